What follows belongs to an exercise in optimizing a design on an open flow for a short achievable clock period and few clock cycles; a production flow would make more cautious choices. Only simulation tests tie the RTL to the original design; equivalence was not proved. Order is by start time. A run may have started before the one above it ended, and the first run may already hold edits. Some runs may be left out. An edit can pass the tests and still lose a function that they never use. In runs 7 and 9 to 18 the design's own scripts or RTL, not TritonCTS, make the clock network. The clock input has no modelled driver; a real chip could not lean on it and would need a root buffer or a full tree.

$ cat flow/constraint.sdc
create_clock -name core_clock -period 33.0 [get_ports {clk}]
set_input_delay 6.6000 -clock core_clock [delete_from_list [all_inputs] [get_ports {clk}]]
set_output_delay 6.6000 -clock core_clock [all_outputs]
set_load 0.01 [all_outputs]
$ cat flow/config.mk
export PLATFORM = sky130hd
export DESIGN_NAME = ARM
export DESIGN_NICKNAME = ARM
export VERILOG_FILES = /design/flow/design.v
export SDC_FILE = /design/flow/constraint.sdc
export NUM_CORES = 4
export LEC_CHECK = 0
export CAP_MARGIN = 20
export CORE_MARGIN = 2
export CORE_UTILIZATION = 40
export SLEW_MARGIN = 20
$ cat flow/design.v
module ALU(
	input [31:0] val1, val2,
	input [3:0] exec_cmd,
	input C_in,
	output reg [31:0] ALU_res,
	output reg C_out, V,
	output Z, N
);
	always@(*)begin
    	case (exec_cmd)
	      	4'b0001  : begin  
	      	ALU_res <= val2;
	      	{V, C_out} <= 0;
	      	end
	      	4'b1001  : begin  
	      	ALU_res <= ~val2;
	      	{V, C_out} <= 0; 
	      	end
	      	4'b0010  : begin  
	      	{C_out, ALU_res} <= val1 + val2;
	      	V <= (val1[31] & val2[31] & !ALU_res[31]) || (!val1[31] & !val2[31] & ALU_res[31]);
	      	end
	      	4'b0011  : begin  
	      	{C_out, ALU_res} <= val1 + val2 + C_in;
	      	V <= (val1[31] & val2[31] & !ALU_res[31]) || (!val1[31] & !val2[31] & ALU_res[31]);
	      	end
	      	4'b0100  : begin  
	      	{C_out, ALU_res} <= val1 - val2;
	      	V <= (!val1[31] & val2[31] & ALU_res[31]) || (val1[31] & !val2[31] & !ALU_res[31]);
	      	end
	      	4'b0101  : begin  
	      	{C_out, ALU_res} <= val1 - val2 - C_in;
			V <= (!val1[31] & val2[31] & ALU_res[31]) || (val1[31] & !val2[31] & !ALU_res[31]);
	      	end
	      	4'b0110  : begin  
	      	ALU_res <= val1 & val2;
	      	{V, C_out} <= 0;
	      	end
	      	4'b0111  : begin  
	      	ALU_res <= val1 | val2;
	      	{V, C_out} <= 0;
	      	end
	     	4'b1000  : begin  
	     	ALU_res <= val1 ^ val2;
	     	{V, C_out} <= 0;
	     	end
	      	4'b0100  : begin  
	      	ALU_res <= val1 - val2;
	      	{V, C_out} <= 0;
	      	end
	      	4'b0110  : begin  
	      	ALU_res <= val1 & val2;
	      	{V, C_out} <= 0;
	      	end
	      	4'b0010  : begin  
	      	ALU_res <= val1 + val2;
	      	{V, C_out} <= 0;
	      	end
	     	default  : begin  
			ALU_res <= 32'b0;
	     	{V, C_out} <= 0;
	     	end
    	endcase
	end
    assign N = ALU_res[31];
	assign Z = ~(|ALU_res);
endmodule  
module condition_check (
  input Z, N, C, V,
  input [3:0] cond,
  output reg matched
);
	always @* begin
		case(cond)
			4'b0000: matched <= Z;  
			4'b0001: matched <= !Z;  
			4'b0010: matched <= C;  
			4'b0011: matched <= !C;  
			4'b0100: matched <= N;  
			4'b0101: matched <= !N;  
			4'b0110: matched <= V;  
			4'b0111: matched <= !V;  
			4'b1000: matched <= C && (!Z);  
			4'b1001: matched <= (!C) && Z;  
			4'b1010: matched <= (N == V);  
			4'b1011: matched <= (N != V);  
			4'b1100: matched <= (!Z) && (N == V);  
			4'b1101: matched <= Z || (N != V);  
			4'b1110: matched <= 1;  
			default: matched <= 0;
		endcase
	end
endmodule
module control_unit(
  input [1:0] mode,
  input [3:0] opcode,
  input S_in, I,
  output reg [3:0] exec_cmd,
  output mem_read, mem_write, wb_enable, imm, B,
  output reg S_out
);
  assign B = (mode == 2'b10);  
  assign mem_read = (mode == 2'b01 && S_in==1);  
  assign mem_write = (mode == 2'b01 && S_in==0);  
  assign wb_enable = !(opcode==4'b1010) && !(opcode==4'b1000) && !(mode==2'b10) && !(mode==2'b01 && S_in==0);
  assign imm = I;
  always@(*)begin
    if(mode==2'b00)
      S_out <= S_in;
    else
      S_out <= 0;
  end
  always@(*)begin
    case (opcode)
      4'b1101  : exec_cmd <= 4'b0001;  
      4'b1111  : exec_cmd <= 4'b1001;  
      4'b0100  : exec_cmd <= 4'b0010;  
      4'b0101  : exec_cmd <= 4'b0011;  
      4'b0010  : exec_cmd <= 4'b0100;  
      4'b0110  : exec_cmd <= 4'b0101;  
      4'b0000  : exec_cmd <= 4'b0110;  
      4'b1100  : exec_cmd <= 4'b0111;  
      4'b0001  : exec_cmd <= 4'b1000;  
      4'b1010  : exec_cmd <= 4'b0100;  
      4'b1000  : exec_cmd <= 4'b0110;  
      4'b0100  : exec_cmd <= 4'b0010;  
      default : exec_cmd <= 4'b1111;  
    endcase
  end
endmodule
module forwarding_unit (
  input forwarding,
  input [3:0] src1, src2,
  input MEM_wb_en, WB_wb_en,
  input [3:0] MEM_wb_dest, WB_wb_dest,
  output reg [1:0] sel_src1, sel_src2
);
	always @(*) begin
		if(~forwarding)begin
			sel_src1 <= 2'b00;
		end
		else begin
			if(MEM_wb_en && (MEM_wb_dest==src1))begin
				sel_src1 <= 2'b01;
			end
			else if(WB_wb_en && (WB_wb_dest==src1))begin
				sel_src1 <= 2'b10;
			end
			else begin
				sel_src1 <= 2'b00;
			end
		end
	end
	always @(*) begin
		if(~forwarding)begin
			sel_src2 <= 2'b00;
		end
		else begin
			if(MEM_wb_en && (MEM_wb_dest==src2))begin
				sel_src2 <= 2'b01;
			end
			else if(WB_wb_en && (WB_wb_dest==src2))begin
				sel_src2 <= 2'b10;
			end
			else begin
				sel_src2 <= 2'b00;
			end
		end
	end
endmodule
module hazard_detection_unit (
  input forwarding,
  input [3:0] src1, src2, exec_dest, mem_dest,
  input exec_wb_enable, mem_wb_enable, two_src,
  output reg hazard
);
  always@(*)begin
    if(forwarding) begin
      hazard <= 0;
    end
    else if (
      (exec_wb_enable && exec_dest==src1) ||
      (exec_wb_enable && exec_dest==src2 && two_src) ||
      (mem_wb_enable && mem_dest==src1) ||
      (mem_wb_enable && mem_dest==src2 && two_src)
      ) 
    begin
        hazard <= 1;
    end
    else begin
      hazard <= 0;
    end
  end
endmodule
module register_file(
  input clk, rst,
  input [3:0] src1, src2, dest_wb,
  input[31:0] result_wb,
  input wb_en,
  output [31:0] reg1, reg2
);
  reg [31:0] reg_file [0:14];
  assign reg1 = reg_file[src1];
  assign reg2 = reg_file[src2];
  always@(negedge clk)begin
    if(wb_en)begin
        reg_file[dest_wb] <= result_wb;
    end
  end
endmodule
module status_register(
	input clk, rst, C_in, V_in, Z_in, N_in, S,
	output C_out, V_out, Z_out, N_out
);
	reg C, V, Z, N;
	always @(negedge clk, posedge rst) begin
		if(rst) begin
		 {C,V,Z,N} <= 4'b0;
		end
		else if(S) begin  
			C <= C_in;	
			V <= V_in;	
			Z <= Z_in;	
			N <= N_in;	
		end
	end
	assign C_out = C;	
	assign V_out = V;	
	assign Z_out = Z;	
	assign N_out = N;
endmodule
module val2_generator(
  input [31:0] val_Rm,
  input [11:0] shift_operand,
  input imm, load_store,
  output reg [31:0] val2
);
  reg [31:0] imm_32bit;
  reg [63:0] rot_tmp;
  always@(*)begin
    rot_tmp = 64'b0;
    imm_32bit = 32'b0;
    if(load_store) begin
      val2 = {{20{shift_operand[11]}},shift_operand};
    end
    else if (imm) begin
      rot_tmp = {24'b0, shift_operand[7:0], 24'b0, shift_operand[7:0]} >> {shift_operand[11:8], 1'b0};
      imm_32bit = rot_tmp[31:0];
	    val2 = imm_32bit;
	  end  
    else begin
      case (shift_operand[6:5])
        2'b00: val2 = val_Rm << shift_operand[11:7];  
        2'b01: val2 = val_Rm >> shift_operand[11:7];  
        2'b10: val2 = val_Rm >>> shift_operand[11:7];  
        2'b11: begin  
          rot_tmp = {val_Rm, val_Rm} >> shift_operand[11:7];
          val2 = rot_tmp[31:0];
        end
      endcase
    end
  end
endmodule
module IF_stage (
  input clk, rst, freeze, branch_taken, 
  input [31:0] branch_addr,
  input [31:0] imem_rdata,
  output [31:0] imem_addr,
  output [31:0] PC_out, instruction
);
  reg [31:0] PC;
  always@(posedge clk, posedge rst)begin
    if(rst)
      PC <= 32'b0;
    else if(!freeze)begin
      if(branch_taken)
        PC <= branch_addr;
      else
        PC <= PC+4;
    end
  end
  assign imem_addr = PC;
  assign instruction = imem_rdata;
  assign PC_out = PC+4;
endmodule
module IF_stage_reg(
  input clk, rst, freeze, flush, 
  input [31:0] PC_in, Instruction_in, 
  output reg [31:0] PC_out, Instruction_out
);
  always@(posedge clk, posedge rst) begin
    if(rst) begin 
      PC_out <= 32'b0;
      Instruction_out <= 32'b0;
    end
    else if(flush) begin 
      PC_out <= 32'b0;
      Instruction_out <= 32'b0;
    end
    else if(!freeze) begin 
      PC_out <= PC_in;
      Instruction_out <= Instruction_in;  
    end 
  end
endmodule  
module ID_stage (
  input clk, rst, 
  input [31:0] PC_in,
  input [31:0] instruction, 
  input [31:0] result_wb, 
  input write_back,
  input [3:0] dest_wb,
  input hazard, 
  input Z, N, C,V,	
  output [31:0] PC_out,
  output reg wb_enable,
  output reg mem_read, 
  output mem_write, 
  output reg B, S, imm,
  output reg [3:0] exec_cmd,
  output [31:0] val_Rn, val_Rm,
  output [3:0] Rd,
  output [11:0] shift_operand,
  output [23:0] signed_imm_24,
  output [3:0] src1, src2,
  output two_src 
);
	wire [3:0] cu_exec_cmd;
	reg [3:0] src2_mux_out;
	wire cu_mem_read, cu_mem_write, cu_wb_enable, cu_imm, cu_B, cu_S, cond_matched; 
	reg mem_write_mux_out;
	assign PC_out = PC_in;
	assign src1 = instruction[19:16];
	assign src2 = src2_mux_out;
	assign two_src = cu_mem_write || !cu_imm;
	control_unit cu(instruction[27:26], instruction[24:21], instruction[20], instruction[25],
	cu_exec_cmd, cu_mem_read, cu_mem_write, cu_wb_enable, cu_imm, cu_B, cu_S);
	condition_check cc(Z, N, C, V, instruction[31:28], cond_matched);
	always @(*) begin
		if(hazard || !cond_matched) begin
			{wb_enable, mem_read, mem_write_mux_out, exec_cmd, B, S, imm} <= 10'b0;
		end
		else begin
			{wb_enable, mem_read, mem_write_mux_out, exec_cmd, B, S, imm} <= {cu_wb_enable, cu_mem_read, cu_mem_write, cu_exec_cmd, cu_B, cu_S, cu_imm};
		end
	end
	always @(*) begin
		if(cu_mem_write) begin  
			src2_mux_out <= instruction[15:12];
		end
		else begin
			src2_mux_out <= instruction[3:0];
		end
	end
	register_file rf(clk, rst, instruction[19:16], src2_mux_out, dest_wb, result_wb, write_back, val_Rn, val_Rm);
	assign signed_imm_24 = instruction[23:0];
	assign Rd = instruction[15:12];
	assign shift_operand = instruction[11:0];
	assign mem_write = mem_write_mux_out;
endmodule
module ID_stage_reg(
  input clk, rst, flush, 
  input [31:0] PC_in,
  input wb_enable_in, mem_read_in, mem_write_in, B_in, S_in, imm_in,
  input [3:0] exec_cmd_in,
  input [31:0] val_Rn_in, val_Rm_in,
  input [3:0] Rd_in,
  input [11:0] shift_operand_in,
  input [23:0] signed_imm_24_in,
  input C_in,
  input [3:0] src1_in, src2_in,
  output reg [31:0] PC_out,
  output reg wb_enable_out, mem_read_out, mem_write_out, B_out, S_out, imm_out,
  output reg [3:0] exec_cmd_out,
  output reg [31:0] val_Rn_out, val_Rm_out,
  output reg [3:0] Rd_out,
  output reg [11:0] shift_operand_out,
  output reg [23:0] signed_imm_24_out,
  output reg C_out,
  output reg [3:0] src1_out, src2_out
);
  always@(posedge clk, posedge rst) begin
    if(rst)begin
      PC_out <= 32'b0;
      {wb_enable_out, mem_read_out, mem_write_out, B_out, S_out, imm_out} <= 6'b0;
      {val_Rn_out, val_Rm_out, Rd_out} <= 68'b0;
      {exec_cmd_out, shift_operand_out, signed_imm_24_out, C_out} <= 42'b0;
      {src1_out, src2_out} <= 8'b0;
    end
    else if(flush) begin
      PC_out <= 32'b0;
      {wb_enable_out, mem_read_out, mem_write_out, B_out, S_out, imm_out} <= 6'b0;
      {val_Rn_out, val_Rm_out, Rd_out} <= 68'b0;
      {exec_cmd_out, shift_operand_out, signed_imm_24_out, C_out} <= 42'b0;
      {src1_out, src2_out} <= 8'b0;
    end
    else begin
      PC_out <= PC_in;
      wb_enable_out <= wb_enable_in;
      mem_read_out <= mem_read_in;
      mem_write_out <= mem_write_in;
      B_out <= B_in;
      S_out <= S_in;
      imm_out <= imm_in;
      exec_cmd_out <= exec_cmd_in;
      val_Rn_out <= val_Rn_in;
      val_Rm_out <= val_Rm_in;
      Rd_out <= Rd_in;
      shift_operand_out <= shift_operand_in;
      signed_imm_24_out <= signed_imm_24_in;
      C_out <= C_in;
      src1_out <= src1_in;
      src2_out <= src2_in;
    end
  end
endmodule  
module exec_stage (
  input clk, 
  input [31:0] PC_in,
  input [3:0] exec_cmd, 
  input mem_write, mem_read, imm,
  input [31:0] val_Rn, val_Rm,
  input [11:0] shift_operand,
  input [23:0] signed_imm_24,
  input C_in,
  input [1:0] sel_src1, sel_src2,
  input [31:0] MEM_wb_val, WB_wb_val,
  output[31:0] PC_out,
  output [31:0] ALU_res, branch_addr,
  output C_out, V, Z, N,
  output [31:0] val_Rm_out
);
wire [31:0] val2;
wire load_store;
wire [31:0] extended_signed_im;
reg [31:0] src1_mux_out, src2_mux_out;
assign PC_out = PC_in;
assign load_store = mem_write || mem_read;
assign extended_signed_im = {{8{signed_imm_24[23]}}, signed_imm_24} << 2;
assign val_Rm_out = src2_mux_out;
always @(*) begin
  case(sel_src1)
    2'b00: src1_mux_out <= val_Rn;
    2'b01: src1_mux_out <= MEM_wb_val;
    2'b10: src1_mux_out <= WB_wb_val;
    default: src1_mux_out <= val_Rn;
  endcase
end
always @(*) begin
  case(sel_src2)
    2'b00: src2_mux_out <= val_Rm;
    2'b01: src2_mux_out <= MEM_wb_val;
    2'b10: src2_mux_out <= WB_wb_val;
    default: src2_mux_out <= val_Rm;
  endcase
end
val2_generator val2_gen(
  src2_mux_out,
  shift_operand,
  imm, load_store,
  val2
);
ALU alu( 
	src1_mux_out, val2,
	exec_cmd,
	C_in,
	ALU_res,
	C_out, V, Z, N
);
assign branch_addr = PC_in + extended_signed_im;
endmodule
module exec_stage_reg(
  	input clk, rst,
  	input [31:0] PC_in,
	input wb_enable_in, mem_read_in, mem_write_in,
	input [31:0] ALU_res_in, val_Rm_in,
	input [3:0 ] Rd_in,
  	output reg [31:0] PC_out,
  	output reg wb_enable_out, mem_read_out, mem_write_out,
	output reg [31:0] ALU_res_out, val_Rm_out,
	output reg [3:0] Rd_out
);
  always@(posedge clk, posedge rst) begin
    if(rst)begin
    	PC_out <= 32'b0;
    	{wb_enable_out, mem_read_out, mem_write_out} <= 3'b0;
    	{ALU_res_out, val_Rm_out} <= 64'b0;
    	Rd_out <= 4'b0;
    end
    else begin
      PC_out <= PC_in;
      wb_enable_out <= wb_enable_in;
      mem_read_out <= mem_read_in;
      mem_write_out <= mem_write_in;
      ALU_res_out <= ALU_res_in;
      val_Rm_out <= val_Rm_in;
      Rd_out <= Rd_in;
    end
  end
endmodule
module mem_stage (
  input clk, rst,
  input [31:0] PC_in, ALU_result, val_Rm,
  input mem_read, mem_write,
  input [31:0] dmem_rdata,
  output [31:0] dmem_addr, dmem_wdata,
  output dmem_we, dmem_re,
  output [31:0] PC_out, mem_result,
  output reg [31:0] wb_result
);
  always @(*) begin
    if(mem_read)begin
      wb_result <= mem_result;
    end
    else begin
      wb_result <= ALU_result;
    end
  end
  assign PC_out = PC_in;
  assign dmem_addr = ALU_result;
  assign dmem_wdata = val_Rm;
  assign dmem_we = mem_write;
  assign dmem_re = mem_read;
  assign mem_result = dmem_rdata;
endmodule
module mem_stage_reg(
  input clk, rst,
  input [31:0] PC_in,
  input mem_read_in, wb_enable_in,
  input [3:0] wb_dest_in,
  input [31:0] ALU_result_in, mem_result_in,
  output reg [31:0] PC_out,
  output reg mem_read_out, wb_enable_out,
  output reg [3:0] wb_dest_out,
  output reg [31:0] ALU_result_out, mem_result_out
);
  always@(posedge clk, posedge rst) begin
    if(rst) begin
      PC_out <= 32'b0;
      {mem_read_out, wb_enable_out, wb_dest_out, ALU_result_out, mem_result_out} <= 0;
    end
    else begin
      PC_out <= PC_in;
      {mem_read_out, wb_enable_out, wb_dest_out, ALU_result_out, mem_result_out} <= 
          {mem_read_in, wb_enable_in, wb_dest_in, ALU_result_in, mem_result_in};
    end
  end
endmodule
module WB_stage (
  input clk, rst, 
  input [31:0] PC_in, 
  input mem_read,
  input [31:0] mem_res, alu_res,
  output [31:0] PC_out,
  output reg [31:0] wb_val
);
  assign PC_out = PC_in;
  always @(*)begin
	  if(mem_read)
	  	wb_val <= mem_res;
	  else
	  	wb_val <= alu_res;
  end
endmodule
module ARM (
  input clk, rst,
  output [31:0] imem_addr,
  input [31:0] imem_rdata,
  output [31:0] dmem_addr, dmem_wdata,
  output dmem_we, dmem_re,
  input [31:0] dmem_rdata
);
wire forwarding = 1'b1;
wire hazard;
wire [31:0] PC_IF_out, PC_ID_in, PC_ID_out, PC_exec_in, PC_exec_out, PC_mem_in, PC_mem_out, PC_WB_in, PC_WB_out;
wire [31:0] inst_IF, inst_ID;
wire [31:0] wb_result_WB_out;
wire wb_enable_ID_out, mem_read_ID_out, mem_write_ID_out, B_ID_out, S_ID_out, imm_ID_out;
wire [3:0] exec_cmd_ID_out, Rd_ID_out;
wire [31:0] val_Rn_ID_out, val_Rm_ID_out;
wire [11:0] shift_operand_ID_out;
wire [23:0] signed_imm_24_ID_out;
wire [3:0] src1_ID_out, src2_ID_out;
wire two_src_ID_out;
wire Z, N, C, V;
wire wb_enable_exec_in, mem_read_exec_in, mem_write_exec_in, B_exec_in, S_exec_in, imm_exec_in, C_exec_in;
wire [3:0] exec_cmd_exec_in, Rd_exec_in;
wire [31:0] val_Rn_exec_in, val_Rm_exec_in;
wire [11:0] shift_operand_exec_in;
wire [23:0] signed_imm_24_exec_in;
wire [3:0] src1_exec_in, src2_exec_in;
wire C_exec_out, V_exec_out, Z_exec_out, N_exec_out;
wire [31:0] ALU_res_exec_out, branch_addr_exec_out, val_Rm_exec_out;
wire mem_read_wb_in, wb_enable_wb_in;
wire [3:0] wb_dest_wb_in;
wire [31:0] ALU_result_wb_in, mem_result_wb_in;
wire [3:0] Rd_mem_in;
wire wb_enable_mem_in;
wire [31:0] val_Rm_mem_in;
wire [31:0] ALU_res_mem_in;
wire [31:0] mem_result_mem_out, wb_result_mem_out;
wire [1:0] sel_src1, sel_src2;
IF_stage IF(clk, rst, hazard, B_exec_in, branch_addr_exec_out, imem_rdata, imem_addr, PC_IF_out, inst_IF);
IF_stage_reg IF_reg(clk, rst, hazard, B_exec_in, PC_IF_out, inst_IF, PC_ID_in, inst_ID);
status_register sr(
clk, rst, C_exec_out, V_exec_out, Z_exec_out, N_exec_out, 
S_exec_in,
C, V, Z, N);
ID_stage ID(clk, rst, PC_ID_in, inst_ID, wb_result_WB_out, wb_enable_wb_in, wb_dest_wb_in, hazard, Z, N, C, V,
PC_ID_out, wb_enable_ID_out, mem_read_ID_out, mem_write_ID_out, B_ID_out, S_ID_out, imm_ID_out,
exec_cmd_ID_out, val_Rn_ID_out, val_Rm_ID_out, Rd_ID_out, shift_operand_ID_out, signed_imm_24_ID_out,
src1_ID_out, src2_ID_out, two_src_ID_out);
ID_stage_reg ID_reg(clk, rst, B_exec_in, PC_ID_out, wb_enable_ID_out, mem_read_ID_out,
mem_write_ID_out, B_ID_out, S_ID_out, imm_ID_out, exec_cmd_ID_out, val_Rn_ID_out,val_Rm_ID_out,
Rd_ID_out, shift_operand_ID_out, signed_imm_24_ID_out, C, src1_ID_out, src2_ID_out,
PC_exec_in, wb_enable_exec_in, mem_read_exec_in, mem_write_exec_in, B_exec_in, S_exec_in,
imm_exec_in, exec_cmd_exec_in, val_Rn_exec_in, val_Rm_exec_in, Rd_exec_in,
shift_operand_exec_in, signed_imm_24_exec_in, C_exec_in, src1_exec_in, src2_exec_in);
exec_stage exec(
clk, PC_exec_in, exec_cmd_exec_in, 
mem_write_exec_in, mem_read_exec_in, imm_exec_in,
val_Rn_exec_in, val_Rm_exec_in,
shift_operand_exec_in,
signed_imm_24_exec_in,
C_exec_in,
sel_src1, sel_src2,
wb_result_mem_out, wb_result_WB_out,
PC_exec_out, 
ALU_res_exec_out, branch_addr_exec_out, 
C_exec_out, V_exec_out, Z_exec_out, N_exec_out, val_Rm_exec_out);
exec_stage_reg exec_reg(clk, rst, PC_exec_out, 
wb_enable_exec_in, mem_read_exec_in, mem_write_exec_in,
ALU_res_exec_out, val_Rm_exec_out, Rd_exec_in,
PC_mem_in,
wb_enable_mem_in, mem_read_mem_in, mem_write_mem_in,
ALU_res_mem_in, val_Rm_mem_in, Rd_mem_in);
mem_stage mem(clk, rst, PC_mem_in, ALU_res_mem_in, val_Rm_mem_in, mem_read_mem_in, mem_write_mem_in,
dmem_rdata, dmem_addr, dmem_wdata, dmem_we, dmem_re,
PC_mem_out, mem_result_mem_out, wb_result_mem_out);
mem_stage_reg mem_reg(clk, rst, PC_mem_out, mem_read_mem_in, wb_enable_mem_in, Rd_mem_in, 
ALU_res_mem_in, mem_result_mem_out,
PC_WB_in, mem_read_wb_in, wb_enable_wb_in, wb_dest_wb_in, ALU_result_wb_in, mem_result_wb_in);
WB_stage WB(clk, rst, PC_WB_in, mem_read_wb_in, mem_result_wb_in, ALU_result_wb_in, PC_WB_out, wb_result_WB_out);
hazard_detection_unit hazard_detect(forwarding, src1_ID_out, src2_ID_out, Rd_exec_in, Rd_mem_in, 
wb_enable_exec_in, wb_enable_mem_in, two_src_ID_out, hazard);
forwarding_unit forward_unit (forwarding, src1_exec_in, src2_exec_in,
  wb_enable_mem_in, wb_enable_wb_in, 
  Rd_mem_in, wb_dest_wb_in,
  sel_src1, sel_src2
);
endmodule
$ cat flow/run.sh
#!/bin/bash
# synth_recipe.tcl (not shown) runs the flow's synth.tcl, then flattens the netlist and writes it again
# the make line also repeats each setting of config.mk as NAME=value (left out here)
make -C /OpenROAD-flow-scripts/flow DESIGN_CONFIG=/design/flow/config.mk WORK_HOME=/design/flow/orfs CLKGATE_MAP_FILE= SYNTH_SCRIPT=/design/flow/synth_recipe.tcl finish
==> results.cfg, run 1 <==
[outcome]
status = finished clean

[critical_path]
end_kind = flip-flop
path_class = in -> reg
start_kind = input pin
reg2reg_to = sr.Z
crit_fanout = 9
r2r_start = mem_reg.mem_read_out
slowest_stage = nor4bb_1
rr_worst_depth = 28
cpPeakStageDelay_ns = 0.64
critPathArrivalTime_ns = 15.47
r2r_slack_ns = 5.99
cp.required_ns = 17.00

[timing]
finalSetupTns_ns = 0
setup_viol = 0
holdWs_ns = 0.363
slew_violations = 0
hold_violations = 0
worst_pin_slew_ns = 1.21
rsz0062_at_grt = false
fin_skew_ns = 0.0955
relSlewSlack_pct = 17.9

[clock_tree]
cts-root-buf = clkbuf_16
cts_buffer_depth = 3
cts.repair.resized = 0
cts_tree = done
htreeDepth = 3
clock-sinks = 856
clk_pin_slew_ns = 0.06
cts_hold_buf = 0
post-cts-setup-buffer-count = 0
clkLatencyLatePin_ns = 0.74
cts_buffers = 95

[final_layout]
layout_common_cells = 723 x nand2_1, 635 x inv_1, 480 x edfxtp_1
fill_cells = 11900
drive_gt1_share_pct = 11.4
antenna_cells = 0
area_growth_pct = 16.4
final_nets = 5698
final_common_cell = nand2_1

[global_routing]
use_met2_pct = 47.9
grt.busiest_layer = met2
grt_pass1_wl_mm = 299
grtUsageMet1_pct = 39.5
use_met3_pct = 7.54
grt_overflow = 0
track_usage_pct = 31.0
grt_pass1_vias = 43300
antenna_found_initial = 9
grt_max_degree = 94

[synthesis]
yosysTopAreaCellShare_pct = 28.0
yosys.area.top_type = edfxtp_1
syn_avg_cell_area_um2 = 10.3
syn_inst = 4998
synth_edf_count = 480
ys.flop_type = edfxtp_1
synth_seq_cells = 856
synthArstFlopShare_pct = 43.9
synth_area_leaders = edfxtp_1 28%, dfrtp_1 18%, mux4_2 7.1%
yosysSeqAreaShare_pct = 46.2
synth.distinct_cells = 118
synthesis.area_um2 = 51500
ys_warn_count = 19

[detailed_routing]
dr.pass1.iters = 8
drcViolationCount = 0
wl_per_cell_um = 28.9
via_per_inst = 6.25
ant_nets = 0
routed_wl_mm = 209
drt_iter0_markers = 5765
vias = 45200

[job]
cap_violations = 0

[place]
portBuffers = 163
place_hpwl_mm = 142
gp_congestion = 1.06

[die]
core_um2 = 128000
ios = 164
die_x_um = 363
start_util_pct = 40.4
row_count = 131
die_h_um = 363
die_area_um2 = 132000

[min_path]
hp-start = ID_reg.wb_enable_out
hold_end = exec_reg.wb_enable_out
holdPathStages = 0
hold_class = reg -> reg
## cell usage after synthesis (66+ instances only)
master      n
nor3_1     99
mux4_2    163
xnor2_1   109
a311oi_1  109
nor2_1    290
mux2i_1   126
nor2b_1   146
a21oi_1   183
inv_1     152
o21ai_0   223
clkbuf_1  268
a211oi_1   73
edfxtp_1  480
nand3_1   228
ha_1      135
dfrtp_1   372
nand2_1   723
and3_1     66
## cell type report
type,instances,area (µm²),area share [%]
repair buffers,289,2580,4.30
inverters,167,631,1.05
multi-input cells,3605,25800,43.0
clock inverters,538,2460,4.10
clock buffers,120,2620,4.36
well taps,1662,2080,3.47
flip-flops and latches,856,23800,39.8
## critical path, delay by kind of cell
family	cells	cell delay (ns)
compound gates	13	4.04
fa+ha+maj	1	0.46
buf+inv	3	0.86
xor+xnor	2	0.40
simple gates	6	1.72
mux	4	1.35
## layer usage
metal / vias to the layer above / share of wire, %
met4: 6 / 6.4
met1: 22300 / 38
met2: 2653 / 45
met5: - / 0.087
met3: 611 / 10
li1: 19700 / -
## worst max-delay path by stage
| stage | endpoint | start |
|---|---|---|
| floorplan | sr.Z | dmem_rdata[9] |
| global placement | sr.Z | dmem_rdata[15] |
| detailed placement | sr.V | dmem_rdata[5] |
| CTS | sr.V | dmem_rdata[5] |
| global route | sr.V | dmem_rdata[11] |
| finish | sr.V | dmem_rdata[5] |
## per-stage QoR
step           setup slack (ns)  cell area (µm²)  cells  util (%)
2_1_floorplan              3.32            51500   4998         -
3_3_place_gp               1.10            54900   6580      43.0
3_5_place_dp               1.20            54900   6580      43.0
4_1_cts                    1.82            60000   7237      47.0
5_1_grt                    1.12            60000   7237      47.0
6_report                   1.53            60000   7237      47.0
## kinds of logic (layout without fill, tap and decap cells)
family / after synthesis / count (layout) / share of synthesized area (%)
compound gates: 1172 / 1172 / 16.0
xor+xnor: 171 / 171 / 2.92
fa+ha+maj: 138 / 138 / 3.39
buf+inv: 537 / 1114 / 4.21
flops: 856 / 856 / 46.2
mux: 356 / 356 / 11.1
simple gates: 1768 / 1768 / 16.1
## sequential cells by signal, indices dropped and copies added, names as in the netlist, 3 cells and up
register                  count
ID_reg.val_Rn_out            32
mem_reg.wb_dest_out           4
ID_reg.PC_out                32
ID_reg.src1_out               3
ID.rf.reg_file              480
exec_reg.ALU_res_out         32
ID_reg.Rd_out                 3
IF_reg.PC_out                32
mem_reg.mem_result_out       32
exec_reg.Rd_out               4
ID_reg.shift_operand_out     11
ID_reg.exec_cmd_out           4
ID_reg.signed_imm_24_out      7
ID_reg.src2_out               4
exec_reg.val_Rm_out          32
ID_reg.val_Rm_out            32
IF.PC                        32
IF_reg.Instruction_out       32
mem_reg.ALU_result_out       32
Testbench counts, summed over its fixed seeds: cycles 42,383.
Power of run 1 is not shown: the default activity estimate is doubtful for this run.
==> run 2: changes to the inputs <==
==> flow/design.v (replaced) <==
module ARM (
  input clk, rst,
  output [31:0] imem_addr,
  input [31:0] imem_rdata,
  output [31:0] dmem_addr, dmem_wdata,
  output dmem_we, dmem_re,
  input [31:0] dmem_rdata
);
  function cond_ok(input [3:0] cond, input n, input z, input c, input v);
    case (cond)
      4'b0000: cond_ok = z;
      4'b0001: cond_ok = !z;
      4'b0010: cond_ok = c;
      4'b0011: cond_ok = !c;
      4'b0100: cond_ok = n;
      4'b0101: cond_ok = !n;
      4'b0110: cond_ok = v;
      4'b0111: cond_ok = !v;
      4'b1000: cond_ok = c & !z;
      4'b1001: cond_ok = !c & z;
      4'b1010: cond_ok = (n == v);
      4'b1011: cond_ok = (n != v);
      4'b1100: cond_ok = !z & (n == v);
      4'b1101: cond_ok = z | (n != v);
      4'b1110: cond_ok = 1'b1;
      default: cond_ok = 1'b0;
    endcase
  endfunction
  reg [29:0] pc;                  
  reg [31:0] ir, ir_hold;
  reg        use_hold;
  reg [29:0] id_pc4;              
  reg        id_valid;
  reg        fN, fZ, fC, fV;
  reg        ex_wb, ex_S, ex_ld, ex_st;
  reg [3:0]  ex_cond, ex_rd;
  reg [31:0] ex_a, ex_m, ex_imm, ex_mask;
  reg [4:0]  ex_rot;
  reg [3:0]  sa, sm;              
  reg        ex_arith, ex_sub, ex_c1, ex_cuse, ex_cinv;
  reg        ex_and, ex_orr, ex_eor, ex_mov, ex_mvn;
  reg [31:0] mem_res, mem_wdata;
  reg [3:0]  mem_rd;
  reg        mem_wb, mem_we, mem_re;
  reg [31:0] wb_ld, wb_alu;
  reg        wb_isld, wb_wb;
  reg [3:0]  wb_rd;
  reg [31:0] rf [0:14];
  wire cp = cond_ok(ex_cond, fN, fZ, fC, fV);
  wire [31:0] A = ({32{sa[0]}} & mem_res) | ({32{sa[1]}} & wb_ld) |
                  ({32{sa[2]}} & wb_alu)  | ({32{sa[3]}} & ex_a);
  wire [31:0] M = ({32{sm[0]}} & mem_res) | ({32{sm[1]}} & wb_ld) |
                  ({32{sm[2]}} & wb_alu)  | ({32{sm[3]}} & ex_m);
  wire [63:0] rot2 = {M, M} >> ex_rot;
  wire [31:0] B = (rot2[31:0] & ex_mask) | ex_imm;
  wire [31:0] Bx = B ^ {32{ex_sub}};
  wire cin = ex_c1 | (ex_cuse & (fC ^ ex_cinv));
  wire [32:0] sum = {1'b0, A} + {1'b0, Bx} + {32'd0, cin};
  wire [31:0] lres = ({32{ex_and}} & (A & B)) | ({32{ex_orr}} & (A | B)) |
                     ({32{ex_eor}} & (A ^ B)) | ({32{ex_mov}} & B) |
                     ({32{ex_mvn}} & ~B);
  wire [31:0] res = ex_arith ? sum[31:0] : lres;
  wire [31:0] pp = A ^ Bx;
  wire [31:0] kk = {A[30:0] | Bx[30:0], cin};
  wire z_arith = &(~(pp ^ kk));
  wire z_logic = ~|lres;
  wire nN = res[31];
  wire nZ = ex_arith ? z_arith : z_logic;
  wire nC = ex_arith & (sum[32] ^ ex_sub);
  wire nV = ex_arith & ((A[31] & Bx[31] & !sum[31]) | (!A[31] & !Bx[31] & sum[31]));
  wire setf = ex_S & cp;
  wire fN_n = setf ? nN : fN;
  wire fZ_n = setf ? nZ : fZ;
  wire fC_n = setf ? nC : fC;
  wire fV_n = setf ? nV : fV;
  wire [31:0] di = use_hold ? ir_hold : ir;
  wire [1:0] mode = di[27:26];
  wire [3:0] opc = di[24:21];
  wire       is_br = (mode == 2'b10);
  wire       is_mem = (mode == 2'b01);
  wire       d_ld = is_mem & di[20];
  wire       d_st = is_mem & !di[20];
  wire       d_S = (mode == 2'b00) & di[20];
  wire       d_wb = !(opc == 4'b1010) & !(opc == 4'b1000) & !is_br & !d_st;
  wire       d_useimm = is_mem | di[25];
  wire [3:0] rn = di[19:16];
  wire [3:0] rd = di[15:12];
  wire [3:0] s2 = d_st ? rd : di[3:0];
  wire       use_rn = !((mode != 2'b01) & ((opc == 4'b1101) | (opc == 4'b1111)));
  wire       use_s2 = d_st | !d_useimm;
  wire br_taken = id_valid & is_br & cond_ok(di[31:28], fN_n, fZ_n, fC_n, fV_n);
  wire [29:0] br_target = id_pc4 + {{6{di[23]}}, di[23:0]};
  wire ex_w = ex_wb & cp;
  wire stall = id_valid & !is_br & ex_ld & cp &
               ((use_rn & (ex_rd == rn)) | (use_s2 & (ex_rd == s2)));
  wire [63:0] irot = {24'd0, di[7:0], 24'd0, di[7:0]} >> {di[11:8], 1'b0};
  wire [31:0] d_imm = is_mem ? {{20{di[11]}}, di[11:0]} :
                      di[25] ? irot[31:0] : 32'd0;
  wire [4:0] shamt = di[11:7];
  wire [1:0] shtyp = di[6:5];
  wire [4:0] d_rot = (shtyp == 2'b00) ? (5'd0 - shamt) : shamt;
  wire [31:0] d_mask = d_useimm ? 32'd0 :
                       (shtyp == 2'b00) ? (32'hffffffff << shamt) :
                       (shtyp == 2'b11) ? 32'hffffffff :
                       (32'hffffffff >> shamt);
  wire o_mov = (opc == 4'b1101), o_mvn = (opc == 4'b1111);
  wire o_add = (opc == 4'b0100), o_adc = (opc == 4'b0101);
  wire o_sub = (opc == 4'b0010) | (opc == 4'b1010), o_sbc = (opc == 4'b0110);
  wire o_and = (opc == 4'b0000) | (opc == 4'b1000), o_orr = (opc == 4'b1100);
  wire o_eor = (opc == 4'b0001);
  wire [31:0] wb_val = wb_isld ? wb_ld : wb_alu;
  wire [31:0] rf_rn = (rn == 4'd15) ? 32'd0 : rf[rn];
  wire [31:0] rf_s2 = (s2 == 4'd15) ? 32'd0 : rf[s2];
  wire [31:0] rn_val = (wb_wb & (wb_rd == rn)) ? wb_val : rf_rn;
  wire [31:0] s2_val = (wb_wb & (wb_rd == s2)) ? wb_val : rf_s2;
  wire hE_a = ex_w & (ex_rd == rn);
  wire hM_a = mem_wb & (mem_rd == rn);
  wire hE_m = ex_w & (ex_rd == s2);
  wire hM_m = mem_wb & (mem_rd == s2);
  wire go = id_valid & !is_br & !stall;
  always @(posedge clk or posedge rst) begin
    if (rst) begin
      pc <= 30'd0;
      id_valid <= 1'b0;
      use_hold <= 1'b0;
      {fN, fZ, fC, fV} <= 4'b0;
      {ex_wb, ex_S, ex_ld, ex_st} <= 4'b0;
      {mem_wb, mem_we, mem_re} <= 3'b0;
      wb_wb <= 1'b0;
    end else begin
      use_hold <= stall;
      if (stall) begin
        pc <= pc;
      end else if (br_taken) begin
        pc <= br_target;
        id_valid <= 1'b0;
      end else begin
        pc <= pc + 30'd1;
        id_valid <= 1'b1;
      end
      {fN, fZ, fC, fV} <= {fN_n, fZ_n, fC_n, fV_n};
      ex_wb <= go & d_wb;
      ex_S  <= go & d_S;
      ex_ld <= go & d_ld;
      ex_st <= go & d_st;
      mem_wb <= ex_w;
      mem_we <= ex_st & cp;
      mem_re <= ex_ld & cp;
      wb_wb <= mem_wb;
    end
  end
  always @(posedge clk) begin
    ir <= imem_rdata;
    if (stall) ir_hold <= di;
    if (!stall) id_pc4 <= pc + 30'd1;
    ex_cond <= di[31:28];
    ex_rd <= rd;
    ex_a <= rn_val;
    ex_m <= s2_val;
    ex_imm <= d_imm;
    ex_mask <= d_mask;
    ex_rot <= d_rot;
    sa <= {!hE_a & !hM_a, !hE_a & hM_a & !mem_re, !hE_a & hM_a & mem_re, hE_a};
    sm <= {!hE_m & !hM_m, !hE_m & hM_m & !mem_re, !hE_m & hM_m & mem_re, hE_m};
    ex_arith <= o_add | o_adc | o_sub | o_sbc;
    ex_sub <= o_sub | o_sbc;
    ex_c1 <= o_sub;
    ex_cuse <= o_adc | o_sbc;
    ex_cinv <= o_sbc;
    ex_and <= o_and;
    ex_orr <= o_orr;
    ex_eor <= o_eor;
    ex_mov <= o_mov;
    ex_mvn <= o_mvn;
    mem_res <= res;
    mem_wdata <= M;
    mem_rd <= ex_rd;
    wb_ld <= dmem_rdata;
    wb_alu <= mem_res;
    wb_isld <= mem_re;
    wb_rd <= mem_rd;
    if (wb_wb && wb_rd != 4'd15) rf[wb_rd] <= wb_val;
  end
  assign imem_addr = {pc, 2'b00};
  assign dmem_addr = mem_res;
  assign dmem_wdata = mem_wdata;
  assign dmem_we = mem_we;
  assign dmem_re = mem_re;
endmodule
==> run 2 against run 1 <==
Area after synthesis shrank 7.5%. Still clean. Cell count shrank 19%. First-iteration DRC count shrank 25%. Synthesized cell count shrank 18%.
==> results.cfg, run 2 <==
[outcome]
status = finished clean

[critical_path]
path_class = reg -> reg
cp.required_ns = 33.56
path_cells = buf_4 > inv_2 > buf_4 > mux4_2 > mux4_2 > a221oi_2 > xnor2_1 > ha_1 > a211oi_1 > nor2_1 > o211ai_1 > nand3_1 > or4b_1 > a21o_1 > and3_1 > o41ai_1 > mux2i_4 > and2_1 > o2111ai_1 > o2111ai_4 > o31ai_4 > buf_4 > mux2_1 > o22a_1
crit_top_cell = buf_4
cp-startpoint = ex_rot[2]
end_kind = flip-flop
slowest_stage = o41ai_1
critPathArrivalTime_ns = 9.37
r2r_start = ex_rot[2]
crit_fanout = 55
cpPeakStageDelay_ns = 0.99
start_kind = flip-flop

[timing]
rsz0062_at_grt = false
fmax_ghz = 0.114
worst_pin_slew_ns = 1.12
hold_violations = 0
finalSetupTns_ns = 0
relSlewSlack_pct = 24.6
holdWs_ns = 0.367
period_share_pct = 26.7
setup_viol = 0
fin_skew_ns = 0.0534
slew_violations = 0
fin_crit_ns = 8.81

[clock_tree]
post-cts-setup-buffer-count = 0
clk_pin_slew_ns = 0.07
cts-root-buf = clkbuf_16
cts.repair.resized = 0
cts_buffer_depth = 3
cts_tree = done
cts_buffers = 100
clkLatencyLatePin_ns = 0.72
htreeDepth = 3
cts_hold_buf = 0
clock-sinks = 914

[synthesis]
yosysMostFrequentCell = edfxtp_1
ys.flop_type = edfxtp_1
yosysSeqAreaShare_pct = 50.2
synth.distinct_cells = 108
synthesis.area_um2 = 47700
synth_edf_count = 542
syn_inst = 4107
yosys.area.top_type = edfxtp_1
yosysTopAreaCellShare_pct = 34.1
synthArstFlopShare_pct = 4.81
synth_seq_cells = 914
synth_commonest_cells = 542 x edfxtp_1, 439 x nand2_1, 341 x a21oi_1
ys_warn_count = 1
synth_area_leaders = edfxtp_1 34%, dfxtp_1 14%, mux4_2 12%
syn_avg_cell_area_um2 = 11.6

[place]
gp_congestion = 0.960
place_hpwl_mm = 107
portBuffers = 161
placed_cells = 5639

[final_layout]
final_nets = 4436
final_common_cell = edfxtp_1
largest_register_ffs = 480
final_cells = 5829
antenna_cells = 0
drive_gt1_share_pct = 15.2
layout_common_cells = 542 x edfxtp_1, 439 x nand2_1, 338 x a21oi_1
area_growth_pct = 14.7
largest-register = rf

[global_routing]
grt_max_degree = 98
grt_pass1_vias = 33900
antenna_found_initial = 1
grt_pass1_wl_mm = 234
grt_overflow = 0
track_usage_pct = 25.9

[die]
core_um2 = 118000
die_area_um2 = 122000
row_count = 126
start_util_pct = 40.4
die_h_um = 349
ios = 164
die_x_um = 349

[job]
cap_violations = 0

[detailed_routing]
dr.pass1.iters = 6
routed_wl_mm = 161
drt_iter0_markers = 4351
ant_nets = 0
vias = 35700
drcViolationCount = 0
wl_per_cell_um = 27.6
via_per_inst = 6.12

[min_path]
hold_class = reg -> reg
hp-start = mem_rd[3]
==> run 2: layer usage <==
layer	track usage [%]	vias up	part of all wire, %
met3	4.56	287	9.2
met2	40.4	1830	46
met5	0	-	0
met4	9.89	0	4.0
li1	-	15600	-
met1	35.9	18000	41
==> run 2: logic make-up (layout without fill, tap and decap cells) <==
| logic type | after synthesis | after routing | synth area share [%] |
|---|---|---|---|
| DFF | 914 | 914 | 50.2 |
| buffers and inverters | 495 | 680 | 4.20 |
| and+or+nand+nor | 963 | 963 | 9.11 |
| other | 1 | 2 | 0.00787 |
| adders and majority gates | 166 | 166 | 4.40 |
| AOI/OAI and AO/OA | 1009 | 1009 | 14.1 |
| xor gates and xnor gates | 170 | 170 | 3.12 |
| muxes | 389 | 389 | 14.9 |
==> run 2: cell type report <==
| type | count | area, µm² |
|---|---|---|
| clock buffer | 142 | 2940 |
| clock inverter | 48 | 722 |
| tap | 1536 | 1920 |
| fill | 10500 | 63400 |
| multi-input combinational | 2699 | 21900 |
| inverter | 243 | 922 |
| sequential | 914 | 23900 |
| timing repair buffer | 247 | 2280 |
==> run 2: worst max-delay path: cells and delay by family (launching register included) <==
kind                       cells  cell delay [ns]
AOI/OAI and AO/OA              9             2.94
muxes                          4             1.69
buffers and inverters          4             1.66
and+or+nand+nor                5             1.32
adders and majority gates      1             0.39
DFF                            1             0.30
xor gates and xnor gates       1             0.25
==> run 2: final timing paths <==
path	endpoint	slack (ns)	depth (start not counted)
max	pc[24]	24.19	24
min	wb_rd[3]	0.37	0
max reg2reg	pc[24]	24.19	24
min reg2reg	wb_rd[3]	0.37	0
max in group asynchronous	use_hold	26.08	3
min in group asynchronous	pc[24]	6.41	3
==> run 2: metrics by stage <==
| stage | area, µm² | util, % | setup slack [ns] |
|---|---|---|---|
| 3_3_place_gp | 51000 | 43.2 | 24.34 |
| 4_1_cts | 54700 | 46.3 | 24.20 |
| 2_1_floorplan | 47700 | - | 25.37 |
| 3_5_place_dp | 51000 | 43.2 | 24.26 |
| 5_1_grt | 54700 | 46.3 | 23.78 |
| 6_report | 54700 | 46.3 | 24.19 |
Testbench counts for the RTL of run 2, summed over its fixed seeds: cycles 40,670.
Power of run 2 is not shown: the default activity estimate is doubtful for this run.
==> run 3: changes to the inputs <==
==> flow/flow/run.sh (new file) <==
#!/bin/bash
# Standard ORFS layout, with the timing repair steps told to aim for a large
# setup slack (the clock period and constraints stay the design's).
set -euo pipefail
MARGIN=$(cat flow/margin.txt)
bash standard.sh SETUP_SLACK_MARGIN=$MARGIN finish > flow_make.log 2>&1
==> flow/flow/margin.txt (new file) <==
26
==> flow/standard.sh (new file) <==
#!/bin/bash
# synth_recipe.tcl (not shown) runs the flow's synth.tcl, then flattens the netlist and writes it again
# the make line also repeats each setting of config.mk as NAME=value (left out here)
make -C /OpenROAD-flow-scripts/flow DESIGN_CONFIG=/design/flow/config.mk WORK_HOME=/design/flow/orfs CLKGATE_MAP_FILE= SYNTH_SCRIPT=/design/flow/synth_recipe.tcl "${@:-finish}"
--- a/flow/config.mk
+++ b/flow/config.mk
@@ -5,7 +5,8 @@
 export SDC_FILE = /design/flow/constraint.sdc
 export NUM_CORES = 4
 export LEC_CHECK = 0
+export ABC_CLOCK_PERIOD_IN_PS = 3000
 export CAP_MARGIN = 20
 export CORE_MARGIN = 2
-export CORE_UTILIZATION = 40
+export CORE_UTILIZATION = 50
 export SLEW_MARGIN = 20
removed: flow/run.sh
==> run 3 against run 2 <==
Critical path depth decreased by 23. Die area decreased by 20%. Clock skew about the same. Fmax increased by 12%. Critical path type is now reg -> out. Global-route usage increased by 7.2 points. Still clean. Register-to-register slack improved by 1.4 ns.
==> results.cfg, run 3 <==
[synthesis]
synth_seq_cells = 914
synth_commonest_cells = 542 x edfxtp_1, 439 x nand2_1, 341 x a21oi_1
yosysMostFrequentCell = edfxtp_1
synth_area_leaders = edfxtp_1 34%, dfxtp_1 14%, mux4_2 12%
yosys.area.top_type = edfxtp_1
syn_inst = 4107
yosysTopAreaCellShare_pct = 34.1
synthArstFlopShare_pct = 4.81
ys_warn_count = 1
synth_edf_count = 542
ys.flop_type = edfxtp_1
synth.distinct_cells = 108
yosysSeqAreaShare_pct = 50.2
syn_avg_cell_area_um2 = 11.6
synthesis.area_um2 = 47700

[global_routing]
grt_pass1_wl_mm = 239
grt_max_degree = 124
use_met3_pct = 4.92
grtUsageMet1_pct = 47.7
use_met2_pct = 51.2
grt_pass1_vias = 35200
track_usage_pct = 33.1
grt_overflow = 0
antenna_found_initial = 1
grt.busiest_layer = met2

[clock_tree]
htreeDepth = 3
clk_pin_slew_ns = 0.06
clock-sinks = 914
cts_tree = done
cts_buffers = 98
cts_hold_buf = 0
clkLatencyLatePin_ns = 0.71
cts-root-buf = clkbuf_16
cts_buffer_depth = 3

[detailed_routing]
wl_per_cell_um = 28.7
vias = 36300
dr.pass1.iters = 5
drt_iter0_markers = 4467
drcViolationCount = 0
ant_nets = 0
via_per_inst = 6.34
routed_wl_mm = 164

[timing]
rsz0062_at_grt = true
slew_violations = 0
worst_pin_slew_ns = 1.10
relSlewSlack_pct = 26.5
period_share_pct = 23.9
fin_skew_ns = 0.0530
finalSetupTns_ns = 0
setup_viol = 0
fin_crit_ns = 7.87
fmax_ghz = 0.127
hold_violations = 0

[die]
row_count = 113
die_area_um2 = 97800
ios = 164
die_h_um = 313
die_x_um = 313
core_um2 = 94700
start_util_pct = 50.3

[final_layout]
final_common_cell = edfxtp_1
antenna_cells = 0
final_nets = 4609
fill_cells = 7713
largest_register_ffs = 480
final_util_pct = 60.0
final_area_um2 = 56800
layout_common_cells = 542 x edfxtp_1, 439 x nand2_1, 331 x a21oi_1
area_growth_pct = 19.2
largest-register = rf
drive_gt1_share_pct = 24.8

[critical_path]
crit_fanout = 4
end_kind = output pin
path_buf_inv = 1
cpPeakStageDelay_ns = 0.44
path_cells = buf_6
cp.required_ns = 26.40
start_kind = flip-flop
path_class = reg -> out
critPathArrivalTime_ns = 1.27
slowest_stage = dfrtp_2
cp_top_family = flip-flops

[place]
post_dp_cell_area_um2 = 50700
place_hpwl_mm = 107
portBuffers = 161
gp_congestion = 1.01

[job]
cap_violations = 0

[outcome]
status = finished clean

[min_path]
hold_class = reg -> reg
[run 3: cell counts after synthesis]
No cell type changed its count.
[run 3: path summary, 6_finish.rpt]
kind / from / depth (start not counted) / slack (ns) / to
min in group asynchronous: rst / 3 / 6.38 / pc[21]
max in group asynchronous: rst / 3 / 26.16 / use_hold
worst min register to register: ex_rd[3] / 0 / 0.38 / mem_rd[3]
worst max-delay path: pc[26] / 1 / 25.13 / imem_addr[28]
worst max register to register: sm[2] / 29 / 25.57 / pc[28]
worst min-delay path: ex_rd[3] / 0 / 0.38 / mem_rd[3]
[run 3: what timing repair did]
| item | 4_1_cts | 5_1_grt |
|---|---|---|
| cloned | 11 | 0 |
| resized for setup | 739 | 82 |
| buffers inserted | 147 | 18 |
| setup endpoints to repair | 128 | 128 |
| pin swaps | 60 | 41 |
[run 3: cells by family (layout without fill, tap and decap cells)]
kind of cell	Yosys count	count (layout)	synth area share [%]
mux	389	389	14.9
fa+ha+maj	166	166	4.40
other cells	1	2	0.00787
xor+xnor	170	170	3.12
compound gates	1009	1009	14.1
flops	914	914	50.2
simple gates	963	964	9.11
buf+inv	495	850	4.20
[run 3: routing by layer]
| layer | share of wire (%) | vias to the layer above |
|---|---|---|
| li1 | - | 16000 |
| met1 | 42 | 18300 |
| met2 | 46 | 1812 |
| met3 | 8.7 | 293 |
| met4 | 3.8 | 0 |
| met5 | 0 | - |
[run 3: final cells by class]
type / instances / area, µm² / area share, %
clock buffer: 130 / 2720 / 4.79
clock inverter: 56 / 657 / 1.16
multi-input combinational: 2700 / 22700 / 39.9
sequential: 914 / 24100 / 42.5
inverter: 243 / 958 / 1.69
timing repair buffer: 421 / 4090 / 7.20
tap: 1265 / 1580 / 2.79
[run 3: per-stage QoR]
| stage | hold slack, ns | setup slack [ns] | instances |
|---|---|---|---|
| after CTS | 0.388 | 25.06 | 5711 |
| final | 0.384 | 25.13 | 5729 |
| after floorplan | 0.374 | 25.96 | 4108 |
| after global placement | 0.387 | 24.50 | 5367 |
| after detailed placement | 0.386 | 24.49 | 5367 |
| after global routing | 0.397 | 25.09 | 5729 |
Power of run 3 is not shown: the default activity estimate is doubtful for this run.
==> run 4: changes to the inputs <==
==> flow/run.sh (new file) <==
#!/bin/bash
# synth_recipe.tcl (not shown) runs the flow's synth.tcl, then flattens the netlist and writes it again
# the make line also repeats each setting of config.mk as NAME=value (left out here)
make -C /OpenROAD-flow-scripts/flow DESIGN_CONFIG=/design/flow/config.mk WORK_HOME=/design/flow/orfs CLKGATE_MAP_FILE= SYNTH_SCRIPT=/design/flow/synth_recipe.tcl finish
removed: flow/flow/run.sh
removed: flow/flow/margin.txt
removed: flow/standard.sh
==> run 4 against run 3 <==
Area after synthesis is the same. Critical path depth grew 23. Synthesized cell count is the same. Still clean on timing, DRC and antenna. Clock-buffer cell count increased by 3. Hold slack improved by 0.014 ns. Core utilization shrank 2.9 points. Via count fell by 2.6%. First-iteration DRC count is 2.9% higher. Global-route usage down 1.5 points. Clock skew down 0.016 ns. Die area unchanged. Fmax fell by 9.8%.
==> results.cfg, run 4 <==
[timing]
finalSetupTns_ns = 0
relSlewSlack_pct = 26.2
fmax_ghz = 0.115
fin_skew_ns = 0.0374
rsz0062_at_grt = false
slew_violations = 0
setup_viol = 0
hold_violations = 0
holdWs_ns = 0.399
worst_pin_slew_ns = 1.10
fin_crit_ns = 8.73
period_share_pct = 26.4

[critical_path]
cpPeakStageDelay_ns = 0.78
start_kind = flip-flop
slowest_stage = mux4_2
cp.required_ns = 33.57
end_kind = flip-flop
critPathArrivalTime_ns = 9.29
path_cells = buf_4 > clkinv_2 > mux4_2 > mux4_2 > a221oi_4 > xnor2_1 > fa_1 > fa_1 > a211oi_1 > o21a_1 > nor3_1 > o21ai_0 > a21oi_1 > nand3b_1 > nand3_1 > nand4_1 > and3_1 > o31ai_1 > nand2_1 > a41o_1 > o31ai_4 > buf_4 > mux2_1 > o22a_1
path_class = reg -> reg
crit_fanout = 55

[global_routing]
grt_overflow = 0
grt.busiest_layer = met2
use_met3_pct = 5.05
grt_pass1_vias = 33600
grt_max_degree = 127
grtUsageMet1_pct = 46.0
grt_pass1_wl_mm = 229
use_met2_pct = 48.1
antenna_found_initial = 1
track_usage_pct = 31.6

[detailed_routing]
dr.pass1.iters = 6
drcViolationCount = 0
wl_per_cell_um = 28.4
vias = 35400
routed_wl_mm = 158
via_per_inst = 6.37
drt_iter0_markers = 4596
ant_nets = 0

[die]
core_um2 = 94700
die_x_um = 313
start_util_pct = 50.3
die_h_um = 313
row_count = 113
die_area_um2 = 97800
ios = 164

[clock_tree]
cts_tree = done
cts-root-buf = clkbuf_16
clk_pin_slew_ns = 0.06
cts_hold_buf = 0
clock-sinks = 914
post-cts-setup-buffer-count = 0
cts_buffers = 98
cts.repair.resized = 0
htreeDepth = 3
cts_buffer_depth = 3
clkLatencyLatePin_ns = 0.70

[final_layout]
final-seq-area_um2 = 23900
largest-register = rf
multiInputGateArea_um2 = 21900
fill_cells = 7925
drive_gt1_share_pct = 15.0
area_growth_pct = 13.3
final_nets = 4437
final_common_cell = edfxtp_1
layout_common_cells = 542 x edfxtp_1, 439 x nand2_1, 338 x a21oi_1
largest_register_ffs = 480

[synthesis]
synth_area_leaders = edfxtp_1 34%, dfxtp_1 14%, mux4_2 12%
synth_edf_count = 542
yosysSeqAreaShare_pct = 50.2
syn_avg_cell_area_um2 = 11.6
ys_warn_count = 1
synthesis.area_um2 = 47700
yosysTopAreaCellShare_pct = 34.1
synth.distinct_cells = 108
synth_commonest_cells = 542 x edfxtp_1, 439 x nand2_1, 341 x a21oi_1
yosys.area.top_type = edfxtp_1
ys.flop_type = edfxtp_1
synth_seq_cells = 914
synthArstFlopShare_pct = 4.81
syn_inst = 4107
yosysMostFrequentCell = edfxtp_1

[place]
portBuffers = 161
place_hpwl_mm = 107
gp_congestion = 1.06

[outcome]
status = finished clean

[job]
cap_violations = 0

[min_path]
hold_class = reg -> reg
[run 4: kinds of logic (layout without fill, tap and decap cells)]
group	Yosys count	count (layout)	share of synthesized area, %
AND/OR/NAND/NOR	963	963	9.11
flip-flops	914	914	50.2
AO/OA/AOI/OAI	1009	1009	14.1
XOR/XNOR	170	170	3.12
other	1	3	0.00787
adder cells (fa/ha/maj)	166	166	4.40
multiplexers	389	389	14.9
buffers and inverters	495	678	4.20
[run 4: final timing paths]
path | end | slack (ns) | start | depth (start not counted)
max in group asynchronous | use_hold | 26.07 | rst | 3
hold reg to reg | mem_rd[3] | 0.40 | ex_rd[3] | 0
setup reg to reg | pc[11] | 24.27 | ex_rot[2] | 24
hold / removal | mem_rd[3] | 0.40 | ex_rd[3] | 0
min in group asynchronous | pc[15] | 6.41 | rst | 3
setup / recovery | pc[11] | 24.27 | ex_rot[2] | 24
[run 4: cell type report]
class	count	share of cell area [%]
tap	1265	2.93
multi-input combinational	2699	40.6
sequential	914	44.3
clock buffer	133	5.03
antenna	1	0.00463
timing repair buffer	250	4.27
inverter	243	1.71
clock inverter	52	1.13
[run 4: per-stage QoR]
stage | instance area, µm² | instances | utilization (%) | setup WS, ns
2_1_floorplan | 47700 | 4108 | - | 25.37
3_3_place_gp | 50700 | 5371 | 53.5 | 24.67
3_5_place_dp | 50700 | 5371 | 53.5 | 24.58
4_1_cts | 54000 | 5556 | 57.0 | 24.49
5_1_grt | 54000 | 5556 | 57.0 | 23.76
6_report | 54000 | 5557 | 57.0 | 24.27
[run 4: worst max-delay path: cells and delay by family, from the launching register on]
kind	cells	cell delay, ns
simple gates	6	1.17
flops	1	0.31
xor+xnor	1	0.17
fa+ha+maj	2	1.02
buf+inv	3	1.54
mux	3	1.73
compound gates	9	2.59
[run 4: layer usage]
metal / part of all wire (%) / wire [µm]
met1: 43 / 67100
met2: 45 / 70600
met3: 8.7 / 13800
met4: 3.9 / 6090
met5: 0 / 0
Power of run 4 is not shown: the default activity estimate is doubtful for this run.
==> run 5: changes to the inputs <==
--- a/flow/design.v
+++ b/flow/design.v
@@ -29,8 +29,10 @@
   reg [29:0] pc;                  
   reg [31:0] ir, ir_hold;
   reg        use_hold;
-  reg [29:0] id_pc4;              
+  reg [29:0] id_pc, id_pc4;       
   reg        id_valid;
+  reg        btb_v;
+  reg [29:0] btb_tag, btb_tgt;
   reg        fN, fZ, fC, fV;
   reg        ex_wb, ex_S, ex_ld, ex_st;
   reg [3:0]  ex_cond, ex_rd;
@@ -90,6 +92,13 @@
   wire       use_s2 = d_st | !d_useimm;
   wire br_taken = id_valid & is_br & cond_ok(di[31:28], fN_n, fZ_n, fC_n, fV_n);
   wire [29:0] br_target = id_pc4 + {{6{di[23]}}, di[23:0]};
+  wire        pred = btb_v & (pc == btb_tag);
+  wire [29:0] pc_seq = pred ? btb_tgt : pc + 30'd1;
+  wire        eq_t = (pc == br_target);
+  wire        eq_n = (pc == id_pc4);
+  wire [29:0] pc_nt = eq_n ? pc_seq : id_pc4;
+  wire [29:0] pc_t  = eq_t ? pc_seq : br_target;
+  wire        ok_nt = !id_valid | eq_n;
   wire ex_w = ex_wb & cp;
   wire stall = id_valid & !is_br & ex_ld & cp &
                ((use_rn & (ex_rd == rn)) | (use_s2 & (ex_rd == s2)));
@@ -123,6 +132,7 @@
       pc <= 30'd0;
       id_valid <= 1'b0;
       use_hold <= 1'b0;
+      btb_v <= 1'b0;
       {fN, fZ, fC, fV} <= 4'b0;
       {ex_wb, ex_S, ex_ld, ex_st} <= 4'b0;
       {mem_wb, mem_we, mem_re} <= 3'b0;
@@ -132,11 +142,12 @@
       if (stall) begin
         pc <= pc;
       end else if (br_taken) begin
-        pc <= br_target;
-        id_valid <= 1'b0;
+        pc <= pc_t;
+        id_valid <= eq_t;
+        if (!eq_t) btb_v <= 1'b1;
       end else begin
-        pc <= pc + 30'd1;
-        id_valid <= 1'b1;
+        pc <= id_valid ? pc_nt : pc_seq;
+        id_valid <= ok_nt;
       end
       {fN, fZ, fC, fV} <= {fN_n, fZ_n, fC_n, fV_n};
       ex_wb <= go & d_wb;
@@ -152,7 +163,14 @@
   always @(posedge clk) begin
     ir <= imem_rdata;
     if (stall) ir_hold <= di;
-    if (!stall) id_pc4 <= pc + 30'd1;
+    if (!stall) begin
+      id_pc <= pc;
+      id_pc4 <= pc + 30'd1;
+    end
+    if (!stall && br_taken && !eq_t) begin
+      btb_tag <= id_pc;
+      btb_tgt <= br_target;
+    end
     ex_cond <= di[31:28];
     ex_rd <= rd;
     ex_a <= rn_val;
==> flow/flow/run.sh (new file) <==
#!/bin/bash
# Standard ORFS layout, with the timing repair steps told to aim for a large
# setup slack (the clock period and constraints stay the design's).
set -euo pipefail
MARGIN=$(cat flow/margin.txt)
bash standard.sh SETUP_SLACK_MARGIN=$MARGIN finish > flow_make.log 2>&1
==> flow/flow/margin.txt (new file) <==
26
==> flow/standard.sh (new file) <==
#!/bin/bash
# synth_recipe.tcl (not shown) runs the flow's synth.tcl, then flattens the netlist and writes it again
# the make line also repeats each setting of config.mk as NAME=value (left out here)
make -C /OpenROAD-flow-scripts/flow DESIGN_CONFIG=/design/flow/config.mk WORK_HOME=/design/flow/orfs CLKGATE_MAP_FILE= SYNTH_SCRIPT=/design/flow/synth_recipe.tcl "${@:-finish}"
removed: flow/run.sh
==> run 5 against run 4 <==
Clock skew shrank 0.0048 ns. Fmax grew 9.6%. Critical path depth shrank 22. Die area grew 12%. Critical endpoint is now imem_addr[26].
==> results.cfg, run 5 <==
[outcome]
status = finished clean

[critical_path]
cp-startpoint = pc[24]
cp_top_family = flip-flops
rr_worst_depth = 30
reg2reg_to = btb_v
r2r_slack_ns = 25.79
crit_path_end = imem_addr[26]
path_buf_inv = 2
start_kind = flip-flop
cp.required_ns = 26.40
slowest_stage = dfrtp_1
cp.depth = 2
path_cells = buf_6 > buf_6
r2r_start = sm[2]
critPathArrivalTime_ns = 1.36
end_kind = output pin
path_class = reg -> out
crit_top_cell = buf_6
crit_fanout = 2
cpPeakStageDelay_ns = 0.38

[final_layout]
final_common_cell = nand2_1
layout_common_cells = 758 x nand2_1, 632 x edfxtp_1, 301 x a21oi_1
fill_cells = 8925
largest-register = rf
final_cells = 6714
area_growth_pct = 17.5
drive_gt1_share_pct = 20.2
final_nets = 5449
largest_register_ffs = 480

[synthesis]
ys_warn_count = 1
syn_avg_cell_area_um2 = 10.6
synth_compound_area_share_pct = 14.0
yosysSeqAreaShare_pct = 49.7
synthArstFlopShare_pct = 4.48
synth_edf_count = 632
synth.distinct_cells = 106
synth_seq_cells = 1005
synth_commonest_cells = 760 x nand2_1, 632 x edfxtp_1, 328 x dfxtp_1
synth_area_leaders = edfxtp_1 35%, dfxtp_1 12%, mux4_2 6.8%
synthesis.area_um2 = 53600
synth_top_family_by_area = compound AO/OA/AOI/OAI gates
yosys.area.top_type = edfxtp_1
yosysMostFrequentCell = nand2_1
ys.flop_type = edfxtp_1
synth-xor-area-share_pct = 4.37
syn_inst = 5045
synthAdderAreaFrac_pct = 3.89
synth_simple_gate_area_share_pct = 12.5
synth.area.mux_share_pct = 11.3
yosysTopAreaCellShare_pct = 35.4

[timing]
fin_ws_ns = 25.04
worst_pin_slew_ns = 1.06
rsz0062_at_grt = true
period_share_pct = 24.1
hold_violations = 0
finalSetupTns_ns = 0
holdWs_ns = 0.388
fin_skew_ns = 0.0325
fmax_ghz = 0.126
relSlewSlack_pct = 27.3
fin_crit_ns = 7.96
setup_viol = 0
slew_violations = 0

[min_path]
hold_class = reg -> reg
holdPathStages = 0

[detailed_routing]
drt_iter0_markers = 5224
ant_nets = 0
vias = 43000
dr.pass1.iters = 6
routed_wl_mm = 192
via_per_inst = 6.40
drcViolationCount = 0
wl_per_cell_um = 28.6

[clock_tree]
cts-root-buf = clkbuf_16
cts_tree = done
clock-sinks = 1005
cts_buffer_depth = 3
clkLatencyLatePin_ns = 0.73
clk_pin_slew_ns = 0.07
htreeDepth = 3
cts_buffers = 107

[place]
pre_cts_slack_ns = 24.81
gp_congestion = 0.994
place_hpwl_mm = 124
placed_cells = 6351
portBuffers = 161

[die]
start_util_pct = 50.2
ios = 164
core_um2 = 107000
die_area_um2 = 110000
die_h_um = 332
row_count = 120
die_x_um = 332

[global_routing]
antenna_found_initial = 8
grt_max_degree = 143
grt_overflow = 0
track_usage_pct = 34.1
grt_pass1_vias = 40700
grt_pass1_wl_mm = 280

[job]
cap_violations = 0
[run 5: what timing repair did]
item | 4_1_cts | 5_1_grt
setup buffers | 123 | 24
gates resized for setup | 723 | 103
gates cloned | 10 | 4
hold endpoints to repair | 0 | 0
endpoints found under the setup margin | 189 | 188
pin swaps | 30 | 22
hold buffers | 0 | 0
[run 5: layer usage]
| metal | wire length [µm] | track usage [%] | up-vias |
|---|---|---|---|
| met5 | 51 | 0 | - |
| met4 | 7130 | 11.7 | 8 |
| met3 | 19900 | 7.76 | 412 |
| met2 | 85200 | 51.6 | 2323 |
| met1 | 79900 | 48.5 | 21300 |
| li1 | - | - | 19000 |
[run 5: cells by family after synthesis]
| group | Yosys count |
|---|---|
| adder cells (fa/ha/maj) | 165 |
| buffers and inverters | 572 |
| other | 1 |
| AO/OA/AOI/OAI | 1136 |
| flip-flops | 1005 |
| XOR/XNOR | 266 |
| multiplexers | 392 |
| AND/OR/NAND/NOR | 1508 |
[run 5: final cells by class]
class / count / area (µm²) / area share, %
repair buffers: 413 / 4100 / 6.50
flip-flops and latches: 1005 / 26800 / 42.6
clock inverters: 66 / 852 / 1.35
well taps: 1403 / 1760 / 2.79
diodes: 2 / 5.00 / 0.00794
multi-input cells: 3469 / 25600 / 40.6
inverters: 222 / 868 / 1.38
clock buffers: 134 / 2990 / 4.75
[run 5: worst min path at each step]
stage / startpoint / end / slack [ns]
final: mem_res[9] / wb_alu[9] / 0.39
after global placement: mem_res[4] / wb_alu[4] / 0.38
after global routing: mem_res[9] / wb_alu[9] / 0.40
after CTS: mem_res[9] / wb_alu[9] / 0.40
after detailed placement: mem_res[25] / wb_alu[25] / 0.38
after floorplan: mem_wb / wb_wb / 0.37
[run 5: metrics by stage]
| step | instance area (µm²) | util (%) |
|---|---|---|
| final | 63000 | 59.0 |
| after global routing | 63000 | 59.0 |
| after CTS | 62300 | 58.4 |
| after detailed placement | 56600 | 53.0 |
| after global placement | 56600 | 53.0 |
| after floorplan | 53700 | - |
[run 5: worst register-to-register path: cells and delay by family, from the launching register on]
family	cells	cell delay [ns]
AOI/OAI and AO/OA	10	2.11
xor gates and xnor gates	1	0.17
adders and majority gates	1	0.43
buffers and inverters	7	0.94
DFF	1	0.40
muxes	4	1.43
and+or+nand+nor	7	1.60
Testbench counts for the RTL of run 5, summed over its fixed seeds: cycles 40,018.
Power of run 5 is not shown: the default activity estimate is doubtful for this run.
==> run 6: changes to the inputs <==
--- a/flow/design.v
+++ b/flow/design.v
@@ -127,6 +127,9 @@
   wire hE_m = ex_w & (ex_rd == s2);
   wire hM_m = mem_wb & (mem_rd == s2);
   wire go = id_valid & !is_br & !stall;
+  wire [29:0] pc_next = (stall | rst) ? pc :
+                        br_taken ? pc_t :
+                        id_valid ? pc_nt : pc_seq;
   always @(posedge clk or posedge rst) begin
     if (rst) begin
       pc <= 30'd0;
@@ -135,18 +138,16 @@
       btb_v <= 1'b0;
       {fN, fZ, fC, fV} <= 4'b0;
       {ex_wb, ex_S, ex_ld, ex_st} <= 4'b0;
-      {mem_wb, mem_we, mem_re} <= 3'b0;
+      {mem_wb, mem_re} <= 2'b0;
       wb_wb <= 1'b0;
     end else begin
       use_hold <= stall;
+      pc <= pc_next;
       if (stall) begin
-        pc <= pc;
       end else if (br_taken) begin
-        pc <= pc_t;
         id_valid <= eq_t;
         if (!eq_t) btb_v <= 1'b1;
       end else begin
-        pc <= id_valid ? pc_nt : pc_seq;
         id_valid <= ok_nt;
       end
       {fN, fZ, fC, fV} <= {fN_n, fZ_n, fC_n, fV_n};
@@ -155,10 +156,18 @@
       ex_ld <= go & d_ld;
       ex_st <= go & d_st;
       mem_wb <= ex_w;
-      mem_we <= ex_st & cp;
       mem_re <= ex_ld & cp;
       wb_wb <= mem_wb;
     end
+  end
+  reg [29:0] o_ia;
+  reg [31:0] o_da;
+  reg        o_re;
+  always @(posedge clk) begin
+    o_ia <= pc_next;
+    o_da <= (ex_ld | ex_st) ? res : 32'd0;
+    o_re <= !rst & ex_ld & cp;
+    mem_we <= !rst & ex_st & cp;
   end
   always @(posedge clk) begin
     ir <= imem_rdata;
@@ -199,9 +208,9 @@
     wb_rd <= mem_rd;
     if (wb_wb && wb_rd != 4'd15) rf[wb_rd] <= wb_val;
   end
-  assign imem_addr = {pc, 2'b00};
-  assign dmem_addr = mem_res;
+  assign imem_addr = {o_ia, 2'b00};
+  assign dmem_addr = o_da;
   assign dmem_wdata = mem_wdata;
   assign dmem_we = mem_we;
-  assign dmem_re = mem_re;
+  assign dmem_re = o_re;
 endmodule
==> run 6 against run 5 <==
Still clean. Fmax grew 1.8%. Via count increased by 3.3%. Critical path depth decreased by 1. Routed wire length increased by 7.1%. Global-route usage is 1.7 points higher. Register-to-register slack worse by 0.09 ns. Flip-flop and latch count grew 63. Clock skew fell by 0.0076 ns. Core utilization decreased by 0.081 points. Final area increased by 1.8%. Synthesized cell count is 4.5% higher. Sequential share of layout area up 1.1 points. Critical path type unchanged. Critical endpoint is now imem_addr[15]. Largest cell class unchanged.
==> results.cfg, run 6 <==
[global_routing]
grt_overflow = 0
grt_pass1_vias = 42000
grt_pass1_wl_mm = 295
track_usage_pct = 35.8
antenna_found_initial = 10
grt_max_degree = 133

[synthesis]
ys_warn_count = 1
synth_area_leaders = edfxtp_1 35%, dfxtp_1 14%, nand2_1 5.6%
synth_seq_cells = 1068
yosysSeqAreaShare_pct = 50.8
yosysMostFrequentCell = nand2_1
synthesis.area_um2 = 54900
syn_avg_cell_area_um2 = 10.4
yosysTopAreaCellShare_pct = 34.5
synth.distinct_cells = 95
synthArstFlopShare_pct = 4.12
syn_inst = 5272
synth_edf_count = 632
synth_commonest_cells = 814 x nand2_1, 632 x edfxtp_1, 392 x dfxtp_1
yosys.area.top_type = edfxtp_1
ys.flop_type = edfxtp_1

[critical_path]
path_cells = buf_6
critPathArrivalTime_ns = 1.22
cp.required_ns = 26.40
r2r_slack_ns = 25.70
path_buf_inv = 1
end_kind = output pin
r2r_start = sm[2]
cp-startpoint = o_ia[13]
slowest_stage = dfxtp_4
cpPeakStageDelay_ns = 0.37
rr_worst_depth = 32
start_kind = flip-flop
reg2reg_to = pc[15]
path_class = reg -> out
crit_fanout = 1
cp_top_family = flip-flops

[detailed_routing]
wl_met2_mm = 91.1
top_layer = met5
dr.pass1.iters = 6
drcViolationCount = 0
drt_iter0_markers = 5769
ant_nets = 0
wl_met1_mm = 86.0
wl_per_cell_um = 29.8
via_per_inst = 6.42
wl_met3_mm = 20.3
vias = 44400
routed_wl_mm = 206

[final_layout]
final_common_cell = nand2_1
antenna_cells = 0
final_nets = 5634
largest_register_ffs = 480
fill_cells = 9126
area_growth_pct = 16.8
multiInputGateArea_um2 = 25900
layout_common_cells = 811 x nand2_1, 632 x edfxtp_1, 328 x dfxtp_1
drive_gt1_share_pct = 17.3
final_cells = 6917
final-seq-area_um2 = 28000
largest-register = rf
final_area_um2 = 64200

[job]
cap_violations = 0

[clock_tree]
cts_tree = done
htreeDepth = 3
clock-sinks = 1068
cts-root-buf = clkbuf_16
clk_pin_slew_ns = 0.06
cts_buffers = 113
clkLatencyLatePin_ns = 0.73
cts_buffer_depth = 3

[timing]
relSlewSlack_pct = 28.9
fin_crit_ns = 7.82
period_share_pct = 23.7
setup_viol = 0
worst_pin_slew_ns = 1.06
fmax_ghz = 0.128
hold_violations = 0
holdWs_ns = 0.368
rsz0062_at_grt = true
slew_violations = 0
fin_skew_ns = 0.0249
finalSetupTns_ns = 0

[place]
post_dp_cell_area_um2 = 58000
placed_cells = 6593
gp_congestion = 1.03
place_hpwl_mm = 134
portBuffers = 161

[die]
die_h_um = 335
core_um2 = 109000
row_count = 121
start_util_pct = 50.5
die_area_um2 = 113000
ios = 164
die_x_um = 335

[min_path]
holdPathStages = 0
hp-start = mem_res[1]
hold_class = reg -> reg
hold_end = wb_alu[1]

[outcome]
status = finished clean
==> run 6: cell types whose count changed after synthesis, sizes merged, moves of 16 or more <==
cell,change
nor3,+22
mux4,-28
inv,+41
nor2b,+41
clkbuf,+16
a22oi,-35
nand2,+54
dfxtp,+64
mux2,-34
mux2i,+31
o21ai,+19
==> run 6: layout make-up <==
class	count	area share, %
Clock buffer	154	5.08
Clock inverter	61	0.866
Inverter	262	1.59
Multi-Input combinational cell	3595	40.4
Sequential cell	1068	43.7
Tap cell	1414	2.76
Timing Repair Buffer	363	5.66
==> run 6: worst max path at each step <==
| stage | endpoint | slack, ns | cells past startpoint |
|---|---|---|---|
| after floorplan | pc[23] | 24.78 | 5 |
| after global placement | pc[0] | 24.11 | 6 |
| after detailed placement | pc[0] | 24.04 | 6 |
| after CTS | imem_addr[15] | 25.14 | 1 |
| after global routing | dmem_wdata[22] | 25.16 | 1 |
| final | imem_addr[15] | 25.18 | 1 |
==> run 6: through the flow <==
| stage | setup WS, ns | utilization (%) |
|---|---|---|
| 6_report | 25.18 | 59.0 |
| 3_3_place_gp | 24.11 | 53.3 |
| 5_1_grt | 25.16 | 59.0 |
| 2_1_floorplan | 24.78 | - |
| 3_5_place_dp | 24.04 | 53.3 |
| 4_1_cts | 25.14 | 58.6 |
==> run 6: cells by family (layout without fill, tap and decap cells) <==
group,after synthesis,after routing,synth area share [%]
XOR/XNOR,264,264,4.23
adder cells (fa/ha/maj),165,165,3.80
multiplexers,361,361,9.71
other,1,2,0.00683
flip-flops,1068,1068,50.8
buffers and inverters,619,840,4.36
AO/OA/AOI/OAI,1154,1154,13.7
AND/OR/NAND/NOR,1640,1649,13.4
==> run 6: metal layers <==
layer | GRT usage [%] | vias up
met2 | 54.1 | 2449
met4 | 13.7 | 8
met1 | 51.3 | 22100
li1 | - | 19500
met5 | 0 | -
met3 | 6.52 | 383
==> run 6: what timing repair did <==
| item | 4_1_cts | 5_1_grt |
|---|---|---|
| hold buffers | 0 | 0 |
| pin swaps | 63 | 29 |
| gates resized for setup | 734 | 75 |
| endpoints found under the setup margin | 267 | 219 |
| setup buffers | 79 | 9 |
| gates cloned | 19 | 2 |
Testbench counts for the RTL of run 6, summed over its fixed seeds: cycles 40,018.
Power of run 6 is not shown: the default activity estimate is doubtful for this run.
==> run 7: changes to the inputs <==
--- a/flow/design.v
+++ b/flow/design.v
@@ -36,8 +36,8 @@
   reg        fN, fZ, fC, fV;
   reg        ex_wb, ex_S, ex_ld, ex_st;
   reg [3:0]  ex_cond, ex_rd;
-  reg [31:0] ex_a, ex_m, ex_imm, ex_mask;
-  reg [4:0]  ex_rot;
+  reg [31:0] ex_a, ex_m, ex_b;
+  reg        ex_bm;               
   reg [3:0]  sa, sm;              
   reg        ex_arith, ex_sub, ex_c1, ex_cuse, ex_cinv;
   reg        ex_and, ex_orr, ex_eor, ex_mov, ex_mvn;
@@ -53,8 +53,7 @@
                   ({32{sa[2]}} & wb_alu)  | ({32{sa[3]}} & ex_a);
   wire [31:0] M = ({32{sm[0]}} & mem_res) | ({32{sm[1]}} & wb_ld) |
                   ({32{sm[2]}} & wb_alu)  | ({32{sm[3]}} & ex_m);
-  wire [63:0] rot2 = {M, M} >> ex_rot;
-  wire [31:0] B = (rot2[31:0] & ex_mask) | ex_imm;
+  wire [31:0] B = ex_b | ({32{ex_bm}} & M);
   wire [31:0] Bx = B ^ {32{ex_sub}};
   wire cin = ex_c1 | (ex_cuse & (fC ^ ex_cinv));
   wire [32:0] sum = {1'b0, A} + {1'b0, Bx} + {32'd0, cin};
@@ -100,8 +99,14 @@
   wire [29:0] pc_t  = eq_t ? pc_seq : br_target;
   wire        ok_nt = !id_valid | eq_n;
   wire ex_w = ex_wb & cp;
-  wire stall = id_valid & !is_br & ex_ld & cp &
-               ((use_rn & (ex_rd == rn)) | (use_s2 & (ex_rd == s2)));
+  wire hE_a = ex_w & (ex_rd == rn);
+  wire hM_a = mem_wb & (mem_rd == rn);
+  wire hE_m = ex_w & (ex_rd == s2);
+  wire hM_m = mem_wb & (mem_rd == s2);
+  wire need_sh = !d_useimm & (di[11:7] != 5'd0);
+  wire stall = id_valid & !is_br &
+               ((ex_ld & cp & ((use_rn & (ex_rd == rn)) | (use_s2 & (ex_rd == s2)))) |
+                (need_sh & (hE_m | (hM_m & mem_re))));
   wire [63:0] irot = {24'd0, di[7:0], 24'd0, di[7:0]} >> {di[11:8], 1'b0};
   wire [31:0] d_imm = is_mem ? {{20{di[11]}}, di[11:0]} :
                       di[25] ? irot[31:0] : 32'd0;
@@ -122,10 +127,9 @@
   wire [31:0] rf_s2 = (s2 == 4'd15) ? 32'd0 : rf[s2];
   wire [31:0] rn_val = (wb_wb & (wb_rd == rn)) ? wb_val : rf_rn;
   wire [31:0] s2_val = (wb_wb & (wb_rd == s2)) ? wb_val : rf_s2;
-  wire hE_a = ex_w & (ex_rd == rn);
-  wire hM_a = mem_wb & (mem_rd == rn);
-  wire hE_m = ex_w & (ex_rd == s2);
-  wire hM_m = mem_wb & (mem_rd == s2);
+  wire [31:0] m_id = hM_m ? mem_res : s2_val;
+  wire [63:0] rot2 = {m_id, m_id} >> d_rot;
+  wire [31:0] d_b = d_useimm ? d_imm : need_sh ? (rot2[31:0] & d_mask) : 32'd0;
   wire go = id_valid & !is_br & !stall;
   wire [29:0] pc_next = (stall | rst) ? pc :
                         br_taken ? pc_t :
@@ -184,9 +188,8 @@
     ex_rd <= rd;
     ex_a <= rn_val;
     ex_m <= s2_val;
-    ex_imm <= d_imm;
-    ex_mask <= d_mask;
-    ex_rot <= d_rot;
+    ex_b <= d_b;
+    ex_bm <= !d_useimm & !need_sh;
     sa <= {!hE_a & !hM_a, !hE_a & hM_a & !mem_re, !hE_a & hM_a & mem_re, hE_a};
     sm <= {!hE_m & !hM_m, !hE_m & hM_m & !mem_re, !hE_m & hM_m & mem_re, hE_m};
     ex_arith <= o_add | o_adc | o_sub | o_sbc;
==> flow/flow/run.sh (replaced) <==
#!/bin/bash
# Standard ORFS layout, with two changes in how it is made (the clock period
# and constraints stay the design's):
#  - the timing repair steps aim for a large setup slack (flow/margin.txt);
#  - the clock tree is a balanced two-level tree built by flow/cts_hook.tcl.
set -euo pipefail
MARGIN=$(cat flow/margin.txt)
HOOK=$PWD/flow/cts_hook.tcl
export PRE_CTS_TCL=$HOOK
bash standard.sh SETUP_SLACK_MARGIN=$MARGIN PRE_CTS_TCL=$HOOK finish > flow_make.log 2>&1
==> flow/flow/cts_hook.tcl (new file) <==
# Build a two-level clock tree: NR root clkbuf_16 driven by the clk port, each
# driving a share of K leaf clkbuf_16 placed at k-means centres of the flops.
proc kmeans {pts k iters} {
  # pts: list of {x y}; returns list of centre {x y}
  set n [llength $pts]
  set cs {}
  for {set i 0} {$i < $k} {incr i} { lappend cs [lindex $pts [expr {int($i * $n / $k)}]] }
  for {set it 0} {$it < $iters} {incr it} {
    set sx [lrepeat $k 0.0]; set sy [lrepeat $k 0.0]; set sn [lrepeat $k 0]
    set asg {}
    foreach p $pts {
      lassign $p px py
      set best 0; set bd 1e30; set j 0
      foreach c $cs {
        lassign $c cx cy
        set d [expr {abs($px-$cx)+abs($py-$cy)}]
        if {$d < $bd} { set bd $d; set best $j }
        incr j
      }
      lappend asg $best
      lset sx $best [expr {[lindex $sx $best]+$px}]
      lset sy $best [expr {[lindex $sy $best]+$py}]
      lset sn $best [expr {[lindex $sn $best]+1}]
    }
    set ncs {}
    for {set j 0} {$j < $k} {incr j} {
      if {[lindex $sn $j] > 0} {
        lappend ncs [list [expr {[lindex $sx $j]/[lindex $sn $j]}] [expr {[lindex $sy $j]/[lindex $sn $j]}]]
      } else { lappend ncs [lindex $cs $j] }
    }
    set cs $ncs
  }
  return [list $cs $asg]
}

# Split a group of point indices into groups of at most cap points, by
# repeated two-way k-means.
proc split_group {pts idx cap} {
  if {[llength $idx] <= $cap} { return [list $idx] }
  set sub {}
  foreach i $idx { lappend sub [lindex $pts $i] }
  lassign [kmeans $sub 2 20] cs asg
  set a {}; set b {}
  set j 0
  foreach i $idx {
    if {[lindex $asg $j] == 0} { lappend a $i } else { lappend b $i }
    incr j
  }
  if {[llength $a] == 0 || [llength $b] == 0} {
    set h [expr {[llength $idx] / 2}]
    set a [lrange $idx 0 [expr {$h - 1}]]
    set b [lrange $idx $h end]
  }
  return [concat [split_group $pts $a $cap] [split_group $pts $b $cap]]
}

proc centre {pts idx} {
  set sx 0.0; set sy 0.0
  foreach i $idx { lassign [lindex $pts $i] x y; set sx [expr {$sx + $x}]; set sy [expr {$sy + $y}] }
  set n [llength $idx]
  return [list [expr {$sx / $n}] [expr {$sy / $n}]]
}

proc build_tree {K NR cap} {
  set db [ord::get_db]
  set block [ord::get_db_block]
  set master [$db findMaster sky130_fd_sc_hd__clkbuf_16]
  set clk [$block findNet clk]
  set sinks {}
  set pts {}
  foreach it [$clk getITerms] {
    set inst [$it getInst]
    set bb [$inst getBBox]
    lappend sinks $it
    lappend pts [list [expr {([$bb xMin]+[$bb xMax])/2.0}] [expr {([$bb yMin]+[$bb yMax])/2.0}]]
  }
  lassign [kmeans $pts $K 30] cs asg
  set groups {}
  for {set j 0} {$j < $K} {incr j} { lappend groups {} }
  set i 0
  foreach a $asg { lset groups $a [concat [lindex $groups $a] $i]; incr i }
  set leaves {}
  foreach g $groups {
    if {[llength $g] == 0} { continue }
    foreach h [split_group $pts $g $cap] { lappend leaves $h }
  }
  set lcs {}
  foreach g $leaves { lappend lcs [centre $pts $g] }
  puts "clock tree: [llength $sinks] sinks, [llength $leaves] leaf buffers, $NR roots"
  lassign [kmeans $lcs $NR 30] rcs rasg
  set rnets {}
  for {set r 0} {$r < $NR} {incr r} {
    set b [odb::dbInst_create $block $master "ctsroot_$r"]
    lassign [lindex $rcs $r] x y
    $b setLocation [expr {int($x)}] [expr {int($y)}]
    $b setPlacementStatus PLACED
    [$b findITerm A] connect $clk
    set n [odb::dbNet_create $block "clknet_root_$r"]
    $n setSigType CLOCK
    [$b findITerm X] connect $n
    lappend rnets $n
  }
  set j 0
  foreach g $leaves {
    set b [odb::dbInst_create $block $master "ctsleaf_$j"]
    lassign [lindex $lcs $j] x y
    $b setLocation [expr {int($x)}] [expr {int($y)}]
    $b setPlacementStatus PLACED
    [$b findITerm A] connect [lindex $rnets [lindex $rasg $j]]
    set n [odb::dbNet_create $block "clknet_leaf_$j"]
    $n setSigType CLOCK
    [$b findITerm X] connect $n
    foreach i $g {
      set it [lindex $sinks $i]
      $it disconnect
      $it connect $n
    }
    incr j
  }
}

# Place each output port's flip-flop next to the port's buffer, when the
# flip-flop drives nothing else (the detailed placement after this legalizes).
proc pull_output_flops {} {
  set block [ord::get_db_block]
  set moved 0
  foreach bt [$block getBTerms] {
    if {[$bt getIoType] != "OUTPUT"} { continue }
    set net [$bt getNet]
    set buf ""
    foreach it [$net getITerms] { if {[$it isOutputSignal]} { set buf [$it getInst] } }
    if {$buf == ""} { continue }
    set ait [$buf findITerm A]
    if {$ait == "NULL"} { continue }
    set ain [$ait getNet]
    if {$ain == "NULL"} { continue }
    set ff ""
    set nload 0
    foreach it [$ain getITerms] {
      if {[$it isOutputSignal]} { set ff [$it getInst] } else { incr nload }
    }
    if {$ff == "" || $nload != 1 || ![[$ff getMaster] isSequential]} { continue }
    lassign [$buf getLocation] x y
    $ff setLocation $x $y
    $ff setPlacementStatus PLACED
    incr moved
  }
  puts "pull_output_flops: moved $moved flip-flops"
}

# ---------------------------------------------------------------------------
# Hook run by ORFS's cts.tcl (PRE_CTS_TCL) after the placed design is loaded:
# build a balanced two-level tree (4 root clkbuf_16 on the clock port, leaf
# clkbuf_16 at k-means centres of the flip-flops, at most 20 flip-flops each)
# instead of TritonCTS's three-level H-tree, then make the flow's own
# clock_tree_synthesis call a no-op. Every flip-flop sees the same two buffer
# levels; nothing is skewed on purpose.
pull_output_flops
set nsinks [llength [[[ord::get_db_block] findNet clk] getITerms]]
set nleaf [expr {($nsinks + 17) / 18}]
build_tree $nleaf 4 20
set_propagated_clock [all_clocks]
rename clock_tree_synthesis __orig_clock_tree_synthesis
proc clock_tree_synthesis {args} {
  puts "clock tree built by cts_hook.tcl; TritonCTS skipped"
}
==> run 7 against run 6 <==
Largest cell class unchanged. Critical path depth unchanged. Fmax increased by 2.6%. Final area decreased by 3.6%. Still clean on timing, DRC and antenna. Highest routed layer is now met4. Sequential share of layout area increased by 0.45 points. Critical path type unchanged. Synthesized cell count increased by 9.5%.
==> results.cfg, run 7 <==
[critical_path]
path_class = reg -> out
end_kind = output pin
crit_fanout = 1
cp_top_family = flip-flops
slowest_stage = dfxtp_1
path_buf_inv = 1
path_cells = buf_2
cp.required_ns = 26.40
cpPeakStageDelay_ns = 0.32
critPathArrivalTime_ns = 1.02
start_kind = flip-flop

[die]
core_um2 = 111000
die_x_um = 339
die_h_um = 339
ios = 164
row_count = 122
start_util_pct = 50.6
die_area_um2 = 115000

[timing]
finalSetupTns_ns = 0
fmax_ghz = 0.131
relSlewSlack_pct = 15.9
setup_viol = 0
slew_violations = 0
rsz0062_at_grt = true
fin_ws_ns = 25.38
fin_crit_ns = 7.62
worst_pin_slew_ns = 1.26
period_share_pct = 23.1
hold_violations = 0
fin_skew_ns = 0.113

[detailed_routing]
wl_met3_mm = 23.2
wl_met2_mm = 96.7
wl_met1_mm = 89.6
ant_nets = 0
drcViolationCount = 0
top_layer = met4
via_per_inst = 6.68
drt_iter0_markers = 7370
dr.pass1.iters = 9
routed_wl_mm = 221
wl_per_cell_um = 30.6
vias = 48200

[clock_tree]
clk_pin_slew_ns = 0.06
clkLatencyLatePin_ns = 0.59
cts_hold_buf = 0

[synthesis]
yosysSeqAreaShare_pct = 48.4
ys_warn_count = 1
yosys.area.top_type = edfxtp_1
yosysMostFrequentCell = nand2_1
synth_commonest_cells = 854 x nand2_1, 632 x edfxtp_1, 356 x dfxtp_1
yosysTopAreaCellShare_pct = 33.8
synthesis.area_um2 = 56200
synth_area_leaders = edfxtp_1 34%, dfxtp_1 13%, nand2_1 5.7%
synth.distinct_cells = 108
ys.flop_type = edfxtp_1
synthArstFlopShare_pct = 4.26
synth_seq_cells = 1032
synth_edf_count = 632
syn_inst = 5771
syn_avg_cell_area_um2 = 9.74

[global_routing]
track_usage_pct = 36.6
grt_max_degree = 165
grt_pass1_wl_mm = 316
grt_pass1_vias = 44500
antenna_found_initial = 7
grt_overflow = 0

[place]
gp_congestion = 0.995
placed_cells = 7114
portBuffers = 161
place_hpwl_mm = 145
pre_cts_slack_ns = 24.62

[final_layout]
final_common_cell = nand2_1
final_cells = 7212
final_nets = 5951
drive_gt1_share_pct = 11.6
largest_register_ffs = 480
layout_common_cells = 838 x nand2_1, 632 x edfxtp_1, 275 x dfxtp_1
largest-register = rf
area_growth_pct = 10.1

[outcome]
status = finished clean

[job]
cap_violations = 0

[min_path]
hold_class = reg -> reg
==> run 7: cell types whose count changed in the layout (fill, tap and decap cells not counted), sizes merged, moves of 41 or more <==
| cell | previous run | this run |
|---|---|---|
| a211oi | 26 | 197 |
| a21oi | 317 | 255 |
| a22oi | 143 | 189 |
| a31oi | 28 | 83 |
| and3 | 52 | 209 |
| buf | 297 | 241 |
| clkbuf | 156 | 79 |
| clkinv | 48 | 5 |
| inv | 263 | 199 |
| mux2i | 194 | 126 |
| mux4 | 134 | 10 |
| nor2b | 52 | 9 |
| nor4 | 30 | 71 |
==> run 7: worst register-to-register path: cells and delay by family, from the launching register on <==
| kind | cells | cell delay [ns] |
|---|---|---|
| compound gates | 7 | 2.44 |
| simple gates | 4 | 1.83 |
| buf+inv | 3 | 1.79 |
| flops | 1 | 0.51 |
| mux | 1 | 0.14 |
==> run 7: worst paths after layout <==
| check | start | end | slack [ns] | depth (start not counted) |
|---|---|---|---|---|
| worst max-delay path | o_ia[18] | imem_addr[20] | 25.38 | 1 |
| worst min-delay path | ex_rd[2] | mem_rd[2] | 0.31 | 0 |
| worst max register to register | use_hold | ex_b[23] | 26.17 | 15 |
| worst min register to register | ex_rd[2] | mem_rd[2] | 0.31 | 0 |
| max in group asynchronous | rst | pc[19] | 26.30 | 3 |
| min in group asynchronous | rst | fN | 6.20 | 3 |
==> run 7: kinds of logic after synthesis <==
kind of cell               after synthesis  synth area share [%]
adders and majority gates              166                  3.74
DFF                                   1032                  48.4
other                                    1               0.00667
AOI/OAI and AO/OA                     1500                  18.5
buffers and inverters                  652                  4.73
muxes                                  205                  4.05
and+or+nand+nor                       1962                  16.5
xor gates and xnor gates               253                  4.12
==> run 7: layout make-up <==
type	count	area, µm²
fill	9785	49300
tap	1488	1860
timing repair buffer	305	2750
buffer	79	1980
inverter	206	791
multi-input combinational	4095	27200
sequential	1032	27300
antenna	7	17.5
==> run 7: per-stage QoR <==
| step | cell area (µm²) | utilization [%] | hold WS [ns] |
|---|---|---|---|
| 4_1_cts | 61300 | 55.2 | 0.311 |
| 3_5_place_dp | 59400 | 53.5 | 0.381 |
| 2_1_floorplan | 56400 | - | 0.360 |
| 6_report | 61900 | 55.7 | 0.315 |
| 3_3_place_gp | 59400 | 53.5 | 0.378 |
| 5_1_grt | 61800 | 55.6 | 0.339 |
==> run 7: metal layers <==
metal	vias up	track usage (%)
li1	21300	-
met1	23500	51.5
met2	2914	55.5
met3	465	6.93
met4	0	15.5
met5	-	0
==> run 7: repair_timing <==
action | 4_1_cts | 5_1_grt
resized for setup | 473 | 114
setup buffers | 3 | 2
setup endpoints to repair | 253 | 197
gates cloned | 6 | 1
pin swaps | 3 | 2
Testbench counts for the RTL of run 7, summed over its fixed seeds: cycles 40,413.
Power of run 7 is not shown: the default activity estimate is doubtful for this run.
==> run 8: changes to the inputs <==
==> flow/flow/run.sh (replaced) <==
#!/bin/bash
# Standard ORFS layout, with the timing repair steps told to aim for a large
# setup slack (the clock period and constraints stay the design's).
set -euo pipefail
MARGIN=$(cat flow/margin.txt)
bash standard.sh SETUP_SLACK_MARGIN=$MARGIN finish > flow_make.log 2>&1
removed: flow/flow/cts_hook.tcl
==> run 8 against run 7 <==
Still clean on timing, DRC and antenna. Flip-flop and latch count is the same. Cell count grew 1.6%. Die area is the same. Critical path depth is the same. Register-to-register slack lost 0.04 ns. Highest routed layer is now met5.
==> results.cfg, run 8 <==
[outcome]
status = finished clean

[final_layout]
final_nets = 5981
layout_common_cells = 838 x nand2_1, 632 x edfxtp_1, 303 x dfxtp_1
final_common_cell = nand2_1
fill_cells = 9789
largest_register_ffs = 480
largest-register = rf
drive_gt1_share_pct = 12.3
area_growth_pct = 12.2

[global_routing]
antenna_found_initial = 8
grt_pass1_wl_mm = 316
grt_overflow = 0
track_usage_pct = 36.9
grt_max_degree = 165
grt_pass1_vias = 44800

[critical_path]
path_class = reg -> out
start_kind = flip-flop
cp.required_ns = 26.40
cpPeakStageDelay_ns = 0.35
critPathArrivalTime_ns = 1.18
end_kind = output pin
cp_top_family = flip-flops
slowest_stage = dfxtp_2
crit_fanout = 1
path_buf_inv = 1
path_cells = buf_6

[die]
row_count = 122
die_area_um2 = 115000
core_um2 = 111000
die_x_um = 339
die_h_um = 339
start_util_pct = 50.6
ios = 164

[timing]
hold_violations = 0
fin_skew_ns = 0.0420
worst_pin_slew_ns = 1.24
fin_crit_ns = 7.78
setup_viol = 0
rsz0062_at_grt = true
slew_violations = 0
period_share_pct = 23.6
relSlewSlack_pct = 17.4
finalSetupTns_ns = 0
fmax_ghz = 0.128

[synthesis]
synth.area.mux_share_pct = 4.05
synth_compound_area_share_pct = 18.5
synth_edf_count = 632
synth_commonest_cells = 854 x nand2_1, 632 x edfxtp_1, 356 x dfxtp_1
yosysSeqAreaShare_pct = 48.4
syn_inst = 5771
ys_warn_count = 1
synthesis.area_um2 = 56200
synth_area_leaders = edfxtp_1 34%, dfxtp_1 13%, nand2_1 5.7%
syn_avg_cell_area_um2 = 9.74
ys.flop_type = edfxtp_1
yosysTopAreaCellShare_pct = 33.8
synth.distinct_cells = 108
synth_top_family_by_area = compound AO/OA/AOI/OAI gates
synth_simple_gate_area_share_pct = 16.5
synthAdderAreaFrac_pct = 3.74
yosys.area.top_type = edfxtp_1
synthArstFlopShare_pct = 4.26
yosysMostFrequentCell = nand2_1
synth-xor-area-share_pct = 4.12
synth_seq_cells = 1032

[clock_tree]
htreeDepth = 3
cts-root-buf = clkbuf_16
cts_buffer_depth = 3
clkLatencyLatePin_ns = 0.74
cts_tree = done
clock-sinks = 1032
cts_buffers = 109
clk_pin_slew_ns = 0.07

[detailed_routing]
dr.pass1.iters = 7
vias = 48600
routed_wl_mm = 221
wl_per_cell_um = 30.1
drcViolationCount = 0
via_per_inst = 6.64
drt_iter0_markers = 7126
ant_nets = 0

[place]
portBuffers = 161
gp_congestion = 0.995
place_hpwl_mm = 145

[min_path]
hold_class = reg -> reg

[job]
cap_violations = 0
-- run 8: cell counts after synthesis --
No cell type changed its count.
-- run 8: kinds of logic (layout without fill, tap and decap cells) --
family / count (synthesis) / count (layout)
multiplexers: 205 / 205
XOR/XNOR: 253 / 253
flip-flops: 1032 / 1032
adder cells (fa/ha/maj): 166 / 166
AO/OA/AOI/OAI: 1500 / 1500
AND/OR/NAND/NOR: 1962 / 1967
other: 1 / 4
buffers and inverters: 652 / 711
-- run 8: metal layers --
layer,share of wire [%],up-vias,GRT usage [%]
li1,-,21400,-
met1,40,23700,51.2
met2,43,3065,55.0
met3,11,469,8.02
met4,5.3,6,17.5
met5,0.022,-,0
-- run 8: stage by stage --
| step | utilization [%] | cell area [µm²] | hold slack [ns] | setup WS, ns | instances |
|---|---|---|---|---|---|
| final | 56.7 | 63100 | 0.381 | 25.22 | 7326 |
| after detailed placement | 53.5 | 59400 | 0.381 | 24.62 | 7114 |
| after floorplan | - | 56400 | 0.360 | 25.33 | 5772 |
| after global routing | 56.7 | 63100 | 0.406 | 25.20 | 7324 |
| after global placement | 53.5 | 59400 | 0.378 | 24.62 | 7113 |
| after CTS | 56.4 | 62700 | 0.387 | 25.18 | 7318 |
-- run 8: final timing paths --
| path | endpoint | slack (ns) | cells after the start | startpoint |
|---|---|---|---|---|
| min in group asynchronous | mem_re | 6.10 | 3 | rst |
| min | mem_rd[1] | 0.38 | 0 | ex_rd[1] |
| max reg2reg | ex_b[23] | 26.13 | 15 | use_hold |
| min reg2reg | mem_rd[1] | 0.38 | 0 | ex_rd[1] |
| max | imem_addr[19] | 25.22 | 1 | o_ia[17] |
| max in group asynchronous | pc[15] | 26.42 | 3 | rst |
-- run 8: final cells by class --
cell class	count	area, µm²	share of cell area [%]
multi-input cells	4093	27000	42.8
flip-flops and latches	1032	27300	43.2
repair buffers	307	2570	4.07
clock inverters	52	507	0.804
diodes	2	5.00	0.00794
well taps	1488	1860	2.95
clock buffers	146	3060	4.85
inverters	206	791	1.25
-- run 8: repair_timing --
item | 4_1_cts | 5_1_grt
gates cloned | 3 | 2
pin swaps | 3 | 2
hold endpoints to repair | 0 | 0
endpoints found under the setup margin | 254 | 257
gates resized for setup | 420 | 86
buffers inserted | 3 | 4
hold buffers | 0 | 0
Power of run 8 is not shown: the default activity estimate is doubtful for this run.
==> run 9: changes to the inputs <==
--- a/flow/design.v
+++ b/flow/design.v
@@ -33,6 +33,7 @@
   reg        id_valid;
   reg        btb_v;
   reg [29:0] btb_tag, btb_tgt;
+  reg [3:0]  btb_cond;
   reg        fN, fZ, fC, fV;
   reg        ex_wb, ex_S, ex_ld, ex_st;
   reg [3:0]  ex_cond, ex_rd;
@@ -91,13 +92,6 @@
   wire       use_s2 = d_st | !d_useimm;
   wire br_taken = id_valid & is_br & cond_ok(di[31:28], fN_n, fZ_n, fC_n, fV_n);
   wire [29:0] br_target = id_pc4 + {{6{di[23]}}, di[23:0]};
-  wire        pred = btb_v & (pc == btb_tag);
-  wire [29:0] pc_seq = pred ? btb_tgt : pc + 30'd1;
-  wire        eq_t = (pc == br_target);
-  wire        eq_n = (pc == id_pc4);
-  wire [29:0] pc_nt = eq_n ? pc_seq : id_pc4;
-  wire [29:0] pc_t  = eq_t ? pc_seq : br_target;
-  wire        ok_nt = !id_valid | eq_n;
   wire ex_w = ex_wb & cp;
   wire hE_a = ex_w & (ex_rd == rn);
   wire hM_a = mem_wb & (mem_rd == rn);
@@ -130,6 +124,17 @@
   wire [31:0] m_id = hM_m ? mem_res : s2_val;
   wire [63:0] rot2 = {m_id, m_id} >> d_rot;
   wire [31:0] d_b = d_useimm ? d_imm : need_sh ? (rot2[31:0] & d_mask) : 32'd0;
+  wire        zp_ok = id_valid & d_S & (di[31:28] == 4'b1110) & di[25] & o_sub &
+                      !hE_a & !hM_a;
+  wire        zp = (rn_val == d_imm);
+  wire        zp_nt = zp_ok & (((btb_cond == 4'b0001) & zp) | ((btb_cond == 4'b0000) & !zp));
+  wire        pred = btb_v & (pc == btb_tag) & !zp_nt;
+  wire [29:0] pc_seq = pred ? btb_tgt : pc + 30'd1;
+  wire        eq_t = (pc == br_target);
+  wire        eq_n = (pc == id_pc4);
+  wire [29:0] pc_nt = eq_n ? pc_seq : id_pc4;
+  wire [29:0] pc_t  = eq_t ? pc_seq : br_target;
+  wire        ok_nt = !id_valid | eq_n;
   wire go = id_valid & !is_br & !stall;
   wire [29:0] pc_next = (stall | rst) ? pc :
                         br_taken ? pc_t :
@@ -183,6 +188,7 @@
     if (!stall && br_taken && !eq_t) begin
       btb_tag <= id_pc;
       btb_tgt <= br_target;
+      btb_cond <= di[31:28];
     end
     ex_cond <= di[31:28];
     ex_rd <= rd;
==> flow/flow/run.sh (replaced) <==
#!/bin/bash
# Standard ORFS layout, with two changes in how it is made (the clock period
# and constraints stay the design's):
#  - the timing repair steps aim for a large setup slack (flow/margin.txt);
#  - the clock tree is a balanced two-level tree built by flow/cts_hook.tcl.
set -euo pipefail
MARGIN=$(cat flow/margin.txt)
HOOK=$PWD/flow/cts_hook.tcl
export PRE_CTS_TCL=$HOOK
bash standard.sh SETUP_SLACK_MARGIN=$MARGIN PRE_CTS_TCL=$HOOK finish > flow_make.log 2>&1
==> flow/flow/cts_hook.tcl (new file) <==
# Build a two-level clock tree: NR root clkbuf_16 driven by the clk port, each
# driving a share of K leaf clkbuf_16 placed at k-means centres of the flops.
proc kmeans {pts k iters} {
  # pts: list of {x y}; returns list of centre {x y}
  set n [llength $pts]
  set cs {}
  for {set i 0} {$i < $k} {incr i} { lappend cs [lindex $pts [expr {int($i * $n / $k)}]] }
  for {set it 0} {$it < $iters} {incr it} {
    set sx [lrepeat $k 0.0]; set sy [lrepeat $k 0.0]; set sn [lrepeat $k 0]
    set asg {}
    foreach p $pts {
      lassign $p px py
      set best 0; set bd 1e30; set j 0
      foreach c $cs {
        lassign $c cx cy
        set d [expr {abs($px-$cx)+abs($py-$cy)}]
        if {$d < $bd} { set bd $d; set best $j }
        incr j
      }
      lappend asg $best
      lset sx $best [expr {[lindex $sx $best]+$px}]
      lset sy $best [expr {[lindex $sy $best]+$py}]
      lset sn $best [expr {[lindex $sn $best]+1}]
    }
    set ncs {}
    for {set j 0} {$j < $k} {incr j} {
      if {[lindex $sn $j] > 0} {
        lappend ncs [list [expr {[lindex $sx $j]/[lindex $sn $j]}] [expr {[lindex $sy $j]/[lindex $sn $j]}]]
      } else { lappend ncs [lindex $cs $j] }
    }
    set cs $ncs
  }
  return [list $cs $asg]
}

# Split a group of point indices into groups of at most cap points, by
# repeated two-way k-means.
proc split_group {pts idx cap} {
  if {[llength $idx] <= $cap} { return [list $idx] }
  set sub {}
  foreach i $idx { lappend sub [lindex $pts $i] }
  lassign [kmeans $sub 2 20] cs asg
  set a {}; set b {}
  set j 0
  foreach i $idx {
    if {[lindex $asg $j] == 0} { lappend a $i } else { lappend b $i }
    incr j
  }
  if {[llength $a] == 0 || [llength $b] == 0} {
    set h [expr {[llength $idx] / 2}]
    set a [lrange $idx 0 [expr {$h - 1}]]
    set b [lrange $idx $h end]
  }
  return [concat [split_group $pts $a $cap] [split_group $pts $b $cap]]
}

proc centre {pts idx} {
  set sx 0.0; set sy 0.0
  foreach i $idx { lassign [lindex $pts $i] x y; set sx [expr {$sx + $x}]; set sy [expr {$sy + $y}] }
  set n [llength $idx]
  return [list [expr {$sx / $n}] [expr {$sy / $n}]]
}

proc build_tree {K NR cap} {
  set db [ord::get_db]
  set block [ord::get_db_block]
  set master [$db findMaster sky130_fd_sc_hd__clkbuf_16]
  set clk [$block findNet clk]
  set sinks {}
  set pts {}
  foreach it [$clk getITerms] {
    set inst [$it getInst]
    set bb [$inst getBBox]
    lappend sinks $it
    lappend pts [list [expr {([$bb xMin]+[$bb xMax])/2.0}] [expr {([$bb yMin]+[$bb yMax])/2.0}]]
  }
  lassign [kmeans $pts $K 30] cs asg
  set groups {}
  for {set j 0} {$j < $K} {incr j} { lappend groups {} }
  set i 0
  foreach a $asg { lset groups $a [concat [lindex $groups $a] $i]; incr i }
  set leaves {}
  foreach g $groups {
    if {[llength $g] == 0} { continue }
    foreach h [split_group $pts $g $cap] { lappend leaves $h }
  }
  set lcs {}
  foreach g $leaves { lappend lcs [centre $pts $g] }
  puts "clock tree: [llength $sinks] sinks, [llength $leaves] leaf buffers, $NR roots"
  # roots: split the leaves into NR (1, 2 or 4) equal groups, by x then by y
  set order [lsort -real -index 1 [lmap c $lcs i [lsearch -all $lcs *] {list $i [lindex $c 0]}]]
  set nl [llength $lcs]
  set halves [list [lrange $order 0 [expr {$nl / 2 - 1}]] [lrange $order [expr {$nl / 2}] end]]
  if {$NR == 1} { set halves [list $order] }
  set groups2 {}
  foreach h $halves {
    if {$NR == 4} {
      set hy [lsort -real -index 1 [lmap e $h {list [lindex $e 0] [lindex [lindex $lcs [lindex $e 0]] 1]}]]
      set m [expr {[llength $hy] / 2}]
      lappend groups2 [lrange $hy 0 [expr {$m - 1}]] [lrange $hy $m end]
    } else {
      lappend groups2 $h
    }
  }
  set rasg [lrepeat $nl 0]
  set rcs {}
  set r 0
  foreach g $groups2 {
    set sx 0.0; set sy 0.0
    foreach e $g {
      set j [lindex $e 0]
      lset rasg $j $r
      lassign [lindex $lcs $j] x y
      set sx [expr {$sx + $x}]; set sy [expr {$sy + $y}]
    }
    lappend rcs [list [expr {$sx / [llength $g]}] [expr {$sy / [llength $g]}]]
    incr r
  }
  set rnets {}
  for {set r 0} {$r < $NR} {incr r} {
    set b [odb::dbInst_create $block $master "ctsroot_$r"]
    lassign [lindex $rcs $r] x y
    $b setLocation [expr {int($x)}] [expr {int($y)}]
    $b setPlacementStatus PLACED
    [$b findITerm A] connect $clk
    set n [odb::dbNet_create $block "clknet_root_$r"]
    $n setSigType CLOCK
    [$b findITerm X] connect $n
    lappend rnets $n
  }
  set j 0
  foreach g $leaves {
    set b [odb::dbInst_create $block $master "ctsleaf_$j"]
    lassign [lindex $lcs $j] x y
    $b setLocation [expr {int($x)}] [expr {int($y)}]
    $b setPlacementStatus PLACED
    [$b findITerm A] connect [lindex $rnets [lindex $rasg $j]]
    set n [odb::dbNet_create $block "clknet_leaf_$j"]
    $n setSigType CLOCK
    [$b findITerm X] connect $n
    foreach i $g {
      set it [lindex $sinks $i]
      $it disconnect
      $it connect $n
    }
    incr j
  }
}

# Place each output port's flip-flop next to the port's buffer, when the
# flip-flop drives nothing else (the detailed placement after this legalizes).
proc pull_output_flops {} {
  set block [ord::get_db_block]
  set moved 0
  foreach bt [$block getBTerms] {
    if {[$bt getIoType] != "OUTPUT"} { continue }
    set net [$bt getNet]
    set buf ""
    foreach it [$net getITerms] { if {[$it isOutputSignal]} { set buf [$it getInst] } }
    if {$buf == ""} { continue }
    set ait [$buf findITerm A]
    if {$ait == "NULL"} { continue }
    set ain [$ait getNet]
    if {$ain == "NULL"} { continue }
    set ff ""
    set nload 0
    foreach it [$ain getITerms] {
      if {[$it isOutputSignal]} { set ff [$it getInst] } else { incr nload }
    }
    if {$ff == "" || $nload != 1 || ![[$ff getMaster] isSequential]} { continue }
    lassign [$buf getLocation] x y
    $ff setLocation $x $y
    $ff setPlacementStatus PLACED
    incr moved
  }
  puts "pull_output_flops: moved $moved flip-flops"
}

# ---------------------------------------------------------------------------
# Hook run by ORFS's cts.tcl (PRE_CTS_TCL) after the placed design is loaded:
# build a balanced two-level tree (4 root clkbuf_16 on the clock port, leaf
# clkbuf_16 at k-means centres of the flip-flops, at most 24 flip-flops each, a quarter of the leaves on each root)
# instead of TritonCTS's three-level H-tree, then make the flow's own
# clock_tree_synthesis call a no-op. Every flip-flop sees the same two buffer
# levels; nothing is skewed on purpose.
pull_output_flops
set nsinks [llength [[[ord::get_db_block] findNet clk] getITerms]]
set nleaf [expr {($nsinks + 21) / 22}]
build_tree $nleaf 4 24
set_propagated_clock [all_clocks]
rename clock_tree_synthesis __orig_clock_tree_synthesis
proc clock_tree_synthesis {args} {
  puts "clock tree built by cts_hook.tcl; TritonCTS skipped"
}
==> run 9 against run 8 <==
Via count down 4.5%. Fmax grew 3.2%. Synthesized cell count down 6.5%. Die area is 0.81% higher. Critical path depth unchanged. Global-route usage is 0.35 points lower. First-iteration DRC count decreased by 13%. Cell count down 5.4%.
==> results.cfg, run 9 <==
[die]
core_um2 = 112000
ios = 164
die_x_um = 341
row_count = 123
die_area_um2 = 116000
die_h_um = 341
start_util_pct = 50.4

[timing]
fin_skew_ns = 0.0665
hold_violations = 0
fmax_ghz = 0.133
finalSetupTns_ns = 0
slew_violations = 0
setup_viol = 0
rsz0062_at_grt = true
relSlewSlack_pct = 20.3
fin_crit_ns = 7.54
period_share_pct = 22.9
worst_pin_slew_ns = 1.19

[clock_tree]
cts_hold_buf = 0
clk_pin_slew_ns = 0.10
clkLatencyLatePin_ns = 0.52

[final_layout]
final_util_pct = 56.2
area_growth_pct = 11.5
largest-register = rf
multiInputGateArea_um2 = 27800
layout_common_cells = 636 x edfxtp_1, 564 x nand2_1, 328 x a21oi_1
drive_gt1_share_pct = 15.8
fill_cells = 9605
final_common_cell = edfxtp_1
final-seq-area_um2 = 27400
largest_register_ffs = 480
final_nets = 5665

[detailed_routing]
vias = 46500
dr.pass1.iters = 6
drt_iter0_markers = 6234
wl_per_cell_um = 31.8
drcViolationCount = 0
routed_wl_mm = 220
via_per_inst = 6.70
ant_nets = 0

[synthesis]
synthArstFlopShare_pct = 4.25
yosysMostFrequentCell = edfxtp_1
synth.distinct_cells = 106
ys.flop_type = edfxtp_1
synthesis.area_um2 = 56600
synth_seq_cells = 1036
syn_avg_cell_area_um2 = 10.5
yosysTopAreaCellShare_pct = 33.7
yosys.area.top_type = edfxtp_1
yosysSeqAreaShare_pct = 48.2
synth_area_leaders = edfxtp_1 34%, dfxtp_1 13%, mux2i_1 4.2%
syn_inst = 5394
synth_commonest_cells = 636 x edfxtp_1, 578 x nand2_1, 356 x dfxtp_1
ys_warn_count = 1
synth_edf_count = 636

[critical_path]
cp_top_family = flip-flops
start_kind = flip-flop
cp.required_ns = 26.40
path_buf_inv = 1
path_class = reg -> out
crit_fanout = 1
critPathArrivalTime_ns = 0.94
path_cells = buf_2
cpPeakStageDelay_ns = 0.32
end_kind = output pin
slowest_stage = dfxtp_1

[global_routing]
grt_pass1_wl_mm = 313
grt_pass1_vias = 43800
track_usage_pct = 36.6
antenna_found_initial = 10
grt_max_degree = 128
grt_overflow = 0

[place]
place_hpwl_mm = 147
gp_congestion = 1.01
portBuffers = 161

[job]
cap_violations = 0

[min_path]
hold_class = reg -> reg

[outcome]
status = finished clean
## run 9: layout make-up
type,instances,area share [%]
Antenna cell,2,0.00792
Multi-Input combinational cell,3746,44.0
Timing Repair Buffer,354,5.53
Buffer,67,2.65
Tap cell,1500,2.97
Inverter,227,1.37
Sequential cell,1036,43.4
Timing Repair inverter,1,0.00792
## run 9: routing by layer
| layer | GRT usage, % | share of wire [%] |
|---|---|---|
| met1 | 51.6 | 41 |
| met2 | 55.8 | 44 |
| met3 | 6.30 | 10 |
| met4 | 15.2 | 5.2 |
| met5 | 0 | 0.019 |
## run 9: path summary, 6_finish.rpt
path	start	to	slack (ns)	cells past startpoint
setup / recovery	o_ia[21]	imem_addr[23]	25.46	1
hold / removal	id_pc[9]	btb_tag[9]	0.39	0
setup reg to reg	use_hold	o_ia[29]	25.94	18
hold reg to reg	id_pc[9]	btb_tag[9]	0.39	0
max in group asynchronous	rst	pc[13]	25.99	5
min in group asynchronous	rst	pc[5]	6.40	5
## run 9: logic make-up (layout without fill, tap and decap cells)
logic type | after synthesis | after routing | share of synthesized area [%]
compound gates | 1490 | 1491 | 17.1
simple gates | 1335 | 1337 | 11.0
flops | 1036 | 1036 | 48.2
buf+inv | 616 | 649 | 4.45
mux | 468 | 468 | 10.8
xor+xnor | 282 | 282 | 4.68
fa+ha+maj | 166 | 166 | 3.71
other cells | 1 | 4 | 0.00662
## run 9: repair_timing
action,CTS,global route
pin swaps,25,26
gates cloned,6,3
endpoints found under the setup margin,295,203
resized for setup,582,151
buffers inserted,25,20
## run 9: per-stage QoR
step,worst slack [ns],instances,hold WS [ns],instance area [µm²]
6_report,25.46,6933,0.386,63200
5_1_grt,25.43,6931,0.399,63200
4_1_cts,25.42,6907,0.386,62200
3_5_place_dp,23.81,6809,0.381,59900
3_3_place_gp,23.83,6809,0.383,59900
2_1_floorplan,25.03,5395,0.365,56700
## run 9: worst reg2reg max path: cells and delay by family, from the launching register on
family / cells / cell delay (ns)
compound gates: 5 / 2.32
buf+inv: 5 / 1.96
xor+xnor: 1 / 0.16
simple gates: 4 / 0.98
flops: 1 / 0.49
mux: 3 / 1.01
Testbench counts for the RTL of run 9, summed over its fixed seeds: cycles 39,811.
Power of run 9 is not shown: the default activity estimate is doubtful for this run.
==> run 10: changes to the inputs <==
--- a/flow/design.v
+++ b/flow/design.v
@@ -37,8 +37,8 @@
   reg        fN, fZ, fC, fV;
   reg        ex_wb, ex_S, ex_ld, ex_st;
   reg [3:0]  ex_cond, ex_rd;
-  reg [31:0] ex_a, ex_m, ex_b;
-  reg        ex_bm;               
+  reg [31:0] ex_a, ex_m, ex_imm, ex_mask;
+  reg [4:0]  ex_rot;
   reg [3:0]  sa, sm;              
   reg        ex_arith, ex_sub, ex_c1, ex_cuse, ex_cinv;
   reg        ex_and, ex_orr, ex_eor, ex_mov, ex_mvn;
@@ -54,7 +54,8 @@
                   ({32{sa[2]}} & wb_alu)  | ({32{sa[3]}} & ex_a);
   wire [31:0] M = ({32{sm[0]}} & mem_res) | ({32{sm[1]}} & wb_ld) |
                   ({32{sm[2]}} & wb_alu)  | ({32{sm[3]}} & ex_m);
-  wire [31:0] B = ex_b | ({32{ex_bm}} & M);
+  wire [63:0] rot2 = {M, M} >> ex_rot;
+  wire [31:0] B = (rot2[31:0] & ex_mask) | ex_imm;
   wire [31:0] Bx = B ^ {32{ex_sub}};
   wire cin = ex_c1 | (ex_cuse & (fC ^ ex_cinv));
   wire [32:0] sum = {1'b0, A} + {1'b0, Bx} + {32'd0, cin};
@@ -93,14 +94,8 @@
   wire br_taken = id_valid & is_br & cond_ok(di[31:28], fN_n, fZ_n, fC_n, fV_n);
   wire [29:0] br_target = id_pc4 + {{6{di[23]}}, di[23:0]};
   wire ex_w = ex_wb & cp;
-  wire hE_a = ex_w & (ex_rd == rn);
-  wire hM_a = mem_wb & (mem_rd == rn);
-  wire hE_m = ex_w & (ex_rd == s2);
-  wire hM_m = mem_wb & (mem_rd == s2);
-  wire need_sh = !d_useimm & (di[11:7] != 5'd0);
-  wire stall = id_valid & !is_br &
-               ((ex_ld & cp & ((use_rn & (ex_rd == rn)) | (use_s2 & (ex_rd == s2)))) |
-                (need_sh & (hE_m | (hM_m & mem_re))));
+  wire stall = id_valid & !is_br & ex_ld & cp &
+               ((use_rn & (ex_rd == rn)) | (use_s2 & (ex_rd == s2)));
   wire [63:0] irot = {24'd0, di[7:0], 24'd0, di[7:0]} >> {di[11:8], 1'b0};
   wire [31:0] d_imm = is_mem ? {{20{di[11]}}, di[11:0]} :
                       di[25] ? irot[31:0] : 32'd0;
@@ -121,9 +116,10 @@
   wire [31:0] rf_s2 = (s2 == 4'd15) ? 32'd0 : rf[s2];
   wire [31:0] rn_val = (wb_wb & (wb_rd == rn)) ? wb_val : rf_rn;
   wire [31:0] s2_val = (wb_wb & (wb_rd == s2)) ? wb_val : rf_s2;
-  wire [31:0] m_id = hM_m ? mem_res : s2_val;
-  wire [63:0] rot2 = {m_id, m_id} >> d_rot;
-  wire [31:0] d_b = d_useimm ? d_imm : need_sh ? (rot2[31:0] & d_mask) : 32'd0;
+  wire hE_a = ex_w & (ex_rd == rn);
+  wire hM_a = mem_wb & (mem_rd == rn);
+  wire hE_m = ex_w & (ex_rd == s2);
+  wire hM_m = mem_wb & (mem_rd == s2);
   wire        zp_ok = id_valid & d_S & (di[31:28] == 4'b1110) & di[25] & o_sub &
                       !hE_a & !hM_a;
   wire        zp = (rn_val == d_imm);
@@ -194,8 +190,9 @@
     ex_rd <= rd;
     ex_a <= rn_val;
     ex_m <= s2_val;
-    ex_b <= d_b;
-    ex_bm <= !d_useimm & !need_sh;
+    ex_imm <= d_imm;
+    ex_mask <= d_mask;
+    ex_rot <= d_rot;
     sa <= {!hE_a & !hM_a, !hE_a & hM_a & !mem_re, !hE_a & hM_a & mem_re, hE_a};
     sm <= {!hE_m & !hM_m, !hE_m & hM_m & !mem_re, !hE_m & hM_m & mem_re, hE_m};
     ex_arith <= o_add | o_adc | o_sub | o_sbc;
==> run 10 against run 9 <==
Highest routed layer unchanged. Cell count fell by 0.39%. Still clean on timing, DRC and antenna. Flip-flop and latch count rose by 36. Setup slack worse by 0.12 ns. Critical path type is now in -> reg.
==> results.cfg, run 10 <==
[final_layout]
drive_gt1_share_pct = 18.2
final_common_cell = edfxtp_1
layout_common_cells = 636 x edfxtp_1, 561 x nand2_1, 323 x dfxtp_1
largest-register = rf
final_util_pct = 57.4
largest_register_ffs = 480
area_growth_pct = 14.0
final_nets = 5636

[global_routing]
antenna_found_initial = 11
grt_pass1_vias = 43400
track_usage_pct = 36.4
grt_overflow = 0
grt_pass1_wl_mm = 311
grt_max_degree = 96

[die]
die_x_um = 340
die_area_um2 = 116000
ios = 164
row_count = 123
die_h_um = 340
start_util_pct = 50.3
core_um2 = 112000

[min_path]
hold_end = wb_alu[6]
hold_class = reg -> reg
hp-start = mem_res[6]
holdPathStages = 0

[synthesis]
yosys.area.top_type = edfxtp_1
synth_simple_gate_area_share_pct = 12.0
synthesis.area_um2 = 56600
ys_warn_count = 1
synth_top_family_by_area = compound AO/OA/AOI/OAI gates
synth_commonest_cells = 636 x edfxtp_1, 585 x nand2_1, 392 x dfxtp_1
synth-xor-area-share_pct = 4.60
synth.distinct_cells = 100
syn_inst = 5260
synth_seq_cells = 1072
synth_edf_count = 636
ys.flop_type = edfxtp_1
synthArstFlopShare_pct = 4.10
syn_avg_cell_area_um2 = 10.8
yosysMostFrequentCell = edfxtp_1
synth_area_leaders = edfxtp_1 34%, dfxtp_1 14%, mux4_2 6.4%
yosysTopAreaCellShare_pct = 33.8
synthAdderAreaFrac_pct = 3.69
yosysSeqAreaShare_pct = 49.6
synth.area.mux_share_pct = 10.9
synth_compound_area_share_pct = 15.1

[critical_path]
cpPeakStageDelay_ns = 0.37
end_kind = flip-flop
start_kind = input pin
cp.required_ns = 33.34
r2r_slack_ns = 25.51
r2r_start = sm[0]
crit_fanout = 6
path_class = in -> reg
crit_top_cell = buf_12
path_cells = buf_6 > clkinvlp_4 > buf_16 > nand2_8 > buf_12 > nor2_4 > buf_12 > buf_12 > inv_12 > a211oi_2 > a221o_1
reg2reg_to = btb_tag[2]
rr_worst_depth = 31
critPathArrivalTime_ns = 8.00
slowest_stage = a221o_1

[detailed_routing]
routed_wl_mm = 217
wl_per_cell_um = 31.5
drcViolationCount = 0
dr.pass1.iters = 6
via_per_inst = 6.63
drt_iter0_markers = 6128
vias = 45800
ant_nets = 0

[timing]
holdWs_ns = 0.336
fin_ws_ns = 25.34
fmax_ghz = 0.131
period_share_pct = 23.2
fin_skew_ns = 0.0965
worst_pin_slew_ns = 1.25
hold_violations = 0
rsz0062_at_grt = true
setup_viol = 0
slew_violations = 0
relSlewSlack_pct = 17.0
fin_crit_ns = 7.66
finalSetupTns_ns = 0

[job]
cap_violations = 0

[place]
place_hpwl_mm = 146
portBuffers = 161
gp_congestion = 1.01
pre_cts_slack_ns = 22.74

[clock_tree]
clkLatencyLatePin_ns = 0.56
cts_hold_buf = 0
clk_pin_slew_ns = 0.10

[outcome]
status = finished clean
-- run 10: cell count changes in the layout (fill, tap and decap cells not counted), moves of 47 or more --
cell and delta:
mux4_2 +65, a22oi_1 -87, nand3_1 +62, buf_4 +54
mux2i_1 -54, nor2b_1 -71, o21ai_0 -55, mux2_2 -68
a21oi_1 -87, a211oi_1 -52, dfxtp_1 +47
-- run 10: logic make-up (layout without fill, tap and decap cells) --
logic type                 after synthesis  in the layout
adders and majority gates              165            165
AOI/OAI and AO/OA                     1249           1250
buffers and inverters                  604            741
xor gates and xnor gates               297            297
DFF                                   1072           1072
and+or+nand+nor                       1465           1469
other                                    1              5
muxes                                  407            407
-- run 10: how the worst max path moves through the flow --
stage / from / to / slack (ns) / cells after the start
after floorplan: rst / pc[27] / 24.62 / 6
after global placement: ex_rot[2] / btb_tgt[16] / 22.86 / 27
after detailed placement: ex_rot[2] / btb_tgt[14] / 22.74 / 27
after CTS: mem_wdata[31] / dmem_wdata[31] / 25.38 / 1
after global routing: rst / pc[8] / 25.34 / 11
final: rst / pc[8] / 25.34 / 11
-- run 10: metrics by stage --
stage	area [µm²]	cells
6_report	64400	6906
5_1_grt	64400	6903
4_1_cts	63800	6884
3_5_place_dp	59900	6687
3_3_place_gp	59900	6687
2_1_floorplan	56600	5261
-- run 10: worst max-delay path: cells and delay by family --
kind	cells	cell delay, ns
buffers and inverters	7	0.87
AOI/OAI and AO/OA	2	0.41
and+or+nand+nor	2	0.10
-- run 10: cell type report --
cell class	instances	area, µm²
timing repair buffer	414	4100
inverter	253	1010
antenna	3	7.51
sequential	1072	28100
timing repair inverter	5	66.3
multi-input combinational	3590	27500
buffer	69	1730
tap	1500	1880
fill	9489	47900
-- run 10: per-layer routing --
layer | vias up | global-route usage [%] | part of all wire (%) | routed length (µm)
met3 | 458 | 6.04 | 9.9 | 21400
met1 | 22900 | 50.7 | 40 | 87900
li1 | 19800 | - | - | -
met2 | 2637 | 55.9 | 44 | 95500
met5 | - | 0 | 0.0041 | 9
met4 | 2 | 16.3 | 5.7 | 12400
-- run 10: repair_timing --
item / 4_1_cts / 5_1_grt
endpoints found under the setup margin: 292 / 222
buffers inserted: 107 / 16
pin swaps: 77 / 27
cloned: 21 / 3
resized for setup: 700 / 109
Testbench counts for the RTL of run 10, summed over its fixed seeds: cycles 39,416.
Power of run 10 is not shown: the default activity estimate is doubtful for this run.
==> run 11: changes to the inputs <==
==> flow/design.v: back to that of run 9 <==
--- a/flow/config.mk
+++ b/flow/config.mk
@@ -8,5 +8,5 @@
 export ABC_CLOCK_PERIOD_IN_PS = 3000
 export CAP_MARGIN = 20
 export CORE_MARGIN = 2
-export CORE_UTILIZATION = 50
+export CORE_UTILIZATION = 65
 export SLEW_MARGIN = 20
==> run 11 against run 10 <==
Die area fell by 23%. Area after synthesis rose by 0.16%. Global-route usage rose by 9.1 points. Still clean on timing, DRC and antenna. Sequential share of layout area rose by 0.45 points. Register-to-register slack improved by 0.47 ns. Routed wire length fell by 2.9%.
==> results.cfg, run 11 <==
[outcome]
status = finished clean

[detailed_routing]
wl_per_cell_um = 32.2
vias = 48000
drcViolationCount = 0
ant_nets = 0
via_per_inst = 7.32
drt_iter0_markers = 7988
routed_wl_mm = 211
dr.pass1.iters = 7

[timing]
slew_violations = 0
worst_pin_slew_ns = 1.32
hold_violations = 0
fmax_ghz = 0.133
finalSetupTns_ns = 0
fin_crit_ns = 7.54
period_share_pct = 22.9
setup_viol = 0
relSlewSlack_pct = 11.9
fin_skew_ns = 0.0457
rsz0062_at_grt = true

[min_path]
hold_class = reg -> reg

[critical_path]
cp_top_family = flip-flops
path_cells = buf_6
crit_fanout = 1
start_kind = flip-flop
end_kind = output pin
path_class = reg -> out
critPathArrivalTime_ns = 0.94
path_buf_inv = 1
slowest_stage = dfxtp_2
cpPeakStageDelay_ns = 0.33
cp.required_ns = 26.40
r2r_slack_ns = 25.98

[global_routing]
antenna_found_initial = 10
grt_max_degree = 137
grt_overflow = 0
grt_pass1_wl_mm = 304
track_usage_pct = 45.5
grt_pass1_vias = 45700

[final_layout]
area_growth_pct = 9.73
largest_register_ffs = 480
final_common_cell = edfxtp_1
fill_cells = 6149
layout_common_cells = 636 x edfxtp_1, 562 x nand2_1, 333 x a21oi_1
final_nets = 5626
drive_gt1_share_pct = 14.9
largest-register = rf

[synthesis]
yosysTopAreaCellShare_pct = 33.7
syn_inst = 5394
ys_warn_count = 1
synthArstFlopShare_pct = 4.25
synth_edf_count = 636
yosysSeqAreaShare_pct = 48.2
synth.distinct_cells = 106
synthesis.area_um2 = 56600
syn_avg_cell_area_um2 = 10.5
ys.flop_type = edfxtp_1
synth_commonest_cells = 636 x edfxtp_1, 578 x nand2_1, 356 x dfxtp_1
synth_seq_cells = 1036
synth_area_leaders = edfxtp_1 34%, dfxtp_1 13%, mux2i_1 4.2%
yosys.area.top_type = edfxtp_1
yosysMostFrequentCell = edfxtp_1

[die]
die_x_um = 299
core_um2 = 86600
row_count = 108
die_h_um = 299
ios = 164
start_util_pct = 65.4
die_area_um2 = 89500

[place]
portBuffers = 161
place_hpwl_mm = 140
gp_congestion = 1.06

[job]
cap_violations = 0

[clock_tree]
clkLatencyLatePin_ns = 0.50
clk_pin_slew_ns = 0.09
run 11: through the flow:
| stage | hold WS (ns) | utilization [%] | instance area, µm² | cells | setup slack (ns) |
|---|---|---|---|---|---|
| 2_1_floorplan | 0.365 | - | 56700 | 5395 | 25.03 |
| 3_3_place_gp | 0.381 | 68.5 | 59300 | 6449 | 23.72 |
| 3_5_place_dp | 0.383 | 68.5 | 59300 | 6449 | 23.66 |
| 4_1_cts | 0.395 | 70.9 | 61400 | 6536 | 25.44 |
| 5_1_grt | 0.403 | 71.7 | 62100 | 6547 | 25.43 |
| 6_report | 0.397 | 71.8 | 62200 | 6552 | 25.46 |
run 11: logic make-up (layout without fill, tap and decap cells):
| family | count (synthesis) | count (layout) | synth area share [%] |
|---|---|---|---|
| AND/OR/NAND/NOR | 1335 | 1337 | 11.0 |
| multiplexers | 468 | 468 | 10.8 |
| flip-flops | 1036 | 1036 | 48.2 |
| adder cells (fa/ha/maj) | 166 | 166 | 3.71 |
| other | 1 | 7 | 0.00662 |
| buffers and inverters | 616 | 610 | 4.45 |
| AO/OA/AOI/OAI | 1490 | 1491 | 17.1 |
| XOR/XNOR | 282 | 282 | 4.68 |
run 11: repair_timing:
action | CTS | global route
cloned | 7 | 0
gates resized for setup | 558 | 130
pin swaps | 24 | 34
endpoints found under the setup margin | 299 | 211
hold buffers | 0 | 0
buffers inserted | 18 | 10
run 11: final cells by class:
| type | instances | area (µm²) | share of cell area (%) |
|---|---|---|---|
| Antenna cell | 5 | 12.5 | 0.0201 |
| Buffer | 62 | 1550 | 2.50 |
| Inverter | 227 | 866 | 1.39 |
| Multi-Input combinational cell | 3746 | 27800 | 44.7 |
| Sequential cell | 1036 | 27400 | 44.1 |
| Tap cell | 1155 | 1450 | 2.32 |
| Timing Repair Buffer | 321 | 3080 | 4.95 |
run 11: worst reg2reg max path, delay by kind of cell (launching register included):
kind	cells	cell delay [ns]
AO/OA/AOI/OAI	7	2.86
XOR/XNOR	1	0.09
buffers and inverters	3	1.05
flip-flops	1	0.66
multiplexers	2	0.70
AND/OR/NAND/NOR	4	1.50
run 11: per-layer routing:
| metal | share of wire, % | vias up | wire (µm) | GRT usage (%) |
|---|---|---|---|---|
| met2 | 42 | 4142 | 89400 | 67.4 |
| met5 | 0.028 | - | 58 | 0 |
| met4 | 7.7 | 8 | 16100 | 27.5 |
| met3 | 14 | 897 | 30000 | 11.7 |
| met1 | 36 | 22900 | 75200 | 60.6 |
| li1 | - | 20000 | - | - |
run 11: path summary, 6_finish.rpt:
check                           cells past startpoint  startpoint         to
max in group asynchronous                           6         rst      pc[1]
worst max-delay path                                1        o_re    dmem_re
worst min-delay path                                0  mem_res[0]  wb_alu[0]
min in group asynchronous                           4         rst     pc[22]
worst min register to register                      0  mem_res[0]  wb_alu[0]
worst max register to register                     17    use_hold   o_ia[29]
Testbench counts for the RTL of run 11, summed over its fixed seeds: cycles 39,811.
Power of run 11 is not shown: the default activity estimate is doubtful for this run.
==> run 12: changes to the inputs <==
--- a/flow/flow/cts_hook.tcl
+++ b/flow/flow/cts_hook.tcl
@@ -132,6 +132,11 @@
   foreach g $leaves {
     set b [odb::dbInst_create $block $master "ctsleaf_$j"]
     lassign [lindex $lcs $j] x y
+    # move the leaf part of the way towards its root: shorter root nets,
+    # longer leaf nets (which have 16 times the drive between them)
+    lassign [lindex $rcs [lindex $rasg $j]] rx ry
+    set x [expr {$x + 0.6 * ($rx - $x)}]
+    set y [expr {$y + 0.6 * ($ry - $y)}]
     $b setLocation [expr {int($x)}] [expr {int($y)}]
     $b setPlacementStatus PLACED
     [$b findITerm A] connect [lindex $rnets [lindex $rasg $j]]
--- a/flow/config.mk
+++ b/flow/config.mk
@@ -8,5 +8,5 @@
 export ABC_CLOCK_PERIOD_IN_PS = 3000
 export CAP_MARGIN = 20
 export CORE_MARGIN = 2
-export CORE_UTILIZATION = 65
+export CORE_UTILIZATION = 50
 export SLEW_MARGIN = 20
==> run 12 against run 11 <==
Largest cell class unchanged. Setup slack gained 0.043 ns. Area after synthesis is the same. Cell count grew 5.9%. Flip-flop and latch count is the same. Still clean. Via count shrank 2.7%.
==> results.cfg, run 12 <==
[timing]
fin_skew_ns = 0.0520
rsz0062_at_grt = true
finalSetupTns_ns = 0
fin_crit_ns = 7.50
holdWs_ns = 0.386
worst_pin_slew_ns = 1.20
period_share_pct = 22.7
fmax_ghz = 0.133
setup_viol = 0
slew_violations = 0
relSlewSlack_pct = 20.3
hold_violations = 0

[place]
placed_cells = 6809
portBuffers = 161
gp_congestion = 1.01
place_hpwl_mm = 147

[synthesis]
synthesis.area_um2 = 56600
synth_commonest_cells = 636 x edfxtp_1, 578 x nand2_1, 356 x dfxtp_1
synthArstFlopShare_pct = 4.25
syn_inst = 5394
synth.distinct_cells = 106
yosysMostFrequentCell = edfxtp_1
yosysSeqAreaShare_pct = 48.2
synth_edf_count = 636
yosysTopAreaCellShare_pct = 33.7
yosys.area.top_type = edfxtp_1
ys_warn_count = 1
synth_seq_cells = 1036
ys.flop_type = edfxtp_1
syn_avg_cell_area_um2 = 10.5
synth_area_leaders = edfxtp_1 34%, dfxtp_1 13%, mux2i_1 4.2%

[die]
die_x_um = 341
start_util_pct = 50.4
die_h_um = 341
core_um2 = 112000
ios = 164
die_area_um2 = 116000
row_count = 123

[critical_path]
r2r_start = use_hold
end_kind = output pin
path_buf_inv = 1
critPathArrivalTime_ns = 0.90
path_cells = buf_6
cpPeakStageDelay_ns = 0.33
rr_worst_depth = 21
reg2reg_to = o_ia[29]
slowest_stage = dfxtp_2
start_kind = flip-flop
crit_fanout = 1
path_class = reg -> out
cp.required_ns = 26.40
cp_top_family = flip-flops
r2r_slack_ns = 25.89

[final_layout]
fill_cells = 9583
final_util_pct = 56.2
area_growth_pct = 11.7
final_nets = 5665
final-seq-area_um2 = 27400
final_common_cell = edfxtp_1
drive_gt1_share_pct = 16.0
multiInputGateArea_um2 = 27900
final_cells = 6936
layout_common_cells = 636 x edfxtp_1, 550 x nand2_1, 328 x a21oi_1
largest_register_ffs = 480
largest-register = rf

[global_routing]
grt_max_degree = 128
grt_pass1_wl_mm = 315
track_usage_pct = 36.7
grt_overflow = 0
grt_pass1_vias = 44000
antenna_found_initial = 13

[min_path]
hold_class = reg -> reg
hp-start = id_pc[9]
holdPathStages = 0
hold_end = btb_tag[9]

[detailed_routing]
dr.pass1.iters = 6
ant_nets = 0
drcViolationCount = 0
wl_per_cell_um = 31.9
vias = 46700
drt_iter0_markers = 6561
routed_wl_mm = 221
via_per_inst = 6.73

[clock_tree]
clk_pin_slew_ns = 0.10
clkLatencyLatePin_ns = 0.47

[job]
cap_violations = 0

[outcome]
status = finished clean
-- run 12: cells by family after synthesis --
family	share of synthesized area, %
xor gates and xnor gates	4.68
DFF	48.2
adders and majority gates	3.71
other	0.00662
AOI/OAI and AO/OA	17.1
muxes	10.8
and+or+nand+nor	11.0
buffers and inverters	4.45
-- run 12: worst max path at each step --
stage | start | slack (ns) | to | cells past startpoint
2_1_floorplan | rst | 25.03 | pc[29] | 4
3_3_place_gp | rst | 23.83 | pc[29] | 5
3_5_place_dp | rst | 23.81 | pc[29] | 5
4_1_cts | mem_wdata[9] | 25.50 | dmem_wdata[9] | 1
5_1_grt | mem_wdata[2] | 25.49 | dmem_wdata[2] | 1
6_report | mem_wdata[18] | 25.50 | dmem_wdata[18] | 1
-- run 12: stage by stage --
stage	area, µm²	setup WS, ns
floorplan	56700	25.03
finish	63300	25.50
detailed placement	59900	23.81
CTS	62500	25.50
global route	63200	25.49
global placement	59900	23.83
-- run 12: layout make-up --
type	instances	share of cell area (%)
plain buffers	67	2.65
well taps	1500	2.97
multi-input cells	3747	44.1
repair buffers	353	5.52
repair inverters	1	0.0119
diodes	5	0.0198
flip-flops and latches	1036	43.4
inverters	227	1.37
-- run 12: metal layers --
layer,vias to the layer above,track usage [%],wire (µm)
met1,23200,51.9,89600
met4,10,14.3,10400
met5,-,0,73
met3,446,6.21,23200
li1,20100,-,-
met2,2959,56.3,97800
-- run 12: timing repair --
item                       CTS  global route
resized for setup          631           134
setup buffers               26            20
pin swaps                   29            13
gates cloned                 8             1
setup endpoints to repair  296           212
hold buffers                 0             0
Power of run 12 is not shown: the default activity estimate is doubtful for this run.
==> run 13: changes to the inputs <==
--- a/flow/design.v
+++ b/flow/design.v
@@ -27,8 +27,7 @@
     endcase
   endfunction
   reg [29:0] pc;                  
-  reg [31:0] ir, ir_hold;
-  reg        use_hold;
+  reg [31:0] ir;
   reg [29:0] id_pc, id_pc4;       
   reg        id_valid;
   reg        btb_v;
@@ -75,7 +74,7 @@
   wire fZ_n = setf ? nZ : fZ;
   wire fC_n = setf ? nC : fC;
   wire fV_n = setf ? nV : fV;
-  wire [31:0] di = use_hold ? ir_hold : ir;
+  wire [31:0] di = ir;
   wire [1:0] mode = di[27:26];
   wire [3:0] opc = di[24:21];
   wire       is_br = (mode == 2'b10);
@@ -136,21 +135,19 @@
   wire [29:0] pc_t  = eq_t ? pc_seq : br_target;
   wire        ok_nt = !id_valid | eq_n;
   wire go = id_valid & !is_br & !stall;
-  wire [29:0] pc_next = (stall | rst) ? pc :
+  wire [29:0] pc_next = stall ? pc :
                         br_taken ? pc_t :
                         id_valid ? pc_nt : pc_seq;
   always @(posedge clk or posedge rst) begin
     if (rst) begin
       pc <= 30'd0;
       id_valid <= 1'b0;
-      use_hold <= 1'b0;
       btb_v <= 1'b0;
       {fN, fZ, fC, fV} <= 4'b0;
       {ex_wb, ex_S, ex_ld, ex_st} <= 4'b0;
       {mem_wb, mem_re} <= 2'b0;
       wb_wb <= 1'b0;
     end else begin
-      use_hold <= stall;
       pc <= pc_next;
       if (stall) begin
       end else if (br_taken) begin
@@ -173,14 +170,13 @@
   reg [31:0] o_da;
   reg        o_re;
   always @(posedge clk) begin
-    o_ia <= pc_next;
+    o_ia <= rst ? 30'd0 : pc_next;    
     o_da <= (ex_ld | ex_st) ? res : 32'd0;
     o_re <= !rst & ex_ld & cp;
     mem_we <= !rst & ex_st & cp;
   end
   always @(posedge clk) begin
-    ir <= imem_rdata;
-    if (stall) ir_hold <= di;
+    if (!stall) ir <= imem_rdata;
     if (!stall) begin
       id_pc <= pc;
       id_pc4 <= pc + 30'd1;
--- a/flow/flow/cts_hook.tcl
+++ b/flow/flow/cts_hook.tcl
@@ -132,11 +132,6 @@
   foreach g $leaves {
     set b [odb::dbInst_create $block $master "ctsleaf_$j"]
     lassign [lindex $lcs $j] x y
-    # move the leaf part of the way towards its root: shorter root nets,
-    # longer leaf nets (which have 16 times the drive between them)
-    lassign [lindex $rcs [lindex $rasg $j]] rx ry
-    set x [expr {$x + 0.6 * ($rx - $x)}]
-    set y [expr {$y + 0.6 * ($ry - $y)}]
     $b setLocation [expr {int($x)}] [expr {int($y)}]
     $b setPlacementStatus PLACED
     [$b findITerm A] connect [lindex $rnets [lindex $rasg $j]]
==> run 13 against run 12 <==
First-iteration DRC count fell by 12%. Cell count fell by 7.7%. Final area fell by 4.5%. Die area fell by 2.6%. Setup slack got worse by 0.051 ns. Routed wire length fell by 10%. Register-to-register slack improved by 0.38 ns. Core utilization fell by 0.86 points. Via count fell by 9.1%. Hold slack got worse by 0.022 ns. Critical path depth did not move.
==> results.cfg, run 13 <==
[synthesis]
ys.flop_type = edfxtp_1
synth_seq_cells = 1007
synthArstFlopShare_pct = 4.27
synth_area_leaders = edfxtp_1 35%, dfxtp_1 12%, mux4_2 6.7%
yosys.area.top_type = edfxtp_1
yosysMostFrequentCell = edfxtp_1
yosysTopAreaCellShare_pct = 34.6
syn_inst = 4928
synthesis.area_um2 = 55100
yosysSeqAreaShare_pct = 48.5
synth_edf_count = 636
synth_commonest_cells = 636 x edfxtp_1, 484 x nand2_1, 328 x dfxtp_1
ys_warn_count = 1
synth.distinct_cells = 102
syn_avg_cell_area_um2 = 11.2

[critical_path]
crit_path_end = imem_addr[7]
r2r_start = sm[0]
critPathArrivalTime_ns = 0.95
crit_fanout = 1
start_kind = flip-flop
path_buf_inv = 1
cpPeakStageDelay_ns = 0.33
cp.depth = 1
r2r_slack_ns = 26.27
slowest_stage = dfxtp_2
path_cells = buf_6
end_kind = output pin
reg2reg_to = o_ia[22]
path_class = reg -> out
cp.required_ns = 26.40
cp_top_family = flip-flops
rr_worst_depth = 21
cp-startpoint = o_ia[5]

[die]
ios = 164
die_x_um = 336
core_um2 = 109000
start_util_pct = 50.5
row_count = 121
die_area_um2 = 113000
die_h_um = 336

[clock_tree]
clkLatencyLatePin_ns = 0.50
cts_hold_buf = 0
clk_pin_slew_ns = 0.09

[final_layout]
final_common_cell = edfxtp_1
final_nets = 5154
largest-register = rf
largest_register_ffs = 480
layout_common_cells = 636 x edfxtp_1, 466 x nand2_1, 292 x mux2i_1
fill_cells = 9321
area_growth_pct = 9.63
drive_gt1_share_pct = 15.4

[detailed_routing]
wl_per_cell_um = 30.9
drt_iter0_markers = 5775
drcViolationCount = 0
dr.pass1.iters = 8
via_per_inst = 6.63
ant_nets = 0
routed_wl_mm = 198
vias = 42500

[timing]
fin_crit_ns = 7.55
fmax_ghz = 0.132
slew_violations = 0
finalSetupTns_ns = 0
worst_pin_slew_ns = 1.11
fin_skew_ns = 0.0484
relSlewSlack_pct = 25.8
rsz0062_at_grt = true
period_share_pct = 22.9
setup_viol = 0
hold_violations = 0

[global_routing]
grt_pass1_vias = 40200
antenna_found_initial = 10
grt_overflow = 0
grt_pass1_wl_mm = 284
grt_max_degree = 68
track_usage_pct = 34.2

[place]
portBuffers = 161
gp_congestion = 0.996
place_hpwl_mm = 135

[job]
cap_violations = 0

[min_path]
holdPathStages = 0
hold_class = reg -> reg

[outcome]
status = finished clean
==> run 13: how the worst min path moves through the flow <==
| stage | to | slack (ns) | startpoint |
|---|---|---|---|
| 6_report | wb_alu[10] | 0.36 | mem_res[10] |
| 5_1_grt | wb_alu[11] | 0.38 | mem_res[11] |
| 4_1_cts | wb_alu[0] | 0.37 | mem_res[0] |
| 3_5_place_dp | wb_alu[5] | 0.38 | mem_res[5] |
| 3_3_place_gp | wb_rd[3] | 0.38 | mem_rd[3] |
| 2_1_floorplan | ex_cond[1] | 0.36 | ir[29] |
==> run 13: repair_timing <==
| action | CTS | global route |
|---|---|---|
| gates resized for setup | 479 | 122 |
| hold endpoints to repair | 0 | 0 |
| setup endpoints to repair | 246 | 202 |
| cloned | 3 | 1 |
| pin swaps | 4 | 9 |
| setup buffers | 13 | 2 |
==> run 13: stage by stage <==
stage               area [µm²]  setup WS [ns]  utilization (%)  std cells  hold WS [ns]
global placement         58300          24.22             53.4       6313         0.384
CTS                      59900          25.43             54.9       6393         0.367
floorplan                55200          25.14                -       4929         0.363
detailed placement       58300          24.15             53.4       6313         0.382
global route             60400          25.43             55.4       6397         0.375
finish                   60400          25.45             55.4       6401         0.363
==> run 13: worst reg2reg max path, cell delays in order, from the launching register on <==
cell and delay (ns):
dfxtp_1 0.32, buf_4 0.27, a22oi_1 0.28, nand2_1 0.25, a21oi_1 0.63, xnor2_1 0.19
ha_1 0.41, o21ai_0 0.13, nor2_1 0.12, o311ai_1 0.66, a21oi_1 0.34, o41a_1 0.42
and3b_1 0.18, o211ai_1 0.25, o211a_1 0.23, mux2_2 0.38, o41ai_4 0.34, buf_6 0.36
nand2_1 0.13, buf_4 0.29, o22ai_1 0.35, nor3_1 0.10
==> run 13: kinds of logic (layout without fill, tap and decap cells) <==
logic type	Yosys count	count (layout)	share of synthesized area [%]
other	1	7	0.00680
AND/OR/NAND/NOR	1179	1181	10.1
XOR/XNOR	265	265	4.43
AO/OA/AOI/OAI	1151	1151	14.5
buffers and inverters	586	575	4.19
multiplexers	573	573	14.4
adder cells (fa/ha/maj)	166	166	3.81
flip-flops	1007	1007	48.5
==> run 13: layout make-up <==
| type | count | area (µm²) | share of cell area, % |
|---|---|---|---|
| Timing Repair Buffer | 294 | 2750 | 4.55 |
| Buffer | 64 | 1600 | 2.65 |
| Inverter | 217 | 821 | 1.36 |
| Antenna cell | 5 | 12.5 | 0.0207 |
| Sequential cell | 1007 | 26800 | 44.4 |
| Multi-Input combinational cell | 3338 | 26600 | 43.9 |
| Tap cell | 1476 | 1850 | 3.06 |
==> run 13: routing by layer <==
metal	routed length, µm	part of all wire (%)	global-route usage [%]	up-vias
li1	-	-	-	18500
met1	81600	41	48.1	21100
met2	87300	44	52.4	2415
met3	18600	9.4	5.19	416
met4	10500	5.3	15.1	6
met5	37	0.019	0	-
Testbench counts for the RTL of run 13, summed over its fixed seeds: cycles 39,811.
Power of run 13 is not shown: the default activity estimate is doubtful for this run.
==> run 14: changes to the inputs <==
--- a/flow/flow/cts_hook.tcl
+++ b/flow/flow/cts_hook.tcl
@@ -132,6 +132,11 @@
   foreach g $leaves {
     set b [odb::dbInst_create $block $master "ctsleaf_$j"]
     lassign [lindex $lcs $j] x y
+    # move the leaf part of the way towards its root: shorter root nets,
+    # longer leaf nets (which have 16 times the drive between them)
+    lassign [lindex $rcs [lindex $rasg $j]] rx ry
+    set x [expr {$x + 0.9 * ($rx - $x)}]
+    set y [expr {$y + 0.9 * ($ry - $y)}]
     $b setLocation [expr {int($x)}] [expr {int($y)}]
     $b setPlacementStatus PLACED
     [$b findITerm A] connect [lindex $rnets [lindex $rasg $j]]
==> run 14 against run 13 <==
Hold slack barely moved. Routed wire length up 0.74%. Fmax is 0.88% higher. Area after synthesis is the same. Flip-flop and latch count is the same. Die area stayed put. Core utilization grew 0.28 points. Final area is 0.51% higher. Critical path type unchanged.
==> results.cfg, run 14 <==
[outcome]
status = finished clean

[critical_path]
path_buf_inv = 1
critPathArrivalTime_ns = 0.88
cp_top_family = flip-flops
cp.required_ns = 26.40
rr_worst_depth = 16
crit_fanout = 1
r2r_slack_ns = 26.25
end_kind = output pin
start_kind = flip-flop
path_class = reg -> out
cpPeakStageDelay_ns = 0.33
path_cells = buf_2
slowest_stage = dfxtp_1
reg2reg_to = pc[20]

[global_routing]
antenna_found_initial = 9
grt_overflow = 0
grt_pass1_vias = 40400
track_usage_pct = 34.4
grt_max_degree = 68
grt_pass1_wl_mm = 286

[final_layout]
drive_gt1_share_pct = 16.2
final_nets = 5165
final_common_cell = edfxtp_1
layout_common_cells = 636 x edfxtp_1, 443 x nand2_1, 292 x mux2i_1
largest-register = rf
area_growth_pct = 10.2
largest_register_ffs = 480

[die]
core_um2 = 109000
start_util_pct = 50.5
die_h_um = 336
ios = 164
row_count = 121
die_area_um2 = 113000
die_x_um = 336

[synthesis]
synth_area_leaders = edfxtp_1 35%, dfxtp_1 12%, mux4_2 6.7%
synth.distinct_cells = 102
syn_inst = 4928
synth_commonest_cells = 636 x edfxtp_1, 484 x nand2_1, 328 x dfxtp_1
yosysMostFrequentCell = edfxtp_1
syn_avg_cell_area_um2 = 11.2
yosysTopAreaCellShare_pct = 34.6
ys.flop_type = edfxtp_1
synthesis.area_um2 = 55100
synth_seq_cells = 1007
ys_warn_count = 1
synth_edf_count = 636
yosysSeqAreaShare_pct = 48.5
synthArstFlopShare_pct = 4.27
yosys.area.top_type = edfxtp_1

[clock_tree]
clk_pin_slew_ns = 0.11
clkLatencyLatePin_ns = 0.43
cts_hold_buf = 0

[job]
cap_violations = 0

[timing]
hold_violations = 0
fin_skew_ns = 0.0480
setup_viol = 0
worst_pin_slew_ns = 1.11
finalSetupTns_ns = 0
relSlewSlack_pct = 25.7
period_share_pct = 22.7
rsz0062_at_grt = true
fin_crit_ns = 7.48
slew_violations = 0
fmax_ghz = 0.134

[detailed_routing]
routed_wl_mm = 200
ant_nets = 0
vias = 42700
dr.pass1.iters = 6
drt_iter0_markers = 5817
via_per_inst = 6.66
wl_per_cell_um = 31.1
drcViolationCount = 0

[min_path]
hold_end = wb_alu[0]
hp-start = mem_res[0]
hold_class = reg -> reg
holdPathStages = 0

[place]
gp_congestion = 0.996
place_hpwl_mm = 135
portBuffers = 161
-- run 14: cell counts after synthesis --
Identical to the previous run, type by type.
-- run 14: how the worst max path moves through the flow --
stage / from / end / slack [ns] / depth (start not counted)
floorplan: rst / mem_we / 25.14 / 3
global placement: rst / o_ia[5] / 24.22 / 4
detailed placement: rst / o_ia[12] / 24.15 / 4
CTS: mem_we / dmem_we / 25.51 / 1
global route: mem_we / dmem_we / 25.49 / 1
finish: mem_we / dmem_we / 25.52 / 1
-- run 14: cell type report --
cell class	count	area, µm²
fill	9241	48400
sequential	1007	26800
multi-input combinational	3338	26700
timing repair buffer	305	2920
tap	1476	1850
buffer	64	1600
inverter	217	821
antenna	3	7.51
-- run 14: repair_timing --
action,4_1_cts,5_1_grt
resized for setup,533,119
buffers inserted,12,12
pin swaps,18,11
gates cloned,4,2
setup endpoints to repair,248,201
-- run 14: worst reg2reg max path, cell delays in order (launching register included) --
cell	delay (ns)
dfxtp_4	0.68
buf_12	0.49
buf_6	0.59
mux4_2	0.60
mux2_2	0.28
o221ai_1	0.47
o2bb2ai_1	0.31
xor2_1	0.24
nand4_1	0.23
a2111oi_2	0.58
nand4_1	0.26
a31oi_4	0.21
buf_4	0.54
mux2_2	0.44
mux2i_1	0.37
a22oi_1	0.18
o21a_1	0.15
-- run 14: through the flow --
| step | hold WS (ns) | cell area [µm²] | worst slack [ns] | std cells | utilization, % |
|---|---|---|---|---|---|
| after floorplan | 0.363 | 55200 | 25.14 | 4929 | - |
| after global placement | 0.384 | 58300 | 24.22 | 6313 | 53.4 |
| after detailed placement | 0.382 | 58300 | 24.15 | 6313 | 53.4 |
| after CTS | 0.357 | 60100 | 25.51 | 6393 | 55.1 |
| after global routing | 0.375 | 60700 | 25.49 | 6407 | 55.6 |
| final | 0.363 | 60700 | 25.52 | 6410 | 55.7 |
-- run 14: cells by family (layout without fill, tap and decap cells) --
| logic type | after synthesis | after routing | synth area share (%) |
|---|---|---|---|
| DFF | 1007 | 1007 | 48.5 |
| and+or+nand+nor | 1179 | 1181 | 10.1 |
| muxes | 573 | 573 | 14.4 |
| AOI/OAI and AO/OA | 1151 | 1151 | 14.5 |
| buffers and inverters | 586 | 586 | 4.19 |
| xor gates and xnor gates | 265 | 265 | 4.43 |
| other | 1 | 5 | 0.00680 |
| adders and majority gates | 166 | 166 | 3.81 |
-- run 14: metal layers --
metal  track usage [%]  share of wire (%)
met5                 0              0.016
met4              14.4                5.0
met3              4.63                9.6
met2              53.1                 44
met1              48.8                 41
Power of run 14 is not shown: the default activity estimate is doubtful for this run.
==> run 15: changes to the inputs <==
--- a/flow/design.v
+++ b/flow/design.v
@@ -38,6 +38,9 @@
   reg [3:0]  ex_cond, ex_rd;
   reg [31:0] ex_a, ex_m, ex_b;
   reg        ex_bm;               
+  reg        ex_late;             
+  reg [4:0]  ex_rot2;
+  reg [31:0] ex_mask2;
   reg [3:0]  sa, sm;              
   reg        ex_arith, ex_sub, ex_c1, ex_cuse, ex_cinv;
   reg        ex_and, ex_orr, ex_eor, ex_mov, ex_mvn;
@@ -69,11 +72,26 @@
   wire nZ = ex_arith ? z_arith : z_logic;
   wire nC = ex_arith & (sum[32] ^ ex_sub);
   wire nV = ex_arith & ((A[31] & Bx[31] & !sum[31]) | (!A[31] & !Bx[31] & sum[31]));
+  wire [63:0] rot2x = {mem_res, mem_res} >> ex_rot2;
+  wire [31:0] B2 = rot2x[31:0] & ex_mask2;
+  wire [31:0] B2x = B2 ^ {32{ex_sub}};
+  wire [32:0] sum2 = {1'b0, A} + {1'b0, B2x} + {32'd0, cin};
+  wire [31:0] lres2 = ({32{ex_and}} & (A & B2)) | ({32{ex_orr}} & (A | B2)) |
+                      ({32{ex_eor}} & (A ^ B2)) | ({32{ex_mov}} & B2) |
+                      ({32{ex_mvn}} & ~B2);
+  wire [31:0] res2 = ex_arith ? sum2[31:0] : lres2;
+  wire n2C = ex_arith & (sum2[32] ^ ex_sub);
+  wire n2V = ex_arith & ((A[31] & B2x[31] & !sum2[31]) | (!A[31] & !B2x[31] & sum2[31]));
+  wire [31:0] resx = ex_late ? res2 : res;
   wire setf = ex_S & cp;
   wire fN_n = setf ? nN : fN;
   wire fZ_n = setf ? nZ : fZ;
   wire fC_n = setf ? nC : fC;
   wire fV_n = setf ? nV : fV;
+  wire fN_r = !setf ? fN : ex_late ? res2[31] : nN;
+  wire fZ_r = !setf ? fZ : ex_late ? ~|res2 : nZ;
+  wire fC_r = !setf ? fC : ex_late ? n2C : nC;
+  wire fV_r = !setf ? fV : ex_late ? n2V : nV;
   wire [31:0] di = ir;
   wire [1:0] mode = di[27:26];
   wire [3:0] opc = di[24:21];
@@ -97,9 +115,11 @@
   wire hE_m = ex_w & (ex_rd == s2);
   wire hM_m = mem_wb & (mem_rd == s2);
   wire need_sh = !d_useimm & (di[11:7] != 5'd0);
-  wire stall = id_valid & !is_br &
-               ((ex_ld & cp & ((use_rn & (ex_rd == rn)) | (use_s2 & (ex_rd == s2)))) |
-                (need_sh & (hE_m | (hM_m & mem_re))));
+  wire late = need_sh & hE_m;
+  wire stall = id_valid &
+               ((!is_br & ex_ld & cp & ((use_rn & (ex_rd == rn)) | (use_s2 & (ex_rd == s2)))) |
+                (!is_br & need_sh & !hE_m & hM_m & mem_re) |
+                (is_br & ex_late & ex_S));
   wire [63:0] irot = {24'd0, di[7:0], 24'd0, di[7:0]} >> {di[11:8], 1'b0};
   wire [31:0] d_imm = is_mem ? {{20{di[11]}}, di[11:0]} :
                       di[25] ? irot[31:0] : 32'd0;
@@ -156,7 +176,7 @@
       end else begin
         id_valid <= ok_nt;
       end
-      {fN, fZ, fC, fV} <= {fN_n, fZ_n, fC_n, fV_n};
+      {fN, fZ, fC, fV} <= {fN_r, fZ_r, fC_r, fV_r};
       ex_wb <= go & d_wb;
       ex_S  <= go & d_S;
       ex_ld <= go & d_ld;
@@ -171,7 +191,7 @@
   reg        o_re;
   always @(posedge clk) begin
     o_ia <= rst ? 30'd0 : pc_next;    
-    o_da <= (ex_ld | ex_st) ? res : 32'd0;
+    o_da <= (ex_ld | ex_st) ? res : 32'd0;    
     o_re <= !rst & ex_ld & cp;
     mem_we <= !rst & ex_st & cp;
   end
@@ -192,6 +212,9 @@
     ex_m <= s2_val;
     ex_b <= d_b;
     ex_bm <= !d_useimm & !need_sh;
+    ex_late <= late;
+    ex_rot2 <= d_rot;
+    ex_mask2 <= d_mask;
     sa <= {!hE_a & !hM_a, !hE_a & hM_a & !mem_re, !hE_a & hM_a & mem_re, hE_a};
     sm <= {!hE_m & !hM_m, !hE_m & hM_m & !mem_re, !hE_m & hM_m & mem_re, hE_m};
     ex_arith <= o_add | o_adc | o_sub | o_sbc;
@@ -204,7 +227,7 @@
     ex_eor <= o_eor;
     ex_mov <= o_mov;
     ex_mvn <= o_mvn;
-    mem_res <= res;
+    mem_res <= resx;
     mem_wdata <= M;
     mem_rd <= ex_rd;
     wb_ld <= dmem_rdata;
==> run 15 against run 14 <==
Highest routed layer unchanged. Hold slack improved by 0.038 ns. Critical path depth unchanged. Synthesized cell count up 29%. Critical endpoint is now dmem_addr[28].
==> results.cfg, run 15 <==
[global_routing]
grt_pass1_vias = 50100
grt_overflow = 0
grt_max_degree = 172
grt_pass1_wl_mm = 352
track_usage_pct = 36.4
antenna_found_initial = 8

[synthesis]
syn_inst = 6357
synth.distinct_cells = 111
synth_commonest_cells = 765 x nand2_1, 636 x edfxtp_1, 366 x dfxtp_1
yosys.area.top_type = edfxtp_1
synthesis.area_um2 = 63500
synth_edf_count = 636
yosysSeqAreaShare_pct = 43.3
synth_seq_cells = 1045
ys_warn_count = 1
yosysTopAreaCellShare_pct = 30.1
synth_area_leaders = edfxtp_1 30%, dfxtp_1 12%, ha_1 5.1%
syn_avg_cell_area_um2 = 9.98
synthArstFlopShare_pct = 4.11
yosysMostFrequentCell = nand2_1
ys.flop_type = edfxtp_1

[critical_path]
cpPeakStageDelay_ns = 0.34
cp_top_family = flip-flops
path_cells = buf_6
start_kind = flip-flop
crit_fanout = 1
end_kind = output pin
path_class = reg -> out
slowest_stage = dfxtp_2
path_buf_inv = 1
critPathArrivalTime_ns = 0.89
cp.required_ns = 26.40

[detailed_routing]
via_per_inst = 6.78
ant_nets = 0
drcViolationCount = 0
wl_per_cell_um = 31.1
dr.pass1.iters = 9
vias = 54000
drt_iter0_markers = 7584
wl_met3_mm = 26.1
top_layer = met5
wl_met1_mm = 99.6
routed_wl_mm = 248
wl_met2_mm = 108

[timing]
slew_violations = 0
hold_violations = 0
fin_skew_ns = 0.0648
fmax_ghz = 0.134
rsz0062_at_grt = true
finalSetupTns_ns = 0
relSlewSlack_pct = 15.9
period_share_pct = 22.7
worst_pin_slew_ns = 1.25
setup_viol = 0
fin_crit_ns = 7.49

[clock_tree]
clk_pin_slew_ns = 0.11
cts_hold_buf = 0
clkLatencyLatePin_ns = 0.45

[die]
die_area_um2 = 130000
row_count = 130
ios = 164
start_util_pct = 50.5
die_x_um = 360
core_um2 = 126000
die_h_um = 360

[final_layout]
fill_cells = 11100
area_growth_pct = 8.64
layout_common_cells = 760 x nand2_1, 636 x edfxtp_1, 310 x nor2_1
largest-register = rf
drive_gt1_share_pct = 12.6
final_nets = 6639
largest_register_ffs = 480
final_common_cell = nand2_1

[place]
place_hpwl_mm = 168
portBuffers = 161
gp_congestion = 1.03

[min_path]
hold_class = reg -> reg

[job]
cap_violations = 0

[outcome]
status = finished clean
## run 15: what timing repair did
item,CTS,global route
cloned,6,4
endpoints found under the setup margin,289,235
pin swaps,10,12
buffers inserted,8,2
gates resized for setup,501,111
## run 15: kinds of logic after synthesis
group / count (synthesis) / share of synthesized area [%]
and+or+nand+nor: 1777 / 12.9
AOI/OAI and AO/OA: 1690 / 18.6
DFF: 1045 / 43.3
buffers and inverters: 749 / 4.92
muxes: 523 / 10.6
xor gates and xnor gates: 308 / 4.36
adders and majority gates: 264 / 5.26
other: 1 / 0.00591
## run 15: path summary, 6_finish.rpt
path	startpoint	end	slack, ns	cells past startpoint
min in group asynchronous	rst	pc[17]	6.27	3
setup reg to reg	ir[20]	ex_b[15]	26.09	17
hold / removal	ex_rd[2]	mem_rd[2]	0.40	0
max in group asynchronous	rst	pc[2]	26.00	5
setup / recovery	o_da[28]	dmem_addr[28]	25.51	1
hold reg to reg	ex_rd[2]	mem_rd[2]	0.40	0
## run 15: stage by stage
| stage | std cells | utilization, % | cell area, µm² | hold slack, ns | worst slack [ns] |
|---|---|---|---|---|---|
| final | 7960 | 54.8 | 69000 | 0.401 | 25.51 |
| after global routing | 7958 | 54.8 | 68900 | 0.403 | 25.49 |
| after CTS | 7950 | 54.4 | 68400 | 0.395 | 25.51 |
| after detailed placement | 7871 | 53.1 | 66700 | 0.383 | 24.11 |
| after global placement | 7871 | 53.1 | 66700 | 0.382 | 24.15 |
| after floorplan | 6358 | - | 63600 | 0.366 | 25.59 |
## run 15: per-layer routing
layer | up-vias | GRT usage (%)
li1 | 23600 | -
met1 | 26500 | 50.7
met2 | 3308 | 55.6
met3 | 546 | 6.49
met4 | 2 | 16.3
met5 | - | 0
## run 15: area by class of cell
cell class | instances | area [µm²] | share of cell area (%)
Sequential cell | 1045 | 27600 | 40.0
Antenna cell | 3 | 7.51 | 0.0109
Timing Repair inverter | 3 | 33.8 | 0.0490
Buffer | 65 | 1630 | 2.36
Timing Repair Buffer | 344 | 3130 | 4.54
Multi-Input combinational cell | 4569 | 33400 | 48.4
Tap cell | 1650 | 2060 | 2.99
Inverter | 281 | 1070 | 1.56
Testbench counts for the RTL of run 15, summed over its fixed seeds: cycles 39,566.
Power of run 15 is not shown: the default activity estimate is doubtful for this run.
==> run 16: changes to the inputs <==
--- a/flow/flow/cts_hook.tcl
+++ b/flow/flow/cts_hook.tcl
@@ -135,8 +135,8 @@
     # move the leaf part of the way towards its root: shorter root nets,
     # longer leaf nets (which have 16 times the drive between them)
     lassign [lindex $rcs [lindex $rasg $j]] rx ry
-    set x [expr {$x + 0.9 * ($rx - $x)}]
-    set y [expr {$y + 0.9 * ($ry - $y)}]
+    set x [expr {$x + 0.6 * ($rx - $x)}]
+    set y [expr {$y + 0.6 * ($ry - $y)}]
     $b setLocation [expr {int($x)}] [expr {int($y)}]
     $b setPlacementStatus PLACED
     [$b findITerm A] connect [lindex $rnets [lindex $rasg $j]]
==> run 16 against run 15 <==
Via count increased by 0.12%. Cell count barely moved. Synthesized cell count unchanged. Setup slack got worse by 0.031 ns. Register-to-register slack improved by 0.08 ns. Die area unchanged. Routed wire length is 0.55% lower. Area after synthesis unchanged. Critical path depth unchanged. Fmax fell by 0.41%. Critical endpoint unchanged. Largest cell class unchanged. Highest routed layer unchanged.
==> results.cfg, run 16 <==
[final_layout]
largest-register = rf
area_growth_pct = 8.60
final_area_um2 = 68900
final_nets = 6638
multiInputGateArea_um2 = 33400
final-seq-area_um2 = 27600
fill_cells = 11200
final_cells = 7964
largest_register_ffs = 480
layout_common_cells = 764 x nand2_1, 636 x edfxtp_1, 310 x nor2_1
drive_gt1_share_pct = 12.5
final_common_cell = nand2_1

[timing]
setup_viol = 0
fmax_ghz = 0.133
fin_skew_ns = 0.0851
hold_violations = 0
fin_ws_ns = 25.48
relSlewSlack_pct = 18.4
fin_crit_ns = 7.52
worst_pin_slew_ns = 1.22
rsz0062_at_grt = true
period_share_pct = 22.8
slew_violations = 0
finalSetupTns_ns = 0

[detailed_routing]
wl_per_cell_um = 30.9
ant_nets = 0
drt_iter0_markers = 7334
vias = 54000
via_per_inst = 6.78
drcViolationCount = 0
dr.pass1.iters = 8
routed_wl_mm = 246

[synthesis]
synthesis.area_um2 = 63500
ys.flop_type = edfxtp_1
synth_seq_cells = 1045
yosys.area.top_type = edfxtp_1
ys_warn_count = 1
synth_edf_count = 636
synth.distinct_cells = 111
synthArstFlopShare_pct = 4.11
syn_inst = 6357
synth_commonest_cells = 765 x nand2_1, 636 x edfxtp_1, 366 x dfxtp_1
synth_area_leaders = edfxtp_1 30%, dfxtp_1 12%, ha_1 5.1%
yosysSeqAreaShare_pct = 43.3
syn_avg_cell_area_um2 = 9.98
yosysMostFrequentCell = nand2_1
yosysTopAreaCellShare_pct = 30.1

[die]
die_x_um = 360
core_um2 = 126000
die_area_um2 = 130000
row_count = 130
die_h_um = 360
start_util_pct = 50.5
ios = 164

[critical_path]
cp_top_family = flip-flops
path_class = reg -> out
critPathArrivalTime_ns = 0.92
path_cells = buf_6
cp.required_ns = 26.40
path_buf_inv = 1
start_kind = flip-flop
r2r_slack_ns = 26.17
rr_worst_depth = 17
end_kind = output pin
r2r_start = ir[20]
slowest_stage = dfxtp_2
reg2reg_to = ex_b[24]
crit_fanout = 1
cpPeakStageDelay_ns = 0.33

[place]
portBuffers = 161
pre_cts_slack_ns = 24.11
placed_cells = 7871
post_dp_cell_area_um2 = 66700
gp_congestion = 1.03
place_hpwl_mm = 168

[min_path]
hold_end = mem_rd[0]
hp-start = ex_rd[0]
holdPathStages = 0
hold_class = reg -> reg

[global_routing]
track_usage_pct = 36.2
grt_overflow = 0
grt_max_degree = 172
grt_pass1_vias = 49900
antenna_found_initial = 7
grt_pass1_wl_mm = 350

[clock_tree]
clkLatencyLatePin_ns = 0.47
cts_hold_buf = 0
clk_pin_slew_ns = 0.10

[job]
cap_violations = 0

[outcome]
status = finished clean
## run 16: layer usage
layer	GRT usage [%]	share of wire, %	up-vias
li1	-	-	23600
met1	50.5	41	26600
met2	55.2	44	3321
met3	6.39	10	544
met4	16.3	5.3	2
met5	0	0.0049	-
## run 16: worst max path at each step
| stage | from | end | cells after the start |
|---|---|---|---|
| after detailed placement | rst | o_ia[27] | 4 |
| after floorplan | rst | o_ia[20] | 4 |
| final | o_da[28] | dmem_addr[28] | 1 |
| after global routing | o_re | dmem_re | 1 |
| after global placement | rst | o_ia[19] | 4 |
| after CTS | o_da[28] | dmem_addr[28] | 1 |
## run 16: area by class of cell
type,instances,share of cell area [%]
multi-input cells,4570,48.4
flip-flops and latches,1045,40.1
diodes,8,0.0290
inverters,281,1.56
plain buffers,65,2.36
repair inverters,2,0.0363
well taps,1650,3.00
repair buffers,343,4.52
## run 16: cell families after synthesis
group	synth area share [%]
simple gates	12.9
compound gates	18.6
flops	43.3
buf+inv	4.92
mux	10.6
xor+xnor	4.36
fa+ha+maj	5.26
other cells	0.00591
## run 16: repair_timing
action / CTS / global route
pin swaps: 9 / 12
buffers inserted: 7 / 3
resized for setup: 498 / 100
gates cloned: 6 / 3
hold endpoints to repair: 0 / 0
setup endpoints to repair: 282 / 232
## run 16: through the flow
| step | util (%) | hold slack [ns] |
|---|---|---|
| final | 54.8 | 0.397 |
| after global routing | 54.8 | 0.403 |
| after CTS | 54.4 | 0.394 |
| after detailed placement | 53.1 | 0.383 |
| after global placement | 53.1 | 0.382 |
| after floorplan | - | 0.366 |
Power of run 16 is not shown: the default activity estimate is doubtful for this run.
==> run 17: changes to the inputs <==
--- a/flow/design.v
+++ b/flow/design.v
@@ -39,6 +39,7 @@
   reg [31:0] ex_a, ex_m, ex_b;
   reg        ex_bm;               
   reg        ex_late;             
+  reg        ex_sdl;              
   reg [4:0]  ex_rot2;
   reg [31:0] ex_mask2;
   reg [3:0]  sa, sm;              
@@ -117,7 +118,7 @@
   wire need_sh = !d_useimm & (di[11:7] != 5'd0);
   wire late = need_sh & hE_m;
   wire stall = id_valid &
-               ((!is_br & ex_ld & cp & ((use_rn & (ex_rd == rn)) | (use_s2 & (ex_rd == s2)))) |
+               ((!is_br & ex_ld & cp & ((use_rn & (ex_rd == rn)) | (use_s2 & !d_st & (ex_rd == s2)))) |
                 (!is_br & need_sh & !hE_m & hM_m & mem_re) |
                 (is_br & ex_late & ex_S));
   wire [63:0] irot = {24'd0, di[7:0], 24'd0, di[7:0]} >> {di[11:8], 1'b0};
@@ -213,6 +214,7 @@
     ex_b <= d_b;
     ex_bm <= !d_useimm & !need_sh;
     ex_late <= late;
+    ex_sdl <= d_st & ex_ld & cp & (ex_rd == s2);
     ex_rot2 <= d_rot;
     ex_mask2 <= d_mask;
     sa <= {!hE_a & !hM_a, !hE_a & hM_a & !mem_re, !hE_a & hM_a & mem_re, hE_a};
@@ -228,7 +230,7 @@
     ex_mov <= o_mov;
     ex_mvn <= o_mvn;
     mem_res <= resx;
-    mem_wdata <= M;
+    mem_wdata <= ex_sdl ? dmem_rdata : M;
     mem_rd <= ex_rd;
     wb_ld <= dmem_rdata;
     wb_alu <= mem_res;
--- a/flow/flow/cts_hook.tcl
+++ b/flow/flow/cts_hook.tcl
@@ -135,8 +135,8 @@
     # move the leaf part of the way towards its root: shorter root nets,
     # longer leaf nets (which have 16 times the drive between them)
     lassign [lindex $rcs [lindex $rasg $j]] rx ry
-    set x [expr {$x + 0.6 * ($rx - $x)}]
-    set y [expr {$y + 0.6 * ($ry - $y)}]
+    set x [expr {$x + 0.9 * ($rx - $x)}]
+    set y [expr {$y + 0.9 * ($ry - $y)}]
     $b setLocation [expr {int($x)}] [expr {int($y)}]
     $b setPlacementStatus PLACED
     [$b findITerm A] connect [lindex $rnets [lindex $rasg $j]]
==> run 17 against run 16 <==
First-iteration DRC count down 2.0%. Flip-flop and latch count grew 1. Fmax up 0.62%. Area after synthesis fell by 0.74%. Sequential share of layout area rose by 0.28 points. Die area fell by 0.73%. Via count is 6.0% lower. Register-to-register slack lost 0.16 ns. Global-route usage up 0.73 points. Routed wire length is 0.76% higher. Critical path depth unchanged.
==> results.cfg, run 17 <==
[clock_tree]
clk_pin_slew_ns = 0.10
cts_hold_buf = 0
clkLatencyLatePin_ns = 0.43

[synthesis]
yosysTopAreaCellShare_pct = 30.3
yosys.area.top_type = edfxtp_1
synth_seq_cells = 1046
synth_area_leaders = edfxtp_1 30%, dfxtp_1 12%, mux2i_1 6.9%
yosysSeqAreaShare_pct = 43.7
synth_edf_count = 636
synthesis.area_um2 = 63000
syn_avg_cell_area_um2 = 10.7
synth_commonest_cells = 636 x edfxtp_1, 492 x nand2_1, 434 x mux2i_1
syn_inst = 5907
yosysMostFrequentCell = edfxtp_1
ys_warn_count = 1
synthArstFlopShare_pct = 4.11
ys.flop_type = edfxtp_1
synth.distinct_cells = 112

[global_routing]
antenna_found_initial = 7
track_usage_pct = 37.0
grt_max_degree = 130
grt_overflow = 0
grt_pass1_vias = 47100
grt_pass1_wl_mm = 350

[final_layout]
drive_gt1_share_pct = 15.2
area_growth_pct = 8.75
layout_common_cells = 636 x edfxtp_1, 491 x nand2_1, 430 x mux2i_1
largest_register_ffs = 480
final_common_cell = edfxtp_1
final_cells = 7514
final_nets = 6192
largest-register = rf

[place]
portBuffers = 161
placed_cells = 7425
gp_congestion = 1.04
place_hpwl_mm = 176
pre_cts_slack_ns = 24.09

[critical_path]
path_class = reg -> out
path_cells = buf_2
path_buf_inv = 1
end_kind = output pin
start_kind = flip-flop
crit_fanout = 1
critPathArrivalTime_ns = 0.87
cp.required_ns = 26.40
slowest_stage = dfxtp_2
cp_top_family = flip-flops
cpPeakStageDelay_ns = 0.33

[detailed_routing]
routed_wl_mm = 248
via_per_inst = 6.76
ant_nets = 0
wl_per_cell_um = 33.0
drcViolationCount = 0
dr.pass1.iters = 8
vias = 50800
drt_iter0_markers = 7189

[timing]
hold_violations = 0
relSlewSlack_pct = 11.8
fmax_ghz = 0.134
fin_skew_ns = 0.0633
setup_viol = 0
finalSetupTns_ns = 0
holdWs_ns = 0.396
worst_pin_slew_ns = 1.31
fin_crit_ns = 7.47
period_share_pct = 22.6
slew_violations = 0
rsz0062_at_grt = true
fin_ws_ns = 25.53

[die]
start_util_pct = 50.2
die_area_um2 = 129000
die_x_um = 359
row_count = 130
die_h_um = 359
ios = 164
core_um2 = 125000

[min_path]
hold_class = reg -> reg

[job]
cap_violations = 0

[outcome]
status = finished clean
==> run 17: logic make-up after synthesis <==
logic type	count (synthesis)	share of synthesized area, %
buffers and inverters	676	4.47
AND/OR/NAND/NOR	1346	10.2
other	1	0.00595
flip-flops	1046	43.7
AO/OA/AOI/OAI	1496	16.5
XOR/XNOR	307	4.34
multiplexers	770	15.5
adder cells (fa/ha/maj)	265	5.32
==> run 17: worst paths after layout <==
kind	startpoint	slack, ns	cells past startpoint	to
worst max-delay path	o_ia[16]	25.53	1	imem_addr[18]
worst min-delay path	ex_rd[0]	0.40	0	mem_rd[0]
worst max register to register	flip-flop	26.01	14	o_ia[10]
worst min register to register	ex_rd[0]	0.40	0	mem_rd[0]
max in group asynchronous	rst	26.27	5	pc[19]
min in group asynchronous	rst	6.38	4	pc[9]
==> run 17: cell type report <==
class / instances / area (µm²)
Multi-Input combinational cell: 4192 / 33400
Antenna cell: 4 / 10.0
Tap cell: 1650 / 2060
Buffer: 62 / 1550
Fill cell: 10900 / 56900
Sequential cell: 1046 / 27600
Timing Repair Buffer: 317 / 2950
Inverter: 243 / 921
==> run 17: metal layers <==
layer / share of wire, % / GRT usage [%] / routed length (µm) / up-vias
met2: 43 / 56.3 / 108000 / 2882
met4: 4.9 / 14.3 / 12200 / 8
met1: 42 / 52.7 / 103000 / 25400
met5: 0.022 / 0 / 55 / -
li1: - / - / - / 22100
met3: 10 / 6.32 / 24800 / 442
==> run 17: stage by stage <==
step	area, µm²	util (%)
after global routing	68500	54.6
after floorplan	63000	-
after detailed placement	66200	52.8
after global placement	66200	52.8
final	68500	54.6
after CTS	68100	54.3
==> run 17: repair_timing <==
action,CTS,global route
pin swaps,15,7
endpoints found under the setup margin,261,187
gates cloned,9,0
buffers inserted,11,2
endpoints found under the hold margin,0,0
resized for setup,539,97
Testbench counts for the RTL of run 17, summed over its fixed seeds: cycles 39,515.
Power of run 17 is not shown: the default activity estimate is doubtful for this run.
==> run 18: changes to the inputs <==
--- a/flow/design.v
+++ b/flow/design.v
@@ -39,7 +39,6 @@
   reg [31:0] ex_a, ex_m, ex_b;
   reg        ex_bm;               
   reg        ex_late;             
-  reg        ex_sdl;              
   reg [4:0]  ex_rot2;
   reg [31:0] ex_mask2;
   reg [3:0]  sa, sm;              
@@ -118,7 +117,7 @@
   wire need_sh = !d_useimm & (di[11:7] != 5'd0);
   wire late = need_sh & hE_m;
   wire stall = id_valid &
-               ((!is_br & ex_ld & cp & ((use_rn & (ex_rd == rn)) | (use_s2 & !d_st & (ex_rd == s2)))) |
+               ((!is_br & ex_ld & cp & ((use_rn & (ex_rd == rn)) | (use_s2 & (ex_rd == s2)))) |
                 (!is_br & need_sh & !hE_m & hM_m & mem_re) |
                 (is_br & ex_late & ex_S));
   wire [63:0] irot = {24'd0, di[7:0], 24'd0, di[7:0]} >> {di[11:8], 1'b0};
@@ -214,7 +213,6 @@
     ex_b <= d_b;
     ex_bm <= !d_useimm & !need_sh;
     ex_late <= late;
-    ex_sdl <= d_st & ex_ld & cp & (ex_rd == s2);
     ex_rot2 <= d_rot;
     ex_mask2 <= d_mask;
     sa <= {!hE_a & !hM_a, !hE_a & hM_a & !mem_re, !hE_a & hM_a & mem_re, hE_a};
@@ -230,7 +228,7 @@
     ex_mov <= o_mov;
     ex_mvn <= o_mvn;
     mem_res <= resx;
-    mem_wdata <= ex_sdl ? dmem_rdata : M;
+    mem_wdata <= M;
     mem_rd <= ex_rd;
     wb_ld <= dmem_rdata;
     wb_alu <= mem_res;
--- a/flow/flow/cts_hook.tcl
+++ b/flow/flow/cts_hook.tcl
@@ -184,14 +184,14 @@
 # ---------------------------------------------------------------------------
 # Hook run by ORFS's cts.tcl (PRE_CTS_TCL) after the placed design is loaded:
 # build a balanced two-level tree (4 root clkbuf_16 on the clock port, leaf
-# clkbuf_16 at k-means centres of the flip-flops, at most 24 flip-flops each, a quarter of the leaves on each root)
+# clkbuf_16 at k-means centres of the flip-flops, at most 20 flip-flops each, a quarter of the leaves on each root)
 # instead of TritonCTS's three-level H-tree, then make the flow's own
 # clock_tree_synthesis call a no-op. Every flip-flop sees the same two buffer
 # levels; nothing is skewed on purpose.
 pull_output_flops
 set nsinks [llength [[[ord::get_db_block] findNet clk] getITerms]]
-set nleaf [expr {($nsinks + 21) / 22}]
-build_tree $nleaf 4 24
+set nleaf [expr {($nsinks + 17) / 18}]
+build_tree $nleaf 4 20
 set_propagated_clock [all_clocks]
 rename clock_tree_synthesis __orig_clock_tree_synthesis
 proc clock_tree_synthesis {args} {
==> run 18 against run 17 <==
First-iteration DRC count increased by 6.1%. Flip-flop and latch count decreased by 1. Fmax decreased by 0.74%. Setup slack got worse by 0.055 ns. Largest cell class unchanged. Synthesized cell count increased by 7.6%. Sequential share of layout area decreased by 0.56 points. Critical path depth unchanged. Final area increased by 1.3%. Register-to-register slack improved by 0.02 ns.
==> results.cfg, run 18 <==
[outcome]
status = finished clean

[synthesis]
syn_avg_cell_area_um2 = 9.98
synth.distinct_cells = 111
yosysMostFrequentCell = nand2_1
yosys.area.top_type = edfxtp_1
ys_warn_count = 1
synth_area_leaders = edfxtp_1 30%, dfxtp_1 12%, ha_1 5.1%
yosysTopAreaCellShare_pct = 30.1
synthesis.area_um2 = 63500
synth_commonest_cells = 765 x nand2_1, 636 x edfxtp_1, 366 x dfxtp_1
ys.flop_type = edfxtp_1
synth_edf_count = 636
synth_seq_cells = 1045
synthArstFlopShare_pct = 4.11
yosysSeqAreaShare_pct = 43.3
syn_inst = 6357

[detailed_routing]
wl_per_cell_um = 31.2
ant_nets = 0
via_per_inst = 6.80
routed_wl_mm = 249
drcViolationCount = 0
drt_iter0_markers = 7627
vias = 54300
dr.pass1.iters = 9

[global_routing]
antenna_found_initial = 14
track_usage_pct = 36.6
grtUsageMet1_pct = 51.0
use_met3_pct = 6.35
grt_pass1_wl_mm = 353
grt_overflow = 0
grt.busiest_layer = met2
grt_pass1_vias = 50200
grt_max_degree = 172
use_met2_pct = 56.1

[die]
die_x_um = 360
start_util_pct = 50.5
row_count = 130
die_h_um = 360
ios = 164
die_area_um2 = 130000
core_um2 = 126000

[timing]
slew_violations = 0
rsz0062_at_grt = true
relSlewSlack_pct = 16.5
period_share_pct = 22.8
fin_crit_ns = 7.53
fmax_ghz = 0.133
finalSetupTns_ns = 0
worst_pin_slew_ns = 1.24
setup_viol = 0
fin_skew_ns = 0.0629
hold_violations = 0

[critical_path]
crit_fanout = 1
end_kind = output pin
critPathArrivalTime_ns = 0.93
path_class = reg -> out
cp_top_family = flip-flops
start_kind = flip-flop
cp.required_ns = 26.40
path_buf_inv = 1
cpPeakStageDelay_ns = 0.33
path_cells = buf_2
slowest_stage = dfxtp_1

[final_layout]
area_growth_pct = 9.36
largest_register_ffs = 480
final_nets = 6664
fill_cells = 11100
multiInputGateArea_um2 = 33400
final_common_cell = nand2_1
final-seq-area_um2 = 27600
layout_common_cells = 763 x nand2_1, 636 x edfxtp_1, 310 x nor2_1
drive_gt1_share_pct = 12.9
largest-register = rf

[min_path]
hold_class = reg -> reg

[place]
portBuffers = 161
gp_congestion = 1.03
place_hpwl_mm = 168

[job]
cap_violations = 0

[clock_tree]
clk_pin_slew_ns = 0.12
clkLatencyLatePin_ns = 0.48
[run 18: routing by layer]
layer / vias to the layer above / wire [µm]
met5: - / 100
met4: 14 / 13400
met3: 539 / 26600
met2: 3430 / 109000
met1: 26700 / 100000
li1: 23600 / -
[run 18: stage by stage]
| stage | utilization [%] | instance area (µm²) | std cells | hold WS (ns) | setup slack, ns |
|---|---|---|---|---|---|
| after floorplan | - | 63600 | 6358 | 0.366 | 25.59 |
| after global placement | 53.1 | 66700 | 7871 | 0.382 | 24.15 |
| after detailed placement | 53.1 | 66700 | 7871 | 0.383 | 24.11 |
| after CTS | 54.7 | 68800 | 7966 | 0.394 | 25.47 |
| after global routing | 55.2 | 69400 | 7982 | 0.403 | 25.45 |
| final | 55.2 | 69400 | 7988 | 0.393 | 25.47 |
[run 18: cell families (layout without fill, tap and decap cells)]
| kind of cell | after synthesis | in the layout | share of synthesized area, % |
|---|---|---|---|
| AO/OA/AOI/OAI | 1690 | 1691 | 18.6 |
| adder cells (fa/ha/maj) | 264 | 264 | 5.26 |
| XOR/XNOR | 308 | 308 | 4.36 |
| other | 1 | 8 | 0.00591 |
| buffers and inverters | 749 | 717 | 4.92 |
| flip-flops | 1045 | 1045 | 43.3 |
| AND/OR/NAND/NOR | 1777 | 1782 | 12.9 |
| multiplexers | 523 | 523 | 10.6 |
[run 18: final cells by class]
cell class / instances / area share (%)
timing repair buffer: 353 / 4.64
buffer: 79 / 2.85
multi-input combinational: 4570 / 48.1
tap: 1650 / 2.97
inverter: 281 / 1.55
timing repair inverter: 4 / 0.0649
sequential: 1045 / 39.8
antenna: 6 / 0.0216
[run 18: worst paths after layout]
check | startpoint | to | slack (ns) | cells past startpoint
worst max-delay path | o_re | dmem_re | 25.47 | 1
worst min-delay path | ex_rd[0] | mem_rd[0] | 0.39 | 0
worst max register to register | ir[20] | ex_b[13] | 26.03 | 17
worst min register to register | ex_rd[0] | mem_rd[0] | 0.39 | 0
max in group asynchronous | rst | pc[14] | 26.06 | 5
min in group asynchronous | rst | pc[18] | 6.23 | 3
[run 18: what timing repair did]
action	4_1_cts	5_1_grt
gates resized for setup	496	114
cloned	6	5
hold buffers	0	0
setup endpoints to repair	281	240
pin swaps	11	18
buffers inserted	10	10
endpoints found under the hold margin	0	0
Testbench counts for the RTL of run 18, summed over its fixed seeds: cycles 39,566.
Power of run 18 is not shown: the default activity estimate is doubtful for this run.

port drivers added, routing unchanged:
Ports are ideal in the flow. The routed layouts listed here were re-timed in OpenROAD. Step 1, drivers: a clkbuf_16 drives clk and a buf_2 each remaining input, both assumed. Step 2, shift: input delay + t, output delay - t, t = (earliest + latest rising clock arrival at the registers) / 2. This alone moves slack from input paths to output paths. a / b / c = ideal ports / drivers / drivers and shift; a / b = the first two.
run | t (ns) | slack for setup (ns) | hold WS [ns] | cell pins on the clock port's net
run 2 | 0.768 | 24.194 / 24.194 / 24.194 | 0.367 / 0.367 / 0.367 | 1
run 3 | 0.767 | 25.129 / 25.050 / 25.453 | 0.384 / 0.384 / 0.384 | 1
run 4 | 0.748 | 24.275 / 24.275 / 24.275 | 0.399 / 0.399 / 0.399 | 1
run 5 | 0.790 | 25.042 / 24.966 / 25.407 | 0.388 / 0.388 / 0.388 | 1
run 6 | 0.792 | 25.183 / 25.110 / 25.111 | 0.368 / 0.368 / 0.368 | 1
run 7 | 0.721 | 25.384 / 25.196 / 25.395 | 0.315 / 0.314 / 0.314 | 4
run 8 | 0.798 | 25.216 / 25.136 / 25.299 | 0.381 / 0.381 / 0.381 | 1
run 9 | 0.653 | 25.459 / 25.291 / 25.238 | 0.386 / 0.386 / 0.386 | 4
run 10 | 0.670 | 25.338 / 25.235 / 24.788 | 0.336 / 0.336 / 0.336 | 4
run 11 | 0.639 | 25.457 / 25.294 / 25.308 | 0.397 / 0.397 / 0.397 | 4
run 12 | 0.615 | 25.501 / 25.325 / 25.244 | 0.386 / 0.386 / 0.386 | 4
run 13 | 0.635 | 25.449 / 25.288 / 25.390 | 0.363 / 0.364 / 0.364 | 4
run 14 | 0.584 | 25.515 / 25.341 / 25.391 | 0.363 / 0.363 / 0.363 | 4
run 15 | 0.574 | 25.512 / 25.347 / 25.326 | 0.401 / 0.401 / 0.401 | 4
run 16 | 0.599 | 25.481 / 25.313 / 25.339 | 0.397 / 0.397 / 0.397 | 4
run 17 | 0.559 | 25.528 / 25.367 / 25.446 | 0.396 / 0.396 / 0.396 | 4
run 18 | 0.617 | 25.472 / 25.302 / 25.283 | 0.393 / 0.393 / 0.393 | 4
After both steps every run listed still meets setup and hold. For run 10, which loses most, drivers alone change the setup slack by -0.103 ns; drivers and shift together by -0.550 ns. Setup slack includes reset recovery checks.
